What follows belongs to an exercise in optimizing a design on an open flow for small area, a short achievable clock period and few clock cycles; a production flow would make more cautious choices. At most, simulation tests tie the RTL to the original design; equivalence was not proved. Order is by start time. A run may have started before the one above it ended, and the first run may already hold edits. Not every run is shown, and edits may drop behaviour that the tests do not exercise. No functional check of the RTL was part of runs 2 to 8, 12, 13 and 15. Power and IR drop assume default switching activity.

==> design/flow/design.v <==
`timescale 10ns/1ns
module muldiv (result, valid, clock, reset, start, opera1, opera2, muordi);
output [63:0] result;
output valid;
input [31:0] opera1;
input [63:0] opera2;
input  start, reset, muordi, clock;
reg  valid, OPE, w4;
reg [63:0] result, result_copy;
reg [31:0] opera1_copy, opera1_copydiv;
reg [5:0] i;
reg [1:0] cust;
wire w2, w3;
wire [31:0] opera1_not, opera1_copy_not;
wire [63:0] opera2_not, result_not;
wire [31:0] w1, w9, w10, w13, D, A, sum;
wire [63:0] B, w11, w12;
parameter Q0 = 2'b00,    
          Q2 = 2'b01,    
          Q3 = 2'b10,    
          Q4 = 2'b11;    
assign A = 32'h00000000;
assign B = 64'h0000000000000000;
assign w2 = opera1[31];
assign w3 = opera2[63];
assign opera1_not = w2 ? ~opera1 : opera1;
assign opera1_copy_not = w2 ? opera1 : ~opera1;
assign opera2_not = w3 ? ~opera2 : opera2;
assign result_not = ~result_copy;
Add_rca M1 ( w10, , opera1_not, A, w2);           
Add_rca M6 ( w13, , opera1_copy_not, A, ~w2);     
Add_rca64 M2 ( w11, , opera2_not, B, w3);         
Add_rca64 M4 ( w12, , result_not, B, 1'b1);       
assign D = result_copy[63:32];
Add_rca M3 ( w1, , opera1_copy, D, 1'b0);         
Add_rca M5 ( w9, , opera1_copydiv, D, 1'b0);      
assign sum = OPE ? w9 : w1;
always @(posedge clock or posedge reset)
begin
    if (reset) begin
        cust <= Q0;
        valid <= 1'b0;
        result <= 64'h0000000000000000;
    end else if (start) begin
        valid <= 1'b0;
        i <= 6'd0;
        w4 <= w2 ^ w3;
        opera1_copy <= w10;
        opera1_copydiv <= w13;
        if (muordi == 1'b0) begin
            OPE <= 1'b0;
            result_copy <= {32'h00000000, w11[31:0]};
            cust <= Q2;
        end else begin
            OPE <= 1'b1;
            result_copy <= w11;
            cust <= Q3;
        end
    end else begin
        case (cust)
        Q2: begin  
            if (result_copy[0])
                result_copy <= {1'b0, w1, result_copy[31:1]};
            else
                result_copy <= {1'b0, result_copy[63:1]};
            i <= i + 6'd1;
            if (i == 6'd31)
                cust <= Q4;
        end
        Q3: begin  
            OPE <= ~sum[31];
            if (i == 6'd32) begin
                result_copy <= {sum, result_copy[30:0], ~sum[31]};
                cust <= Q4;
            end else begin
                result_copy <= {sum[30:0], result_copy[31:0], ~sum[31]};
            end
            i <= i + 6'd1;
        end
        Q4: begin  
            result <= w4 ? w12 : result_copy;
            valid <= 1'b1;
            cust <= Q0;
        end
        default: ;
        endcase
    end
end
endmodule
`timescale 10ns/1ns
module Add_rca64 (sum, c_out, a, b, c_in);
output [63:0] sum;
output c_out;
  input [63:0] a, b;
input c_in;
wire c_in32, c_out;
wire [63:0] sum;
  Add_rca M1 (sum[31:0], c_in32, a[31:0], b[31:0], c_in);
  Add_rca M2 (sum[63:32], c_out, a[63:32], b[63:32], c_in32);
endmodule
`timescale 10ns/1ns
module Add_rca (sum, c_out, a, b, c_in);
output [31:0] sum;
output c_out;
  input [31:0] a, b;
input c_in;
wire c_in4, c_in8, c_in12, c_in16, c_in20, c_in24, c_in28, c_out;
wire [31:0] sum;
  Add_rca_4 M1 (sum[3:0], c_in4, a[3:0], b[3:0], c_in);
  Add_rca_4 M2 (sum[7:4], c_in8, a[7:4], b[7:4], c_in4);
  Add_rca_4 M3 (sum[11:8], c_in12, a[11:8], b[11:8], c_in8);
  Add_rca_4 M4 (sum[15:12], c_in16, a[15:12], b[15:12], c_in12);
  Add_rca_4 M5 (sum[19:16], c_in20, a[19:16], b[19:16], c_in16);
  Add_rca_4 M6 (sum[23:20], c_in24, a[23:20], b[23:20], c_in20);
  Add_rca_4 M7 (sum[27:24], c_in28, a[27:24], b[27:24], c_in24);
  Add_rca_4 M8 (sum[31:28], c_out, a[31:28], b[31:28], c_in28);
endmodule
`timescale 10ns/1ns
module Add_rca_4 (sum, c_out, a, b, c_in);
  output [3: 0] sum;
output c_out;
  input [3: 0] a, b;
input c_in;
wire [3: 0] sum;
wire c_in2, c_in3, c_in4;
Add_full M1 (sum[0], c_in2, a[0], b[0], c_in);
Add_full M2 (sum[1], c_in3, a[1], b[1], c_in2);
Add_full M3 (sum[2], c_in4, a[2], b[2], c_in3);
Add_full M4 (sum[3], c_out, a[3], b[3], c_in4);
endmodule
`timescale 10ns/1ns
module Add_full (sum, c_out, a, b, c_in);
output sum, c_out;
input a, b, c_in;
wire w1, w2, w3;
Add_half M1 (w1, w2, a, b);
Add_half M2 (sum, w3, w1, c_in);
or M3 (c_out, w2, w3);
endmodule
`timescale 10ns/1ns
module Add_half (sum, c_out, a, b);
output sum, c_out;
input a, b;
xor M1 (sum, a, b);
and M2 (c_out, a, b);
endmodule
==> design/flow/run.sh <==
#!/bin/bash
# synth_recipe.tcl (not shown) runs the flow's synth.tcl, then flattens the netlist and writes it again
# the make line also repeats each setting of config.mk as NAME=value (left out here)
make -C /OpenROAD-flow-scripts/flow DESIGN_CONFIG=/design/flow/config.mk WORK_HOME=/design/flow/orfs CLKGATE_MAP_FILE= SYNTH_SCRIPT=/design/flow/synth_recipe.tcl finish
==> design/flow/config.mk <==
export PLATFORM = sky130hd
export DESIGN_NAME = muldiv
export DESIGN_NICKNAME = muldiv
export VERILOG_FILES = /design/flow/design.v
export SDC_FILE = /design/flow/constraint.sdc
export NUM_CORES = 4
export LEC_CHECK = 0
export CAP_MARGIN = 20
export CORE_MARGIN = 2
export CORE_UTILIZATION = 40
export SLEW_MARGIN = 20
==> design/flow/constraint.sdc <==
create_clock -name core_clock -period 14.0 [get_ports {clock}]
set_input_delay 2.8000 -clock core_clock [delete_from_list [all_inputs] [get_ports {clock}]]
set_output_delay 2.8000 -clock core_clock [all_outputs]
set_load 0.01 [all_outputs]
==> results of run 1 <==
-- sequential cells by signal, summed over array words and instances (netlist names) --
register        count
OPE                 1
i                   6
opera1_copydiv     31
opera1_copy        32
result_copy        64
valid               1
w4                  1
cust                2
result             64
-- worst max-delay path, delay by kind of cell --
kind / cells / cell delay (ps)
fa+ha+maj: 63 / 10290
buf+inv: 2 / 490
compound gates: 2 / 280
-- Yosys cell counts, types with 2 or more instances --
library cell	instances	share of area, %
sky130_fd_sc_hd__a211oi_1	2	0.10
sky130_fd_sc_hd__a21o_1	22	1.1
sky130_fd_sc_hd__a21oi_1	8	0.28
sky130_fd_sc_hd__a221o_1	7	0.48
sky130_fd_sc_hd__buf_1	8	0.21
sky130_fd_sc_hd__buf_2	23	0.80
sky130_fd_sc_hd__clkbuf_1	33	0.86
sky130_fd_sc_hd__dfrtp_1	67	12
sky130_fd_sc_hd__edfxtp_1	135	28
sky130_fd_sc_hd__fa_1	60	8.3
sky130_fd_sc_hd__ha_1	193	17
sky130_fd_sc_hd__inv_1	109	2.8
sky130_fd_sc_hd__mux2i_1	125	8.7
sky130_fd_sc_hd__mux4_2	28	4.4
sky130_fd_sc_hd__nand2_1	125	3.2
sky130_fd_sc_hd__nand3_1	3	0.10
sky130_fd_sc_hd__nor2_1	21	0.55
sky130_fd_sc_hd__nor2b_1	2	0.087
sky130_fd_sc_hd__o21ai_0	122	4.2
sky130_fd_sc_hd__xnor2_1	8	0.48
sky130_fd_sc_hd__xor2_1	95	5.8
-- metrics by stage --
stage | std cells | total power, W | hold slack [ps] | instance area (um^2) | util (%)
2_1_floorplan | 1217 | 0.00154 | 516 | 14600 | -
3_5_place_dp | 1798 | 0.00195 | 470 | 16700 | 47.0
3_3_place_gp | 1798 | 0.00193 | 460 | 16700 | 47.0
4_1_cts | 1842 | 0.00259 | 484 | 17600 | 49.4
5_1_grt | 1842 | 0.00274 | 497 | 17700 | 49.7
6_report | 1842 | 0.00255 | 476 | 17700 | 49.7
-- where the power goes --
| group | internal, W | switching [W] | total [W] |
|---|---|---|---|
| logic | 0.000538 | 0.000464 | 0.00100 |
| registers | 0.000814 | 0.000117 | 0.000931 |
| clock network | 0.000369 | 0.000253 | 0.000622 |
-- final cells by class --
| class | instances | area (um^2) | area share (%) |
|---|---|---|---|
| clock inverter | 10 | 97.6 | 0.552 |
| clock buffer | 34 | 669 | 3.79 |
| multi-input combinational | 839 | 8390 | 47.5 |
| inverter | 110 | 413 | 2.34 |
| tap | 461 | 577 | 3.26 |
| sequential | 202 | 5730 | 32.4 |
| timing repair buffer | 186 | 1800 | 10.2 |
-- what timing repair did --
item                                    CTS  global route
buffers inserted                          0             0
pin swaps                                 0            14
endpoints found under the setup margin    6             6
resized for setup                        33            22
cloned                                    0             0
hold buffers                              0             0
-- layer usage --
metal  vias to the layer above  track usage (%)  part of all wire [%]  wire [um]
li1                       4558                -                     -          -
met1                      4558             25.2                    47      15600
met2                       201             29.5                    47      15600
met3                        38             2.31                   4.1       1340
met4                         0             3.51                   1.6        523
met5                         -                0                     0          0
-- final timing paths --
path / slack [ps] / from / endpoint
max in group asynchronous: 10060 / reset / result[36]
min in group asynchronous: 2770 / reset / result[49]
max: 310 / opera2[0] / result_copy[63]
min reg2reg: 480 / result[8] / result[8]
min: 480 / result[8] / result[8]
max reg2reg: 430 / result_copy[32] / result_copy[63]
-- logic make-up after synthesis --
logic type / count (synthesis) / synth area share [%]
adders and majority gates: 253 / 25.0
DFF: 202 / 39.6
buffers and inverters: 176 / 4.85
and+or+nand+nor: 158 / 4.36
xor gates and xnor gates: 103 / 6.24
muxes: 154 / 13.1
AOI/OAI and AO/OA: 171 / 6.79
==> flow_results.xml, run 1 <==
<?xml version="1.0" encoding="UTF-8"?>
<metrics>
  <group name="critical_path">
    <metric name="crit_path_max_fanout" unit="">1</metric>
    <metric name="crit_path_frequent_cell" unit="">sky130_fd_sc_hd__ha_2</metric>
    <metric name="timing.reg2reg.worst_path_depth" unit="">37</metric>
    <metric name="timing.critical_path.slowest_stage_cell" unit="">sky130_fd_sc_hd__clkdlybuf4s50_1</metric>
    <metric name="critPathRequiredTime" unit="ps">14240</metric>
    <metric name="crit_path_max_incr_delay" unit="ps">450</metric>
    <metric name="crit_path_end_kind" unit="">flip-flop</metric>
    <metric name="timing_worst_setup_path_type" unit="">input pin to flip-flop</metric>
    <metric name="timing.critical_path.from_type" unit="">input pin</metric>
    <metric name="worstPathArrival" unit="ps">13930</metric>
  </group>
  <group name="synth">
    <metric name="synthesis.nets" unit="">1570</metric>
    <metric name="post_synth.cell_area_avg" unit="um^2">11.9</metric>
    <metric name="synth_cell_type_count" unit="">42</metric>
    <metric name="yosys_register_bits" unit="">202</metric>
    <metric name="netlist_area" unit="mm^2">0.0145</metric>
    <metric name="synth_async_sr_flop_share" unit="%">33.2</metric>
    <metric name="synth-edff-count" unit="">135</metric>
    <metric name="synth_warnings" unit="">1</metric>
    <metric name="postSynth.topFlopCell" unit="">sky130_fd_sc_hd__edfxtp_1</metric>
    <metric name="syn_inst" unit="">1217</metric>
    <metric name="ys_seq_area_share" unit="%">39.6</metric>
  </group>
  <group name="drt">
    <metric name="routed_wirelength" unit="mm">33.1</metric>
    <metric name="first_pass_iteration_count_of_the_detailed_router" unit="">5</metric>
    <metric name="postRouteAntennaNets" unit="">0</metric>
    <metric name="vias_per_cell" unit="">5.08</metric>
    <metric name="post_drt_wl_per_cell" unit="um">18.0</metric>
    <metric name="detailroute.via_count" unit="">9355</metric>
    <metric name="drc" unit="">0</metric>
    <metric name="first_iter_violations" unit="">534</metric>
  </group>
  <group name="die">
    <metric name="ios" unit="">165</metric>
    <metric name="die_width" unit="um">194</metric>
    <metric name="initial_core_utilization" unit="%">40.6</metric>
    <metric name="die_h" unit="um">194</metric>
    <metric name="placeableCoreArea" unit="mm^2">0.0356</metric>
    <metric name="fp.dieArea" unit="mm^2">0.0377</metric>
    <metric name="rows" unit="">69</metric>
  </group>
  <group name="pwr">
    <metric name="power-per-cell-area" unit="mW/mm^2">145</metric>
    <metric name="worst_ir_drop_vdd" unit="mV">0.0897</metric>
    <metric name="leakage_power" unit="nW">7.83</metric>
  </group>
  <group name="status">
    <metric name="run_status" unit="">complete, no violations</metric>
  </group>
  <group name="sta">
    <metric name="final_critical_path_setup_slack" unit="ps">314</metric>
    <metric name="fmax" unit="GHz">0.0731</metric>
    <metric name="skew_final" unit="ps">7.13</metric>
    <metric name="slew_viol_final" unit="">0</metric>
    <metric name="setup_viol_count_final" unit="">0</metric>
    <metric name="maxSlewHeadroom" unit="%">28.9</metric>
    <metric name="timing.final.crit_period" unit="ps">13690</metric>
    <metric name="timing.final.hold_violations" unit="">0</metric>
    <metric name="final.setup.tns" unit="ps">0</metric>
    <metric name="final_min_period_over_clock_period" unit="%">97.8</metric>
    <metric name="max_slew.worst_pin.slew" unit="ps">1060</metric>
  </group>
  <group name="layout">
    <metric name="layout_commonest_cell" unit="">sky130_fd_sc_hd__clkdlybuf4s50_1</metric>
    <metric name="most-common-layout-cells" unit="">sky130_fd_sc_hd__clkdlybuf4s50_1, sky130_fd_sc_hd__edfxtp_1, sky130_fd_sc_hd__ha_1</metric>
    <metric name="final_layout_size_suffix_gt1_share" unit="%">15.3</metric>
    <metric name="nets" unit="">1716</metric>
    <metric name="area_delta_synth_final" unit="%">22.3</metric>
    <metric name="antenna-diode-count" unit="">0</metric>
    <metric name="filler_cell_count" unit="">3245</metric>
  </group>
  <group name="placement">
    <metric name="globalplace.congestion" unit="">0.794</metric>
    <metric name="io_port_bufs" unit="">164</metric>
    <metric name="pre_cts_slack" unit="ps">-817</metric>
    <metric name="dp_hpwl" unit="mm">24.0</metric>
  </group>
  <group name="hold_path">
    <metric name="hp-class" unit="">flip-flop to flip-flop</metric>
    <metric name="hold_path_cell_cnt" unit="">2</metric>
  </group>
  <group name="global_route">
    <metric name="grt_first_pass_wirelength" unit="mm">54.4</metric>
    <metric name="grt_pass1_vias" unit="">9995</metric>
    <metric name="groute.usage.overall" unit="%">17.8</metric>
    <metric name="antenna_found_initial" unit="">0</metric>
    <metric name="grt_overflow" unit="">0</metric>
    <metric name="grt_max_degree" unit="">113</metric>
  </group>
  <group name="cts">
    <metric name="cts_buffers" unit="">24</metric>
    <metric name="clock_insertion_delay_worst_skew" unit="ps">520</metric>
    <metric name="clk_tree_root_cell" unit="">sky130_fd_sc_hd__clkbuf_16</metric>
    <metric name="cts_tree" unit="">done</metric>
    <metric name="cts_htree_levels" unit="">1</metric>
    <metric name="cts.reportedPaths.clkPinSlew" unit="ps">60</metric>
    <metric name="clockBufferDepth" unit="">3</metric>
    <metric name="cts.sinks" unit="">202</metric>
  </group>
  <group name="job">
    <metric name="max_cap_violations" unit="">0</metric>
  </group>
</metrics>
Testbench counts, summed over its fixed seeds: cycles 82,817.
==> run 2: changes to the inputs <==
==> design/flow/design.v (replaced) <==
module muldiv (result, valid, clock, reset, start, opera1, opera2, muordi);
output [63:0] result;
output valid;
input [31:0] opera1;
input [63:0] opera2;
input  start, reset, muordi, clock;
reg        valid;
reg        busy;       
reg        dv;         
reg        pre;        
reg        post;       
reg        cdv;        
reg        prev;       
reg [3:0]  cnt;
reg [64:0] P;          
reg [32:0] M;          
assign result = P[63:0];
wire dolast = dv ? (cnt == 4'd15) : (cnt == 4'd7);
wire b1_one = P[0] ^ prev;
wire b1_two = (P[1] & ~P[0] & ~prev) | (~P[1] & P[0] & prev);
wire b1_neg = P[1];
wire b2_one = P[2] ^ P[1];
wire b2_two = (P[3] & ~P[2] & ~P[1]) | (~P[3] & P[2] & P[1]);
wire b2_neg = P[3];
wire [34:0] Mx  = {{2{M[32]}}, M};
wire [34:0] M2x = {M[32], M, 1'b0};
reg  negcyc;           
wire        s1_one = dv ? ~negcyc : b1_one;
wire        s1_two = dv ? 1'b0    : b1_two;
wire        s1_neg = dv ? 1'b0    : b1_neg;
wire        s2_one = dv ? ~negcyc : b2_one;
wire        s2_two = dv ? 1'b0    : b2_two;
wire        s2_neg = dv ? 1'b0    : b2_neg;
wire [34:0] B1 = (({35{s1_one}} & Mx) | ({35{s1_two}} & M2x)) ^ {35{s1_neg}};
wire [34:0] B2 = (({35{s2_one}} & Mx) | ({35{s2_two}} & M2x)) ^ {35{s2_neg}};
wire [34:0] A1 = negcyc ? {3'b000, ~P[31:0]} :
                 dv     ? {2'b00, P[63:31]} :
                          {{2{P[64]}}, P[64:32]};
wire        c1 = negcyc ? 1'b1 : dv ? cdv : s1_neg;
wire [34:0] S1 = A1 + B1 + {34'd0, c1};
wire        q1 = ~S1[34];
wire [31:0] r1 = q1 ? S1[31:0] : P[62:31];
wire [34:0] A2 = negcyc ? {3'b000, ~P[63:32]} :
                 dv     ? {2'b00, r1, P[30]} :
                          {{2{S1[34]}}, S1[34:2]};
wire        c2 = negcyc ? S1[32] : dv ? cdv : s2_neg;
wire [34:0] S2 = A2 + B2 + {34'd0, c2};
wire        q2 = ~S2[34];
wire [31:0] r2 = (q2 | dolast) ? S2[31:0] : {r1[30:0], P[30]};
always @(posedge clock or posedge reset)
begin
    if (reset) begin
        valid <= 1'b0;
        busy <= 1'b0;
        negcyc <= 1'b0;
    end else if (start) begin
        valid <= 1'b0;
        busy <= 1'b1;
        negcyc <= muordi & opera2[63];
    end else if (busy) begin
        if (negcyc) begin
            negcyc <= 1'b0;
            if (~pre) begin
                busy <= 1'b0;
                valid <= 1'b1;
            end
        end else if (dolast) begin
            if (dv & post)
                negcyc <= 1'b1;
            else begin
                busy <= 1'b0;
                valid <= 1'b1;
            end
        end
    end
end
always @(posedge clock)
begin
    if (start) begin
        dv <= muordi;
        cnt <= 4'd0;
        prev <= 1'b0;
        post <= muordi & (opera1[31] ^ opera2[63]);
        pre <= muordi & opera2[63];
        cdv <= ~opera1[31];
        if (muordi) begin
            M <= {1'b1, opera1[31] ? opera1 : ~opera1};
            P <= {1'b0, opera2};
        end else begin
            M <= {opera2[63], opera2[31:0]};
            P <= {33'd0, opera1};
        end
    end else if (busy) begin
        if (negcyc) begin
            P <= {1'b0, S2[31:0], S1[31:0]};
            pre <= 1'b0;
        end else begin
            cnt <= cnt + 4'd1;
            if (dv)
                P <= {1'b0, r2, P[29:0], q1, q2};
            else begin
                P <= {S2[34:2], S2[1:0], S1[1:0], P[31:4]};
                prev <= P[3];
            end
        end
    end
end
endmodule
==> run 2 against run 1 <==
Clock-buffer cell count fell by 20; clock skew rose by 12 ps; synthesized area fell by 4.5%; die area fell by 4.4%; sequential share of layout area fell by 11 points; synthesized cell count rose by 35%; utilization fell by 4.6 points; non-clock buffer count fell by 3.
==> flow_results.xml, run 2 <==
<?xml version="1.0" encoding="UTF-8"?>
<metrics>
  <group name="status">
    <metric name="run_status" unit="">complete, no violations</metric>
  </group>
  <group name="global_route">
    <metric name="antenna_found_initial" unit="">0</metric>
    <metric name="grt_first_pass_wirelength" unit="mm">76.3</metric>
    <metric name="grt.met1_usage" unit="%">42.1</metric>
    <metric name="grt_overflow" unit="">0</metric>
    <metric name="groute.usage.overall" unit="%">27.9</metric>
    <metric name="grt_max_degree" unit="">83</metric>
    <metric name="grt_pass1_vias" unit="">12200</metric>
    <metric name="grt_most_used_layer" unit="">met1</metric>
    <metric name="gr-usage-met3" unit="%">4.28</metric>
    <metric name="grt_util_met2" unit="%">41.3</metric>
  </group>
  <group name="synth">
    <metric name="yosys_register_bits" unit="">110</metric>
    <metric name="synthSimpleGateAreaFrac" unit="%">14.0</metric>
    <metric name="post_synth_xor_area_fraction" unit="%">9.71</metric>
    <metric name="synth_fa_ha_area_share" unit="%">6.65</metric>
    <metric name="synth_area_leader_cell" unit="">sky130_fd_sc_hd__edfxtp_1</metric>
    <metric name="synthDominantCellAreaShare" unit="%">22.2</metric>
    <metric name="synth_cell_type_count" unit="">88</metric>
    <metric name="synthesis.nets" unit="">1810</metric>
    <metric name="ys_seq_area_share" unit="%">23.5</metric>
    <metric name="post_synth.cell_area_avg" unit="um^2">8.42</metric>
    <metric name="synth_top_cells_by_count" unit="">sky130_fd_sc_hd__a21oi_1, sky130_fd_sc_hd__nand2_1, sky130_fd_sc_hd__mux2i_1</metric>
    <metric name="synth_async_sr_flop_share" unit="%">2.73</metric>
    <metric name="netlist_area" unit="mm^2">0.0138</metric>
    <metric name="postSynth.topFlopCell" unit="">sky130_fd_sc_hd__edfxtp_1</metric>
    <metric name="synth_area_leaders" unit="">sky130_fd_sc_hd__edfxtp_1, sky130_fd_sc_hd__mux2i_1, sky130_fd_sc_hd__ha_1, sky130_fd_sc_hd__xor2_1, sky130_fd_sc_hd__a21oi_1</metric>
    <metric name="synth_warnings" unit="">1</metric>
    <metric name="largest_family_of_logic_cells_by_synthesized_area" unit="">compound AO/OA/AOI/OAI gates</metric>
    <metric name="synth-edff-count" unit="">102</metric>
    <metric name="most_instantiated_library_cell_after_synthesis" unit="">sky130_fd_sc_hd__a21oi_1</metric>
    <metric name="synth-compound-area-share" unit="%">26.8</metric>
    <metric name="syn_inst" unit="">1639</metric>
    <metric name="muxShareOfSynthArea" unit="%">11.5</metric>
  </group>
  <group name="cts">
    <metric name="cts_tree" unit="">done</metric>
    <metric name="cts_post_setup_buffers_inserted" unit="">0</metric>
    <metric name="cts.reportedPaths.clkPinSlew" unit="ps">80</metric>
    <metric name="cts_repair_resize_count" unit="">0</metric>
    <metric name="cts.sinks" unit="">110</metric>
    <metric name="cts_htree_levels" unit="">3</metric>
    <metric name="clockBufferDepth" unit="">2</metric>
    <metric name="cts-hold-fix-buffers" unit="">0</metric>
    <metric name="clk_tree_root_cell" unit="">sky130_fd_sc_hd__clkbuf_16</metric>
    <metric name="clock_insertion_delay_worst_skew" unit="ps">390</metric>
    <metric name="cts_buffers" unit="">9</metric>
  </group>
  <group name="critical_path">
    <metric name="cpLargestDelayFamily" unit="">compound AO/OA/AOI/OAI gates</metric>
    <metric name="crit_path_frequent_cell" unit="">sky130_fd_sc_hd__buf_4</metric>
    <metric name="critical_path.reg2reg.endpoint" unit="">P[62]</metric>
    <metric name="worst-r2r-setup-slack" unit="ps">4290</metric>
    <metric name="timing.critical_path.from_type" unit="">flip-flop</metric>
    <metric name="critPathRequiredTime" unit="ps">14120</metric>
    <metric name="timing.reg2reg.worst_path_depth" unit="">28</metric>
    <metric name="timing.rr.start" unit="">dv</metric>
    <metric name="crit_path_max_fanout" unit="">79</metric>
    <metric name="crit_path_max_incr_delay" unit="ps">900</metric>
    <metric name="timing.critical_path.slowest_stage_cell" unit="">sky130_fd_sc_hd__buf_4</metric>
    <metric name="crit_path_end_kind" unit="">flip-flop</metric>
    <metric name="worstPathArrival" unit="ps">9830</metric>
    <metric name="timing_worst_setup_path_type" unit="">flip-flop to flip-flop</metric>
    <metric name="worst-path-buf-inv" unit="">5</metric>
  </group>
  <group name="sta">
    <metric name="final_min_period_over_clock_period" unit="%">69.4</metric>
    <metric name="maxSlewHeadroom" unit="%">27.0</metric>
    <metric name="fmax" unit="GHz">0.103</metric>
    <metric name="timing.final.crit_period" unit="ps">9710</metric>
    <metric name="timing.final.hold_violations" unit="">0</metric>
    <metric name="skew_final" unit="ps">19.6</metric>
    <metric name="slew_viol_final" unit="">0</metric>
    <metric name="rsz_0062_raised_after_global_routing" unit="">false</metric>
    <metric name="max_slew.worst_pin.slew" unit="ps">1090</metric>
    <metric name="setup_viol_count_final" unit="">0</metric>
    <metric name="final.setup.tns" unit="ps">0</metric>
  </group>
  <group name="drt">
    <metric name="postRouteAntennaNets" unit="">0</metric>
    <metric name="vias_per_cell" unit="">6.25</metric>
    <metric name="first_pass_iteration_count_of_the_detailed_router" unit="">7</metric>
    <metric name="routed_wirelength" unit="mm">51.3</metric>
    <metric name="post_drt_wl_per_cell" unit="um">24.3</metric>
    <metric name="detailroute.via_count" unit="">13200</metric>
    <metric name="first_iter_violations" unit="">1637</metric>
    <metric name="drc" unit="">0</metric>
  </group>
  <group name="layout">
    <metric name="most-common-layout-cells" unit="">sky130_fd_sc_hd__clkdlybuf4s50_1, sky130_fd_sc_hd__a21oi_1, sky130_fd_sc_hd__nand2_1</metric>
    <metric name="top_regs" unit="">P (65), M (33), cnt (4)</metric>
    <metric name="post-route-cell-area" unit="mm^2">0.0155</metric>
    <metric name="antenna-diode-count" unit="">0</metric>
    <metric name="final_layout_size_suffix_gt1_share" unit="%">7.05</metric>
    <metric name="finalCoreUtilization" unit="%">45.1</metric>
    <metric name="filler_cell_count" unit="">3371</metric>
    <metric name="regMostFlops" unit="">P</metric>
    <metric name="largest_register_ff_count" unit="">65</metric>
    <metric name="layout_commonest_cell" unit="">sky130_fd_sc_hd__clkdlybuf4s50_1</metric>
    <metric name="nets" unit="">1825</metric>
    <metric name="area_delta_synth_final" unit="%">12.1</metric>
  </group>
  <group name="hold_path">
    <metric name="worst_hold_startpoint" unit="">valid</metric>
    <metric name="hp-class" unit="">flip-flop to flip-flop</metric>
    <metric name="hold_end" unit="">valid</metric>
    <metric name="hold_path_cell_cnt" unit="">1</metric>
  </group>
  <group name="die">
    <metric name="rows" unit="">68</metric>
    <metric name="initial_core_utilization" unit="%">40.3</metric>
    <metric name="ios" unit="">165</metric>
    <metric name="placeableCoreArea" unit="mm^2">0.0343</metric>
    <metric name="die_h" unit="um">190</metric>
    <metric name="fp.dieArea" unit="mm^2">0.0360</metric>
    <metric name="die_width" unit="um">190</metric>
  </group>
  <group name="placement">
    <metric name="io_port_bufs" unit="">164</metric>
    <metric name="placed_area" unit="mm^2">0.0152</metric>
    <metric name="globalplace.congestion" unit="">0.931</metric>
    <metric name="dp_hpwl" unit="mm">38.8</metric>
  </group>
  <group name="job">
    <metric name="max_cap_violations" unit="">0</metric>
  </group>
</metrics>
[run 2: logic make-up (layout without fill, tap and decap cells)]
kind of cell / Yosys count / count (layout)
compound gates: 546 / 546
mux: 152 / 152
buf+inv: 211 / 231
flops: 110 / 110
simple gates: 396 / 396
fa+ha+maj: 71 / 71
xor+xnor: 153 / 153
[run 2: per-layer routing]
layer / up-vias / wire length (um)
li1: 6141 / -
met1: 6391 / 23900
met2: 620 / 21800
met3: 51 / 4550
met4: 0 / 1060
met5: - / 0
[run 2: how the worst max path moves through the flow]
stage	slack (ps)	endpoint	cells after the start	start
6_report	4290	P[62]	28	dv
5_1_grt	3750	P[45]	28	dv
4_1_cts	4370	P[62]	28	dv
3_5_place_dp	4440	P[62]	28	dv
3_3_place_gp	4690	P[62]	28	dv
2_1_floorplan	6930	P[62]	26	dv
[run 2: layout make-up]
type                    count  area (um^2)  area share, %
well taps                 455          569           3.68
flip-flops and latches    110         3240           21.0
multi-input cells        1318         9500           61.4
repair buffers            183         1770           11.5
clock buffers              14          254           1.64
inverters                  32          120          0.776
clock inverters             2         10.0         0.0647
[run 2: metrics by stage]
| step | worst slack, ps | hold WS [ps] | cells |
|---|---|---|---|
| 2_1_floorplan | 6930 | 475 | 1639 |
| 3_3_place_gp | 4690 | 492 | 2098 |
| 3_5_place_dp | 4440 | 502 | 2098 |
| 4_1_cts | 4370 | 520 | 2114 |
| 5_1_grt | 3750 | 541 | 2114 |
| 6_report | 4290 | 521 | 2114 |
[run 2: worst register-to-register path, delay by kind of cell (launching register included)]
kind / cells / cell delay [ps]
buffers and inverters: 5 / 2610
flip-flops: 1 / 330
AO/OA/AOI/OAI: 17 / 4600
AND/OR/NAND/NOR: 2 / 280
XOR/XNOR: 1 / 160
adder cells (fa/ha/maj): 3 / 1470
Power of run 2 is not shown: the default activity estimate is doubtful for this run.
==> run 3: changes to the inputs <==
--- a/design/flow/config.mk
+++ b/design/flow/config.mk
@@ -7,5 +7,6 @@
 export LEC_CHECK = 0
+export ABC_CLOCK_PERIOD_IN_PS = 3000
 export CAP_MARGIN = 20
 export CORE_MARGIN = 2
-export CORE_UTILIZATION = 40
+export CORE_UTILIZATION = 60
 export SLEW_MARGIN = 20
==> run 3 against run 2 <==
Via count is 3.1% higher; critical path depth is 5 lower; synthesized area stayed put; die area is 33% lower; register-to-register slack better by 190 ps; critical path type unchanged.
==> flow_results.xml, run 3 <==
<?xml version="1.0" encoding="UTF-8"?>
<metrics>
  <group name="placement">
    <metric name="placed_area" unit="mm^2">0.0150</metric>
    <metric name="globalplace.congestion" unit="">0.996</metric>
    <metric name="dp_hpwl" unit="mm">36.5</metric>
    <metric name="io_port_bufs" unit="">164</metric>
  </group>
  <group name="die">
    <metric name="initial_core_utilization" unit="%">61.0</metric>
    <metric name="ios" unit="">165</metric>
    <metric name="rows" unit="">55</metric>
    <metric name="die_width" unit="um">156</metric>
    <metric name="placeableCoreArea" unit="mm^2">0.0226</metric>
    <metric name="die_h" unit="um">156</metric>
    <metric name="fp.dieArea" unit="mm^2">0.0242</metric>
  </group>
  <group name="drt">
    <metric name="vias_per_cell" unit="">7.02</metric>
    <metric name="drc" unit="">0</metric>
    <metric name="first_pass_iteration_count_of_the_detailed_router" unit="">9</metric>
    <metric name="postRouteAntennaNets" unit="">0</metric>
    <metric name="detailroute.via_count" unit="">13600</metric>
    <metric name="routed_wirelength" unit="mm">48.4</metric>
    <metric name="post_drt_wl_per_cell" unit="um">25.0</metric>
    <metric name="first_iter_violations" unit="">2249</metric>
  </group>
  <group name="sta">
    <metric name="max_slew.worst_pin.slew" unit="ps">1110</metric>
    <metric name="setup_viol_count_final" unit="">0</metric>
    <metric name="final_min_period_over_clock_period" unit="%">68.0</metric>
    <metric name="maxSlewHeadroom" unit="%">26.1</metric>
    <metric name="timing.final.crit_period" unit="ps">9520</metric>
    <metric name="fmax" unit="GHz">0.105</metric>
    <metric name="slew_viol_final" unit="">0</metric>
    <metric name="timing.final.hold_violations" unit="">0</metric>
    <metric name="skew_final" unit="ps">19.3</metric>
    <metric name="rsz_0062_raised_after_global_routing" unit="">false</metric>
    <metric name="final.setup.tns" unit="ps">0</metric>
  </group>
  <group name="synth">
    <metric name="synth_fa_ha_area_share" unit="%">6.65</metric>
    <metric name="ys_seq_area_share" unit="%">23.5</metric>
    <metric name="synth_cell_type_count" unit="">88</metric>
    <metric name="yosys_register_bits" unit="">110</metric>
    <metric name="synthSimpleGateAreaFrac" unit="%">14.0</metric>
    <metric name="synth_top_cells_by_count" unit="">sky130_fd_sc_hd__a21oi_1, sky130_fd_sc_hd__nand2_1, sky130_fd_sc_hd__mux2i_1</metric>
    <metric name="muxShareOfSynthArea" unit="%">11.5</metric>
    <metric name="synth-edff-count" unit="">102</metric>
    <metric name="syn_inst" unit="">1639</metric>
    <metric name="synth_area_leaders" unit="">sky130_fd_sc_hd__edfxtp_1, sky130_fd_sc_hd__mux2i_1, sky130_fd_sc_hd__ha_1, sky130_fd_sc_hd__xor2_1, sky130_fd_sc_hd__a21oi_1</metric>
    <metric name="synth_area_leader_cell" unit="">sky130_fd_sc_hd__edfxtp_1</metric>
    <metric name="synthesis.nets" unit="">1810</metric>
    <metric name="largest_family_of_logic_cells_by_synthesized_area" unit="">compound AO/OA/AOI/OAI gates</metric>
    <metric name="synthDominantCellAreaShare" unit="%">22.2</metric>
    <metric name="post_synth_xor_area_fraction" unit="%">9.71</metric>
    <metric name="synth-compound-area-share" unit="%">26.8</metric>
    <metric name="postSynth.topFlopCell" unit="">sky130_fd_sc_hd__edfxtp_1</metric>
    <metric name="synth_async_sr_flop_share" unit="%">2.73</metric>
    <metric name="most_instantiated_library_cell_after_synthesis" unit="">sky130_fd_sc_hd__a21oi_1</metric>
    <metric name="post_synth.cell_area_avg" unit="um^2">8.42</metric>
    <metric name="netlist_area" unit="mm^2">0.0138</metric>
    <metric name="synth_warnings" unit="">1</metric>
  </group>
  <group name="layout">
    <metric name="most-common-layout-cells" unit="">sky130_fd_sc_hd__clkdlybuf4s50_1, sky130_fd_sc_hd__a21oi_1, sky130_fd_sc_hd__nand2_1</metric>
    <metric name="largest_register_ff_count" unit="">65</metric>
    <metric name="antenna-diode-count" unit="">0</metric>
    <metric name="top_regs" unit="">P (65), M (33), cnt (4)</metric>
    <metric name="layout_commonest_cell" unit="">sky130_fd_sc_hd__clkdlybuf4s50_1</metric>
    <metric name="regMostFlops" unit="">P</metric>
    <metric name="area_delta_synth_final" unit="%">10.8</metric>
    <metric name="post-route-cell-area" unit="mm^2">0.0153</metric>
    <metric name="final_layout_size_suffix_gt1_share" unit="%">7.01</metric>
    <metric name="filler_cell_count" unit="">1880</metric>
    <metric name="nets" unit="">1821</metric>
  </group>
  <group name="critical_path">
    <metric name="timing.critical_path.from_type" unit="">flip-flop</metric>
    <metric name="timing.reg2reg.worst_path_depth" unit="">23</metric>
    <metric name="worst-r2r-setup-slack" unit="ps">4480</metric>
    <metric name="crit_path_max_fanout" unit="">87</metric>
    <metric name="critical_path.reg2reg.endpoint" unit="">P[62]</metric>
    <metric name="crit_path_end" unit="">P[62]</metric>
    <metric name="worst_setup_path_startpoint" unit="">negcyc</metric>
    <metric name="worstPathArrival" unit="ps">9630</metric>
    <metric name="crit_path_max_incr_delay" unit="ps">850</metric>
    <metric name="timing_worst_setup_path_type" unit="">flip-flop to flip-flop</metric>
    <metric name="crit_path_end_kind" unit="">flip-flop</metric>
    <metric name="critical_path.cell_chain" unit="">buf_4, o21ai_0, fa_1, fa_1, nor2b_4, o2111ai_1, a31oi_1, a311oi_1, a31oi_4, buf_4, nor2_1, a21oi_1, mux2i_1, mux2i_1, ha_1, a211oi_1, o41ai_1, o311ai_1, o211ai_1, a21oi_2, o22ai_2, a222oi_1, o211ai_1</metric>
    <metric name="timing.rr.start" unit="">negcyc</metric>
    <metric name="critPathRequiredTime" unit="ps">14110</metric>
    <metric name="timing.critical_path.slowest_stage_cell" unit="">sky130_fd_sc_hd__dfrtp_4</metric>
  </group>
  <group name="global_route">
    <metric name="antenna_found_initial" unit="">0</metric>
    <metric name="grt_overflow" unit="">0</metric>
    <metric name="groute.usage.overall" unit="%">38.8</metric>
    <metric name="grt_first_pass_wirelength" unit="mm">72.6</metric>
    <metric name="grt.met1_usage" unit="%">58.6</metric>
    <metric name="gr-usage-met3" unit="%">6.61</metric>
    <metric name="grt_util_met2" unit="%">58.3</metric>
    <metric name="grt_most_used_layer" unit="">met1</metric>
    <metric name="grt_pass1_vias" unit="">12300</metric>
    <metric name="grt_max_degree" unit="">138</metric>
  </group>
  <group name="status">
    <metric name="run_status" unit="">complete, no violations</metric>
  </group>
  <group name="cts">
    <metric name="cts_post_setup_buffers_inserted" unit="">0</metric>
    <metric name="cts_tree" unit="">done</metric>
    <metric name="cts_buffers" unit="">9</metric>
    <metric name="cts.sinks" unit="">110</metric>
    <metric name="cts_htree_levels" unit="">3</metric>
    <metric name="clock_insertion_delay_worst_skew" unit="ps">380</metric>
    <metric name="cts_repair_resize_count" unit="">0</metric>
    <metric name="cts-hold-fix-buffers" unit="">0</metric>
    <metric name="clockBufferDepth" unit="">2</metric>
    <metric name="cts.reportedPaths.clkPinSlew" unit="ps">90</metric>
    <metric name="clk_tree_root_cell" unit="">sky130_fd_sc_hd__clkbuf_16</metric>
  </group>
  <group name="job">
    <metric name="max_cap_violations" unit="">0</metric>
  </group>
  <group name="hold_path">
    <metric name="hp-class" unit="">flip-flop to flip-flop</metric>
  </group>
</metrics>
## run 3: cell counts after synthesis
No cell type changed its count.
## run 3: worst min path at each step
stage / start / endpoint / slack [ps] / cells after the start
2_1_floorplan: prev / prev / 480 / 2
6_report: valid / valid / 520 / 1
4_1_cts: valid / valid / 510 / 1
3_3_place_gp: valid / valid / 490 / 1
3_5_place_dp: valid / valid / 490 / 1
5_1_grt: valid / valid / 530 / 1
## run 3: worst max-delay path, delay by kind of cell (launching register included)
kind                     cells  cell delay [ps]
adder cells (fa/ha/maj)      3             1350
buffers and inverters        2             1370
AND/OR/NAND/NOR              2              220
AO/OA/AOI/OAI               14             4940
flip-flops                   1              850
multiplexers                 2              400
## run 3: layout make-up
class / count / area, um^2 / share of cell area [%]
tap: 285 / 357 / 2.33
multi-input combinational: 1318 / 9500 / 62.2
sequential: 110 / 3240 / 21.2
clock inverter: 7 / 85.1 / 0.557
inverter: 32 / 120 / 0.786
timing repair buffer: 179 / 1760 / 11.5
clock buffer: 9 / 225 / 1.47
## run 3: layer usage
layer	vias up	part of all wire [%]
met5	-	0
met4	0	1.8
met1	6423	42
li1	6131	-
met2	984	43
met3	75	13
## run 3: cells by family (layout without fill, tap and decap cells)
kind of cell,after synthesis,in the layout
simple gates,396,396
flops,110,110
fa+ha+maj,71,71
compound gates,546,546
mux,152,152
buf+inv,211,227
xor+xnor,153,153
## run 3: metrics by stage
step                      hold slack [ps]  cells  utilization (%)  setup slack [ps]
after CTS                             512   1940             67.5              4660
after global placement                490   1924             66.2              4910
after detailed placement              495   1924             66.2              4700
after global routing                  525   1940             67.5              3930
after floorplan                       475   1639                -              6930
final                                 517   1940             67.5              4480
Power of run 3 is not shown: the default activity estimate is doubtful for this run.
==> run 4: changes to the inputs <==
--- a/design/flow/config.mk
+++ b/design/flow/config.mk
@@ -7,3 +7,2 @@
 export LEC_CHECK = 0
-export ABC_CLOCK_PERIOD_IN_PS = 3000
 export CAP_MARGIN = 20
@@ -11,2 +10,3 @@
 export CORE_UTILIZATION = 60
+export SETUP_SLACK_MARGIN = 5
 export SLEW_MARGIN = 20
==> run 4 against run 3 <==
Sequential share of layout area fell by 0.090 points; synthesized area stayed put; critical path depth grew 3; cell area up 0.43%; clock skew fell by 0.60 ps; utilization is 0.29 points higher; clock-buffer cell count unchanged; non-clock buffer count is 4 higher; global-route usage is essentially flat; register-to-register slack improved by 950 ps; final cell count rose by 0.21%.
==> flow_results.xml, run 4 <==
<?xml version="1.0" encoding="UTF-8"?>
<metrics>
  <group name="die">
    <metric name="initial_core_utilization" unit="%">61.0</metric>
    <metric name="rows" unit="">55</metric>
    <metric name="fp.dieArea" unit="mm^2">0.0242</metric>
    <metric name="die_h" unit="um">156</metric>
    <metric name="ios" unit="">165</metric>
    <metric name="die_width" unit="um">156</metric>
    <metric name="placeableCoreArea" unit="mm^2">0.0226</metric>
  </group>
  <group name="synth">
    <metric name="ys_seq_area_share" unit="%">23.5</metric>
    <metric name="synth_warnings" unit="">1</metric>
    <metric name="synthesis.nets" unit="">1810</metric>
    <metric name="synthDominantCellAreaShare" unit="%">22.2</metric>
    <metric name="synth-edff-count" unit="">102</metric>
    <metric name="yosys_register_bits" unit="">110</metric>
    <metric name="synth_area_leader_cell" unit="">sky130_fd_sc_hd__edfxtp_1</metric>
    <metric name="post_synth.cell_area_avg" unit="um^2">8.42</metric>
    <metric name="synth_cell_type_count" unit="">88</metric>
    <metric name="postSynth.topFlopCell" unit="">sky130_fd_sc_hd__edfxtp_1</metric>
    <metric name="synth_async_sr_flop_share" unit="%">2.73</metric>
    <metric name="synth_area_leaders" unit="">sky130_fd_sc_hd__edfxtp_1, sky130_fd_sc_hd__mux2i_1, sky130_fd_sc_hd__ha_1, sky130_fd_sc_hd__xor2_1, sky130_fd_sc_hd__a21oi_1</metric>
    <metric name="netlist_area" unit="mm^2">0.0138</metric>
    <metric name="most_instantiated_library_cell_after_synthesis" unit="">sky130_fd_sc_hd__a21oi_1</metric>
    <metric name="synth_top_cells_by_count" unit="">sky130_fd_sc_hd__a21oi_1, sky130_fd_sc_hd__nand2_1, sky130_fd_sc_hd__mux2i_1</metric>
    <metric name="syn_inst" unit="">1639</metric>
  </group>
  <group name="global_route">
    <metric name="grt_first_pass_wirelength" unit="mm">72.7</metric>
    <metric name="grt_pass1_vias" unit="">12300</metric>
    <metric name="grt_max_degree" unit="">138</metric>
    <metric name="grt_overflow" unit="">0</metric>
    <metric name="groute.usage.overall" unit="%">38.8</metric>
    <metric name="antenna_found_initial" unit="">0</metric>
  </group>
  <group name="layout">
    <metric name="area_delta_synth_final" unit="%">11.2</metric>
    <metric name="finalCoreUtilization" unit="%">67.8</metric>
    <metric name="layout_commonest_cell" unit="">sky130_fd_sc_hd__clkdlybuf4s50_1</metric>
    <metric name="top_regs" unit="">P (65), M (33), cnt (4)</metric>
    <metric name="nets" unit="">1825</metric>
    <metric name="regMostFlops" unit="">P</metric>
    <metric name="largest_register_ff_count" unit="">65</metric>
    <metric name="antenna-diode-count" unit="">0</metric>
    <metric name="filler_cell_count" unit="">1873</metric>
    <metric name="final_layout_size_suffix_gt1_share" unit="%">7.29</metric>
    <metric name="most-common-layout-cells" unit="">sky130_fd_sc_hd__clkdlybuf4s50_1, sky130_fd_sc_hd__a21oi_1, sky130_fd_sc_hd__nand2_1</metric>
  </group>
  <group name="critical_path">
    <metric name="critPathRequiredTime" unit="ps">14110</metric>
    <metric name="worstPathArrival" unit="ps">8680</metric>
    <metric name="timing_worst_setup_path_type" unit="">flip-flop to flip-flop</metric>
    <metric name="timing.reg2reg.worst_path_depth" unit="">26</metric>
    <metric name="timing.critical_path.from_type" unit="">flip-flop</metric>
    <metric name="crit_path_max_fanout" unit="">69</metric>
    <metric name="crit_path_end_kind" unit="">flip-flop</metric>
  </group>
  <group name="sta">
    <metric name="skew_final" unit="ps">18.7</metric>
    <metric name="timing.final.hold_violations" unit="">0</metric>
    <metric name="final.setup.tns" unit="ps">0</metric>
    <metric name="timing.final.crit_period" unit="ps">8570</metric>
    <metric name="max_slew.worst_pin.slew" unit="ps">1120</metric>
    <metric name="rsz_0062_raised_after_global_routing" unit="">false</metric>
    <metric name="slew_viol_final" unit="">0</metric>
    <metric name="final_min_period_over_clock_period" unit="%">61.2</metric>
    <metric name="fmax" unit="GHz">0.117</metric>
    <metric name="maxSlewHeadroom" unit="%">25.4</metric>
    <metric name="holdWs" unit="ps">518</metric>
    <metric name="setup_viol_count_final" unit="">0</metric>
  </group>
  <group name="cts">
    <metric name="cts.reportedPaths.clkPinSlew" unit="ps">90</metric>
    <metric name="clock_insertion_delay_worst_skew" unit="ps">380</metric>
    <metric name="cts_buffers" unit="">9</metric>
    <metric name="cts.sinks" unit="">110</metric>
    <metric name="cts_tree" unit="">done</metric>
    <metric name="clockBufferDepth" unit="">2</metric>
    <metric name="cts_htree_levels" unit="">3</metric>
    <metric name="clk_tree_root_cell" unit="">sky130_fd_sc_hd__clkbuf_16</metric>
  </group>
  <group name="drt">
    <metric name="first_iter_violations" unit="">2211</metric>
    <metric name="postRouteAntennaNets" unit="">0</metric>
    <metric name="first_pass_iteration_count_of_the_detailed_router" unit="">10</metric>
    <metric name="detailroute.via_count" unit="">13700</metric>
    <metric name="drc" unit="">0</metric>
    <metric name="post_drt_wl_per_cell" unit="um">25.1</metric>
    <metric name="vias_per_cell" unit="">7.04</metric>
    <metric name="routed_wirelength" unit="mm">48.8</metric>
  </group>
  <group name="placement">
    <metric name="io_port_bufs" unit="">164</metric>
    <metric name="globalplace.congestion" unit="">0.996</metric>
    <metric name="dp_hpwl" unit="mm">36.5</metric>
  </group>
  <group name="hold_path">
    <metric name="hold_path_cell_cnt" unit="">1</metric>
    <metric name="hp-class" unit="">flip-flop to flip-flop</metric>
  </group>
  <group name="job">
    <metric name="max_cap_violations" unit="">0</metric>
  </group>
  <group name="status">
    <metric name="run_status" unit="">complete, no violations</metric>
  </group>
</metrics>
-- run 4: cells by family (layout without fill, tap and decap cells) --
group / after synthesis / in the layout / synth area share [%]
adder cells (fa/ha/maj): 71 / 71 / 6.65
flip-flops: 110 / 110 / 23.5
AO/OA/AOI/OAI: 546 / 546 / 26.8
buffers and inverters: 211 / 231 / 7.85
XOR/XNOR: 153 / 153 / 9.71
AND/OR/NAND/NOR: 396 / 396 / 14.0
multiplexers: 152 / 152 / 11.5
-- run 4: final timing paths --
kind	startpoint	to	slack, ps
hold reg to reg	valid	valid	520
setup reg to reg	dv	P[62]	5430
max in group asynchronous	reset	negcyc	11250
setup / recovery	dv	P[62]	5430
hold / removal	valid	valid	520
min in group asynchronous	reset	valid	2600
-- run 4: timing repair --
action,CTS,global route
gates cloned,0,1
hold buffers,0,0
resized for setup,1,5
endpoints found under the setup margin,20,27
pin swaps,0,1
setup buffers,0,3
-- run 4: final cells by class --
| type | count | area (um^2) | share of cell area (%) |
|---|---|---|---|
| multi-input combinational | 1318 | 9530 | 62.0 |
| sequential | 110 | 3240 | 21.1 |
| timing repair buffer | 183 | 1800 | 11.7 |
| tap | 285 | 357 | 2.32 |
| clock buffer | 9 | 225 | 1.47 |
| inverter | 32 | 120 | 0.782 |
| clock inverter | 7 | 85.1 | 0.554 |
-- run 4: critical path, stage by stage, from the launching register on --
cell and delay [ps]:
sky130_fd_sc_hd__edfxtp_1 510, sky130_fd_sc_hd__clkbuf_16 340, sky130_fd_sc_hd__inv_1 110, sky130_fd_sc_hd__nand2_2 60
sky130_fd_sc_hd__buf_4 500, sky130_fd_sc_hd__xnor2_1 200, sky130_fd_sc_hd__fa_1 480, sky130_fd_sc_hd__fa_1 510
sky130_fd_sc_hd__nor2b_4 140, sky130_fd_sc_hd__o2111ai_1 200, sky130_fd_sc_hd__a31oi_1 410, sky130_fd_sc_hd__a311oi_1 220
sky130_fd_sc_hd__a31oi_4 200, sky130_fd_sc_hd__buf_4 540, sky130_fd_sc_hd__nor2_1 80, sky130_fd_sc_hd__a21oi_1 330
sky130_fd_sc_hd__mux2i_1 150, sky130_fd_sc_hd__mux2i_1 250, sky130_fd_sc_hd__ha_1 350, sky130_fd_sc_hd__a211oi_1 410
sky130_fd_sc_hd__o41ai_1 180, sky130_fd_sc_hd__o311ai_2 390, sky130_fd_sc_hd__o211ai_1 300, sky130_fd_sc_hd__a21oi_4 420
sky130_fd_sc_hd__o22ai_2 400, sky130_fd_sc_hd__a222oi_1 400, sky130_fd_sc_hd__o211ai_1 130
-- run 4: metal layers --
metal	share of wire [%]	vias to the layer above	GRT usage, %	wire [um]
met1	42	6491	58.6	20600
met3	13	72	6.61	6190
li1	-	6146	-	-
met2	43	981	58.3	21100
met4	1.8	0	7.86	900
met5	0	-	0	0
-- run 4: stage by stage --
step                cells  setup WS [ps]  instance area (um^2)
finish               1944           5430                 15400
global route         1944           5020                 15400
CTS                  1940           5010                 15300
detailed placement   1924           4700                 15000
global placement     1924           4910                 15000
floorplan            1639           6930                 13800
Power of run 4 is not shown: the default activity estimate is doubtful for this run.
==> run 5: changes to the inputs <==
==> design/flow/design.v (replaced) <==
module muldiv (result, valid, clock, reset, start, opera1, opera2, muordi);
output [63:0] result;
output valid;
input [31:0] opera1;
input [63:0] opera2;
input  start, reset, muordi, clock;
reg        valid;
reg        busy;       
reg        negcyc;     
reg        dv;         
reg        pre;        
reg        post;       
reg        sa;         
reg        prev;       
reg [3:0]  cnt;
reg [64:0] P;          
reg [32:0] M;          
assign result = P[63:0];
wire dolast = dv ? (cnt == 4'd15) : (cnt == 4'd7);
wire [31:0] Dm = M[31:0] ^ {32{sa}};
wire [31:0] Dabove;    
genvar gi;
generate for (gi = 0; gi < 32; gi = gi + 1) begin : g_dab
    if (gi == 31) assign Dabove[gi] = 1'b0;
    else          assign Dabove[gi] = |Dm[31:gi+1];
end endgenerate
wire        skip = dv & ~P[63] & ~|P[62:56] & ~|(P[55:24] & ~Dabove) & (cnt <= 4'd11);
wire [34:0] Mx  = {{2{M[32]}}, M};
wire [34:0] M2x = {M[32], M, 1'b0};
wire        d1_neg = ~(P[63] ^ sa);
wire        s1_one = dv ? ~negcyc : P[0] ^ prev;
wire        s1_two = ~dv & ((P[1] & ~P[0] & ~prev) | (~P[1] & P[0] & prev));
wire        s1_neg = negcyc ? 1'b0 : dv ? d1_neg : P[1];
wire [34:0] B1 = (({35{s1_one}} & Mx) | ({35{s1_two}} & M2x)) ^ {35{s1_neg}};
wire [34:0] A1 = negcyc ? {3'b000, ~P[31:0]} :
                 dv     ? {{2{P[64]}}, P[64:63], P[62:31]} :
                          {{2{P[64]}}, P[64:32]};
wire        c1 = negcyc | s1_neg;
wire [34:0] S1;
pfx_add #(35) u_add1 (.a(A1), .b(B1), .cin(c1), .s(S1));
wire        q1 = ~S1[31];
wire        d2_neg = ~(S1[31] ^ sa);
wire        s2_one = dv ? ~negcyc : P[2] ^ P[1];
wire        s2_two = ~dv & ((P[3] & ~P[2] & ~P[1]) | (~P[3] & P[2] & P[1]));
wire        s2_neg = negcyc ? 1'b0 : dv ? d2_neg : P[3];
wire [34:0] B2 = (({35{s2_one}} & Mx) | ({35{s2_two}} & M2x)) ^ {35{s2_neg}};
wire [34:0] A2 = negcyc ? {3'b000, ~P[63:32]} :
                 dv     ? {S1[34:32], S1[30:0], P[30]} :
                          {{2{S1[34]}}, S1[34:2]};
wire        c2 = negcyc ? S1[32] : s2_neg;
wire [34:0] S2;
pfx_add #(35) u_add2 (.a(A2), .b(B2), .cin(c2), .s(S2));
wire        q2 = ~S2[31];
always @(posedge clock or posedge reset)
begin
    if (reset) begin
        valid <= 1'b0;
        busy <= 1'b0;
        negcyc <= 1'b0;
    end else if (start) begin
        valid <= 1'b0;
        busy <= 1'b1;
        negcyc <= muordi & opera2[63];
    end else if (busy) begin
        if (negcyc) begin
            negcyc <= 1'b0;
            if (~pre) begin
                busy <= 1'b0;
                valid <= 1'b1;
            end
        end else if (dolast) begin
            if (dv & post)
                negcyc <= 1'b1;
            else begin
                busy <= 1'b0;
                valid <= 1'b1;
            end
        end
    end
end
always @(posedge clock)
begin
    if (start) begin
        dv <= muordi;
        cnt <= 4'd0;
        prev <= 1'b0;
        pre <= opera2[63];
        post <= opera1[31] ^ opera2[63];
        sa <= opera1[31];
        if (muordi) begin
            M <= {opera1[31], opera1};
            P <= {1'b0, opera2};
        end else begin
            M <= {opera2[63], opera2[31:0]};
            P <= {33'd0, opera1};
        end
    end else if (busy) begin
        if (negcyc) begin
            P <= {1'b0, S2[31:0], S1[31:0]};
            pre <= 1'b0;
        end else if (skip) begin
            cnt <= cnt + 4'd4;
            P <= {1'b0, P[55:0], 8'd0};
        end else begin
            cnt <= cnt + 4'd1;
            if (dv)
                P <= {S2[31], S2[31:0], P[29:0], q1, q2};
            else begin
                P <= {S2[34:2], S2[1:0], S1[1:0], P[31:4]};
                prev <= P[3];
            end
        end
    end
end
endmodule
module pfx_add #(parameter W = 35) (a, b, cin, s);
input  [W-1:0] a, b;
input          cin;
output [W-1:0] s;
localparam L = $clog2(W);
wire [W-1:0] pp = a ^ b;
wire [W-1:0] g [0:L];
wire [W-1:0] p [0:L];
assign g[0] = (a & b) | {{(W-1){1'b0}}, pp[0] & cin};
assign p[0] = pp;
genvar k, i;
generate for (k = 0; k < L; k = k + 1) begin : g_lvl
    for (i = 0; i < W; i = i + 1) begin : g_bit
        if ((i >> k) & 1) begin : g_op
            assign g[k+1][i] = g[k][i] | (p[k][i] & g[k][((i >> k) << k) - 1]);
            assign p[k+1][i] = p[k][i] & p[k][((i >> k) << k) - 1];
        end else begin : g_pass
            assign g[k+1][i] = g[k][i];
            assign p[k+1][i] = p[k][i];
        end
    end
end endgenerate
assign s = pp ^ {g[L][W-2:0], cin};
endmodule
--- a/design/flow/config.mk
+++ b/design/flow/config.mk
@@ -9,3 +9,3 @@
 export CORE_MARGIN = 2
-export CORE_UTILIZATION = 60
+export CORE_UTILIZATION = 45
 export SETUP_SLACK_MARGIN = 5
==> run 5 against run 4 <==
Still clean on timing, DRC and antenna; clock-buffer cell count grew 1; worst setup slack improved by 11 ps; fmax increased by 0.12%; worst hold slack better by 5.1 ps; largest cell class unchanged; highest routed layer unchanged.
==> flow_results.xml, run 5 <==
<?xml version="1.0" encoding="UTF-8"?>
<metrics>
  <group name="cts">
    <metric name="cts.sinks" unit="">110</metric>
    <metric name="clk_tree_root_cell" unit="">sky130_fd_sc_hd__clkbuf_16</metric>
    <metric name="cts-hold-fix-buffers" unit="">0</metric>
    <metric name="cts_htree_levels" unit="">3</metric>
    <metric name="cts_buffers" unit="">9</metric>
    <metric name="cts_tree" unit="">done</metric>
    <metric name="cts.reportedPaths.clkPinSlew" unit="ps">100</metric>
    <metric name="clock_insertion_delay_worst_skew" unit="ps">380</metric>
    <metric name="clockBufferDepth" unit="">2</metric>
  </group>
  <group name="critical_path">
    <metric name="critPathRequiredTime" unit="ps">14210</metric>
    <metric name="critical_path.reg2reg.endpoint" unit="">P[63]</metric>
    <metric name="timing.rr.start" unit="">dv</metric>
    <metric name="crit_path_max_fanout" unit="">80</metric>
    <metric name="timing_worst_setup_path_type" unit="">flip-flop to flip-flop</metric>
    <metric name="crit_path_max_incr_delay" unit="ps">580</metric>
    <metric name="timing.critical_path.slowest_stage_cell" unit="">sky130_fd_sc_hd__edfxtp_1</metric>
    <metric name="crit_path_frequent_cell" unit="">sky130_fd_sc_hd__fa_1</metric>
    <metric name="worst_setup_path_startpoint" unit="">dv</metric>
    <metric name="timing.reg2reg.worst_path_depth" unit="">30</metric>
    <metric name="worst-r2r-setup-slack" unit="ps">5440</metric>
    <metric name="crit_path_end" unit="">P[63]</metric>
    <metric name="worstPathArrival" unit="ps">8760</metric>
    <metric name="timing.critical_path.from_type" unit="">flip-flop</metric>
    <metric name="crit_path_end_kind" unit="">flip-flop</metric>
  </group>
  <group name="drt">
    <metric name="routed_wirelength" unit="mm">50.0</metric>
    <metric name="first_iter_violations" unit="">1870</metric>
    <metric name="detailroute.via_count" unit="">12500</metric>
    <metric name="postRouteAntennaNets" unit="">0</metric>
    <metric name="first_pass_iteration_count_of_the_detailed_router" unit="">9</metric>
    <metric name="vias_per_cell" unit="">6.54</metric>
    <metric name="drc" unit="">0</metric>
    <metric name="post_drt_wl_per_cell" unit="um">26.2</metric>
  </group>
  <group name="die">
    <metric name="die_width" unit="um">173</metric>
    <metric name="initial_core_utilization" unit="%">46.0</metric>
    <metric name="placeableCoreArea" unit="mm^2">0.0279</metric>
    <metric name="die_h" unit="um">173</metric>
    <metric name="rows" unit="">61</metric>
    <metric name="ios" unit="">165</metric>
    <metric name="fp.dieArea" unit="mm^2">0.0299</metric>
  </group>
  <group name="synth">
    <metric name="synthesis.nets" unit="">1678</metric>
    <metric name="synth_area_leaders" unit="">sky130_fd_sc_hd__edfxtp_1, sky130_fd_sc_hd__ha_1, sky130_fd_sc_hd__xnor2_1, sky130_fd_sc_hd__mux2i_1, sky130_fd_sc_hd__a21oi_1</metric>
    <metric name="synthDominantCellAreaShare" unit="%">23.8</metric>
    <metric name="netlist_area" unit="mm^2">0.0129</metric>
    <metric name="synth_cell_type_count" unit="">79</metric>
    <metric name="post_synth.cell_area_avg" unit="um^2">8.58</metric>
    <metric name="synth_area_leader_cell" unit="">sky130_fd_sc_hd__edfxtp_1</metric>
    <metric name="synth_async_sr_flop_share" unit="%">2.73</metric>
    <metric name="synth-edff-count" unit="">102</metric>
    <metric name="synth_top_cells_by_count" unit="">sky130_fd_sc_hd__a21oi_1, sky130_fd_sc_hd__nand2_1, sky130_fd_sc_hd__edfxtp_1</metric>
    <metric name="postSynth.topFlopCell" unit="">sky130_fd_sc_hd__edfxtp_1</metric>
    <metric name="ys_seq_area_share" unit="%">25.2</metric>
    <metric name="synth_warnings" unit="">2</metric>
    <metric name="syn_inst" unit="">1498</metric>
    <metric name="yosys_register_bits" unit="">110</metric>
  </group>
  <group name="sta">
    <metric name="setup_viol_count_final" unit="">0</metric>
    <metric name="max_slew.worst_pin.slew" unit="ps">1120</metric>
    <metric name="timing.final.hold_violations" unit="">0</metric>
    <metric name="final.setup.tns" unit="ps">0</metric>
    <metric name="timing.final.crit_period" unit="ps">8560</metric>
    <metric name="slew_viol_final" unit="">0</metric>
    <metric name="final_min_period_over_clock_period" unit="%">61.1</metric>
    <metric name="rsz_0062_raised_after_global_routing" unit="">false</metric>
    <metric name="maxSlewHeadroom" unit="%">25.2</metric>
    <metric name="skew_final" unit="ps">18.1</metric>
    <metric name="holdWs" unit="ps">523</metric>
    <metric name="fmax" unit="GHz">0.117</metric>
  </group>
  <group name="layout">
    <metric name="filler_cell_count" unit="">2676</metric>
    <metric name="largest_register_ff_count" unit="">65</metric>
    <metric name="nets" unit="">1701</metric>
    <metric name="most-common-layout-cells" unit="">sky130_fd_sc_hd__clkdlybuf4s50_1, sky130_fd_sc_hd__nand2_1, sky130_fd_sc_hd__a21oi_1</metric>
    <metric name="top_regs" unit="">P (65), M (33), cnt (4)</metric>
    <metric name="regMostFlops" unit="">P</metric>
    <metric name="finalCoreUtilization" unit="%">52.4</metric>
    <metric name="final_layout_size_suffix_gt1_share" unit="%">7.67</metric>
    <metric name="layout_commonest_cell" unit="">sky130_fd_sc_hd__clkdlybuf4s50_1</metric>
    <metric name="area_delta_synth_final" unit="%">13.9</metric>
  </group>
  <group name="global_route">
    <metric name="groute.usage.overall" unit="%">31.6</metric>
    <metric name="grt_max_degree" unit="">160</metric>
    <metric name="grt_first_pass_wirelength" unit="mm">71.9</metric>
    <metric name="antenna_found_initial" unit="">0</metric>
    <metric name="grt_pass1_vias" unit="">11300</metric>
    <metric name="grt_overflow" unit="">0</metric>
  </group>
  <group name="hold_path">
    <metric name="hold_path_cell_cnt" unit="">2</metric>
    <metric name="hp-class" unit="">flip-flop to flip-flop</metric>
  </group>
  <group name="placement">
    <metric name="dp_hpwl" unit="mm">35.6</metric>
    <metric name="globalplace.congestion" unit="">1.00</metric>
    <metric name="io_port_bufs" unit="">164</metric>
  </group>
  <group name="status">
    <metric name="run_status" unit="">complete, no violations</metric>
  </group>
  <group name="job">
    <metric name="max_cap_violations" unit="">0</metric>
  </group>
</metrics>
run 5: changes by cell type in the layout (fill, tap and decap cells not counted), sizes merged, moves of 14 or more:
cell | before | now
xor2 | 90 | 38
mux2i | 108 | 62
a21oi | 154 | 116
xnor2 | 63 | 86
a211oi | 72 | 53
nor2 | 102 | 85
inv | 33 | 47
run 5: kinds of logic (layout without fill, tap and decap cells):
logic type / after synthesis / after routing / share of synthesized area [%]
DFF: 110 / 110 / 25.2
xor gates and xnor gates: 125 / 125 / 8.63
muxes: 110 / 110 / 9.03
and+or+nand+nor: 350 / 350 / 13.0
other: 0 / 1 / 0
buffers and inverters: 222 / 250 / 8.61
adders and majority gates: 80 / 80 / 8.60
AOI/OAI and AO/OA: 501 / 501 / 26.9
run 5: area by class of cell:
type / count / area [um^2] / share of cell area [%]
Multi-Input combinational cell: 1166 / 8560 / 58.5
Clock buffer: 10 / 250 / 1.71
Inverter: 45 / 169 / 1.15
Tap cell: 378 / 473 / 3.23
Timing Repair Buffer: 189 / 1870 / 12.8
Clock inverter: 6 / 77.6 / 0.530
Antenna cell: 1 / 2.50 / 0.0171
Sequential cell: 110 / 3240 / 22.1
run 5: worst max-delay path: cells and delay by family, from the launching register on:
| kind | cells | cell delay (ps) |
|---|---|---|
| compound gates | 12 | 3390 |
| xor+xnor | 3 | 530 |
| fa+ha+maj | 4 | 1360 |
| buf+inv | 4 | 1340 |
| flops | 1 | 580 |
| mux | 2 | 470 |
| simple gates | 5 | 610 |
run 5: how the worst min path moves through the flow:
stage	from	slack [ps]	endpoint
final	valid	520	valid
after global routing	prev	580	prev
after CTS	prev	530	prev
after detailed placement	valid	500	valid
after global placement	prev	500	prev
after floorplan	prev	480	prev
run 5: metal layers:
metal	vias to the layer above	track usage [%]	part of all wire, %
met4	0	9.75	3.2
met5	-	0	0
li1	5592	-	-
met2	792	45.0	40
met1	5977	48.1	45
met3	103	5.36	11
run 5: repair_timing:
action | in CTS | in global routing
endpoints found under the hold margin | 0 | 0
resized for setup | 0 | 7
setup endpoints to repair | 0 | 6
setup buffers | 0 | 1
run 5: metrics by stage:
stage          worst slack [ps]  area [um^2]  cells
5_1_grt                    5040        14600   1904
4_1_cts                    5020        14600   1902
3_5_place_dp               5050        14300   1886
3_3_place_gp               5280        14300   1886
6_report                   5440        14600   1905
2_1_floorplan              6430        12900   1498
Power of run 5 is left out: the tool's default activity adds up to more than one toggle a clock period on the data nets, which glitch-free logic cannot reach.
==> run 6: changes to the inputs <==
--- a/design/flow/design.v
+++ b/design/flow/design.v
@@ -19,35 +19,37 @@
 wire dolast = dv ? (cnt == 4'd15) : (cnt == 4'd7);
+wire dvs = dv & ~negcyc;       
+wire mls = ~dv;                
 wire [31:0] Dm = M[31:0] ^ {32{sa}};
-wire [31:0] Dabove;    
+wire [7:0]  dnz, xnz, dab;
 genvar gi;
-generate for (gi = 0; gi < 32; gi = gi + 1) begin : g_dab
-    if (gi == 31) assign Dabove[gi] = 1'b0;
-    else          assign Dabove[gi] = |Dm[31:gi+1];
+generate for (gi = 0; gi < 8; gi = gi + 1) begin : g_nib
+    assign dnz[gi] = |Dm[4*gi+3:4*gi];
+    assign xnz[gi] = |P[4*gi+27:4*gi+24];
+    if (gi == 7) assign dab[gi] = 1'b0;
+    else         assign dab[gi] = dab[gi+1] | dnz[gi+1];
 end endgenerate
-wire        skip = dv & ~P[63] & ~|P[62:56] & ~|(P[55:24] & ~Dabove) & (cnt <= 4'd11);
-wire [34:0] Mx  = {{2{M[32]}}, M};
-wire [34:0] M2x = {M[32], M, 1'b0};
-wire        d1_neg = ~(P[63] ^ sa);
-wire        s1_one = dv ? ~negcyc : P[0] ^ prev;
-wire        s1_two = ~dv & ((P[1] & ~P[0] & ~prev) | (~P[1] & P[0] & prev));
-wire        s1_neg = negcyc ? 1'b0 : dv ? d1_neg : P[1];
-wire [34:0] B1 = (({35{s1_one}} & Mx) | ({35{s1_two}} & M2x)) ^ {35{s1_neg}};
-wire [34:0] A1 = negcyc ? {3'b000, ~P[31:0]} :
-                 dv     ? {{2{P[64]}}, P[64:63], P[62:31]} :
-                          {{2{P[64]}}, P[64:32]};
-wire        c1 = negcyc | s1_neg;
-wire [34:0] S1;
-pfx_add #(35) u_add1 (.a(A1), .b(B1), .cin(c1), .s(S1));
+wire skip = dvs & ~P[63] & ~|P[62:56] & ~|(xnz & ~dab) & (cnt <= 4'd11);
+wire zlo = ~|P[30:0];
+wire [40:0] Mz = {{6{M[32]}}, M, 2'b00};
+wire        b1_one = mls & (P[0] ^ prev);
+wire        b1_two = mls & ((P[1] & ~P[0] & ~prev) | (~P[1] & P[0] & prev));
+wire        neg1   = negcyc ? zlo : dv ? ~(P[63] ^ sa) : P[1];
+wire [35:0] A1 = {P[64], P[64], P[64:31]};
+wire [35:0] B1 = (({36{dvs}} & Mz[37:2]) | ({36{b1_one}} & Mz[36:1]) |
+                  ({36{b1_two}} & Mz[35:0])) ^ {36{neg1}};
+wire        c1 = neg1 & ~negcyc;
+wire [35:0] S1;
+pfx_add #(36) u_add1 (.a(A1), .b(B1), .cin(c1), .s(S1));
 wire        q1 = ~S1[31];
-wire        d2_neg = ~(S1[31] ^ sa);
-wire        s2_one = dv ? ~negcyc : P[2] ^ P[1];
-wire        s2_two = ~dv & ((P[3] & ~P[2] & ~P[1]) | (~P[3] & P[2] & P[1]));
-wire        s2_neg = negcyc ? 1'b0 : dv ? d2_neg : P[3];
-wire [34:0] B2 = (({35{s2_one}} & Mx) | ({35{s2_two}} & M2x)) ^ {35{s2_neg}};
-wire [34:0] A2 = negcyc ? {3'b000, ~P[63:32]} :
-                 dv     ? {S1[34:32], S1[30:0], P[30]} :
-                          {{2{S1[34]}}, S1[34:2]};
-wire        c2 = negcyc ? S1[32] : s2_neg;
-wire [34:0] S2;
-pfx_add #(35) u_add2 (.a(A2), .b(B2), .cin(c2), .s(S2));
+wire        b2_one = mls & (P[2] ^ P[1]);
+wire        b2_two = mls & ((P[3] & ~P[2] & ~P[1]) | (~P[3] & P[2] & P[1]));
+wire        neg2   = negcyc | (dv ? ~(S1[31] ^ sa) : P[3]);
+wire [38:0] A2x = {S1[35], S1[35], S1[35:3], dv ? S1[2] : neg2, S1[1:0], P[30]};
+wire [38:0] A2 = negcyc ? {8'd0, P[30:0]} : A2x;
+wire [43:0] Mw = {{6{M[32]}}, M, 5'd0};
+wire [38:0] B2 = (({39{dvs}} & Mw[43:5]) | ({39{b2_one}} & Mw[39:1]) |
+                  ({39{b2_two}} & Mw[38:0])) ^ {39{neg2}};
+wire        c2 = neg2 & ~negcyc;
+wire [38:0] S2;
+pfx_add #(39) u_add2 (.a(A2), .b(B2), .cin(c2), .s(S2));
 wire        q2 = ~S2[31];
@@ -98,3 +100,3 @@
         if (negcyc) begin
-            P <= {1'b0, S2[31:0], S1[31:0]};
+            P <= {1'b0, ~S1[32:0], ~S2[30:0]};
             pre <= 1'b0;
@@ -108,3 +110,3 @@
             else begin
-                P <= {S2[34:2], S2[1:0], S1[1:0], P[31:4]};
+                P <= {S2[38:6], S2[5:4], S1[2:1], P[31:4]};
                 prev <= P[3];
==> run 6 against run 5 <==
Still clean; via count shrank 4.7%; first-iteration DRC count down 2.0%; clock skew fell by 4.0 ps; utilization rose by 2.1 points; worst hold slack gained 9.9 ps; global-route usage grew 3.3 points; flip-flop and latch count unchanged; critical endpoint is now P[17]; largest cell class unchanged; highest routed layer is now met5.
==> flow_results.xml, run 6 <==
<?xml version="1.0" encoding="UTF-8"?>
<metrics>
  <group name="critical_path">
    <metric name="crit_path_max_incr_delay" unit="ps">570</metric>
    <metric name="timing_worst_setup_path_type" unit="">flip-flop to flip-flop</metric>
    <metric name="worstPathArrival" unit="ps">8850</metric>
    <metric name="timing.critical_path.from_type" unit="">flip-flop</metric>
    <metric name="timing.critical_path.slowest_stage_cell" unit="">sky130_fd_sc_hd__buf_4</metric>
    <metric name="crit_path_frequent_cell" unit="">sky130_fd_sc_hd__a21o_1</metric>
    <metric name="crit_path_end_kind" unit="">flip-flop</metric>
    <metric name="critPathRequiredTime" unit="ps">14110</metric>
    <metric name="timing.reg2reg.worst_path_depth" unit="">31</metric>
    <metric name="crit_path_max_fanout" unit="">44</metric>
  </group>
  <group name="layout">
    <metric name="nets" unit="">1611</metric>
    <metric name="final_layout_size_suffix_gt1_share" unit="%">10.4</metric>
    <metric name="top_regs" unit="">P (65), M (33), cnt (4)</metric>
    <metric name="layout_commonest_cell" unit="">sky130_fd_sc_hd__clkdlybuf4s50_1</metric>
    <metric name="regMostFlops" unit="">P</metric>
    <metric name="most-common-layout-cells" unit="">sky130_fd_sc_hd__clkdlybuf4s50_1, sky130_fd_sc_hd__nand2_1, sky130_fd_sc_hd__edfxtp_1</metric>
    <metric name="stdcell_count" unit="">1768</metric>
    <metric name="largest_register_ff_count" unit="">65</metric>
    <metric name="area_delta_synth_final" unit="%">18.5</metric>
  </group>
  <group name="die">
    <metric name="ios" unit="">165</metric>
    <metric name="fp.dieArea" unit="mm^2">0.0280</metric>
    <metric name="initial_core_utilization" unit="%">46.0</metric>
    <metric name="die_width" unit="um">167</metric>
    <metric name="placeableCoreArea" unit="mm^2">0.0261</metric>
    <metric name="die_h" unit="um">167</metric>
    <metric name="rows" unit="">59</metric>
  </group>
  <group name="cts">
    <metric name="cts.sinks" unit="">110</metric>
    <metric name="clk_tree_root_cell" unit="">sky130_fd_sc_hd__clkbuf_16</metric>
    <metric name="cts_htree_levels" unit="">3</metric>
    <metric name="clock_insertion_delay_worst_skew" unit="ps">380</metric>
    <metric name="cts-hold-fix-buffers" unit="">0</metric>
    <metric name="cts.reportedPaths.clkPinSlew" unit="ps">100</metric>
    <metric name="cts_tree" unit="">done</metric>
    <metric name="clockBufferDepth" unit="">2</metric>
    <metric name="cts_buffers" unit="">9</metric>
  </group>
  <group name="global_route">
    <metric name="groute.usage.overall" unit="%">34.9</metric>
    <metric name="grt_max_degree" unit="">65</metric>
    <metric name="grt_most_used_layer" unit="">met2</metric>
    <metric name="grt_overflow" unit="">0</metric>
    <metric name="grt_pass1_vias" unit="">11200</metric>
    <metric name="grt_first_pass_wirelength" unit="mm">72.8</metric>
    <metric name="grt.met1_usage" unit="%">50.1</metric>
    <metric name="antenna_found_initial" unit="">3</metric>
    <metric name="gr-usage-met3" unit="%">8.65</metric>
    <metric name="grt_util_met2" unit="%">51.6</metric>
  </group>
  <group name="synth">
    <metric name="ys_seq_area_share" unit="%">27.0</metric>
    <metric name="synthesis.nets" unit="">1525</metric>
    <metric name="post_synth.cell_area_avg" unit="um^2">8.96</metric>
    <metric name="synth_top_cells_by_count" unit="">sky130_fd_sc_hd__nand2_1, sky130_fd_sc_hd__edfxtp_1, sky130_fd_sc_hd__xor2_1</metric>
    <metric name="most_instantiated_library_cell_after_synthesis" unit="">sky130_fd_sc_hd__nand2_1</metric>
    <metric name="synth-edff-count" unit="">102</metric>
    <metric name="postSynth.topFlopCell" unit="">sky130_fd_sc_hd__edfxtp_1</metric>
    <metric name="synth_cell_type_count" unit="">66</metric>
    <metric name="synth_area_leader_cell" unit="">sky130_fd_sc_hd__edfxtp_1</metric>
    <metric name="synthDominantCellAreaShare" unit="%">25.5</metric>
    <metric name="yosys_register_bits" unit="">110</metric>
    <metric name="synth_warnings" unit="">3</metric>
    <metric name="synth_async_sr_flop_share" unit="%">2.73</metric>
    <metric name="synth_area_leaders" unit="">sky130_fd_sc_hd__edfxtp_1, sky130_fd_sc_hd__ha_1, sky130_fd_sc_hd__xor2_1, sky130_fd_sc_hd__mux2i_1, sky130_fd_sc_hd__a222oi_1</metric>
    <metric name="netlist_area" unit="mm^2">0.0120</metric>
    <metric name="syn_inst" unit="">1340</metric>
  </group>
  <group name="sta">
    <metric name="skew_final" unit="ps">14.0</metric>
    <metric name="final.setup.tns" unit="ps">0</metric>
    <metric name="holdWs" unit="ps">533</metric>
    <metric name="max_slew.worst_pin.slew" unit="ps">923</metric>
    <metric name="fmax" unit="GHz">0.114</metric>
    <metric name="timing.final.crit_period" unit="ps">8740</metric>
    <metric name="rsz_0062_raised_after_global_routing" unit="">false</metric>
    <metric name="maxSlewHeadroom" unit="%">38.3</metric>
    <metric name="slew_viol_final" unit="">0</metric>
    <metric name="setup_viol_count_final" unit="">0</metric>
    <metric name="final_min_period_over_clock_period" unit="%">62.4</metric>
    <metric name="timing.final.hold_violations" unit="">0</metric>
  </group>
  <group name="drt">
    <metric name="first_iter_violations" unit="">1833</metric>
    <metric name="post_drt_wl_per_cell" unit="um">28.4</metric>
    <metric name="drc" unit="">0</metric>
    <metric name="detailroute.via_count" unit="">11900</metric>
    <metric name="vias_per_cell" unit="">6.72</metric>
    <metric name="first_pass_iteration_count_of_the_detailed_router" unit="">19</metric>
    <metric name="routed_wirelength" unit="mm">50.2</metric>
    <metric name="postRouteAntennaNets" unit="">0</metric>
  </group>
  <group name="hold_path">
    <metric name="hp-class" unit="">flip-flop to flip-flop</metric>
    <metric name="hold_path_cell_cnt" unit="">2</metric>
  </group>
  <group name="job">
    <metric name="max_cap_violations" unit="">0</metric>
  </group>
  <group name="placement">
    <metric name="dp_hpwl" unit="mm">37.0</metric>
    <metric name="io_port_bufs" unit="">164</metric>
    <metric name="dpl.cell_count" unit="">1732</metric>
    <metric name="globalplace.congestion" unit="">1.01</metric>
  </group>
  <group name="status">
    <metric name="run_status" unit="">complete, no violations</metric>
  </group>
</metrics>
[run 6: worst paths after layout]
path                             from  endpoint  slack (ps)
worst max-delay path               dv     P[17]        5260
worst min-delay path            valid     valid         530
worst max register to register     dv     P[17]        5260
worst min register to register  valid     valid         530
max in group asynchronous       reset    negcyc       11260
min in group asynchronous       reset     valid        2600
[run 6: final cells by class]
class                      count  area [um^2]
inverter                      34          129
antenna                        2         5.00
timing repair buffer         209         2010
tap                          335          419
multi-input combinational   1062         8130
fill                        2437        11900
clock inverter                 7         86.3
sequential                   110         3240
clock buffer                   9          225
[run 6: per-stage QoR]
step / setup WS, ps / utilization (%) / instance area [um^2]
detailed placement: 4300 / 52.2 / 13700
finish: 5260 / 54.5 / 14200
global placement: 4500 / 52.2 / 13700
global route: 4970 / 54.5 / 14200
floorplan: 6120 / - / 12000
CTS: 4900 / 53.9 / 14100
[run 6: kinds of logic after synthesis]
family / Yosys count / synth area share, %
adder cells (fa/ha/maj): 85 / 9.73
buffers and inverters: 169 / 6.60
AND/OR/NAND/NOR: 311 / 11.9
XOR/XNOR: 141 / 10.6
multiplexers: 119 / 10.4
flip-flops: 110 / 27.0
AO/OA/AOI/OAI: 405 / 23.8
[run 6: repair_timing]
action / in CTS / in global routing
buffers inserted: 10 / 7
setup endpoints to repair: 43 / 46
gates cloned: 0 / 1
resized for setup: 12 / 16
pin swaps: 4 / 7
[run 6: critical path, delay by kind of cell, from the launching register on]
family	cells	cell delay [ps]
xor gates and xnor gates	5	1510
DFF	1	530
adders and majority gates	4	1320
and+or+nand+nor	4	590
AOI/OAI and AO/OA	14	3100
buffers and inverters	4	1360
[run 6: routing by layer]
metal / part of all wire [%] / vias up / routed length [um]
li1: - / 5239 / -
met1: 43 / 5738 / 21400
met2: 43 / 814 / 21400
met3: 12 / 85 / 5980
met4: 2.8 / 2 / 1390
met5: 0.028 / - / 14
Power of run 6 is left out for the same reason.
==> run 7: changes to the inputs <==
==> design/flow/flow/run.sh (new file) <==
#!/bin/bash
# Standard layout, with the resizer's setup repair aiming for extra slack.
set -euo pipefail
export SETUP_SLACK_MARGIN=7
bash standard.sh > standard_flow.log 2>&1
==> design/flow/standard.sh (new file) <==
#!/bin/bash
# synth_recipe.tcl (not shown) runs the flow's synth.tcl, then flattens the netlist and writes it again
# the make line also repeats each setting of config.mk as NAME=value (left out here)
make -C /OpenROAD-flow-scripts/flow DESIGN_CONFIG=/design/flow/config.mk WORK_HOME=/design/flow/orfs CLKGATE_MAP_FILE= SYNTH_SCRIPT=/design/flow/synth_recipe.tcl "${@:-finish}"
--- a/design/flow/config.mk
+++ b/design/flow/config.mk
@@ -10,3 +10,2 @@
 export CORE_UTILIZATION = 45
-export SETUP_SLACK_MARGIN = 5
 export SLEW_MARGIN = 20
removed: design/flow/run.sh
==> run 7 against run 6 <==
Still clean on timing, DRC and antenna; clock skew shrank 2.7 ps; wire length increased by 8.8%; via count grew 6.1%; synthesized cell count unchanged; sequential share of layout area fell by 2.7 points; cell area grew 13%; highest routed layer is now met4.
==> flow_results.xml, run 7 <==
<?xml version="1.0" encoding="UTF-8"?>
<metrics>
  <group name="status">
    <metric name="run_status" unit="">complete, no violations</metric>
  </group>
  <group name="synth">
    <metric name="synthesis.nets" unit="">1525</metric>
    <metric name="synth_warnings" unit="">3</metric>
    <metric name="synth_area_leaders" unit="">sky130_fd_sc_hd__edfxtp_1, sky130_fd_sc_hd__ha_1, sky130_fd_sc_hd__xor2_1, sky130_fd_sc_hd__mux2i_1, sky130_fd_sc_hd__a222oi_1</metric>
    <metric name="post_synth.cell_area_avg" unit="um^2">8.96</metric>
    <metric name="synth_async_sr_flop_share" unit="%">2.73</metric>
    <metric name="postSynth.topFlopCell" unit="">sky130_fd_sc_hd__edfxtp_1</metric>
    <metric name="yosys_register_bits" unit="">110</metric>
    <metric name="synthDominantCellAreaShare" unit="%">25.5</metric>
    <metric name="netlist_area" unit="mm^2">0.0120</metric>
    <metric name="synth-edff-count" unit="">102</metric>
    <metric name="synth_area_leader_cell" unit="">sky130_fd_sc_hd__edfxtp_1</metric>
    <metric name="ys_seq_area_share" unit="%">27.0</metric>
    <metric name="synth_cell_type_count" unit="">66</metric>
    <metric name="synth_top_cells_by_count" unit="">sky130_fd_sc_hd__nand2_1, sky130_fd_sc_hd__edfxtp_1, sky130_fd_sc_hd__xor2_1</metric>
    <metric name="syn_inst" unit="">1340</metric>
    <metric name="most_instantiated_library_cell_after_synthesis" unit="">sky130_fd_sc_hd__nand2_1</metric>
  </group>
  <group name="sta">
    <metric name="final.setup.tns" unit="ps">0</metric>
    <metric name="timing.final.hold_violations" unit="">0</metric>
    <metric name="rsz_0062_raised_after_global_routing" unit="">true</metric>
    <metric name="timing.final.crit_period" unit="ps">7780</metric>
    <metric name="final_min_period_over_clock_period" unit="%">55.6</metric>
    <metric name="slew_viol_final" unit="">0</metric>
    <metric name="fmax" unit="GHz">0.129</metric>
    <metric name="skew_final" unit="ps">11.3</metric>
    <metric name="setup_viol_count_final" unit="">0</metric>
    <metric name="maxSlewHeadroom" unit="%">28.6</metric>
    <metric name="max_slew.worst_pin.slew" unit="ps">1070</metric>
  </group>
  <group name="global_route">
    <metric name="groute.usage.overall" unit="%">36.9</metric>
    <metric name="grt_pass1_vias" unit="">11600</metric>
    <metric name="grt_overflow" unit="">0</metric>
    <metric name="antenna_found_initial" unit="">0</metric>
    <metric name="grt_max_degree" unit="">68</metric>
    <metric name="grt_first_pass_wirelength" unit="mm">76.8</metric>
  </group>
  <group name="layout">
    <metric name="largest_register_ff_count" unit="">65</metric>
    <metric name="top_regs" unit="">P (65), M (33), cnt (4)</metric>
    <metric name="nets" unit="">1703</metric>
    <metric name="most-common-layout-cells" unit="">sky130_fd_sc_hd__clkdlybuf4s50_1, sky130_fd_sc_hd__nand2_1, sky130_fd_sc_hd__buf_4</metric>
    <metric name="area_delta_synth_final" unit="%">34.2</metric>
    <metric name="final_layout_size_suffix_gt1_share" unit="%">23.4</metric>
    <metric name="layout_commonest_cell" unit="">sky130_fd_sc_hd__clkdlybuf4s50_1</metric>
    <metric name="antenna-diode-count" unit="">0</metric>
    <metric name="regMostFlops" unit="">P</metric>
  </group>
  <group name="cts">
    <metric name="cts_htree_levels" unit="">3</metric>
    <metric name="cts_tree" unit="">done</metric>
    <metric name="cts.sinks" unit="">110</metric>
    <metric name="clk_tree_root_cell" unit="">sky130_fd_sc_hd__clkbuf_16</metric>
    <metric name="cts.reportedPaths.clkPinSlew" unit="ps">90</metric>
    <metric name="clockBufferDepth" unit="">2</metric>
    <metric name="clock_insertion_delay_worst_skew" unit="ps">380</metric>
    <metric name="cts_buffers" unit="">9</metric>
  </group>
  <group name="hold_path">
    <metric name="hold_path_cell_cnt" unit="">2</metric>
    <metric name="hold_end" unit="">valid</metric>
    <metric name="worst_hold_startpoint" unit="">valid</metric>
    <metric name="hp-class" unit="">flip-flop to flip-flop</metric>
  </group>
  <group name="drt">
    <metric name="vias_per_cell" unit="">6.79</metric>
    <metric name="route.layer.met1.wl" unit="mm">22.0</metric>
    <metric name="first_pass_iteration_count_of_the_detailed_router" unit="">20</metric>
    <metric name="first_iter_violations" unit="">1911</metric>
    <metric name="met2_length" unit="mm">22.9</metric>
    <metric name="routed-wl-met3" unit="mm">6.68</metric>
    <metric name="post_drt_wl_per_cell" unit="um">29.4</metric>
    <metric name="routed_wirelength" unit="mm">54.6</metric>
    <metric name="drc" unit="">0</metric>
    <metric name="routed.top_layer" unit="">met4</metric>
    <metric name="postRouteAntennaNets" unit="">0</metric>
    <metric name="detailroute.via_count" unit="">12600</metric>
  </group>
  <group name="critical_path">
    <metric name="timing_worst_setup_path_type" unit="">flip-flop to flip-flop</metric>
    <metric name="timing.critical_path.slowest_stage_cell" unit="">sky130_fd_sc_hd__edfxtp_1</metric>
    <metric name="worst-path-buf-inv" unit="">6</metric>
    <metric name="worstPathArrival" unit="ps">8000</metric>
    <metric name="crit_path_end_kind" unit="">flip-flop</metric>
    <metric name="crit_path_max_incr_delay" unit="ps">570</metric>
    <metric name="timing.critical_path.from_type" unit="">flip-flop</metric>
    <metric name="timing.reg2reg.worst_path_depth" unit="">33</metric>
    <metric name="crit_path_max_fanout" unit="">6</metric>
    <metric name="critPathRequiredTime" unit="ps">14220</metric>
    <metric name="timing.rr.start" unit="">P[10]</metric>
    <metric name="worst-r2r-setup-slack" unit="ps">6220</metric>
    <metric name="critical_path.reg2reg.endpoint" unit="">P[57]</metric>
    <metric name="cpLargestDelayFamily" unit="">compound AO/OA/AOI/OAI gates</metric>
    <metric name="crit_path_frequent_cell" unit="">sky130_fd_sc_hd__a21o_1</metric>
  </group>
  <group name="die">
    <metric name="rows" unit="">59</metric>
    <metric name="fp.dieArea" unit="mm^2">0.0280</metric>
    <metric name="ios" unit="">165</metric>
    <metric name="initial_core_utilization" unit="%">46.0</metric>
    <metric name="die_width" unit="um">167</metric>
    <metric name="placeableCoreArea" unit="mm^2">0.0261</metric>
    <metric name="die_h" unit="um">167</metric>
  </group>
  <group name="placement">
    <metric name="globalplace.congestion" unit="">0.983</metric>
    <metric name="dp_hpwl" unit="mm">37.0</metric>
    <metric name="io_port_bufs" unit="">164</metric>
  </group>
  <group name="job">
    <metric name="max_cap_violations" unit="">0</metric>
  </group>
</metrics>
[run 7: repair_timing]
action,in CTS,in global routing
pin swaps,61,71
resized for setup,123,77
endpoints found under the setup margin,65,61
cloned,5,5
setup buffers,49,53
hold buffers,0,0
[run 7: worst max path at each step]
stage                      start  depth (start not counted)     to
after floorplan            P[27]                         37  P[59]
after global placement    negcyc                         34  P[47]
after detailed placement  negcyc                         37  P[59]
after CTS                  P[24]                         37  P[59]
after global routing        P[7]                         33  P[59]
final                      P[10]                         33  P[57]
[run 7: layout make-up]
class / count / area (um^2)
fillers: 2260 / 10000
multi-input cells: 1061 / 8980
flip-flops and latches: 110 / 3240
repair buffers: 302 / 3040
well taps: 335 / 419
clock buffers: 9 / 225
inverters: 34 / 135
clock inverters: 7 / 82.6
[run 7: tightest hold or removal path, stage by stage, from the launching register on]
cell,delay [ps]
sky130_fd_sc_hd__dfrtp_1,360
sky130_fd_sc_hd__a21oi_1,40
sky130_fd_sc_hd__nor2_1,70
[run 7: kinds of logic (layout without fill, tap and decap cells)]
kind of cell | Yosys count | after routing | share of synthesized area, %
buf+inv | 169 | 352 | 6.60
mux | 119 | 119 | 10.4
fa+ha+maj | 85 | 85 | 9.73
flops | 110 | 110 | 27.0
compound gates | 405 | 405 | 23.8
xor+xnor | 141 | 141 | 10.6
simple gates | 311 | 311 | 11.9
[run 7: layer usage]
metal / vias to the layer above / GRT usage, %
li1: 5419 / -
met1: 6100 / 51.5
met2: 897 / 55.4
met3: 191 / 7.99
met4: 0 / 15.7
met5: - / 0
[run 7: metrics by stage]
| stage | instances | util [%] | cell area, um^2 | hold WS [ps] | worst slack, ps |
|---|---|---|---|---|---|
| after detailed placement | 1730 | 52.6 | 13700 | 486 | 4470 |
| after floorplan | 1340 | - | 12100 | 487 | 6910 |
| after CTS | 1800 | 58.2 | 15200 | 510 | 6260 |
| final | 1858 | 61.7 | 16100 | 507 | 6220 |
| after global routing | 1858 | 61.7 | 16100 | 552 | 6030 |
| after global placement | 1730 | 52.6 | 13700 | 482 | 4670 |
Power of run 7 is left out for the same reason.
==> run 8: changes to the inputs <==
--- a/design/flow/design.v
+++ b/design/flow/design.v
@@ -10,2 +10,3 @@
 reg        dv;         
+reg        dvs;        
 reg        pre;        
@@ -13,3 +14,5 @@
 reg        sa;         
-reg        prev;       
+reg        neg1;       
+reg        r1one, r1two;          
+reg        r2one, r2two, r2neg;   
 reg [3:0]  cnt;
@@ -19,4 +22,2 @@
 wire dolast = dv ? (cnt == 4'd15) : (cnt == 4'd7);
-wire dvs = dv & ~negcyc;       
-wire mls = ~dv;                
 wire [31:0] Dm = M[31:0] ^ {32{sa}};
@@ -31,10 +32,7 @@
 wire skip = dvs & ~P[63] & ~|P[62:56] & ~|(xnz & ~dab) & (cnt <= 4'd11);
-wire zlo = ~|P[30:0];
 wire [40:0] Mz = {{6{M[32]}}, M, 2'b00};
-wire        b1_one = mls & (P[0] ^ prev);
-wire        b1_two = mls & ((P[1] & ~P[0] & ~prev) | (~P[1] & P[0] & prev));
-wire        neg1   = negcyc ? zlo : dv ? ~(P[63] ^ sa) : P[1];
+wire [43:0] Mw = {{6{M[32]}}, M, 5'd0};
 wire [35:0] A1 = {P[64], P[64], P[64:31]};
-wire [35:0] B1 = (({36{dvs}} & Mz[37:2]) | ({36{b1_one}} & Mz[36:1]) |
-                  ({36{b1_two}} & Mz[35:0])) ^ {36{neg1}};
+wire [35:0] B1 = (({36{dvs}} & Mz[37:2]) | ({36{r1one}} & Mz[36:1]) |
+                  ({36{r1two}} & Mz[35:0])) ^ {36{neg1}};
 wire        c1 = neg1 & ~negcyc;
@@ -43,10 +41,7 @@
 wire        q1 = ~S1[31];
-wire        b2_one = mls & (P[2] ^ P[1]);
-wire        b2_two = mls & ((P[3] & ~P[2] & ~P[1]) | (~P[3] & P[2] & P[1]));
-wire        neg2   = negcyc | (dv ? ~(S1[31] ^ sa) : P[3]);
+wire        neg2 = negcyc | (dvs & (S1[31] ^ ~sa)) | r2neg;
 wire [38:0] A2x = {S1[35], S1[35], S1[35:3], dv ? S1[2] : neg2, S1[1:0], P[30]};
 wire [38:0] A2 = negcyc ? {8'd0, P[30:0]} : A2x;
-wire [43:0] Mw = {{6{M[32]}}, M, 5'd0};
-wire [38:0] B2 = (({39{dvs}} & Mw[43:5]) | ({39{b2_one}} & Mw[39:1]) |
-                  ({39{b2_two}} & Mw[38:0])) ^ {39{neg2}};
+wire [38:0] B2 = (({39{dvs}} & Mw[43:5]) | ({39{r2one}} & Mw[39:1]) |
+                  ({39{r2two}} & Mw[38:0])) ^ {39{neg2}};
 wire        c2 = neg2 & ~negcyc;
@@ -55,2 +50,14 @@
 wire        q2 = ~S2[31];
+function [2:0] booth;
+    input x1, x0, xm;
+    booth = {x0 ^ xm, (x1 & ~x0 & ~xm) | (~x1 & x0 & xm), x1};
+endfunction
+wire [2:0] bl1 = booth(opera1[1], opera1[0], 1'b0);
+wire [2:0] bl2 = booth(opera1[3], opera1[2], opera1[1]);
+wire [2:0] bs1 = booth(P[5], P[4], P[3]);
+wire [2:0] bs2 = booth(P[7], P[6], P[5]);
+wire fin_neg  = negcyc & ~pre;              
+wire fin_step = ~negcyc & ~skip & dolast;   
+wire to_neg   = fin_step & dv & post;       
+wire finish   = fin_neg | (fin_step & ~to_neg);
 always @(posedge clock or posedge reset)
@@ -60,3 +67,2 @@
         busy <= 1'b0;
-        negcyc <= 1'b0;
     end else if (start) begin
@@ -64,18 +70,5 @@
         busy <= 1'b1;
-        negcyc <= muordi & opera2[63];
-    end else if (busy) begin
-        if (negcyc) begin
-            negcyc <= 1'b0;
-            if (~pre) begin
-                busy <= 1'b0;
-                valid <= 1'b1;
-            end
-        end else if (dolast) begin
-            if (dv & post)
-                negcyc <= 1'b1;
-            else begin
-                busy <= 1'b0;
-                valid <= 1'b1;
-            end
-        end
+    end else if (busy & finish) begin
+        valid <= 1'b1;
+        busy <= 1'b0;
     end
@@ -86,4 +79,5 @@
         dv <= muordi;
+        negcyc <= muordi & opera2[63];
+        dvs <= muordi & ~opera2[63];
         cnt <= 4'd0;
-        prev <= 1'b0;
         pre <= opera2[63];
@@ -92,2 +86,5 @@
         if (muordi) begin
+            neg1 <= opera2[63] ? ~|opera2[30:0] : ~opera1[31];
+            {r1one, r1two} <= 2'b00;
+            {r2one, r2two, r2neg} <= 3'b000;
             M <= {opera1[31], opera1};
@@ -95,2 +92,4 @@
         end else begin
+            {r1one, r1two, neg1} <= bl1;
+            {r2one, r2two, r2neg} <= bl2;
             M <= {opera2[63], opera2[31:0]};
@@ -102,2 +101,5 @@
             pre <= 1'b0;
+            negcyc <= 1'b0;
+            dvs <= 1'b1;
+            neg1 <= ~sa;
         end else if (skip) begin
@@ -105,9 +107,17 @@
             P <= {1'b0, P[55:0], 8'd0};
+            neg1 <= ~sa;
         end else begin
             cnt <= cnt + 4'd1;
-            if (dv)
+            if (dv) begin
                 P <= {S2[31], S2[31:0], P[29:0], q1, q2};
-            else begin
+                if (to_neg) begin
+                    negcyc <= 1'b1;
+                    dvs <= 1'b0;
+                    neg1 <= ~|P[28:0] & ~q1 & ~q2;
+                end else
+                    neg1 <= S2[31] ^ ~sa;
+            end else begin
                 P <= {S2[38:6], S2[5:4], S1[2:1], P[31:4]};
-                prev <= P[3];
+                {r1one, r1two, neg1} <= bs1;
+                {r2one, r2two, r2neg} <= bs2;
             end
==> design/flow/flow/run.sh (replaced) <==
#!/bin/bash
# Standard layout, except that the port buffers are the smallest buffer cell.
set -euo pipefail
export BUFFER_PORTS_ARGS="-buffer_cell sky130_fd_sc_hd__buf_1"
bash standard.sh > standard_flow.log 2>&1
--- a/design/flow/config.mk
+++ b/design/flow/config.mk
@@ -10,2 +10,3 @@
 export CORE_UTILIZATION = 45
+export SETUP_SLACK_MARGIN = 5
 export SLEW_MARGIN = 20
==> run 8 against run 7 <==
Clock skew rose by 1.0 ps; die area rose by 6.0%; highest routed layer unchanged; first-iteration DRC count rose by 7.1%; worst hold slack got worse by 30 ps; synthesized cell count rose by 7.7%; fmax fell by 9.3%; wire length fell by 5.6%; critical path depth fell by 6; global-route usage fell by 2.2 points; register-to-register slack got worse by 800 ps; still clean.
==> flow_results.xml, run 8 <==
<?xml version="1.0" encoding="UTF-8"?>
<metrics>
  <group name="status">
    <metric name="run_status" unit="">complete, no violations</metric>
  </group>
  <group name="layout">
    <metric name="largest_register_ff_count" unit="">65</metric>
    <metric name="final_layout_size_suffix_gt1_share" unit="%">8.56</metric>
    <metric name="regMostFlops" unit="">P</metric>
    <metric name="nets" unit="">1679</metric>
    <metric name="post-route-cell-area" unit="mm^2">0.0139</metric>
    <metric name="layout_commonest_cell" unit="">sky130_fd_sc_hd__buf_1</metric>
    <metric name="most-common-layout-cells" unit="">sky130_fd_sc_hd__buf_1, sky130_fd_sc_hd__edfxtp_1, sky130_fd_sc_hd__nand2_1</metric>
    <metric name="finalCoreUtilization" unit="%">49.9</metric>
    <metric name="antenna-diode-count" unit="">0</metric>
    <metric name="top_regs" unit="">P (65), M (33), cnt (4)</metric>
    <metric name="filler_cell_count" unit="">2709</metric>
    <metric name="area_delta_synth_final" unit="%">8.98</metric>
  </group>
  <group name="sta">
    <metric name="skew_final" unit="ps">12.3</metric>
    <metric name="fmax" unit="GHz">0.117</metric>
    <metric name="final.setup.tns" unit="ps">0</metric>
    <metric name="final_min_period_over_clock_period" unit="%">61.3</metric>
    <metric name="holdWs" unit="ps">477</metric>
    <metric name="rsz_0062_raised_after_global_routing" unit="">false</metric>
    <metric name="setup_viol_count_final" unit="">0</metric>
    <metric name="timing.final.crit_period" unit="ps">8580</metric>
    <metric name="slew_viol_final" unit="">0</metric>
    <metric name="maxSlewHeadroom" unit="%">25.4</metric>
    <metric name="max_slew.worst_pin.slew" unit="ps">1120</metric>
    <metric name="timing.final.hold_violations" unit="">0</metric>
  </group>
  <group name="placement">
    <metric name="placed_area" unit="mm^2">0.0133</metric>
    <metric name="globalplace.congestion" unit="">0.955</metric>
    <metric name="dp_hpwl" unit="mm">37.0</metric>
    <metric name="io_port_bufs" unit="">164</metric>
  </group>
  <group name="synth">
    <metric name="synthesis.nets" unit="">1628</metric>
    <metric name="netlist_area" unit="mm^2">0.0128</metric>
    <metric name="synth_area_leader_cell" unit="">sky130_fd_sc_hd__edfxtp_1</metric>
    <metric name="synth_warnings" unit="">3</metric>
    <metric name="synth_top_cells_by_count" unit="">sky130_fd_sc_hd__edfxtp_1, sky130_fd_sc_hd__nand2_1, sky130_fd_sc_hd__nor2_1</metric>
    <metric name="syn_inst" unit="">1443</metric>
    <metric name="postSynth.topFlopCell" unit="">sky130_fd_sc_hd__edfxtp_1</metric>
    <metric name="ys_seq_area_share" unit="%">26.9</metric>
    <metric name="synth_cell_type_count" unit="">81</metric>
    <metric name="synth_async_sr_flop_share" unit="%">1.72</metric>
    <metric name="synth-edff-count" unit="">110</metric>
    <metric name="synthDominantCellAreaShare" unit="%">25.9</metric>
    <metric name="yosys_register_bits" unit="">116</metric>
    <metric name="post_synth.cell_area_avg" unit="um^2">8.84</metric>
    <metric name="synth_area_leaders" unit="">sky130_fd_sc_hd__edfxtp_1, sky130_fd_sc_hd__ha_1, sky130_fd_sc_hd__mux2i_1, sky130_fd_sc_hd__a222oi_1, sky130_fd_sc_hd__xnor2_1</metric>
    <metric name="most_instantiated_library_cell_after_synthesis" unit="">sky130_fd_sc_hd__edfxtp_1</metric>
  </group>
  <group name="drt">
    <metric name="post_drt_wl_per_cell" unit="um">27.3</metric>
    <metric name="drc" unit="">0</metric>
    <metric name="vias_per_cell" unit="">6.74</metric>
    <metric name="first_iter_violations" unit="">2047</metric>
    <metric name="routed_wirelength" unit="mm">51.5</metric>
    <metric name="postRouteAntennaNets" unit="">0</metric>
    <metric name="first_pass_iteration_count_of_the_detailed_router" unit="">10</metric>
    <metric name="detailroute.via_count" unit="">12700</metric>
  </group>
  <group name="die">
    <metric name="initial_core_utilization" unit="%">45.8</metric>
    <metric name="fp.dieArea" unit="mm^2">0.0297</metric>
    <metric name="die_width" unit="um">172</metric>
    <metric name="rows" unit="">61</metric>
    <metric name="ios" unit="">165</metric>
    <metric name="placeableCoreArea" unit="mm^2">0.0279</metric>
    <metric name="die_h" unit="um">172</metric>
  </group>
  <group name="critical_path">
    <metric name="crit_path_max_fanout" unit="">75</metric>
    <metric name="timing.critical_path.from_type" unit="">flip-flop</metric>
    <metric name="timing_worst_setup_path_type" unit="">flip-flop to flip-flop</metric>
    <metric name="crit_path_end_kind" unit="">flip-flop</metric>
    <metric name="critPathRequiredTime" unit="ps">14170</metric>
    <metric name="worstPathArrival" unit="ps">8740</metric>
  </group>
  <group name="global_route">
    <metric name="grt_max_degree" unit="">79</metric>
    <metric name="groute.usage.overall" unit="%">34.8</metric>
    <metric name="grt_pass1_vias" unit="">11900</metric>
    <metric name="grt_first_pass_wirelength" unit="mm">75.7</metric>
    <metric name="grt_overflow" unit="">0</metric>
    <metric name="antenna_found_initial" unit="">0</metric>
  </group>
  <group name="cts">
    <metric name="cts-hold-fix-buffers" unit="">0</metric>
    <metric name="cts_htree_levels" unit="">4</metric>
    <metric name="cts_buffers" unit="">17</metric>
    <metric name="cts.sinks" unit="">116</metric>
    <metric name="clockBufferDepth" unit="">2</metric>
    <metric name="cts.reportedPaths.clkPinSlew" unit="ps">70</metric>
    <metric name="clock_insertion_delay_worst_skew" unit="ps">440</metric>
    <metric name="cts_tree" unit="">done</metric>
    <metric name="clk_tree_root_cell" unit="">sky130_fd_sc_hd__clkbuf_16</metric>
  </group>
  <group name="hold_path">
    <metric name="hp-class" unit="">flip-flop to flip-flop</metric>
  </group>
  <group name="job">
    <metric name="max_cap_violations" unit="">0</metric>
  </group>
</metrics>
-- run 8: cell count changes in the layout (fill, tap and decap cells not counted), sizes merged, moves of 14 or more --
| cell | previous run | this run |
|---|---|---|
| xor2 | 99 | 60 |
| nor3 | 15 | 29 |
| xnor2 | 42 | 68 |
| buf | 131 | 184 |
| clkdlybuf4s50 | 162 | 0 |
| inv | 37 | 53 |
-- run 8: routing by layer --
layer / wire length, um / global-route usage (%) / vias to the layer above
met5: 0 / 0 / -
met4: 2330 / 15.6 / 0
met3: 5820 / 6.57 / 143
met2: 22000 / 51.9 / 870
met1: 21400 / 48.7 / 6078
li1: - / - / 5610
-- run 8: worst paths after layout --
kind	startpoint	to	slack, ps	cells after the start
setup / recovery	dvs	P[42]	5420	27
hold / removal	cnt[1]	cnt[1]	480	2
setup reg to reg	dvs	P[42]	5420	27
hold reg to reg	cnt[1]	cnt[1]	480	2
max in group asynchronous	reset	busy	11730	2
min in group asynchronous	reset	busy	2170	2
-- run 8: area by class of cell --
type / count / area, um^2 / share of cell area (%)
sequential: 116 / 3430 / 24.7
inverter: 41 / 154 / 1.11
timing repair buffer: 186 / 792 / 5.70
clock inverter: 15 / 154 / 1.11
clock buffer: 17 / 425 / 3.06
multi-input combinational: 1132 / 8470 / 60.9
tap: 378 / 473 / 3.40
-- run 8: timing repair --
action                     in CTS  in global routing
gates resized for setup         0                  2
setup endpoints to repair       0                 10
buffers inserted                0                  0
-- run 8: logic make-up (layout without fill, tap and decap cells) --
group	Yosys count	after routing	share of synthesized area, %
flip-flops	116	116	26.9
adder cells (fa/ha/maj)	85	85	9.16
multiplexers	118	118	9.74
buffers and inverters	195	259	6.87
AO/OA/AOI/OAI	423	423	24.1
XOR/XNOR	129	129	8.97
AND/OR/NAND/NOR	377	377	14.2
-- run 8: through the flow --
step,setup slack (ps),cells
4_1_cts,5430,1885
3_3_place_gp,5530,1853
2_1_floorplan,6560,1443
6_report,5420,1885
3_5_place_dp,5450,1853
5_1_grt,5010,1885
-- run 8: worst max-delay path, stage by stage (launching register included) --
cell and delay, ps:
sky130_fd_sc_hd__edfxtp_1 350, sky130_fd_sc_hd__buf_6 470, sky130_fd_sc_hd__nand2_1 180, sky130_fd_sc_hd__xnor2_1 190, sky130_fd_sc_hd__fa_1 480, sky130_fd_sc_hd__fa_1 480
sky130_fd_sc_hd__a211oi_1 310, sky130_fd_sc_hd__o211a_1 250, sky130_fd_sc_hd__nor3_2 100, sky130_fd_sc_hd__o2111ai_2 300, sky130_fd_sc_hd__a211oi_2 150, sky130_fd_sc_hd__o41ai_4 500
sky130_fd_sc_hd__xnor3_2 420, sky130_fd_sc_hd__mux2i_1 190, sky130_fd_sc_hd__a22oi_1 110, sky130_fd_sc_hd__fa_1 450, sky130_fd_sc_hd__fa_1 410, sky130_fd_sc_hd__nand2b_1 200
sky130_fd_sc_hd__a211oi_1 790, sky130_fd_sc_hd__o311a_1 290, sky130_fd_sc_hd__o21a_1 220, sky130_fd_sc_hd__a41oi_1 170, sky130_fd_sc_hd__fa_1 630, sky130_fd_sc_hd__nor2_1 90
sky130_fd_sc_hd__a21oi_1 190, sky130_fd_sc_hd__a211oi_1 100, sky130_fd_sc_hd__a21oi_1 170, sky130_fd_sc_hd__o21ai_0 80
Power of run 8 is left out for the same reason.
==> run 9: changes to the inputs <==
==> design/flow/design.v (replaced) <==
module muldiv (result, valid, clock, reset, start, opera1, opera2, muordi);
output [63:0] result;
output valid;
input [31:0] opera1;
input [63:0] opera2;
input  start, reset, muordi, clock;
reg        valid;
reg        busy;       
reg        negcyc;     
reg        dv;         
reg        pre;        
reg        post;       
reg        sa;         
reg        prev;       
reg [3:0]  cnt;
reg [64:0] P;          
reg [32:0] M;          
assign result = P[63:0];
wire dolast = dv ? (cnt == 4'd15) : (cnt == 4'd7);
wire dvs = dv & ~negcyc;       
wire mls = ~dv;                
wire [31:0] Dm = M[31:0] ^ {32{sa}};
wire [7:0]  dnz, xnz, dab;
genvar gi;
generate for (gi = 0; gi < 8; gi = gi + 1) begin : g_nib
    assign dnz[gi] = |Dm[4*gi+3:4*gi];
    assign xnz[gi] = |P[4*gi+27:4*gi+24];
    if (gi == 7) assign dab[gi] = 1'b0;
    else         assign dab[gi] = dab[gi+1] | dnz[gi+1];
end endgenerate
wire skip = dvs & ~P[63] & ~|P[62:56] & ~|(xnz & ~dab) & (cnt <= 4'd11);
wire zlo = ~|P[30:0];
wire [40:0] Mz = {{6{M[32]}}, M, 2'b00};
wire        b1_one = mls & (P[0] ^ prev);
wire        b1_two = mls & ((P[1] & ~P[0] & ~prev) | (~P[1] & P[0] & prev));
wire        neg1   = negcyc ? zlo : dv ? ~(P[63] ^ sa) : P[1];
wire [35:0] A1 = {P[64], P[64], P[64:31]};
wire [35:0] B1 = (({36{dvs}} & Mz[37:2]) | ({36{b1_one}} & Mz[36:1]) |
                  ({36{b1_two}} & Mz[35:0])) ^ {36{neg1}};
wire        c1 = neg1 & ~negcyc;
wire [35:0] S1;
pfx_add #(36) u_add1 (.a(A1), .b(B1), .cin(c1), .s(S1));
wire        q1 = ~S1[31];
wire        b2_one = mls & (P[2] ^ P[1]);
wire        b2_two = mls & ((P[3] & ~P[2] & ~P[1]) | (~P[3] & P[2] & P[1]));
wire        neg2   = negcyc | (dv ? ~(S1[31] ^ sa) : P[3]);
wire [38:0] A2x = {S1[35], S1[35], S1[35:3], dv ? S1[2] : neg2, S1[1:0], P[30]};
wire [38:0] A2 = negcyc ? {8'd0, P[30:0]} : A2x;
wire [43:0] Mw = {{6{M[32]}}, M, 5'd0};
wire [38:0] B2 = (({39{dvs}} & Mw[43:5]) | ({39{b2_one}} & Mw[39:1]) |
                  ({39{b2_two}} & Mw[38:0])) ^ {39{neg2}};
wire        c2 = neg2 & ~negcyc;
wire [38:0] S2;
pfx_add #(39) u_add2 (.a(A2), .b(B2), .cin(c2), .s(S2));
wire        q2 = ~S2[31];
always @(posedge clock or posedge reset)
begin
    if (reset) begin
        valid <= 1'b0;
        busy <= 1'b0;
        negcyc <= 1'b0;
    end else if (start) begin
        valid <= 1'b0;
        busy <= 1'b1;
        negcyc <= muordi & opera2[63];
    end else if (busy) begin
        if (negcyc) begin
            negcyc <= 1'b0;
            if (~pre) begin
                busy <= 1'b0;
                valid <= 1'b1;
            end
        end else if (dolast) begin
            if (dv & post)
                negcyc <= 1'b1;
            else begin
                busy <= 1'b0;
                valid <= 1'b1;
            end
        end
    end
end
always @(posedge clock)
begin
    if (start) begin
        dv <= muordi;
        cnt <= 4'd0;
        prev <= 1'b0;
        pre <= opera2[63];
        post <= opera1[31] ^ opera2[63];
        sa <= opera1[31];
        if (muordi) begin
            M <= {opera1[31], opera1};
            P <= {1'b0, opera2};
        end else begin
            M <= {opera2[63], opera2[31:0]};
            P <= {33'd0, opera1};
        end
    end else if (busy) begin
        if (negcyc) begin
            P <= {1'b0, ~S1[32:0], ~S2[30:0]};
            pre <= 1'b0;
        end else if (skip) begin
            cnt <= cnt + 4'd4;
            P <= {1'b0, P[55:0], 8'd0};
        end else begin
            cnt <= cnt + 4'd1;
            if (dv)
                P <= {S2[31], S2[31:0], P[29:0], q1, q2};
            else begin
                P <= {S2[38:6], S2[5:4], S1[2:1], P[31:4]};
                prev <= P[3];
            end
        end
    end
end
endmodule
module pfx_add #(parameter W = 35) (a, b, cin, s);
input  [W-1:0] a, b;
input          cin;
output [W-1:0] s;
localparam L = (W > 32) ? 6 : (W > 16) ? 5 : (W > 8) ? 4 : 3;
wire [W-1:0] pp = a ^ b;
wire [W-1:0] g [0:L];
wire [W-1:0] p [0:L];
assign g[0] = (a & b) | {{(W-1){1'b0}}, pp[0] & cin};
assign p[0] = pp;
genvar k, i;
generate for (k = 0; k < L; k = k + 1) begin : g_lvl
    for (i = 0; i < W; i = i + 1) begin : g_bit
        if ((i >> k) & 1) begin : g_op
            assign g[k+1][i] = g[k][i] | (p[k][i] & g[k][((i >> k) << k) - 1]);
            assign p[k+1][i] = p[k][i] & p[k][((i >> k) << k) - 1];
        end else begin : g_pass
            assign g[k+1][i] = g[k][i];
            assign p[k+1][i] = p[k][i];
        end
    end
end endgenerate
assign s = pp ^ {g[L][W-2:0], cin};
endmodule
==> design/flow/run.sh (new file) <==
#!/bin/bash
# synth_recipe.tcl (not shown) runs the flow's synth.tcl, then flattens the netlist and writes it again
# the make line also repeats each setting of config.mk as NAME=value (left out here)
make -C /OpenROAD-flow-scripts/flow DESIGN_CONFIG=/design/flow/config.mk WORK_HOME=/design/flow/orfs CLKGATE_MAP_FILE= SYNTH_SCRIPT=/design/flow/synth_recipe.tcl finish
removed: design/flow/flow/run.sh
removed: design/flow/standard.sh
==> run 9 against run 8 <==
Still clean; worst hold slack gained 56 ps; clock skew grew 1.7 ps; die area shrank 5.7%; critical path depth grew 4; utilization grew 4.6 points; critical path type unchanged.
==> flow_results.xml, run 9 <==
<?xml version="1.0" encoding="UTF-8"?>
<metrics>
  <group name="status">
    <metric name="run_status" unit="">complete, no violations</metric>
  </group>
  <group name="critical_path">
    <metric name="crit_path_end_kind" unit="">flip-flop</metric>
    <metric name="crit_path_max_fanout" unit="">44</metric>
    <metric name="worst-r2r-setup-slack" unit="ps">5260</metric>
    <metric name="timing.critical_path.from_type" unit="">flip-flop</metric>
    <metric name="cpLargestDelayFamily" unit="">compound AO/OA/AOI/OAI gates</metric>
    <metric name="crit_path_max_incr_delay" unit="ps">570</metric>
    <metric name="crit_path_frequent_cell" unit="">sky130_fd_sc_hd__a21o_1</metric>
    <metric name="timing.critical_path.slowest_stage_cell" unit="">sky130_fd_sc_hd__buf_4</metric>
    <metric name="critPathRequiredTime" unit="ps">14110</metric>
    <metric name="worst-path-buf-inv" unit="">4</metric>
    <metric name="worstPathArrival" unit="ps">8850</metric>
    <metric name="timing_worst_setup_path_type" unit="">flip-flop to flip-flop</metric>
  </group>
  <group name="drt">
    <metric name="postRouteAntennaNets" unit="">0</metric>
    <metric name="routed_wirelength" unit="mm">50.2</metric>
    <metric name="vias_per_cell" unit="">6.72</metric>
    <metric name="detailroute.via_count" unit="">11900</metric>
    <metric name="post_drt_wl_per_cell" unit="um">28.4</metric>
    <metric name="first_iter_violations" unit="">1833</metric>
    <metric name="first_pass_iteration_count_of_the_detailed_router" unit="">19</metric>
    <metric name="drc" unit="">0</metric>
  </group>
  <group name="global_route">
    <metric name="grt_overflow" unit="">0</metric>
    <metric name="antenna_found_initial" unit="">3</metric>
    <metric name="grt_pass1_vias" unit="">11200</metric>
    <metric name="grt_max_degree" unit="">65</metric>
    <metric name="groute.usage.overall" unit="%">34.9</metric>
    <metric name="grt_first_pass_wirelength" unit="mm">72.8</metric>
  </group>
  <group name="die">
    <metric name="die_width" unit="um">167</metric>
    <metric name="die_h" unit="um">167</metric>
    <metric name="ios" unit="">165</metric>
    <metric name="fp.dieArea" unit="mm^2">0.0280</metric>
    <metric name="initial_core_utilization" unit="%">46.0</metric>
    <metric name="placeableCoreArea" unit="mm^2">0.0261</metric>
    <metric name="rows" unit="">59</metric>
  </group>
  <group name="placement">
    <metric name="io_port_bufs" unit="">164</metric>
    <metric name="dp_hpwl" unit="mm">37.0</metric>
    <metric name="placed_area" unit="mm^2">0.0137</metric>
    <metric name="globalplace.congestion" unit="">1.01</metric>
  </group>
  <group name="sta">
    <metric name="skew_final" unit="ps">14.0</metric>
    <metric name="timing.final.crit_period" unit="ps">8740</metric>
    <metric name="slew_viol_final" unit="">0</metric>
    <metric name="max_slew.worst_pin.slew" unit="ps">923</metric>
    <metric name="final_min_period_over_clock_period" unit="%">62.4</metric>
    <metric name="setup_viol_count_final" unit="">0</metric>
    <metric name="timing.final.hold_violations" unit="">0</metric>
    <metric name="fmax" unit="GHz">0.114</metric>
    <metric name="rsz_0062_raised_after_global_routing" unit="">false</metric>
    <metric name="maxSlewHeadroom" unit="%">38.3</metric>
    <metric name="holdWs" unit="ps">533</metric>
    <metric name="final.setup.tns" unit="ps">0</metric>
  </group>
  <group name="layout">
    <metric name="layout_commonest_cell" unit="">sky130_fd_sc_hd__clkdlybuf4s50_1</metric>
    <metric name="regMostFlops" unit="">P</metric>
    <metric name="filler_cell_count" unit="">2437</metric>
    <metric name="largest_register_ff_count" unit="">65</metric>
    <metric name="most-common-layout-cells" unit="">sky130_fd_sc_hd__clkdlybuf4s50_1, sky130_fd_sc_hd__nand2_1, sky130_fd_sc_hd__edfxtp_1</metric>
    <metric name="post-route-cell-area" unit="mm^2">0.0142</metric>
    <metric name="final_layout_size_suffix_gt1_share" unit="%">10.4</metric>
    <metric name="nets" unit="">1611</metric>
    <metric name="top_regs" unit="">P (65), M (33), cnt (4)</metric>
    <metric name="area_delta_synth_final" unit="%">18.5</metric>
  </group>
  <group name="synth">
    <metric name="synth_warnings" unit="">3</metric>
    <metric name="most_instantiated_library_cell_after_synthesis" unit="">sky130_fd_sc_hd__nand2_1</metric>
    <metric name="ys_seq_area_share" unit="%">27.0</metric>
    <metric name="postSynth.topFlopCell" unit="">sky130_fd_sc_hd__edfxtp_1</metric>
    <metric name="synthesis.nets" unit="">1525</metric>
    <metric name="synth_area_leader_cell" unit="">sky130_fd_sc_hd__edfxtp_1</metric>
    <metric name="netlist_area" unit="mm^2">0.0120</metric>
    <metric name="synth_async_sr_flop_share" unit="%">2.73</metric>
    <metric name="synth-edff-count" unit="">102</metric>
    <metric name="synth_cell_type_count" unit="">66</metric>
    <metric name="synth_top_cells_by_count" unit="">sky130_fd_sc_hd__nand2_1, sky130_fd_sc_hd__edfxtp_1, sky130_fd_sc_hd__xor2_1</metric>
    <metric name="synthDominantCellAreaShare" unit="%">25.5</metric>
    <metric name="post_synth.cell_area_avg" unit="um^2">8.96</metric>
    <metric name="synth_area_leaders" unit="">sky130_fd_sc_hd__edfxtp_1, sky130_fd_sc_hd__ha_1, sky130_fd_sc_hd__xor2_1, sky130_fd_sc_hd__mux2i_1, sky130_fd_sc_hd__a222oi_1</metric>
    <metric name="syn_inst" unit="">1340</metric>
    <metric name="yosys_register_bits" unit="">110</metric>
  </group>
  <group name="cts">
    <metric name="cts_tree" unit="">done</metric>
    <metric name="cts_buffers" unit="">9</metric>
    <metric name="cts_htree_levels" unit="">3</metric>
    <metric name="cts-hold-fix-buffers" unit="">0</metric>
    <metric name="cts.reportedPaths.clkPinSlew" unit="ps">100</metric>
    <metric name="clock_insertion_delay_worst_skew" unit="ps">380</metric>
    <metric name="clockBufferDepth" unit="">2</metric>
    <metric name="cts.sinks" unit="">110</metric>
    <metric name="clk_tree_root_cell" unit="">sky130_fd_sc_hd__clkbuf_16</metric>
  </group>
  <group name="job">
    <metric name="max_cap_violations" unit="">0</metric>
  </group>
  <group name="hold_path">
    <metric name="hp-class" unit="">flip-flop to flip-flop</metric>
  </group>
</metrics>
run 9: worst register-to-register path: cells and delay by family (launching register included):
family	cells	cell delay (ps)
compound gates	14	3140
xor+xnor	5	1520
buf+inv	4	1380
fa+ha+maj	4	1320
simple gates	4	600
flops	1	530
run 9: what timing repair did:
action	CTS	global route
setup buffers	10	7
resized for setup	12	16
hold endpoints to repair	0	0
endpoints found under the setup margin	43	46
gates cloned	0	1
pin swaps	4	7
run 9: cell families (layout without fill, tap and decap cells):
kind of cell / after synthesis / after routing / share of synthesized area [%]
AO/OA/AOI/OAI: 405 / 405 / 23.8
AND/OR/NAND/NOR: 311 / 312 / 11.9
buffers and inverters: 169 / 259 / 6.60
XOR/XNOR: 141 / 141 / 10.6
multiplexers: 119 / 119 / 10.4
flip-flops: 110 / 110 / 27.0
adder cells (fa/ha/maj): 85 / 85 / 9.73
other: 0 / 2 / 0
run 9: stage by stage:
| step | utilization (%) | worst slack, ps | cells |
|---|---|---|---|
| 6_report | 54.5 | 5260 | 1768 |
| 5_1_grt | 54.5 | 4970 | 1766 |
| 4_1_cts | 53.9 | 4900 | 1758 |
| 3_5_place_dp | 52.2 | 4300 | 1732 |
| 3_3_place_gp | 52.2 | 4500 | 1732 |
| 2_1_floorplan | - | 6120 | 1340 |
run 9: final cells by class:
class / count / area, um^2 / share of cell area, %
repair buffers: 209 / 2010 / 14.1
clock buffers: 9 / 225 / 1.58
diodes: 2 / 5.00 / 0.0352
inverters: 34 / 129 / 0.905
flip-flops and latches: 110 / 3240 / 22.8
clock inverters: 7 / 86.3 / 0.606
well taps: 335 / 419 / 2.94
multi-input cells: 1062 / 8130 / 57.1
run 9: worst paths after layout:
kind,start,endpoint,cells after the start
worst min-delay path,valid,valid,2
worst max register to register,dv,P[17],31
max in group asynchronous,reset,negcyc,2
worst max-delay path,dv,P[17],31
worst min register to register,valid,valid,2
min in group asynchronous,reset,valid,2
run 9: layer usage:
| layer | track usage (%) | routed length, um | vias to the layer above |
|---|---|---|---|
| li1 | - | - | 5239 |
| met1 | 50.1 | 21400 | 5738 |
| met2 | 51.6 | 21400 | 814 |
| met3 | 8.65 | 5980 | 85 |
| met4 | 11.1 | 1390 | 2 |
| met5 | 0 | 14 | - |
Testbench counts for the RTL of run 9, summed over its fixed seeds: cycles 28,348.
Power of run 9 is left out for the same reason.
==> run 10: changes to the inputs <==
==> design/flow/design.v (replaced) <==
module muldiv (result, valid, clock, reset, start, opera1, opera2, muordi);
output [63:0] result;
output valid;
input [31:0] opera1;
input [63:0] opera2;
input  start, reset, muordi, clock;
reg        valid;
reg        busy;       
reg        negcyc;     
reg        dv;         
reg        dvs;        
reg        pre;        
reg        post;       
reg        sa;         
reg        neg1;       
reg        r1one, r1two;          
reg        r2one, r2two, r2neg;   
reg [3:0]  cnt;
reg [64:0] P;          
reg [32:0] M;          
assign result = P[63:0];
wire dolast = dv ? (cnt == 4'd15) : (cnt == 4'd7);
wire [31:0] Dm = M[31:0] ^ {32{sa}};
wire [7:0]  dnz, xnz, dab;
genvar gi;
generate for (gi = 0; gi < 8; gi = gi + 1) begin : g_nib
    assign dnz[gi] = |Dm[4*gi+3:4*gi];
    assign xnz[gi] = |P[4*gi+27:4*gi+24];
    if (gi == 7) assign dab[gi] = 1'b0;
    else         assign dab[gi] = dab[gi+1] | dnz[gi+1];
end endgenerate
wire skip = dvs & ~P[63] & ~|P[62:56] & ~|(xnz & ~dab) & (cnt <= 4'd11);
wire [40:0] Mz = {{6{M[32]}}, M, 2'b00};
wire [43:0] Mw = {{6{M[32]}}, M, 5'd0};
wire [35:0] A1 = {P[64], P[64], P[64:31]};
wire [35:0] B1 = (({36{dvs}} & Mz[37:2]) | ({36{r1one}} & Mz[36:1]) |
                  ({36{r1two}} & Mz[35:0])) ^ {36{neg1}};
wire        c1 = neg1 & ~negcyc;
wire [35:0] S1;
wire [36:0] T1 = {A1, c1} + {B1, c1};
assign S1 = T1[36:1];
wire        q1 = ~S1[31];
wire        neg2 = negcyc | (dvs & (S1[31] ^ ~sa)) | r2neg;
wire [38:0] A2x = {S1[35], S1[35], S1[35:3], dv ? S1[2] : neg2, S1[1:0], P[30]};
wire [38:0] A2 = negcyc ? {8'd0, P[30:0]} : A2x;
wire [38:0] B2 = (({39{dvs}} & Mw[43:5]) | ({39{r2one}} & Mw[39:1]) |
                  ({39{r2two}} & Mw[38:0])) ^ {39{neg2}};
wire        c2 = neg2 & ~negcyc;
wire [38:0] S2;
wire [39:0] T2 = {A2, c2} + {B2, c2};
assign S2 = T2[39:1];
wire        q2 = ~S2[31];
function [2:0] booth;
    input x1, x0, xm;
    booth = {x0 ^ xm, (x1 & ~x0 & ~xm) | (~x1 & x0 & xm), x1};
endfunction
wire [2:0] bl1 = booth(opera1[1], opera1[0], 1'b0);
wire [2:0] bl2 = booth(opera1[3], opera1[2], opera1[1]);
wire [2:0] bs1 = booth(P[5], P[4], P[3]);
wire [2:0] bs2 = booth(P[7], P[6], P[5]);
wire fin_neg  = negcyc & ~pre;              
wire fin_step = ~negcyc & ~skip & dolast;   
wire to_neg   = fin_step & dv & post;       
wire finish   = fin_neg | (fin_step & ~to_neg);
always @(posedge clock or posedge reset)
begin
    if (reset) begin
        valid <= 1'b0;
        busy <= 1'b0;
    end else if (start) begin
        valid <= 1'b0;
        busy <= 1'b1;
    end else if (busy & finish) begin
        valid <= 1'b1;
        busy <= 1'b0;
    end
end
always @(posedge clock)
begin
    if (start) begin
        dv <= muordi;
        negcyc <= muordi & opera2[63];
        dvs <= muordi & ~opera2[63];
        cnt <= 4'd0;
        pre <= opera2[63];
        post <= opera1[31] ^ opera2[63];
        sa <= opera1[31];
        if (muordi) begin
            neg1 <= opera2[63] ? ~|opera2[30:0] : ~opera1[31];
            {r1one, r1two} <= 2'b00;
            {r2one, r2two, r2neg} <= 3'b000;
            M <= {opera1[31], opera1};
            P <= {1'b0, opera2};
        end else begin
            {r1one, r1two, neg1} <= bl1;
            {r2one, r2two, r2neg} <= bl2;
            M <= {opera2[63], opera2[31:0]};
            P <= {33'd0, opera1};
        end
    end else if (busy) begin
        if (negcyc) begin
            P <= {1'b0, ~S1[32:0], ~S2[30:0]};
            pre <= 1'b0;
            negcyc <= 1'b0;
            dvs <= 1'b1;
            neg1 <= ~sa;
        end else if (skip) begin
            cnt <= cnt + 4'd4;
            P <= {1'b0, P[55:0], 8'd0};
            neg1 <= ~sa;
        end else begin
            cnt <= cnt + 4'd1;
            if (dv) begin
                P <= {S2[31], S2[31:0], P[29:0], q1, q2};
                if (to_neg) begin
                    negcyc <= 1'b1;
                    dvs <= 1'b0;
                    neg1 <= ~|P[28:0] & ~q1 & ~q2;
                end else
                    neg1 <= S2[31] ^ ~sa;
            end else begin
                P <= {S2[38:6], S2[5:4], S1[2:1], P[31:4]};
                {r1one, r1two, neg1} <= bs1;
                {r2one, r2two, r2neg} <= bs2;
            end
        end
    end
end
endmodule
==> design/flow/flow/run.sh (new file) <==
#!/bin/bash
# Standard layout, except that the port buffers are the smallest buffer cell.
set -euo pipefail
export BUFFER_PORTS_ARGS="-buffer_cell sky130_fd_sc_hd__buf_1"
bash standard.sh > standard_flow.log 2>&1
==> design/flow/standard.sh (new file) <==
#!/bin/bash
# synth_recipe.tcl (not shown) runs the flow's synth.tcl, then flattens the netlist and writes it again
# the make line also repeats each setting of config.mk as NAME=value (left out here)
make -C /OpenROAD-flow-scripts/flow DESIGN_CONFIG=/design/flow/config.mk WORK_HOME=/design/flow/orfs CLKGATE_MAP_FILE= SYNTH_SCRIPT=/design/flow/synth_recipe.tcl "${@:-finish}"
removed: design/flow/run.sh
==> run 10 against run 9 <==
Still clean; utilization fell by 4.6 points; worst setup slack improved by 830 ps; critical path depth fell by 6; cell area rose by 4.2%; wire length rose by 21%; critical path type unchanged; critical endpoint is now P[27]; largest cell class unchanged; highest routed layer is now met4.
==> flow_results.xml, run 10 <==
<?xml version="1.0" encoding="UTF-8"?>
<metrics>
  <group name="status">
    <metric name="run_status" unit="">complete, no violations</metric>
  </group>
  <group name="synth">
    <metric name="synth_area_leaders" unit="">sky130_fd_sc_hd__edfxtp_1, sky130_fd_sc_hd__ha_1, sky130_fd_sc_hd__mux2i_1, sky130_fd_sc_hd__xor2_1, sky130_fd_sc_hd__xnor2_1</metric>
    <metric name="netlist_area" unit="mm^2">0.0136</metric>
    <metric name="synth_area_leader_cell" unit="">sky130_fd_sc_hd__edfxtp_1</metric>
    <metric name="synth_async_sr_flop_share" unit="%">1.72</metric>
    <metric name="post_synth.cell_area_avg" unit="um^2">8.48</metric>
    <metric name="most_instantiated_library_cell_after_synthesis" unit="">sky130_fd_sc_hd__nand2_1</metric>
    <metric name="synth_cell_type_count" unit="">86</metric>
    <metric name="ys_seq_area_share" unit="%">25.2</metric>
    <metric name="synth_warnings" unit="">1</metric>
    <metric name="postSynth.topFlopCell" unit="">sky130_fd_sc_hd__edfxtp_1</metric>
    <metric name="synth_top_cells_by_count" unit="">sky130_fd_sc_hd__nand2_1, sky130_fd_sc_hd__edfxtp_1, sky130_fd_sc_hd__nor2_1</metric>
    <metric name="yosys_register_bits" unit="">116</metric>
    <metric name="syn_inst" unit="">1609</metric>
    <metric name="synthesis.nets" unit="">1786</metric>
    <metric name="synth-edff-count" unit="">110</metric>
    <metric name="synthDominantCellAreaShare" unit="%">24.2</metric>
  </group>
  <group name="placement">
    <metric name="globalplace.congestion" unit="">0.997</metric>
    <metric name="io_port_bufs" unit="">164</metric>
    <metric name="pre_cts_slack" unit="ps">6380</metric>
    <metric name="dp_hpwl" unit="mm">45.5</metric>
    <metric name="placed_area" unit="mm^2">0.0143</metric>
  </group>
  <group name="critical_path">
    <metric name="crit_path_max_fanout" unit="">33</metric>
    <metric name="critPathRequiredTime" unit="ps">14180</metric>
    <metric name="worstPathArrival" unit="ps">8090</metric>
    <metric name="timing_worst_setup_path_type" unit="">flip-flop to flip-flop</metric>
    <metric name="timing.critical_path.from_type" unit="">flip-flop</metric>
    <metric name="crit_path_end_kind" unit="">flip-flop</metric>
  </group>
  <group name="drt">
    <metric name="first_iter_violations" unit="">2208</metric>
    <metric name="drc" unit="">0</metric>
    <metric name="routed_wirelength" unit="mm">60.8</metric>
    <metric name="first_pass_iteration_count_of_the_detailed_router" unit="">9</metric>
    <metric name="post_drt_wl_per_cell" unit="um">29.3</metric>
    <metric name="detailroute.via_count" unit="">14200</metric>
    <metric name="vias_per_cell" unit="">6.86</metric>
    <metric name="postRouteAntennaNets" unit="">0</metric>
  </group>
  <group name="cts">
    <metric name="clockBufferDepth" unit="">2</metric>
    <metric name="clock_insertion_delay_worst_skew" unit="ps">450</metric>
    <metric name="cts.sinks" unit="">116</metric>
    <metric name="cts_tree" unit="">done</metric>
    <metric name="cts.reportedPaths.clkPinSlew" unit="ps">80</metric>
    <metric name="cts_repair_resize_count" unit="">0</metric>
    <metric name="cts_post_setup_buffers_inserted" unit="">0</metric>
    <metric name="clk_tree_root_cell" unit="">sky130_fd_sc_hd__clkbuf_16</metric>
    <metric name="cts-hold-fix-buffers" unit="">0</metric>
    <metric name="cts_buffers" unit="">17</metric>
    <metric name="cts_htree_levels" unit="">4</metric>
  </group>
  <group name="layout">
    <metric name="final_layout_size_suffix_gt1_share" unit="%">8.01</metric>
    <metric name="post-route-cell-area" unit="mm^2">0.0148</metric>
    <metric name="top_regs" unit="">P (65), M (33), cnt (4)</metric>
    <metric name="area_delta_synth_final" unit="%">8.70</metric>
    <metric name="regMostFlops" unit="">P</metric>
    <metric name="largest_register_ff_count" unit="">65</metric>
    <metric name="nets" unit="">1849</metric>
    <metric name="most-common-layout-cells" unit="">sky130_fd_sc_hd__buf_1, sky130_fd_sc_hd__nand2_1, sky130_fd_sc_hd__edfxtp_1</metric>
    <metric name="layout_commonest_cell" unit="">sky130_fd_sc_hd__buf_1</metric>
    <metric name="finalCoreUtilization" unit="%">49.9</metric>
  </group>
  <group name="global_route">
    <metric name="antenna_found_initial" unit="">1</metric>
    <metric name="grt_pass1_vias" unit="">12800</metric>
    <metric name="grt_overflow" unit="">0</metric>
    <metric name="groute.usage.overall" unit="%">37.9</metric>
    <metric name="grt_max_degree" unit="">76</metric>
    <metric name="grt_first_pass_wirelength" unit="mm">87.1</metric>
  </group>
  <group name="die">
    <metric name="fp.dieArea" unit="mm^2">0.0317</metric>
    <metric name="rows" unit="">63</metric>
    <metric name="initial_core_utilization" unit="%">45.9</metric>
    <metric name="die_h" unit="um">178</metric>
    <metric name="die_width" unit="um">178</metric>
    <metric name="ios" unit="">165</metric>
    <metric name="placeableCoreArea" unit="mm^2">0.0297</metric>
  </group>
  <group name="sta">
    <metric name="skew_final" unit="ps">18.0</metric>
    <metric name="timing.final.crit_period" unit="ps">7910</metric>
    <metric name="final_min_period_over_clock_period" unit="%">56.5</metric>
    <metric name="final.setup.tns" unit="ps">0</metric>
    <metric name="timing.final.hold_violations" unit="">0</metric>
    <metric name="final_critical_path_setup_slack" unit="ps">6090</metric>
    <metric name="slew_viol_final" unit="">0</metric>
    <metric name="maxSlewHeadroom" unit="%">21.8</metric>
    <metric name="fmax" unit="GHz">0.126</metric>
    <metric name="setup_viol_count_final" unit="">0</metric>
    <metric name="rsz_0062_raised_after_global_routing" unit="">false</metric>
    <metric name="max_slew.worst_pin.slew" unit="ps">1160</metric>
  </group>
  <group name="job">
    <metric name="max_cap_violations" unit="">0</metric>
  </group>
  <group name="hold_path">
    <metric name="hp-class" unit="">flip-flop to flip-flop</metric>
  </group>
</metrics>
==> run 10: cell types whose count changed in the layout (fill, tap and decap cells not counted), sizes merged, moves of 22 or more <==
cell           delta
xor2             -28
nand2            +26
a21o             +30
xnor2            +28
buf             +141
o21ai            +22
clkdlybuf4s50   -162
==> run 10: final timing paths <==
path                            start    end  slack [ps]  cells past startpoint
min in group asynchronous       reset  valid        2180                      2
worst max register to register  r1two  P[27]        6090                     25
max in group asynchronous       reset   busy       11700                      2
worst min register to register  valid  valid         530                      2
worst min-delay path            valid  valid         530                      2
worst max-delay path            r1two  P[27]        6090                     25
==> run 10: cell type report <==
cell class                 count  area, um^2
multi-input combinational   1307        9380
clock buffer                  17         425
inverter                      40         150
timing repair buffer         190         826
fill                        2939       14900
tap                          390         488
antenna                        2        5.00
sequential                   116        3430
clock inverter                15         120
==> run 10: logic make-up after synthesis <==
family | synth area share (%)
xor+xnor | 9.22
mux | 9.27
compound gates | 26.8
buf+inv | 6.19
fa+ha+maj | 7.17
flops | 25.2
simple gates | 16.2
==> run 10: per-stage QoR <==
step	hold WS, ps	cells
6_report	528	2077
2_1_floorplan	487	1609
3_3_place_gp	508	2042
3_5_place_dp	517	2042
5_1_grt	597	2075
4_1_cts	528	2074
==> run 10: worst max-delay path, stage by stage, from the launching register on <==
cell                        delay [ps]
sky130_fd_sc_hd__edfxtp_1         1080
sky130_fd_sc_hd__a222oi_1          200
sky130_fd_sc_hd__xnor2_1           200
sky130_fd_sc_hd__ha_1              370
sky130_fd_sc_hd__a21oi_1           190
sky130_fd_sc_hd__o21ai_0           160
sky130_fd_sc_hd__a311oi_1          540
sky130_fd_sc_hd__o2bb2ai_1         190
sky130_fd_sc_hd__o22ai_2           270
sky130_fd_sc_hd__nand3_2           210
sky130_fd_sc_hd__nor2_4            320
sky130_fd_sc_hd__buf_4             540
sky130_fd_sc_hd__xor2_1            370
sky130_fd_sc_hd__inv_1             110
sky130_fd_sc_hd__fa_1              440
sky130_fd_sc_hd__nor2b_1           150
sky130_fd_sc_hd__o21a_1            170
sky130_fd_sc_hd__o21ai_0           130
sky130_fd_sc_hd__a21o_1            210
sky130_fd_sc_hd__a211oi_1          360
sky130_fd_sc_hd__o31a_1            190
sky130_fd_sc_hd__nor2_1             70
sky130_fd_sc_hd__o31a_1            350
sky130_fd_sc_hd__nor3_2            390
sky130_fd_sc_hd__nor2b_1            90
sky130_fd_sc_hd__o31a_1            290
==> run 10: per-layer routing <==
metal  GRT usage (%)  vias to the layer above  routed length [um]
met2            53.2                     1048               24200
met3            8.55                      139                7680
met5               0                        -                   0
met1            56.8                     6802               26800
met4            12.2                        0                2210
li1                -                     6255                   -
Testbench counts for the RTL of run 10, summed over its fixed seeds: cycles 28,348.
Power of run 10 is left out for the same reason.
==> run 11: changes to the inputs <==
==> design/flow/flow/run.sh (replaced) <==
#!/bin/bash
# Standard layout, except that the port buffers are the smallest buffer cell
# and the resizer's setup repair aims for more slack.
set -euo pipefail
export BUFFER_PORTS_ARGS="-buffer_cell sky130_fd_sc_hd__buf_1"
export SETUP_SLACK_MARGIN=7
bash standard.sh > standard_flow.log 2>&1
--- a/design/flow/config.mk
+++ b/design/flow/config.mk
@@ -10,3 +10,2 @@
 export CORE_UTILIZATION = 45
-export SETUP_SLACK_MARGIN = 5
 export SLEW_MARGIN = 20
==> run 11 against run 10 <==
Via count barely moved; die area did not move; fmax is 16% higher; synthesized area unchanged.
==> flow_results.xml, run 11 <==
<?xml version="1.0" encoding="UTF-8"?>
<metrics>
  <group name="drt">
    <metric name="first_iter_violations" unit="">2216</metric>
    <metric name="met2_length" unit="mm">25.2</metric>
    <metric name="detailroute.via_count" unit="">14300</metric>
    <metric name="routed.top_layer" unit="">met4</metric>
    <metric name="postRouteAntennaNets" unit="">0</metric>
    <metric name="routed_wirelength" unit="mm">61.9</metric>
    <metric name="route.layer.met1.wl" unit="mm">26.4</metric>
    <metric name="routed-wl-met3" unit="mm">8.28</metric>
    <metric name="post_drt_wl_per_cell" unit="um">29.6</metric>
    <metric name="drc" unit="">0</metric>
    <metric name="first_pass_iteration_count_of_the_detailed_router" unit="">13</metric>
    <metric name="vias_per_cell" unit="">6.82</metric>
  </group>
  <group name="synth">
    <metric name="postSynth.topFlopCell" unit="">sky130_fd_sc_hd__edfxtp_1</metric>
    <metric name="syn_inst" unit="">1609</metric>
    <metric name="most_instantiated_library_cell_after_synthesis" unit="">sky130_fd_sc_hd__nand2_1</metric>
    <metric name="post_synth.cell_area_avg" unit="um^2">8.48</metric>
    <metric name="muxShareOfSynthArea" unit="%">9.27</metric>
    <metric name="synth_top_cells_by_count" unit="">sky130_fd_sc_hd__nand2_1, sky130_fd_sc_hd__edfxtp_1, sky130_fd_sc_hd__nor2_1</metric>
    <metric name="synth_async_sr_flop_share" unit="%">1.72</metric>
    <metric name="netlist_area" unit="mm^2">0.0136</metric>
    <metric name="synth_cell_type_count" unit="">86</metric>
    <metric name="synth-edff-count" unit="">110</metric>
    <metric name="yosys_register_bits" unit="">116</metric>
    <metric name="synth_fa_ha_area_share" unit="%">7.17</metric>
    <metric name="post_synth_xor_area_fraction" unit="%">9.22</metric>
    <metric name="ys_seq_area_share" unit="%">25.2</metric>
    <metric name="largest_family_of_logic_cells_by_synthesized_area" unit="">compound AO/OA/AOI/OAI gates</metric>
    <metric name="synthDominantCellAreaShare" unit="%">24.2</metric>
    <metric name="synthesis.nets" unit="">1786</metric>
    <metric name="synth-compound-area-share" unit="%">26.8</metric>
    <metric name="synth_area_leaders" unit="">sky130_fd_sc_hd__edfxtp_1, sky130_fd_sc_hd__ha_1, sky130_fd_sc_hd__mux2i_1, sky130_fd_sc_hd__xor2_1, sky130_fd_sc_hd__xnor2_1</metric>
    <metric name="synthSimpleGateAreaFrac" unit="%">16.2</metric>
    <metric name="synth_area_leader_cell" unit="">sky130_fd_sc_hd__edfxtp_1</metric>
    <metric name="synth_warnings" unit="">1</metric>
  </group>
  <group name="cts">
    <metric name="cts_htree_levels" unit="">4</metric>
    <metric name="cts.sinks" unit="">116</metric>
    <metric name="clock_insertion_delay_worst_skew" unit="ps">450</metric>
    <metric name="cts-hold-fix-buffers" unit="">0</metric>
    <metric name="cts.reportedPaths.clkPinSlew" unit="ps">80</metric>
    <metric name="cts_tree" unit="">done</metric>
    <metric name="clockBufferDepth" unit="">2</metric>
    <metric name="clk_tree_root_cell" unit="">sky130_fd_sc_hd__clkbuf_16</metric>
    <metric name="cts_buffers" unit="">17</metric>
  </group>
  <group name="die">
    <metric name="fp.dieArea" unit="mm^2">0.0317</metric>
    <metric name="initial_core_utilization" unit="%">45.9</metric>
    <metric name="placeableCoreArea" unit="mm^2">0.0297</metric>
    <metric name="die_width" unit="um">178</metric>
    <metric name="die_h" unit="um">178</metric>
    <metric name="ios" unit="">165</metric>
    <metric name="rows" unit="">63</metric>
  </group>
  <group name="placement">
    <metric name="pre_cts_slack" unit="ps">6380</metric>
    <metric name="io_port_bufs" unit="">164</metric>
    <metric name="dp_hpwl" unit="mm">45.5</metric>
    <metric name="globalplace.congestion" unit="">0.997</metric>
    <metric name="dpl.cell_count" unit="">2042</metric>
  </group>
  <group name="sta">
    <metric name="timing.final.hold_violations" unit="">0</metric>
    <metric name="slew_viol_final" unit="">0</metric>
    <metric name="final_critical_path_setup_slack" unit="ps">7190</metric>
    <metric name="fmax" unit="GHz">0.147</metric>
    <metric name="max_slew.worst_pin.slew" unit="ps">1130</metric>
    <metric name="timing.final.crit_period" unit="ps">6810</metric>
    <metric name="rsz_0062_raised_after_global_routing" unit="">true</metric>
    <metric name="skew_final" unit="ps">20.9</metric>
    <metric name="final.setup.tns" unit="ps">0</metric>
    <metric name="maxSlewHeadroom" unit="%">24.1</metric>
    <metric name="setup_viol_count_final" unit="">0</metric>
    <metric name="holdWs" unit="ps">529</metric>
    <metric name="final_min_period_over_clock_period" unit="%">48.7</metric>
  </group>
  <group name="critical_path">
    <metric name="critPathRequiredTime" unit="ps">14160</metric>
    <metric name="timing.critical_path.from_type" unit="">flip-flop</metric>
    <metric name="worstPathArrival" unit="ps">6970</metric>
    <metric name="crit_path_end_kind" unit="">flip-flop</metric>
    <metric name="crit_path_max_fanout" unit="">18</metric>
    <metric name="timing_worst_setup_path_type" unit="">flip-flop to flip-flop</metric>
  </group>
  <group name="layout">
    <metric name="most-common-layout-cells" unit="">sky130_fd_sc_hd__buf_1, sky130_fd_sc_hd__nand2_1, sky130_fd_sc_hd__edfxtp_1</metric>
    <metric name="regMostFlops" unit="">P</metric>
    <metric name="filler_cell_count" unit="">2917</metric>
    <metric name="seq_area" unit="mm^2">0.00343</metric>
    <metric name="area_delta_synth_final" unit="%">10.9</metric>
    <metric name="largest_register_ff_count" unit="">65</metric>
    <metric name="final_layout_size_suffix_gt1_share" unit="%">10.0</metric>
    <metric name="multi_input_comb_area" unit="mm^2">0.00954</metric>
    <metric name="top_regs" unit="">P (65), M (33), cnt (4)</metric>
    <metric name="stdcell_count" unit="">2090</metric>
    <metric name="layout_commonest_cell" unit="">sky130_fd_sc_hd__buf_1</metric>
    <metric name="nets" unit="">1862</metric>
  </group>
  <group name="global_route">
    <metric name="grt_overflow" unit="">0</metric>
    <metric name="grt_pass1_vias" unit="">12900</metric>
    <metric name="groute.usage.overall" unit="%">38.1</metric>
    <metric name="antenna_found_initial" unit="">2</metric>
    <metric name="grt_max_degree" unit="">76</metric>
    <metric name="grt_first_pass_wirelength" unit="mm">87.5</metric>
  </group>
  <group name="hold_path">
    <metric name="hp-class" unit="">flip-flop to flip-flop</metric>
  </group>
  <group name="status">
    <metric name="run_status" unit="">complete, no violations</metric>
  </group>
  <group name="job">
    <metric name="max_cap_violations" unit="">0</metric>
  </group>
</metrics>
==> run 11: area by class of cell <==
| type | instances | share of cell area (%) |
|---|---|---|
| well taps | 390 | 3.22 |
| multi-input cells | 1307 | 63.0 |
| clock inverters | 15 | 0.794 |
| flip-flops and latches | 116 | 22.7 |
| clock buffers | 17 | 2.81 |
| diodes | 2 | 0.0331 |
| inverters | 40 | 0.992 |
| repair buffers | 203 | 6.43 |
==> run 11: worst max-delay path: stages, from the launching register on <==
cell                       delay [ps]
sky130_fd_sc_hd__edfxtp_1         430
sky130_fd_sc_hd__buf_12           180
sky130_fd_sc_hd__buf_6            160
sky130_fd_sc_hd__a222oi_1         410
sky130_fd_sc_hd__xnor2_1          140
sky130_fd_sc_hd__ha_1             360
sky130_fd_sc_hd__o21ai_0          270
sky130_fd_sc_hd__nand2b_1          90
sky130_fd_sc_hd__a21o_1           180
sky130_fd_sc_hd__a21oi_1          240
sky130_fd_sc_hd__a211oi_1         150
sky130_fd_sc_hd__nor2_1           270
sky130_fd_sc_hd__o21bai_1         100
sky130_fd_sc_hd__a21oi_1          220
sky130_fd_sc_hd__xor2_1           440
sky130_fd_sc_hd__o21ai_0          160
sky130_fd_sc_hd__ha_1             410
sky130_fd_sc_hd__a21oi_1          260
sky130_fd_sc_hd__o21bai_1         100
sky130_fd_sc_hd__a21o_1           200
sky130_fd_sc_hd__a311oi_1         270
sky130_fd_sc_hd__o21ai_0          150
sky130_fd_sc_hd__a31o_2           290
sky130_fd_sc_hd__a211oi_1         300
sky130_fd_sc_hd__and2_1           190
sky130_fd_sc_hd__xor2_1           310
sky130_fd_sc_hd__o221ai_1         210
==> run 11: final timing paths <==
kind | start | to | slack [ps] | cells past startpoint
worst max-delay path | r1one | P[58] | 7190 | 26
worst min-delay path | valid | valid | 530 | 2
worst max register to register | r1one | P[58] | 7190 | 26
worst min register to register | valid | valid | 530 | 2
max in group asynchronous | reset | busy | 11700 | 2
min in group asynchronous | reset | valid | 2180 | 2
==> run 11: cell families after synthesis <==
logic type,count (synthesis)
compound gates,517
xor+xnor,142
fa+ha+maj,77
buf+inv,186
flops,116
mux,120
simple gates,451
==> run 11: metrics by stage <==
| step | area [um^2] | util (%) |
|---|---|---|
| 6_report | 15100 | 50.9 |
| 3_3_place_gp | 14300 | 48.0 |
| 3_5_place_dp | 14300 | 48.0 |
| 4_1_cts | 14900 | 50.2 |
| 5_1_grt | 15100 | 50.9 |
| 2_1_floorplan | 13600 | - |
==> run 11: routing by layer <==
metal  global-route usage [%]  vias up
met5                        0        -
met4                     12.0        0
met3                     9.25      126
met2                     54.4     1023
met1                     56.0     6830
li1                         -     6274
==> run 11: repair_timing <==
item                       CTS  global route
gates resized for setup      6            28
pin swaps                    1             6
setup buffers                7             6
cloned                       0             1
setup endpoints to repair   56            49
Power of run 11 is left out for the same reason.
==> run 12: changes to the inputs <==
--- a/design/flow/design.v
+++ b/design/flow/design.v
@@ -34,2 +34,15 @@
 wire [43:0] Mw = {{6{M[32]}}, M, 5'd0};
+wire [30:0] orl [0:5];    
+assign orl[0] = {P[29:0], 1'b0};
+genvar gk, gj;
+generate for (gk = 0; gk < 5; gk = gk + 1) begin : g_orl
+    for (gj = 0; gj < 31; gj = gj + 1) begin : g_b
+        if ((gj >> gk) & 1) begin : g_op
+            assign orl[gk+1][gj] = orl[gk][gj] | orl[gk][((gj >> gk) << gk) - 1];
+        end else begin : g_pass
+            assign orl[gk+1][gj] = orl[gk][gj];
+        end
+    end
+end endgenerate
+wire [30:0] Pneg = P[30:0] ^ orl[5];
 wire [35:0] A1 = {P[64], P[64], P[64:31]};
@@ -44,6 +57,6 @@
 wire [38:0] A2x = {S1[35], S1[35], S1[35:3], dv ? S1[2] : neg2, S1[1:0], P[30]};
-wire [38:0] A2 = negcyc ? {8'd0, P[30:0]} : A2x;
+wire [38:0] A2 = A2x;
 wire [38:0] B2 = (({39{dvs}} & Mw[43:5]) | ({39{r2one}} & Mw[39:1]) |
                   ({39{r2two}} & Mw[38:0])) ^ {39{neg2}};
-wire        c2 = neg2 & ~negcyc;
+wire        c2 = neg2;
 wire [38:0] S2;
@@ -101,3 +114,3 @@
         if (negcyc) begin
-            P <= {1'b0, ~S1[32:0], ~S2[30:0]};
+            P <= {1'b0, ~S1[32:0], Pneg};
             pre <= 1'b0;
==> run 12 against run 11 <==
Global-route usage shrank 3.4 points; register-to-register slack improved by 180 ps; utilization shrank 0.48 points; synthesized area up 0.28%; still clean on timing, DRC and antenna; synthesized cell count increased by 0.37%; first-iteration DRC count down 14%; clock skew shrank 7.7 ps; final cell count fell by 0.33%.
==> flow_results.xml, run 12 <==
<?xml version="1.0" encoding="UTF-8"?>
<metrics>
  <group name="die">
    <metric name="ios" unit="">165</metric>
    <metric name="die_h" unit="um">178</metric>
    <metric name="die_width" unit="um">178</metric>
    <metric name="rows" unit="">63</metric>
    <metric name="initial_core_utilization" unit="%">45.9</metric>
    <metric name="placeableCoreArea" unit="mm^2">0.0298</metric>
    <metric name="fp.dieArea" unit="mm^2">0.0318</metric>
  </group>
  <group name="cts">
    <metric name="cts_buffers" unit="">17</metric>
    <metric name="clk_tree_root_cell" unit="">sky130_fd_sc_hd__clkbuf_16</metric>
    <metric name="cts.reportedPaths.clkPinSlew" unit="ps">60</metric>
    <metric name="cts.sinks" unit="">116</metric>
    <metric name="cts_htree_levels" unit="">4</metric>
    <metric name="cts-hold-fix-buffers" unit="">0</metric>
    <metric name="clock_insertion_delay_worst_skew" unit="ps">440</metric>
    <metric name="clockBufferDepth" unit="">2</metric>
    <metric name="cts_tree" unit="">done</metric>
  </group>
  <group name="critical_path">
    <metric name="crit_path_end_kind" unit="">flip-flop</metric>
    <metric name="timing.critical_path.slowest_stage_cell" unit="">sky130_fd_sc_hd__or4bb_1</metric>
    <metric name="critPathRequiredTime" unit="ps">14130</metric>
    <metric name="timing.critical_path.from_type" unit="">flip-flop</metric>
    <metric name="critical_path.cell_chain" unit="">buf_12, a222oi_1, xnor2_1, ha_1, o21ai_0, o21ba_1, and2_4, o31a_1, o211ai_1, nand4_1, buf_8, mux2_2, ha_1, nand2_1, nor2_1, or4bb_1, and3_1, or3b_2, or3b_1, nand3_4, a21oi_1, o211ai_1, o221ai_1</metric>
    <metric name="worstPathArrival" unit="ps">6770</metric>
    <metric name="crit_path_max_fanout" unit="">38</metric>
    <metric name="timing_worst_setup_path_type" unit="">flip-flop to flip-flop</metric>
    <metric name="crit_path_max_incr_delay" unit="ps">560</metric>
  </group>
  <group name="layout">
    <metric name="post-route-cell-area" unit="mm^2">0.0150</metric>
    <metric name="antenna-diode-count" unit="">0</metric>
    <metric name="nets" unit="">1862</metric>
    <metric name="regMostFlops" unit="">P</metric>
    <metric name="layout_commonest_cell" unit="">sky130_fd_sc_hd__buf_1</metric>
    <metric name="area_delta_synth_final" unit="%">9.83</metric>
    <metric name="stdcell_count" unit="">2083</metric>
    <metric name="top_regs" unit="">P (65), M (33), cnt (4)</metric>
    <metric name="final_layout_size_suffix_gt1_share" unit="%">8.51</metric>
    <metric name="filler_cell_count" unit="">2930</metric>
    <metric name="most-common-layout-cells" unit="">sky130_fd_sc_hd__buf_1, sky130_fd_sc_hd__xnor2_1, sky130_fd_sc_hd__a21oi_1</metric>
    <metric name="largest_register_ff_count" unit="">65</metric>
  </group>
  <group name="sta">
    <metric name="final.setup.tns" unit="ps">0</metric>
    <metric name="timing.final.hold_violations" unit="">0</metric>
    <metric name="timing.final.crit_period" unit="ps">6640</metric>
    <metric name="rsz_0062_raised_after_global_routing" unit="">false</metric>
    <metric name="final_min_period_over_clock_period" unit="%">47.4</metric>
    <metric name="skew_final" unit="ps">13.2</metric>
    <metric name="setup_viol_count_final" unit="">0</metric>
    <metric name="fmax" unit="GHz">0.151</metric>
    <metric name="slew_viol_final" unit="">0</metric>
    <metric name="maxSlewHeadroom" unit="%">24.8</metric>
    <metric name="max_slew.worst_pin.slew" unit="ps">1130</metric>
  </group>
  <group name="synth">
    <metric name="most_instantiated_library_cell_after_synthesis" unit="">sky130_fd_sc_hd__xnor2_1</metric>
    <metric name="synthesis.nets" unit="">1797</metric>
    <metric name="synth_async_sr_flop_share" unit="%">1.72</metric>
    <metric name="ys_seq_area_share" unit="%">25.1</metric>
    <metric name="syn_inst" unit="">1615</metric>
    <metric name="synth_area_leader_cell" unit="">sky130_fd_sc_hd__edfxtp_1</metric>
    <metric name="synth_cell_type_count" unit="">79</metric>
    <metric name="yosys_register_bits" unit="">116</metric>
    <metric name="synthDominantCellAreaShare" unit="%">24.1</metric>
    <metric name="synth_area_leaders" unit="">sky130_fd_sc_hd__edfxtp_1, sky130_fd_sc_hd__xnor2_1, sky130_fd_sc_hd__ha_1, sky130_fd_sc_hd__a21oi_1, sky130_fd_sc_hd__a222oi_1</metric>
    <metric name="synth_top_cells_by_count" unit="">sky130_fd_sc_hd__xnor2_1, sky130_fd_sc_hd__a21oi_1, sky130_fd_sc_hd__nand2_1</metric>
    <metric name="postSynth.topFlopCell" unit="">sky130_fd_sc_hd__edfxtp_1</metric>
    <metric name="post_synth.cell_area_avg" unit="um^2">8.47</metric>
    <metric name="synth_warnings" unit="">1</metric>
    <metric name="netlist_area" unit="mm^2">0.0137</metric>
    <metric name="synth-edff-count" unit="">110</metric>
  </group>
  <group name="global_route">
    <metric name="grt_overflow" unit="">0</metric>
    <metric name="grt_pass1_vias" unit="">13000</metric>
    <metric name="antenna_found_initial" unit="">1</metric>
    <metric name="gr-usage-met3" unit="%">5.73</metric>
    <metric name="groute.usage.overall" unit="%">34.7</metric>
    <metric name="grt.met1_usage" unit="%">47.5</metric>
    <metric name="grt_first_pass_wirelength" unit="mm">82.3</metric>
    <metric name="grt_most_used_layer" unit="">met2</metric>
    <metric name="grt_max_degree" unit="">76</metric>
    <metric name="grt_util_met2" unit="%">55.1</metric>
  </group>
  <group name="drt">
    <metric name="vias_per_cell" unit="">6.76</metric>
    <metric name="drc" unit="">0</metric>
    <metric name="first_iter_violations" unit="">1910</metric>
    <metric name="detailroute.via_count" unit="">14100</metric>
    <metric name="post_drt_wl_per_cell" unit="um">27.0</metric>
    <metric name="first_pass_iteration_count_of_the_detailed_router" unit="">12</metric>
    <metric name="routed_wirelength" unit="mm">56.3</metric>
    <metric name="postRouteAntennaNets" unit="">0</metric>
  </group>
  <group name="placement">
    <metric name="io_port_bufs" unit="">164</metric>
    <metric name="globalplace.congestion" unit="">0.954</metric>
    <metric name="placed_area" unit="mm^2">0.0143</metric>
    <metric name="dpl.cell_count" unit="">2043</metric>
    <metric name="dp_hpwl" unit="mm">42.4</metric>
  </group>
  <group name="hold_path">
    <metric name="hp-class" unit="">flip-flop to flip-flop</metric>
  </group>
  <group name="job">
    <metric name="max_cap_violations" unit="">0</metric>
  </group>
  <group name="status">
    <metric name="run_status" unit="">complete, no violations</metric>
  </group>
</metrics>
[run 12: metal layers]
| layer | routed length [um] | vias to the layer above |
|---|---|---|
| met3 | 4990 | 112 |
| met1 | 23500 | 6854 |
| met5 | 13 | - |
| met4 | 1990 | 2 |
| li1 | - | 6330 |
| met2 | 25800 | 784 |
[run 12: cell type report]
| class | instances | area, um^2 | share of cell area (%) |
|---|---|---|---|
| Clock inverter | 13 | 149 | 0.991 |
| Timing Repair Buffer | 192 | 908 | 6.04 |
| Tap cell | 390 | 488 | 3.25 |
| Clock buffer | 19 | 433 | 2.88 |
| Sequential cell | 116 | 3430 | 22.8 |
| Inverter | 45 | 169 | 1.12 |
| Multi-Input combinational cell | 1308 | 9450 | 62.9 |
[run 12: metrics by stage]
step                      setup slack (ps)  utilization (%)  hold slack (ps)
after floorplan                       7480                -              453
after global placement                6890             47.9              465
after detailed placement              6800             47.9              479
after CTS                             7130             50.0              488
after global routing                  7040             50.4              530
final                                 7360             50.4              486
[run 12: what timing repair did]
item / CTS / global route
buffers inserted: 2 / 4
endpoints found under the setup margin: 4 / 14
gates cloned: 0 / 1
pin swaps: 0 / 1
resized for setup: 2 / 12
[run 12: worst paths after layout]
kind | startpoint | to | slack, ps | depth (start not counted)
min reg2reg | cnt[1] | cnt[1] | 490 | 2
min | cnt[1] | cnt[1] | 490 | 2
max | dvs | P[63] | 7360 | 23
max in group asynchronous | reset | busy | 11710 | 2
max reg2reg | dvs | P[63] | 7360 | 23
min in group asynchronous | reset | valid | 2180 | 2
[run 12: critical path: cells and delay by family (launching register included)]
kind	cells	cell delay (ps)
fa+ha+maj	2	810
compound gates	8	1640
flops	1	430
xor+xnor	1	110
buf+inv	2	440
mux	1	280
simple gates	9	2590
[run 12: logic make-up (layout without fill, tap and decap cells)]
family / count (synthesis) / after routing / synth area share, %
AOI/OAI and AO/OA: 549 / 549 / 27.8
xor gates and xnor gates: 159 / 159 / 10.2
adders and majority gates: 82 / 82 / 7.55
buffers and inverters: 191 / 269 / 6.21
DFF: 116 / 116 / 25.1
muxes: 105 / 105 / 8.15
and+or+nand+nor: 413 / 413 / 15.0
Power of run 12 is left out for the same reason.
==> run 13: changes to the inputs <==
--- a/design/flow/design.v
+++ b/design/flow/design.v
@@ -55,8 +55,8 @@
 wire        q1 = ~S1[31];
-wire        neg2 = negcyc | (dvs & (S1[31] ^ ~sa)) | r2neg;
-wire [38:0] A2x = {S1[35], S1[35], S1[35:3], dv ? S1[2] : neg2, S1[1:0], P[30]};
-wire [38:0] A2 = A2x;
-wire [38:0] B2 = (({39{dvs}} & Mw[43:5]) | ({39{r2one}} & Mw[39:1]) |
-                  ({39{r2two}} & Mw[38:0])) ^ {39{neg2}};
-wire        c2 = neg2;
+wire        n2e  = dvs ? ~sa : r2neg;
+wire        s1s  = dvs & S1[31];
+wire [38:0] A2 = {S1[35], S1[35], S1[35:3], dv ? S1[2] : r2neg, S1[1:0], P[30]};
+wire [38:0] B2 = ((({39{dvs}} & Mw[43:5]) | ({39{r2one}} & Mw[39:1]) |
+                   ({39{r2two}} & Mw[38:0])) ^ {39{n2e}}) ^ {39{s1s}};
+wire        c2 = n2e ^ s1s;
 wire [38:0] S2;
==> run 13 against run 12 <==
Still clean; worst setup slack got worse by 200 ps; via count fell by 6.9%; synthesized cell count is 6.1% lower; final cell count fell by 4.7%; critical endpoint is now P[64]; largest cell class unchanged; highest routed layer is now met4.
==> flow_results.xml, run 13 <==
<?xml version="1.0" encoding="UTF-8"?>
<metrics>
  <group name="drt">
    <metric name="first_pass_iteration_count_of_the_detailed_router" unit="">13</metric>
    <metric name="first_iter_violations" unit="">2486</metric>
    <metric name="detailroute.via_count" unit="">13100</metric>
    <metric name="vias_per_cell" unit="">6.60</metric>
    <metric name="post_drt_wl_per_cell" unit="um">25.1</metric>
    <metric name="postRouteAntennaNets" unit="">0</metric>
    <metric name="drc" unit="">0</metric>
    <metric name="routed_wirelength" unit="mm">49.9</metric>
  </group>
  <group name="layout">
    <metric name="largest_register_ff_count" unit="">65</metric>
    <metric name="area_delta_synth_final" unit="%">13.1</metric>
    <metric name="layout_commonest_cell" unit="">sky130_fd_sc_hd__buf_1</metric>
    <metric name="nets" unit="">1773</metric>
    <metric name="most-common-layout-cells" unit="">sky130_fd_sc_hd__buf_1, sky130_fd_sc_hd__xnor2_1, sky130_fd_sc_hd__edfxtp_1</metric>
    <metric name="top_regs" unit="">P (65), M (33), cnt (4)</metric>
    <metric name="final_layout_size_suffix_gt1_share" unit="%">11.3</metric>
    <metric name="stdcell_count" unit="">1986</metric>
    <metric name="regMostFlops" unit="">P</metric>
    <metric name="antenna-diode-count" unit="">0</metric>
  </group>
  <group name="global_route">
    <metric name="grt.met1_usage" unit="%">42.9</metric>
    <metric name="grt_most_used_layer" unit="">met2</metric>
    <metric name="grt_max_degree" unit="">75</metric>
    <metric name="gr-usage-met3" unit="%">6.53</metric>
    <metric name="grt_util_met2" unit="%">49.5</metric>
    <metric name="grt_pass1_vias" unit="">12200</metric>
    <metric name="groute.usage.overall" unit="%">31.8</metric>
    <metric name="antenna_found_initial" unit="">0</metric>
    <metric name="grt_first_pass_wirelength" unit="mm">74.2</metric>
    <metric name="grt_overflow" unit="">0</metric>
  </group>
  <group name="critical_path">
    <metric name="timing_worst_setup_path_type" unit="">flip-flop to flip-flop</metric>
    <metric name="crit_path_max_fanout" unit="">37</metric>
    <metric name="critPathRequiredTime" unit="ps">14260</metric>
    <metric name="crit_path_end_kind" unit="">flip-flop</metric>
    <metric name="worstPathArrival" unit="ps">7100</metric>
    <metric name="timing.reg2reg.worst_path_depth" unit="">26</metric>
    <metric name="timing.critical_path.from_type" unit="">flip-flop</metric>
  </group>
  <group name="synth">
    <metric name="largest_family_of_logic_cells_by_synthesized_area" unit="">compound AO/OA/AOI/OAI gates</metric>
    <metric name="syn_inst" unit="">1516</metric>
    <metric name="synth_fa_ha_area_share" unit="%">8.12</metric>
    <metric name="synth_area_leader_cell" unit="">sky130_fd_sc_hd__edfxtp_1</metric>
    <metric name="postSynth.topFlopCell" unit="">sky130_fd_sc_hd__edfxtp_1</metric>
    <metric name="synthesis.nets" unit="">1700</metric>
    <metric name="netlist_area" unit="mm^2">0.0131</metric>
    <metric name="synth_async_sr_flop_share" unit="%">1.72</metric>
    <metric name="synth_cell_type_count" unit="">76</metric>
    <metric name="synth_area_leaders" unit="">sky130_fd_sc_hd__edfxtp_1, sky130_fd_sc_hd__xnor2_1, sky130_fd_sc_hd__ha_1, sky130_fd_sc_hd__mux2i_1, sky130_fd_sc_hd__a222oi_1</metric>
    <metric name="post_synth.cell_area_avg" unit="um^2">8.66</metric>
    <metric name="ys_seq_area_share" unit="%">26.1</metric>
    <metric name="post_synth_xor_area_fraction" unit="%">11.1</metric>
    <metric name="muxShareOfSynthArea" unit="%">8.53</metric>
    <metric name="synth-edff-count" unit="">110</metric>
    <metric name="synthSimpleGateAreaFrac" unit="%">13.4</metric>
    <metric name="most_instantiated_library_cell_after_synthesis" unit="">sky130_fd_sc_hd__xnor2_1</metric>
    <metric name="synth_warnings" unit="">1</metric>
    <metric name="synthDominantCellAreaShare" unit="%">25.2</metric>
    <metric name="synth_top_cells_by_count" unit="">sky130_fd_sc_hd__xnor2_1, sky130_fd_sc_hd__a21oi_1, sky130_fd_sc_hd__edfxtp_1</metric>
    <metric name="synth-compound-area-share" unit="%">26.0</metric>
    <metric name="yosys_register_bits" unit="">116</metric>
  </group>
  <group name="cts">
    <metric name="cts_htree_levels" unit="">4</metric>
    <metric name="cts-hold-fix-buffers" unit="">0</metric>
    <metric name="cts_tree" unit="">done</metric>
    <metric name="cts_buffers" unit="">17</metric>
    <metric name="cts.reportedPaths.clkPinSlew" unit="ps">70</metric>
    <metric name="clockBufferDepth" unit="">2</metric>
    <metric name="cts.sinks" unit="">116</metric>
    <metric name="clk_tree_root_cell" unit="">sky130_fd_sc_hd__clkbuf_16</metric>
    <metric name="clock_insertion_delay_worst_skew" unit="ps">450</metric>
  </group>
  <group name="die">
    <metric name="die_h" unit="um">175</metric>
    <metric name="die_width" unit="um">175</metric>
    <metric name="ios" unit="">165</metric>
    <metric name="rows" unit="">62</metric>
    <metric name="fp.dieArea" unit="mm^2">0.0306</metric>
    <metric name="initial_core_utilization" unit="%">45.8</metric>
    <metric name="placeableCoreArea" unit="mm^2">0.0287</metric>
  </group>
  <group name="hold_path">
    <metric name="hold_path_cell_cnt" unit="">2</metric>
    <metric name="hp-class" unit="">flip-flop to flip-flop</metric>
  </group>
  <group name="job">
    <metric name="max_cap_violations" unit="">0</metric>
  </group>
  <group name="sta">
    <metric name="holdWs" unit="ps">480</metric>
    <metric name="timing.final.hold_violations" unit="">0</metric>
    <metric name="max_slew.worst_pin.slew" unit="ps">1100</metric>
    <metric name="final_min_period_over_clock_period" unit="%">48.8</metric>
    <metric name="skew_final" unit="ps">18.1</metric>
    <metric name="setup_viol_count_final" unit="">0</metric>
    <metric name="maxSlewHeadroom" unit="%">26.8</metric>
    <metric name="timing.final.crit_period" unit="ps">6830</metric>
    <metric name="rsz_0062_raised_after_global_routing" unit="">true</metric>
    <metric name="fmax" unit="GHz">0.146</metric>
    <metric name="final.setup.tns" unit="ps">0</metric>
    <metric name="slew_viol_final" unit="">0</metric>
  </group>
  <group name="placement">
    <metric name="globalplace.congestion" unit="">0.965</metric>
    <metric name="io_port_bufs" unit="">164</metric>
    <metric name="dpl.cell_count" unit="">1926</metric>
    <metric name="dp_hpwl" unit="mm">36.3</metric>
  </group>
  <group name="status">
    <metric name="run_status" unit="">complete, no violations</metric>
  </group>
</metrics>
[run 13: cell types whose count changed after synthesis, moves of 13 or more]
cell / delta
sky130_fd_sc_hd__o221ai_1: +17
sky130_fd_sc_hd__o211ai_1: +13
sky130_fd_sc_hd__a22oi_1: -17
sky130_fd_sc_hd__o21ai_0: -35
sky130_fd_sc_hd__and3_1: -14
sky130_fd_sc_hd__nand2_1: -18
sky130_fd_sc_hd__mux2i_1: +14
[run 13: routing by layer]
layer | routed length (um) | share of wire (%) | vias up
li1 | - | - | 5934
met1 | 20600 | 41 | 6249
met2 | 22200 | 44 | 799
met3 | 4830 | 9.7 | 123
met4 | 2370 | 4.7 | 0
met5 | 0 | 0 | -
[run 13: critical path, cell delays in order (launching register included)]
cell and delay, ps:
sky130_fd_sc_hd__edfxtp_1 430, sky130_fd_sc_hd__buf_12 200, sky130_fd_sc_hd__a222oi_1 410, sky130_fd_sc_hd__xnor2_1 120
sky130_fd_sc_hd__ha_1 370, sky130_fd_sc_hd__nand2_1 110, sky130_fd_sc_hd__or4_4 560, sky130_fd_sc_hd__or4_4 510
sky130_fd_sc_hd__a2111oi_4 320, sky130_fd_sc_hd__buf_4 200, sky130_fd_sc_hd__a211o_4 160, sky130_fd_sc_hd__nand3_4 190
sky130_fd_sc_hd__buf_8 230, sky130_fd_sc_hd__buf_4 150, sky130_fd_sc_hd__xnor2_4 210, sky130_fd_sc_hd__ha_4 260
sky130_fd_sc_hd__a21oi_2 150, sky130_fd_sc_hd__o21ai_1 110, sky130_fd_sc_hd__a21o_1 190, sky130_fd_sc_hd__a21o_1 190
sky130_fd_sc_hd__a21oi_2 170, sky130_fd_sc_hd__o221ai_2 150, sky130_fd_sc_hd__a31oi_4 270, sky130_fd_sc_hd__o21ai_4 140
sky130_fd_sc_hd__a21oi_1 280, sky130_fd_sc_hd__o2111ai_1 260, sky130_fd_sc_hd__a311oi_1 320
[run 13: cell families after synthesis]
kind of cell               Yosys count
AOI/OAI and AO/OA                  478
and+or+nand+nor                    365
DFF                                116
muxes                              107
xor gates and xnor gates           166
buffers and inverters              200
adders and majority gates           84
[run 13: repair_timing]
action | 4_1_cts | 5_1_grt
setup buffers | 5 | 19
pin swaps | 4 | 18
gates cloned | 2 | 2
endpoints found under the hold margin | 0 | 0
gates resized for setup | 12 | 54
setup endpoints to repair | 32 | 27
[run 13: metrics by stage]
stage | setup WS [ps] | area (um^2) | util [%]
6_report | 7170 | 14900 | 51.7
5_1_grt | 6890 | 14900 | 51.7
4_1_cts | 7020 | 14400 | 50.2
3_5_place_dp | 5830 | 13700 | 47.6
3_3_place_gp | 6050 | 13700 | 47.6
2_1_floorplan | 7340 | 13100 | -
[run 13: cell type report]
| cell class | count | area (um^2) |
|---|---|---|
| clock inverters | 15 | 178 |
| clock buffers | 17 | 425 |
| inverters | 44 | 170 |
| fillers | 2780 | 13900 |
| repair buffers | 207 | 988 |
| multi-input cells | 1203 | 9180 |
| flip-flops and latches | 116 | 3430 |
| well taps | 384 | 480 |
[run 13: worst paths after layout]
check                        from  endpoint  slack [ps]
setup reg to reg              dvs     P[64]        7170
hold / removal             cnt[1]    cnt[1]         480
setup / recovery              dvs     P[64]        7170
max in group asynchronous   reset      busy       11700
hold reg to reg            cnt[1]    cnt[1]         480
min in group asynchronous   reset     valid        2180
Power of run 13 is left out for the same reason.
==> run 14: changes to the inputs <==
--- a/design/flow/design.v
+++ b/design/flow/design.v
@@ -15,2 +15,3 @@
 reg        neg1;       
+reg        c1r;        
 reg        r1one, r1two;          
@@ -22,3 +23,3 @@
 wire dolast = dv ? (cnt == 4'd15) : (cnt == 4'd7);
-wire [31:0] Dm = M[31:0] ^ {32{sa}};
+wire [31:0] Dm = M[31:0];
 wire [7:0]  dnz, xnz, dab;
@@ -28,14 +29,15 @@
     assign xnz[gi] = |P[4*gi+27:4*gi+24];
-    if (gi == 7) assign dab[gi] = 1'b0;
-    else         assign dab[gi] = dab[gi+1] | dnz[gi+1];
+    if (gi == 7) begin : g_top
+        assign dab[gi] = 1'b0;
+    end else begin : g_low
+        assign dab[gi] = dab[gi+1] | dnz[gi+1];
+    end
 end endgenerate
 wire skip = dvs & ~P[63] & ~|P[62:56] & ~|(xnz & ~dab) & (cnt <= 4'd11);
-wire [40:0] Mz = {{6{M[32]}}, M, 2'b00};
-wire [43:0] Mw = {{6{M[32]}}, M, 5'd0};
-wire [30:0] orl [0:5];    
-assign orl[0] = {P[29:0], 1'b0};
+wire [29:0] orl [0:5];    
+assign orl[0] = {P[28:0], 1'b0};
 genvar gk, gj;
 generate for (gk = 0; gk < 5; gk = gk + 1) begin : g_orl
-    for (gj = 0; gj < 31; gj = gj + 1) begin : g_b
-        if ((gj >> gk) & 1) begin : g_op
+    for (gj = 0; gj < 30; gj = gj + 1) begin : g_b
+        if (((gj >> gk) & 1) == 1) begin : g_op
             assign orl[gk+1][gj] = orl[gk][gj] | orl[gk][((gj >> gk) << gk) - 1];
@@ -46,21 +48,28 @@
 end endgenerate
-wire [30:0] Pneg = P[30:0] ^ orl[5];
-wire [35:0] A1 = {P[64], P[64], P[64:31]};
-wire [35:0] B1 = (({36{dvs}} & Mz[37:2]) | ({36{r1one}} & Mz[36:1]) |
-                  ({36{r1two}} & Mz[35:0])) ^ {36{neg1}};
-wire        c1 = neg1 & ~negcyc;
-wire [35:0] S1;
-wire [36:0] T1 = {A1, c1} + {B1, c1};
-assign S1 = T1[36:1];
-wire        q1 = ~S1[31];
-wire        n2e  = dvs ? ~sa : r2neg;
-wire        s1s  = dvs & S1[31];
-wire [38:0] A2 = {S1[35], S1[35], S1[35:3], dv ? S1[2] : r2neg, S1[1:0], P[30]};
-wire [38:0] B2 = ((({39{dvs}} & Mw[43:5]) | ({39{r2one}} & Mw[39:1]) |
-                   ({39{r2two}} & Mw[38:0])) ^ {39{n2e}}) ^ {39{s1s}};
-wire        c2 = n2e ^ s1s;
-wire [38:0] S2;
-wire [39:0] T2 = {A2, c2} + {B2, c2};
-assign S2 = T2[39:1];
-wire        q2 = ~S2[31];
+wire [29:0] Pneg = P[29:0] ^ orl[5];
+wire [42:0] Mx = {{7{M[32]}}, M, 3'b000};
+wire [36:0] Y = (({37{r1one}} & Mx[39:3]) | ({37{r1two}} & Mx[38:2])) ^ {37{neg1}};
+wire [36:0] XA = dv ? {5'd0, P[61:30]} : {{4{P[64]}}, P[64:32]};
+wire [36:0] YA = {Y[36:1], dv ? ~sa : Y[0]};
+wire [36:0] ZA = {((({35{r2one}} & Mx[37:3]) | ({35{r2two}} & Mx[36:2]) |
+                    ({35{dvs}} & Mx[39:5])) ^ {35{r2neg}}),
+                  r2neg ^ (dvs & M[1]), dv ? (M[0] ^ r2neg) : neg1};
+wire        cA = dv ? c1r : r2neg;
+wire [36:0] SA = XA ^ YA ^ ZA;
+wire [36:0] CA = {(XA[35:0] & YA[35:0]) | (XA[35:0] & ZA[35:0]) | (YA[35:0] & ZA[35:0]), cA};
+wire [37:0] TTA = {SA, cA} + {CA, cA};
+wire [36:0] TA = TTA[37:1];
+wire [33:0] XB = P[63:30];
+wire [33:0] YB = {Y[33:1], dvs ? sa : neg1};
+wire [33:0] ZB = {34{dvs}} & {M[32], M};
+wire        cB = dvs & c1r;
+wire [33:0] SB = XB ^ YB ^ ZB;
+wire [33:0] CB = {(XB[32:0] & YB[32:0]) | (XB[32:0] & ZB[32:0]) | (YB[32:0] & ZB[32:0]), cB};
+wire [34:0] TTB = {SB, cB} + {CB, cB};
+wire [33:0] TB = TTB[34:1];
+wire [32:0] T1 = {P[62:31], c1r} + {M[31:0] ^ {32{neg1}}, c1r};
+wire        t1n = T1[32];
+wire [31:0] R2 = t1n ? TB[31:0] : TA[31:0];    
+wire        q1 = ~t1n;
+wire        q2 = ~R2[31];
 function [2:0] booth;
@@ -101,6 +110,7 @@
         if (muordi) begin
-            neg1 <= opera2[63] ? ~|opera2[30:0] : ~opera1[31];
-            {r1one, r1two} <= 2'b00;
-            {r2one, r2two, r2neg} <= 3'b000;
-            M <= {opera1[31], opera1};
+            neg1 <= opera2[63] ? ~|opera2[29:0] : 1'b1;
+            c1r <= ~opera1[31];
+            {r1one, r1two} <= {1'b0, ~opera2[63]};
+            {r2one, r2two, r2neg} <= 3'b001;
+            M <= {1'b0, opera1 ^ {32{opera1[31]}}};
             P <= {1'b0, opera2};
@@ -114,3 +124,3 @@
         if (negcyc) begin
-            P <= {1'b0, ~S1[32:0], Pneg};
+            P <= {1'b0, ~TB[33:0], Pneg};
             pre <= 1'b0;
@@ -118,3 +128,5 @@
             dvs <= 1'b1;
-            neg1 <= ~sa;
+            neg1 <= 1'b1;
+            c1r <= ~sa;
+            r1two <= 1'b1;
         end else if (skip) begin
@@ -122,3 +134,4 @@
             P <= {1'b0, P[55:0], 8'd0};
-            neg1 <= ~sa;
+            neg1 <= 1'b1;
+            c1r <= ~sa;
         end else begin
@@ -126,3 +139,3 @@
             if (dv) begin
-                P <= {S2[31], S2[31:0], P[29:0], q1, q2};
+                P <= {R2[31], R2, P[29:0], q1, q2};
                 if (to_neg) begin
@@ -130,7 +143,10 @@
                     dvs <= 1'b0;
-                    neg1 <= ~|P[28:0] & ~q1 & ~q2;
-                end else
-                    neg1 <= S2[31] ^ ~sa;
+                    r1two <= 1'b0;
+                    neg1 <= ~|P[27:0] & ~q1 & ~q2;
+                end else begin
+                    neg1 <= q2;
+                    c1r <= q2 ^ sa;
+                end
             end else begin
-                P <= {S2[38:6], S2[5:4], S1[2:1], P[31:4]};
+                P <= {TA[36:4], TA[3:0], P[31:4]};
                 {r1one, r1two, neg1} <= bs1;
--- a/design/flow/flow/run.sh
+++ b/design/flow/flow/run.sh
@@ -5,3 +5,3 @@
 export BUFFER_PORTS_ARGS="-buffer_cell sky130_fd_sc_hd__buf_1"
-export SETUP_SLACK_MARGIN=7
+export SETUP_SLACK_MARGIN=9
 bash standard.sh > standard_flow.log 2>&1
==> run 14 against run 13 <==
Still clean; via count increased by 28%; cell area up 25%; sequential share of layout area is 4.4 points lower; die area is 31% higher; worst setup slack better by 1900 ps; fmax grew 39%; wire length grew 33%; critical path type is now input pin to flip-flop.
==> flow_results.xml, run 14 <==
<?xml version="1.0" encoding="UTF-8"?>
<metrics>
  <group name="sta">
    <metric name="final_min_period_over_clock_period" unit="%">35.0</metric>
    <metric name="holdWs" unit="ps">505</metric>
    <metric name="maxSlewHeadroom" unit="%">32.0</metric>
    <metric name="timing.final.hold_violations" unit="">0</metric>
    <metric name="setup_viol_count_final" unit="">0</metric>
    <metric name="max_slew.worst_pin.slew" unit="ps">1020</metric>
    <metric name="slew_viol_final" unit="">0</metric>
    <metric name="rsz_0062_raised_after_global_routing" unit="">false</metric>
    <metric name="fmax" unit="GHz">0.204</metric>
    <metric name="timing.final.crit_period" unit="ps">4900</metric>
    <metric name="final.setup.tns" unit="ps">0</metric>
    <metric name="skew_final" unit="ps">16.3</metric>
  </group>
  <group name="die">
    <metric name="placeableCoreArea" unit="mm^2">0.0378</metric>
    <metric name="ios" unit="">165</metric>
    <metric name="die_width" unit="um">200</metric>
    <metric name="rows" unit="">71</metric>
    <metric name="initial_core_utilization" unit="%">45.8</metric>
    <metric name="die_h" unit="um">200</metric>
    <metric name="fp.dieArea" unit="mm^2">0.0400</metric>
  </group>
  <group name="cts">
    <metric name="cts_htree_levels" unit="">4</metric>
    <metric name="clockBufferDepth" unit="">2</metric>
    <metric name="clock_insertion_delay_worst_skew" unit="ps">450</metric>
    <metric name="cts_tree" unit="">done</metric>
    <metric name="cts-hold-fix-buffers" unit="">0</metric>
    <metric name="clk_tree_root_cell" unit="">sky130_fd_sc_hd__clkbuf_16</metric>
    <metric name="cts_buffers" unit="">17</metric>
    <metric name="cts.reportedPaths.clkPinSlew" unit="ps">70</metric>
    <metric name="cts.sinks" unit="">117</metric>
  </group>
  <group name="synth">
    <metric name="synth-edff-count" unit="">111</metric>
    <metric name="syn_inst" unit="">2091</metric>
    <metric name="synth_top_cells_by_count" unit="">sky130_fd_sc_hd__nand2_1, sky130_fd_sc_hd__inv_1, sky130_fd_sc_hd__a21oi_1</metric>
    <metric name="synthDominantCellAreaShare" unit="%">19.3</metric>
    <metric name="yosys_register_bits" unit="">117</metric>
    <metric name="synth_area_leader_cell" unit="">sky130_fd_sc_hd__edfxtp_1</metric>
    <metric name="ys_seq_area_share" unit="%">20.0</metric>
    <metric name="most_instantiated_library_cell_after_synthesis" unit="">sky130_fd_sc_hd__nand2_1</metric>
    <metric name="netlist_area" unit="mm^2">0.0173</metric>
    <metric name="synth_warnings" unit="">1</metric>
    <metric name="synthesis.nets" unit="">2368</metric>
    <metric name="post_synth.cell_area_avg" unit="um^2">8.27</metric>
    <metric name="synth_async_sr_flop_share" unit="%">1.71</metric>
    <metric name="synth_cell_type_count" unit="">84</metric>
    <metric name="synth_area_leaders" unit="">sky130_fd_sc_hd__edfxtp_1, sky130_fd_sc_hd__fa_1, sky130_fd_sc_hd__ha_1, sky130_fd_sc_hd__xnor2_1, sky130_fd_sc_hd__mux2i_1</metric>
    <metric name="postSynth.topFlopCell" unit="">sky130_fd_sc_hd__edfxtp_1</metric>
  </group>
  <group name="drt">
    <metric name="post_drt_wl_per_cell" unit="um">25.4</metric>
    <metric name="first_iter_violations" unit="">2070</metric>
    <metric name="postRouteAntennaNets" unit="">0</metric>
    <metric name="routed_wirelength" unit="mm">66.5</metric>
    <metric name="vias_per_cell" unit="">6.40</metric>
    <metric name="first_pass_iteration_count_of_the_detailed_router" unit="">9</metric>
    <metric name="detailroute.via_count" unit="">16800</metric>
    <metric name="drc" unit="">0</metric>
  </group>
  <group name="global_route">
    <metric name="grt_pass1_vias" unit="">16100</metric>
    <metric name="grt_max_degree" unit="">65</metric>
    <metric name="groute.usage.overall" unit="%">33.2</metric>
    <metric name="antenna_found_initial" unit="">1</metric>
    <metric name="grt_overflow" unit="">0</metric>
    <metric name="grt_first_pass_wirelength" unit="mm">99.4</metric>
  </group>
  <group name="layout">
    <metric name="top_regs" unit="">P (65), M (33), cnt (4)</metric>
    <metric name="layout_commonest_cell" unit="">sky130_fd_sc_hd__nand2_1</metric>
    <metric name="most-common-layout-cells" unit="">sky130_fd_sc_hd__nand2_1, sky130_fd_sc_hd__buf_1, sky130_fd_sc_hd__inv_1</metric>
    <metric name="final_layout_size_suffix_gt1_share" unit="%">6.26</metric>
    <metric name="finalCoreUtilization" unit="%">49.1</metric>
    <metric name="largest_register_ff_count" unit="">65</metric>
    <metric name="area_delta_synth_final" unit="%">7.10</metric>
    <metric name="regMostFlops" unit="">P</metric>
    <metric name="nets" unit="">2374</metric>
  </group>
  <group name="critical_path">
    <metric name="critical_path.cell_chain" unit="">clkbuf_4, clkinv_1, buf_4, nand2_1, nor2_2, a221oi_1, o211ai_1</metric>
    <metric name="worstPathArrival" unit="ps">5200</metric>
    <metric name="crit_path_max_incr_delay" unit="ps">860</metric>
    <metric name="timing.critical_path.slowest_stage_cell" unit="">sky130_fd_sc_hd__nor2_2</metric>
    <metric name="crit_path_max_fanout" unit="">23</metric>
    <metric name="crit_path_end_kind" unit="">flip-flop</metric>
    <metric name="timing_worst_setup_path_type" unit="">input pin to flip-flop</metric>
    <metric name="critPathRequiredTime" unit="ps">14300</metric>
    <metric name="timing.critical_path.from_type" unit="">input pin</metric>
  </group>
  <group name="placement">
    <metric name="io_port_bufs" unit="">164</metric>
    <metric name="dp_hpwl" unit="mm">49.6</metric>
    <metric name="globalplace.congestion" unit="">0.947</metric>
  </group>
  <group name="job">
    <metric name="max_cap_violations" unit="">0</metric>
  </group>
  <group name="hold_path">
    <metric name="hp-class" unit="">flip-flop to flip-flop</metric>
  </group>
  <group name="status">
    <metric name="run_status" unit="">complete, no violations</metric>
  </group>
</metrics>
[run 14: cell types whose count changed in the layout (fill, tap and decap cells not counted), sizes merged, moves of 14 or more]
cell / previous run / this run
inv: 47 / 164
nand2: 101 / 172
fa: 2 / 69
xor2: 42 / 92
a21oi: 111 / 154
nor2: 108 / 150
a22oi: 5 / 42
mux2: 39 / 4
ha: 82 / 108
a222oi: 58 / 33
a211oi: 37 / 60
mux2i: 68 / 88
xnor2: 124 / 140
o21ai: 85 / 99
[run 14: final timing paths]
check / start / end / slack, ps / cells past startpoint
max: start / P[48] / 9100 / 7
min: cnt[1] / cnt[1] / 510 / 2
min in group asynchronous: reset / valid / 2180 / 2
min reg2reg: cnt[1] / cnt[1] / 510 / 2
max in group asynchronous: reset / busy / 11690 / 2
max reg2reg: neg1 / P[62] / 9190 / 13
[run 14: metal layers]
metal	vias up	share of wire (%)	global-route usage, %
met3	151	9.5	5.53
li1	7485	-	-
met5	-	0	0
met4	0	3.8	12.8
met2	985	46	53.0
met1	8172	41	45.1
[run 14: worst max-delay path: cells and delay by family]
family | cells | cell delay, ps
AO/OA/AOI/OAI | 2 | 470
buffers and inverters | 3 | 700
AND/OR/NAND/NOR | 2 | 1190
[run 14: area by class of cell]
type	count	area, um^2
multi-input combinational	1593	12200
tap	511	639
timing repair buffer	205	1000
antenna	1	2.50
inverter	163	616
fill	3714	19200
clock buffer	18	429
sequential	117	3460
clock inverter	14	151
[run 14: cells by family after synthesis]
family	share of synthesized area, %
buf+inv	9.93
mux	5.37
flops	20.0
compound gates	23.3
simple gates	13.8
fa+ha+maj	15.8
xor+xnor	11.7
[run 14: metrics by stage]
| step | cells | instance area [um^2] | setup slack (ps) |
|---|---|---|---|
| after global placement | 2575 | 17700 | 8270 |
| after floorplan | 2091 | 17300 | 9070 |
| final | 2622 | 18500 | 9100 |
| after detailed placement | 2575 | 17700 | 8060 |
| after CTS | 2612 | 18400 | 8950 |
| after global routing | 2621 | 18500 | 9040 |
[run 14: timing repair]
| item | CTS | global route |
|---|---|---|
| setup endpoints to repair | 34 | 27 |
| gates cloned | 0 | 1 |
| resized for setup | 15 | 20 |
| setup buffers | 5 | 8 |
| pin swaps | 0 | 4 |
Testbench counts for the RTL of run 14, summed over its fixed seeds: cycles 28,348.
Power of run 14 is left out for the same reason.
==> run 15: changes to the inputs <==
--- a/design/flow/design.v
+++ b/design/flow/design.v
@@ -102,2 +102,20 @@
     if (start) begin
+        if (muordi)
+            P <= {1'b0, opera2};
+        else
+            P <= {33'd0, opera1};
+    end else if (busy) begin
+        if (negcyc)
+            P <= {1'b0, ~TB[33:0], Pneg};
+        else if (skip)
+            P <= {1'b0, P[55:0], 8'd0};
+        else if (dv)
+            P <= {R2[31], R2, P[29:0], q1, q2};
+        else
+            P <= {TA[36:4], TA[3:0], P[31:4]};
+    end
+end
+always @(posedge clock)
+begin
+    if (~busy) begin
         dv <= muordi;
@@ -115,3 +133,2 @@
             M <= {1'b0, opera1 ^ {32{opera1[31]}}};
-            P <= {1'b0, opera2};
         end else begin
@@ -120,7 +137,5 @@
             M <= {opera2[63], opera2[31:0]};
-            P <= {33'd0, opera1};
         end
-    end else if (busy) begin
+    end else begin
         if (negcyc) begin
-            P <= {1'b0, ~TB[33:0], Pneg};
             pre <= 1'b0;
@@ -133,3 +148,2 @@
             cnt <= cnt + 4'd4;
-            P <= {1'b0, P[55:0], 8'd0};
             neg1 <= 1'b1;
@@ -139,3 +153,2 @@
             if (dv) begin
-                P <= {R2[31], R2, P[29:0], q1, q2};
                 if (to_neg) begin
@@ -150,3 +163,2 @@
             end else begin
-                P <= {TA[36:4], TA[3:0], P[31:4]};
                 {r1one, r1two, neg1} <= bs1;
==> run 15 against run 14 <==
Cell area increased by 1.6%; clock skew decreased by 2.7 ps; die area is 1.5% lower; non-clock buffer count grew 32; final cell count did not move; critical path type is now flip-flop to flip-flop; largest cell class unchanged.
==> flow_results.xml, run 15 <==
<?xml version="1.0" encoding="UTF-8"?>
<metrics>
  <group name="critical_path">
    <metric name="critical_path.reg2reg.endpoint" unit="">c1r</metric>
    <metric name="crit_path_frequent_cell" unit="">sky130_fd_sc_hd__o21ai_0</metric>
    <metric name="worst-r2r-setup-slack" unit="ps">8990</metric>
    <metric name="crit_path_end_kind" unit="">flip-flop</metric>
    <metric name="critical_path.cell_chain" unit="">clkbuf_16, a222oi_1, xor2_1, fa_1, inv_1, ha_2, a21oi_2, o21ai_0, a2111oi_2, a31oi_2, a31oi_4, o21ai_0, xor2_1, o21ai_0, a221o_1, a32o_1</metric>
    <metric name="worst_setup_path_startpoint" unit="">dvs</metric>
    <metric name="cpLargestDelayFamily" unit="">compound AO/OA/AOI/OAI gates</metric>
    <metric name="timing.reg2reg.worst_path_depth" unit="">16</metric>
    <metric name="crit_path_max_incr_delay" unit="ps">570</metric>
    <metric name="path_length_in_cells_of_the_critical_path" unit="">16</metric>
    <metric name="crit_path_end" unit="">c1r</metric>
    <metric name="timing.critical_path.slowest_stage_cell" unit="">sky130_fd_sc_hd__fa_1</metric>
    <metric name="worst-path-buf-inv" unit="">2</metric>
    <metric name="timing_worst_setup_path_type" unit="">flip-flop to flip-flop</metric>
    <metric name="crit_path_max_fanout" unit="">34</metric>
    <metric name="timing.critical_path.from_type" unit="">flip-flop</metric>
    <metric name="critPathRequiredTime" unit="ps">14190</metric>
    <metric name="timing.rr.start" unit="">dvs</metric>
    <metric name="worstPathArrival" unit="ps">5190</metric>
  </group>
  <group name="cts">
    <metric name="cts.sinks" unit="">117</metric>
    <metric name="clock_insertion_delay_worst_skew" unit="ps">440</metric>
    <metric name="cts_buffers" unit="">17</metric>
    <metric name="cts_htree_levels" unit="">4</metric>
    <metric name="cts_tree" unit="">done</metric>
    <metric name="clk_tree_root_cell" unit="">sky130_fd_sc_hd__clkbuf_16</metric>
    <metric name="cts.reportedPaths.clkPinSlew" unit="ps">60</metric>
    <metric name="clockBufferDepth" unit="">2</metric>
  </group>
  <group name="drt">
    <metric name="routed_wirelength" unit="mm">65.6</metric>
    <metric name="post_drt_wl_per_cell" unit="um">25.0</metric>
    <metric name="postRouteAntennaNets" unit="">0</metric>
    <metric name="first_iter_violations" unit="">2037</metric>
    <metric name="vias_per_cell" unit="">6.35</metric>
    <metric name="drc" unit="">0</metric>
    <metric name="first_pass_iteration_count_of_the_detailed_router" unit="">6</metric>
    <metric name="detailroute.via_count" unit="">16700</metric>
  </group>
  <group name="die">
    <metric name="ios" unit="">165</metric>
    <metric name="rows" unit="">71</metric>
    <metric name="placeableCoreArea" unit="mm^2">0.0375</metric>
    <metric name="die_h" unit="um">199</metric>
    <metric name="fp.dieArea" unit="mm^2">0.0394</metric>
    <metric name="die_width" unit="um">199</metric>
    <metric name="initial_core_utilization" unit="%">45.5</metric>
  </group>
  <group name="global_route">
    <metric name="antenna_found_initial" unit="">1</metric>
    <metric name="groute.usage.overall" unit="%">32.6</metric>
    <metric name="grt_max_degree" unit="">78</metric>
    <metric name="grt_pass1_vias" unit="">15900</metric>
    <metric name="grt_first_pass_wirelength" unit="mm">96.5</metric>
    <metric name="grt_overflow" unit="">0</metric>
  </group>
  <group name="layout">
    <metric name="multi_input_comb_area" unit="mm^2">0.0122</metric>
    <metric name="seq_area" unit="mm^2">0.00345</metric>
    <metric name="filler_cell_count" unit="">3723</metric>
    <metric name="layout_commonest_cell" unit="">sky130_fd_sc_hd__inv_1</metric>
    <metric name="regMostFlops" unit="">P</metric>
    <metric name="most-common-layout-cells" unit="">sky130_fd_sc_hd__inv_1, sky130_fd_sc_hd__buf_1, sky130_fd_sc_hd__nand2_1</metric>
    <metric name="final_layout_size_suffix_gt1_share" unit="%">8.76</metric>
    <metric name="antenna-diode-count" unit="">0</metric>
    <metric name="post-route-cell-area" unit="mm^2">0.0188</metric>
    <metric name="largest_register_ff_count" unit="">65</metric>
    <metric name="nets" unit="">2375</metric>
    <metric name="top_regs" unit="">P (65), M (33), cnt (4)</metric>
    <metric name="area_delta_synth_final" unit="%">10.5</metric>
  </group>
  <group name="synth">
    <metric name="postSynth.topFlopCell" unit="">sky130_fd_sc_hd__edfxtp_1</metric>
    <metric name="netlist_area" unit="mm^2">0.0170</metric>
    <metric name="synth_async_sr_flop_share" unit="%">1.71</metric>
    <metric name="synth_cell_type_count" unit="">79</metric>
    <metric name="synthDominantCellAreaShare" unit="%">19.2</metric>
    <metric name="synth_area_leaders" unit="">sky130_fd_sc_hd__edfxtp_1, sky130_fd_sc_hd__fa_1, sky130_fd_sc_hd__ha_1, sky130_fd_sc_hd__xnor2_1, sky130_fd_sc_hd__mux2i_1</metric>
    <metric name="post_synth.cell_area_avg" unit="um^2">8.30</metric>
    <metric name="synth_top_cells_by_count" unit="">sky130_fd_sc_hd__inv_1, sky130_fd_sc_hd__nand2_1, sky130_fd_sc_hd__a21oi_1</metric>
    <metric name="ys_seq_area_share" unit="%">20.2</metric>
    <metric name="most_instantiated_library_cell_after_synthesis" unit="">sky130_fd_sc_hd__inv_1</metric>
    <metric name="syn_inst" unit="">2052</metric>
    <metric name="synth_area_leader_cell" unit="">sky130_fd_sc_hd__edfxtp_1</metric>
    <metric name="synth-edff-count" unit="">109</metric>
    <metric name="synthesis.nets" unit="">2329</metric>
    <metric name="synth_warnings" unit="">1</metric>
    <metric name="yosys_register_bits" unit="">117</metric>
  </group>
  <group name="sta">
    <metric name="skew_final" unit="ps">13.6</metric>
    <metric name="setup_viol_count_final" unit="">0</metric>
    <metric name="timing.final.hold_violations" unit="">0</metric>
    <metric name="slew_viol_final" unit="">0</metric>
    <metric name="rsz_0062_raised_after_global_routing" unit="">true</metric>
    <metric name="fmax" unit="GHz">0.200</metric>
    <metric name="final_min_period_over_clock_period" unit="%">35.8</metric>
    <metric name="timing.final.crit_period" unit="ps">5010</metric>
    <metric name="max_slew.worst_pin.slew" unit="ps">976</metric>
    <metric name="final.setup.tns" unit="ps">0</metric>
    <metric name="maxSlewHeadroom" unit="%">34.4</metric>
  </group>
  <group name="hold_path">
    <metric name="hp-class" unit="">flip-flop to flip-flop</metric>
  </group>
  <group name="status">
    <metric name="run_status" unit="">complete, no violations</metric>
  </group>
  <group name="placement">
    <metric name="placed_area" unit="mm^2">0.0174</metric>
    <metric name="io_port_bufs" unit="">164</metric>
    <metric name="dp_hpwl" unit="mm">47.8</metric>
    <metric name="globalplace.congestion" unit="">0.972</metric>
  </group>
  <group name="job">
    <metric name="max_cap_violations" unit="">0</metric>
  </group>
</metrics>
-- run 15: per-layer routing --
metal / vias to the layer above / global-route usage [%] / share of wire (%) / wire [um]
met2: 1003 / 51.7 / 46 / 29800
met1: 8044 / 43.5 / 40 / 26200
met4: 0 / 13.5 / 4.2 / 2720
met3: 177 / 6.29 / 10 / 6800
li1: 7433 / - / - / -
met5: - / 0 / 0 / 0
-- run 15: cell type report --
| class | count | area share, % |
|---|---|---|
| multi-input cells | 1561 | 64.8 |
| clock buffers | 21 | 2.39 |
| repair buffers | 237 | 6.88 |
| inverters | 164 | 3.27 |
| flip-flops and latches | 117 | 18.3 |
| clock inverters | 11 | 0.930 |
| well taps | 511 | 3.40 |
-- run 15: worst min-delay path by stage --
| stage | cells after the start | startpoint | to |
|---|---|---|---|
| floorplan | 2 | cnt[1] | cnt[1] |
| global placement | 2 | cnt[1] | cnt[1] |
| detailed placement | 2 | cnt[1] | cnt[1] |
| CTS | 2 | cnt[1] | cnt[1] |
| global route | 2 | cnt[1] | cnt[1] |
| finish | 2 | cnt[1] | cnt[1] |
-- run 15: through the flow --
step	worst slack [ps]	hold WS, ps	utilization, %	std cells
global route	8930	511	50.2	2622
global placement	8340	465	46.5	2539
CTS	9000	481	49.0	2596
finish	8990	483	50.2	2622
floorplan	9060	453	-	2052
detailed placement	8270	472	46.5	2539
-- run 15: timing repair --
item / 4_1_cts / 5_1_grt
setup buffers: 25 / 24
hold buffers: 0 / 0
cloned: 0 / 2
resized for setup: 24 / 51
pin swaps: 6 / 14
endpoints found under the setup margin: 31 / 17
-- run 15: logic make-up (layout without fill, tap and decap cells) --
group                      count (synthesis)  in the layout  share of synthesized area [%]
buffers and inverters                    374            433                           9.75
and+or+nand+nor                          480            480                           13.3
DFF                                      117            117                           20.2
AOI/OAI and AO/OA                        578            578                           23.1
xor gates and xnor gates                 227            227                           11.7
muxes                                     99             99                           5.93
adders and majority gates                177            177                           16.0
-- run 15: tightest hold or removal path, stage by stage (launching register included) --
cell and delay (ps):
sky130_fd_sc_hd__dfxtp_1 320, sky130_fd_sc_hd__nand2_1 60, sky130_fd_sc_hd__a21oi_1 60
Power of run 15 is left out for the same reason.
==> run 16: changes to the inputs <==
--- a/design/flow/design.v
+++ b/design/flow/design.v
@@ -102,20 +102,2 @@
     if (start) begin
-        if (muordi)
-            P <= {1'b0, opera2};
-        else
-            P <= {33'd0, opera1};
-    end else if (busy) begin
-        if (negcyc)
-            P <= {1'b0, ~TB[33:0], Pneg};
-        else if (skip)
-            P <= {1'b0, P[55:0], 8'd0};
-        else if (dv)
-            P <= {R2[31], R2, P[29:0], q1, q2};
-        else
-            P <= {TA[36:4], TA[3:0], P[31:4]};
-    end
-end
-always @(posedge clock)
-begin
-    if (~busy) begin
         dv <= muordi;
@@ -133,2 +115,3 @@
             M <= {1'b0, opera1 ^ {32{opera1[31]}}};
+            P <= {1'b0, opera2};
         end else begin
@@ -137,5 +120,7 @@
             M <= {opera2[63], opera2[31:0]};
+            P <= {33'd0, opera1};
         end
-    end else begin
+    end else if (busy) begin
         if (negcyc) begin
+            P <= {1'b0, ~TB[33:0], Pneg};
             pre <= 1'b0;
@@ -148,2 +133,3 @@
             cnt <= cnt + 4'd4;
+            P <= {1'b0, P[55:0], 8'd0};
             neg1 <= 1'b1;
@@ -153,2 +139,3 @@
             if (dv) begin
+                P <= {R2[31], R2, P[29:0], q1, q2};
                 if (to_neg) begin
@@ -163,2 +150,3 @@
             end else begin
+                P <= {TA[36:4], TA[3:0], P[31:4]};
                 {r1one, r1two, neg1} <= bs1;
--- a/design/flow/config.mk
+++ b/design/flow/config.mk
@@ -9,3 +9,3 @@
 export CORE_MARGIN = 2
-export CORE_UTILIZATION = 45
+export CORE_UTILIZATION = 55
 export SLEW_MARGIN = 20
==> run 16 against run 15 <==
Flip-flop and latch count did not move; worst hold slack better by 15 ps; non-clock buffer count shrank 41; register-to-register slack improved by 140 ps; critical path depth decreased by 2; fmax rose by 2.9%.
==> flow_results.xml, run 16 <==
<?xml version="1.0" encoding="UTF-8"?>
<metrics>
  <group name="synth">
    <metric name="most_instantiated_library_cell_after_synthesis" unit="">sky130_fd_sc_hd__nand2_1</metric>
    <metric name="synth_area_leaders" unit="">sky130_fd_sc_hd__edfxtp_1, sky130_fd_sc_hd__fa_1, sky130_fd_sc_hd__ha_1, sky130_fd_sc_hd__xnor2_1, sky130_fd_sc_hd__mux2i_1</metric>
    <metric name="ys_seq_area_share" unit="%">20.0</metric>
    <metric name="synth_cell_type_count" unit="">84</metric>
    <metric name="synth_area_leader_cell" unit="">sky130_fd_sc_hd__edfxtp_1</metric>
    <metric name="postSynth.topFlopCell" unit="">sky130_fd_sc_hd__edfxtp_1</metric>
    <metric name="synth_fa_ha_area_share" unit="%">15.8</metric>
    <metric name="post_synth.cell_area_avg" unit="um^2">8.27</metric>
    <metric name="synth_top_cells_by_count" unit="">sky130_fd_sc_hd__nand2_1, sky130_fd_sc_hd__inv_1, sky130_fd_sc_hd__a21oi_1</metric>
    <metric name="largest_family_of_logic_cells_by_synthesized_area" unit="">compound AO/OA/AOI/OAI gates</metric>
    <metric name="synthDominantCellAreaShare" unit="%">19.3</metric>
    <metric name="synth-edff-count" unit="">111</metric>
    <metric name="synthesis.nets" unit="">2368</metric>
    <metric name="yosys_register_bits" unit="">117</metric>
    <metric name="synth-compound-area-share" unit="%">23.3</metric>
    <metric name="muxShareOfSynthArea" unit="%">5.37</metric>
    <metric name="syn_inst" unit="">2091</metric>
    <metric name="post_synth_xor_area_fraction" unit="%">11.7</metric>
    <metric name="synth_warnings" unit="">1</metric>
    <metric name="synthSimpleGateAreaFrac" unit="%">13.8</metric>
    <metric name="netlist_area" unit="mm^2">0.0173</metric>
    <metric name="synth_async_sr_flop_share" unit="%">1.71</metric>
  </group>
  <group name="cts">
    <metric name="clockBufferDepth" unit="">2</metric>
    <metric name="cts_tree" unit="">done</metric>
    <metric name="clk_tree_root_cell" unit="">sky130_fd_sc_hd__clkbuf_16</metric>
    <metric name="cts.reportedPaths.clkPinSlew" unit="ps">60</metric>
    <metric name="cts_buffers" unit="">17</metric>
    <metric name="clock_insertion_delay_worst_skew" unit="ps">430</metric>
    <metric name="cts.sinks" unit="">117</metric>
    <metric name="cts_htree_levels" unit="">4</metric>
  </group>
  <group name="global_route">
    <metric name="antenna_found_initial" unit="">1</metric>
    <metric name="grt.met1_usage" unit="%">50.5</metric>
    <metric name="grt_util_met2" unit="%">61.6</metric>
    <metric name="grt_most_used_layer" unit="">met2</metric>
    <metric name="gr-usage-met3" unit="%">8.35</metric>
    <metric name="groute.usage.overall" unit="%">38.5</metric>
    <metric name="grt_pass1_vias" unit="">15700</metric>
    <metric name="grt_first_pass_wirelength" unit="mm">96.6</metric>
    <metric name="grt_max_degree" unit="">74</metric>
    <metric name="grt_overflow" unit="">0</metric>
  </group>
  <group name="critical_path">
    <metric name="worst-path-buf-inv" unit="">3</metric>
    <metric name="critical_path.cell_chain" unit="">buf_6, buf_16, xor2_1, ha_1, a21oi_1, o21ai_0, a221o_1, a211oi_1, and3_1, or2_1, buf_4, nand2_1, a311o_1, a22oi_1</metric>
    <metric name="timing.critical_path.slowest_stage_cell" unit="">sky130_fd_sc_hd__a211oi_1</metric>
    <metric name="crit_path_max_fanout" unit="">27</metric>
    <metric name="cpLargestDelayFamily" unit="">compound AO/OA/AOI/OAI gates</metric>
    <metric name="critPathRequiredTime" unit="ps">14260</metric>
    <metric name="crit_path_end_kind" unit="">flip-flop</metric>
    <metric name="timing_worst_setup_path_type" unit="">flip-flop to flip-flop</metric>
    <metric name="worstPathArrival" unit="ps">5130</metric>
    <metric name="crit_path_max_incr_delay" unit="ps">650</metric>
    <metric name="timing.critical_path.from_type" unit="">flip-flop</metric>
  </group>
  <group name="drt">
    <metric name="detailroute.via_count" unit="">16600</metric>
    <metric name="first_pass_iteration_count_of_the_detailed_router" unit="">7</metric>
    <metric name="postRouteAntennaNets" unit="">0</metric>
    <metric name="first_iter_violations" unit="">2095</metric>
    <metric name="drc" unit="">0</metric>
    <metric name="routed_wirelength" unit="mm">64.3</metric>
    <metric name="vias_per_cell" unit="">6.66</metric>
    <metric name="post_drt_wl_per_cell" unit="um">25.8</metric>
  </group>
  <group name="die">
    <metric name="fp.dieArea" unit="mm^2">0.0329</metric>
    <metric name="die_width" unit="um">181</metric>
    <metric name="rows" unit="">64</metric>
    <metric name="ios" unit="">165</metric>
    <metric name="initial_core_utilization" unit="%">56.3</metric>
    <metric name="placeableCoreArea" unit="mm^2">0.0307</metric>
    <metric name="die_h" unit="um">181</metric>
  </group>
  <group name="sta">
    <metric name="timing.final.crit_period" unit="ps">4870</metric>
    <metric name="final.setup.tns" unit="ps">0</metric>
    <metric name="final_min_period_over_clock_period" unit="%">34.8</metric>
    <metric name="slew_viol_final" unit="">0</metric>
    <metric name="maxSlewHeadroom" unit="%">20.1</metric>
    <metric name="fmax" unit="GHz">0.206</metric>
    <metric name="timing.final.hold_violations" unit="">0</metric>
    <metric name="setup_viol_count_final" unit="">0</metric>
    <metric name="rsz_0062_raised_after_global_routing" unit="">true</metric>
    <metric name="skew_final" unit="ps">11.5</metric>
    <metric name="max_slew.worst_pin.slew" unit="ps">1200</metric>
  </group>
  <group name="hold_path">
    <metric name="hp-class" unit="">flip-flop to flip-flop</metric>
  </group>
  <group name="layout">
    <metric name="nets" unit="">2365</metric>
    <metric name="area_delta_synth_final" unit="%">5.99</metric>
    <metric name="final_layout_size_suffix_gt1_share" unit="%">5.76</metric>
    <metric name="top_regs" unit="">P (65), M (33), cnt (4)</metric>
    <metric name="antenna-diode-count" unit="">0</metric>
    <metric name="most-common-layout-cells" unit="">sky130_fd_sc_hd__nand2_1, sky130_fd_sc_hd__buf_1, sky130_fd_sc_hd__inv_1</metric>
    <metric name="regMostFlops" unit="">P</metric>
    <metric name="post-route-cell-area" unit="mm^2">0.0183</metric>
    <metric name="layout_commonest_cell" unit="">sky130_fd_sc_hd__nand2_1</metric>
    <metric name="largest_register_ff_count" unit="">65</metric>
    <metric name="filler_cell_count" unit="">2947</metric>
  </group>
  <group name="job">
    <metric name="max_cap_violations" unit="">0</metric>
  </group>
  <group name="placement">
    <metric name="placed_area" unit="mm^2">0.0175</metric>
    <metric name="globalplace.congestion" unit="">0.953</metric>
    <metric name="dp_hpwl" unit="mm">49.0</metric>
    <metric name="io_port_bufs" unit="">164</metric>
  </group>
  <group name="status">
    <metric name="run_status" unit="">complete, no violations</metric>
  </group>
</metrics>
==> run 16: cell count changes after synthesis, sizes merged, moves of 8 or more <==
cell,before,now
mux2,13,4
nor2,128,150
clkbuf,112,104
a22oi,51,42
o21bai,12,4
nand2,158,172
xnor2,129,140
o221ai,2,12
a31o,0,8
buf,98,114
o211ai,13,24
==> run 16: kinds of logic (layout without fill, tap and decap cells) <==
family / count (synthesis) / in the layout
flip-flops: 117 / 117
XOR/XNOR: 232 / 232
AND/OR/NAND/NOR: 509 / 509
AO/OA/AOI/OAI: 583 / 583
buffers and inverters: 381 / 391
adder cells (fa/ha/maj): 177 / 177
multiplexers: 92 / 92
==> run 16: final timing paths <==
path | slack (ps) | startpoint | cells past startpoint | end
max | 9130 | neg1 | 14 | P[39]
min | 500 | cnt[1] | 2 | cnt[1]
max reg2reg | 9130 | neg1 | 14 | P[39]
min reg2reg | 500 | cnt[1] | 2 | cnt[1]
max in group asynchronous | 11690 | reset | 2 | busy
min in group asynchronous | 2190 | reset | 2 | valid
==> run 16: routing by layer <==
| metal | routed length [um] | vias to the layer above |
|---|---|---|
| li1 | - | 7474 |
| met1 | 25900 | 7994 |
| met2 | 29100 | 984 |
| met3 | 6410 | 182 |
| met4 | 2900 | 2 |
| met5 | 13 | - |
==> run 16: metrics by stage <==
step / setup WS, ps / std cells / utilization, % / hold WS, ps
2_1_floorplan: 9070 / 2091 / - / 470
3_3_place_gp: 8120 / 2457 / 56.9 / 481
3_5_place_dp: 8160 / 2458 / 56.9 / 491
4_1_cts: 9020 / 2493 / 59.1 / 499
5_1_grt: 9000 / 2497 / 59.6 / 540
6_report: 9130 / 2497 / 59.6 / 498
==> run 16: timing repair <==
| item | 4_1_cts | 5_1_grt |
|---|---|---|
| setup buffers | 3 | 3 |
| hold buffers | 0 | 0 |
| setup endpoints to repair | 38 | 21 |
| pin swaps | 0 | 1 |
| cloned | 0 | 1 |
| gates resized for setup | 16 | 22 |
==> run 16: worst reg2reg max path: cells and delay by family (launching register included) <==
family / cells / cell delay (ps)
DFF: 1 / 340
buffers and inverters: 3 / 1020
xor gates and xnor gates: 1 / 200
and+or+nand+nor: 3 / 900
adders and majority gates: 1 / 280
AOI/OAI and AO/OA: 6 / 1980
==> run 16: area by class of cell <==
class	count	area (um^2)	area share, %
multi-input cells	1593	12200	66.8
flip-flops and latches	117	3460	18.9
repair buffers	196	935	5.10
inverters	163	617	3.36
well taps	396	495	2.70
clock buffers	17	425	2.32
clock inverters	15	151	0.826
Testbench counts for the RTL of run 16, summed over its fixed seeds: cycles 28,348.
Power of run 16 is left out for the same reason.
==> run 17: changes to the inputs <==
--- a/design/flow/flow/run.sh
+++ b/design/flow/flow/run.sh
@@ -5,3 +5,3 @@
 export BUFFER_PORTS_ARGS="-buffer_cell sky130_fd_sc_hd__buf_1"
-export SETUP_SLACK_MARGIN=9
+export SETUP_SLACK_MARGIN=9.5
 bash standard.sh > standard_flow.log 2>&1
--- a/design/flow/config.mk
+++ b/design/flow/config.mk
@@ -9,3 +9,3 @@
 export CORE_MARGIN = 2
-export CORE_UTILIZATION = 55
+export CORE_UTILIZATION = 45
 export SLEW_MARGIN = 20
==> run 17 against run 16 <==
First-iteration DRC count down 0.29%; flip-flop and latch count unchanged; worst setup slack better by 400 ps; cell area up 9.9%; worst hold slack better by 3.0 ps; register-to-register slack better by 400 ps; critical path depth up 5; critical endpoint is now P[60].
==> flow_results.xml, run 17 <==
<?xml version="1.0" encoding="UTF-8"?>
<metrics>
  <group name="status">
    <metric name="run_status" unit="">complete, no violations</metric>
  </group>
  <group name="global_route">
    <metric name="grt_overflow" unit="">0</metric>
    <metric name="groute.usage.overall" unit="%">33.6</metric>
    <metric name="grt_pass1_vias" unit="">16400</metric>
    <metric name="grt_first_pass_wirelength" unit="mm">101</metric>
    <metric name="antenna_found_initial" unit="">2</metric>
    <metric name="grt_max_degree" unit="">82</metric>
  </group>
  <group name="sta">
    <metric name="setup_viol_count_final" unit="">0</metric>
    <metric name="timing.final.crit_period" unit="ps">4460</metric>
    <metric name="slew_viol_final" unit="">0</metric>
    <metric name="max_slew.worst_pin.slew" unit="ps">1260</metric>
    <metric name="final.setup.tns" unit="ps">0</metric>
    <metric name="maxSlewHeadroom" unit="%">15.1</metric>
    <metric name="rsz_0062_raised_after_global_routing" unit="">true</metric>
    <metric name="skew_final" unit="ps">17.3</metric>
    <metric name="timing.final.hold_violations" unit="">0</metric>
    <metric name="fmax" unit="GHz">0.224</metric>
    <metric name="final_min_period_over_clock_period" unit="%">31.9</metric>
    <metric name="final_critical_path_setup_slack" unit="ps">9540</metric>
  </group>
  <group name="drt">
    <metric name="vias_per_cell" unit="">6.43</metric>
    <metric name="drc" unit="">0</metric>
    <metric name="postRouteAntennaNets" unit="">0</metric>
    <metric name="routed_wirelength" unit="mm">69.5</metric>
    <metric name="first_iter_violations" unit="">2089</metric>
    <metric name="post_drt_wl_per_cell" unit="um">25.9</metric>
    <metric name="first_pass_iteration_count_of_the_detailed_router" unit="">12</metric>
    <metric name="detailroute.via_count" unit="">17300</metric>
  </group>
  <group name="synth">
    <metric name="synthDominantCellAreaShare" unit="%">19.3</metric>
    <metric name="synth_cell_type_count" unit="">84</metric>
    <metric name="muxShareOfSynthArea" unit="%">5.37</metric>
    <metric name="most_instantiated_library_cell_after_synthesis" unit="">sky130_fd_sc_hd__nand2_1</metric>
    <metric name="post_synth_xor_area_fraction" unit="%">11.7</metric>
    <metric name="synth-compound-area-share" unit="%">23.3</metric>
    <metric name="synthesis.nets" unit="">2368</metric>
    <metric name="synth_fa_ha_area_share" unit="%">15.8</metric>
    <metric name="synth-edff-count" unit="">111</metric>
    <metric name="largest_family_of_logic_cells_by_synthesized_area" unit="">compound AO/OA/AOI/OAI gates</metric>
    <metric name="synth_area_leader_cell" unit="">sky130_fd_sc_hd__edfxtp_1</metric>
    <metric name="netlist_area" unit="mm^2">0.0173</metric>
    <metric name="yosys_register_bits" unit="">117</metric>
    <metric name="synthSimpleGateAreaFrac" unit="%">13.8</metric>
    <metric name="syn_inst" unit="">2091</metric>
    <metric name="postSynth.topFlopCell" unit="">sky130_fd_sc_hd__edfxtp_1</metric>
    <metric name="synth_async_sr_flop_share" unit="%">1.71</metric>
    <metric name="synth_top_cells_by_count" unit="">sky130_fd_sc_hd__nand2_1, sky130_fd_sc_hd__inv_1, sky130_fd_sc_hd__a21oi_1</metric>
    <metric name="ys_seq_area_share" unit="%">20.0</metric>
    <metric name="synth_area_leaders" unit="">sky130_fd_sc_hd__edfxtp_1, sky130_fd_sc_hd__fa_1, sky130_fd_sc_hd__ha_1, sky130_fd_sc_hd__xnor2_1, sky130_fd_sc_hd__mux2i_1</metric>
    <metric name="synth_warnings" unit="">1</metric>
    <metric name="post_synth.cell_area_avg" unit="um^2">8.27</metric>
  </group>
  <group name="layout">
    <metric name="top_regs" unit="">P (65), M (33), cnt (4)</metric>
    <metric name="area_delta_synth_final" unit="%">16.4</metric>
    <metric name="most-common-layout-cells" unit="">sky130_fd_sc_hd__nand2_1, sky130_fd_sc_hd__buf_1, sky130_fd_sc_hd__inv_1</metric>
    <metric name="final_layout_size_suffix_gt1_share" unit="%">14.5</metric>
    <metric name="layout_commonest_cell" unit="">sky130_fd_sc_hd__nand2_1</metric>
    <metric name="nets" unit="">2437</metric>
    <metric name="largest_register_ff_count" unit="">65</metric>
    <metric name="post-route-cell-area" unit="mm^2">0.0201</metric>
    <metric name="regMostFlops" unit="">P</metric>
    <metric name="finalCoreUtilization" unit="%">53.3</metric>
    <metric name="filler_cell_count" unit="">3577</metric>
  </group>
  <group name="cts">
    <metric name="cts.sinks" unit="">117</metric>
    <metric name="clk_tree_root_cell" unit="">sky130_fd_sc_hd__clkbuf_16</metric>
    <metric name="clock_insertion_delay_worst_skew" unit="ps">440</metric>
    <metric name="cts.reportedPaths.clkPinSlew" unit="ps">60</metric>
    <metric name="cts-hold-fix-buffers" unit="">0</metric>
    <metric name="cts_tree" unit="">done</metric>
    <metric name="cts_buffers" unit="">17</metric>
    <metric name="clockBufferDepth" unit="">2</metric>
    <metric name="cts_htree_levels" unit="">4</metric>
  </group>
  <group name="die">
    <metric name="die_h" unit="um">200</metric>
    <metric name="placeableCoreArea" unit="mm^2">0.0378</metric>
    <metric name="initial_core_utilization" unit="%">45.8</metric>
    <metric name="fp.dieArea" unit="mm^2">0.0400</metric>
    <metric name="die_width" unit="um">200</metric>
    <metric name="ios" unit="">165</metric>
    <metric name="rows" unit="">71</metric>
  </group>
  <group name="placement">
    <metric name="pre_cts_slack" unit="ps">8290</metric>
    <metric name="io_port_bufs" unit="">164</metric>
    <metric name="placed_area" unit="mm^2">0.0177</metric>
    <metric name="dp_hpwl" unit="mm">49.7</metric>
    <metric name="globalplace.congestion" unit="">0.969</metric>
  </group>
  <group name="critical_path">
    <metric name="crit_path_max_incr_delay" unit="ps">580</metric>
    <metric name="critical_path.reg2reg.endpoint" unit="">P[60]</metric>
    <metric name="critical_path.cell_chain" unit="">buf_12, buf_6, and2_1, a221oi_2, xor2_1, fa_1, inv_1, ha_4, nand2_1, o21ai_4, a2111oi_4, buf_4, a211oi_4, buf_6, nor2_4, o311ai_4, xnor2_1, nor2_1, a211o_1</metric>
    <metric name="crit_path_frequent_cell" unit="">sky130_fd_sc_hd__buf_6</metric>
    <metric name="worst-r2r-setup-slack" unit="ps">9540</metric>
    <metric name="worstPathArrival" unit="ps">4650</metric>
    <metric name="cpLargestDelayFamily" unit="">compound AO/OA/AOI/OAI gates</metric>
    <metric name="timing.rr.start" unit="">dvs</metric>
    <metric name="timing.critical_path.slowest_stage_cell" unit="">sky130_fd_sc_hd__fa_1</metric>
    <metric name="crit_path_max_fanout" unit="">6</metric>
    <metric name="crit_path_end_kind" unit="">flip-flop</metric>
    <metric name="timing_worst_setup_path_type" unit="">flip-flop to flip-flop</metric>
    <metric name="timing.reg2reg.worst_path_depth" unit="">19</metric>
    <metric name="critPathRequiredTime" unit="ps">14190</metric>
    <metric name="worst-path-buf-inv" unit="">5</metric>
    <metric name="timing.critical_path.from_type" unit="">flip-flop</metric>
  </group>
  <group name="hold_path">
    <metric name="hold_path_cell_cnt" unit="">2</metric>
    <metric name="worst_hold_startpoint" unit="">cnt[1]</metric>
    <metric name="hp-class" unit="">flip-flop to flip-flop</metric>
    <metric name="hold_end" unit="">cnt[1]</metric>
  </group>
  <group name="job">
    <metric name="max_cap_violations" unit="">0</metric>
  </group>
</metrics>
[run 17: cell counts after synthesis]
No cell type changed its count.
[run 17: per-stage QoR]
| stage | std cells | hold slack [ps] |
|---|---|---|
| floorplan | 2091 | 470 |
| global placement | 2574 | 482 |
| detailed placement | 2574 | 491 |
| CTS | 2635 | 499 |
| global route | 2684 | 545 |
| finish | 2685 | 501 |
[run 17: what timing repair did]
item	CTS	global route
gates cloned	2	4
setup endpoints to repair	107	27
pin swaps	14	69
setup buffers	27	45
endpoints found under the hold margin	0	0
gates resized for setup	74	169
[run 17: final cells by class]
cell class	count	area, um^2	area share [%]
multi-input cells	1593	13100	64.9
clock inverters	15	169	0.839
well taps	511	639	3.17
clock buffers	17	425	2.11
repair buffers	268	1760	8.72
diodes	1	2.50	0.0124
flip-flops and latches	117	3460	17.2
inverters	163	619	3.08
[run 17: worst max path at each step]
stage | start | endpoint | slack [ps] | cells past startpoint
after global routing | dvs | P[54] | 9400 | 18
after detailed placement | start | r1two | 8290 | 7
after global placement | start | r1two | 8360 | 7
after CTS | r1one | P[60] | 9490 | 16
after floorplan | start | r1two | 9370 | 5
final | dvs | P[60] | 9540 | 19
[run 17: kinds of logic after synthesis]
logic type               count (synthesis)
adder cells (fa/ha/maj)                177
AND/OR/NAND/NOR                        509
multiplexers                            92
buffers and inverters                  381
flip-flops                             117
AO/OA/AOI/OAI                          583
XOR/XNOR                               232
[run 17: tightest hold or removal path: stages (launching register included)]
cell and delay, ps:
sky130_fd_sc_hd__dfxtp_1 320, sky130_fd_sc_hd__o21ai_0 70, sky130_fd_sc_hd__a21oi_1 60
[run 17: metal layers]
metal  vias up  share of wire, %  track usage, %  routed length, um
met1      8351                39            45.0              27000
met4         2               4.9            15.0               3410
li1       7623                 -               -                  -
met2      1081                45            53.9              31600
met3       215                11            5.28               7540
met5         -             0.013               0                  9
Power of run 17 is left out for the same reason.

## what the ideal ports hide
Ports are ideal in the flow. The routed layouts listed here were re-timed in OpenROAD.
Step 1 assumes that a clkbuf_16 drives the clock port and a buf_2 every other input.
Step 2 adds t to the input delays and takes it off the output delays; t is the mean of the earliest and latest rising clock arrival at the registers after step 1. Input paths then give back, and output paths get back, about the clock's delay inside the block.
a / b / c = ideal ports / drivers / drivers and shift; a / b = the first two.
run	t, ns	setup slack, ns	hold WS [ns]	cell pins on the clock port's net
run 1	0.563	0.314 / 0.334 / -0.229	0.476 / 0.476 / 0.476	1
run 2	0.431	4.287 / 4.287 / 4.287	0.521 / 0.521 / 0.521	1
run 3	0.413	4.479 / 4.479 / 4.479	0.517 / 0.517 / 0.517	1
run 4	0.413	5.432 / 5.432 / 5.432	0.518 / 0.518 / 0.518	1
run 5	0.424	5.443 / 5.443 / 5.443	0.523 / 0.523 / 0.523	1
run 6	0.423	5.262 / 5.262 / 5.262	0.533 / 0.533 / 0.533	1
run 7	0.424	6.221 / 6.221 / 6.221	0.507 / 0.507 / 0.507	1
run 8	0.487	5.424 / 5.424 / 5.424	0.477 / 0.477 / 0.477	1
run 9	0.423	5.262 / 5.262 / 5.262	0.533 / 0.533 / 0.533	1
run 10	0.491	6.094 / 6.094 / 6.094	0.528 / 0.528 / 0.528	1
run 11	0.493	7.187 / 7.187 / 7.187	0.529 / 0.529 / 0.529	1
run 12	0.484	7.362 / 7.362 / 7.362	0.486 / 0.486 / 0.486	1
run 13	0.490	7.167 / 7.167 / 7.167	0.480 / 0.480 / 0.480	1
run 14	0.497	9.101 / 9.131 / 8.634	0.505 / 0.505 / 0.505	1
run 15	0.483	8.994 / 8.994 / 8.734	0.483 / 0.483 / 0.483	1
run 16	0.477	9.134 / 9.134 / 8.695	0.498 / 0.498 / 0.498	1
run 17	0.486	9.538 / 9.538 / 9.072	0.501 / 0.501 / 0.501	1
Met with ideal ports but missed after step 2: setup timing in run 1. The setup slack of run 1, which loses most, moves by +0.020 ns with the drivers and by -0.543 ns with both steps.
